From an optimization exercise on the open Yosys and OpenROAD flow, aimed at small area and a short achievable clock period; shortcuts taken in it are not production practice. RTL that was checked went through simulation tests only; none was proved equivalent to the original. Order is by start time. A run may have started before the one above it ended, and the first run may already hold edits. Some runs may be left out. An edit can pass the tests and still lose a function that they never use. Function not checked in runs 3 to 8, 10, 11 and 13: the RTL went through the layout flow alone.

$ cat run.sh
#!/bin/bash
# synth_recipe.tcl (not shown) runs the flow's synth.tcl, then flattens the netlist and writes it again
# the make line also repeats each setting of config.mk as NAME=value (left out here)
make -C /OpenROAD-flow-scripts/flow DESIGN_CONFIG=/design/flow/config.mk WORK_HOME=/design/flow/orfs CLKGATE_MAP_FILE= SYNTH_SCRIPT=/design/flow/synth_recipe.tcl finish
$ cat config.mk
export PLATFORM = sky130hd
export DESIGN_NAME = queue
export DESIGN_NICKNAME = queue
export VERILOG_FILES = /design/flow/design.v
export SDC_FILE = /design/flow/constraint.sdc
export NUM_CORES = 4
export LEC_CHECK = 0
export CAP_MARGIN = 20
export CORE_MARGIN = 2
export CORE_UTILIZATION = 40
export SLEW_MARGIN = 20
$ cat constraint.sdc
create_clock -name core_clock -period 6.0 [get_ports {clk}]
set_input_delay 1.2000 -clock core_clock [delete_from_list [all_inputs] [get_ports {clk}]]
set_output_delay 1.2000 -clock core_clock [all_outputs]
set_load 0.01 [all_outputs]
$ cat design.v
module queue(clk,rst,datain,rw,dataout,full,empty);
  input clk,rst,rw;
  input [7:0] datain;
  reg [8:0] readptr;
  reg [8:0] writeptr;
  output full,empty;
  output reg [7:0] dataout;
  reg [7:0] mem[255:0];
  assign empty = (writeptr == readptr);
  assign full = (writeptr[7:0] == readptr[7:0]) && (writeptr[8] != readptr[8]);
  always @(posedge clk)
  begin
    if (rst == 1)
      begin
        dataout <= 0;
        readptr <= 0;
        writeptr <= 0;
      end
    else if (rw == 1 && !full)
      begin
        mem[writeptr[7:0]] <= datain;
        writeptr <= writeptr + 1;
      end
    else if (rw == 0 && !empty)
      begin
        dataout <= mem[readptr[7:0]];
        readptr <= readptr + 1;
      end
  end
endmodule
==> run notes, run 1 <==
Status: complete, no violations
DIE HEIGHT: 454 um
Req. time, crit path: 4800 ps
Post-route cell area: 91100 um2
Final HPWL DP: 134000 um
Setup ws final: 1100 ps
Most frequent cells in the layout: edfxtp_1, mux4_2, nor2_1, clkbuf_16, mux2i_1
Max frequency: 204 MHz
Vias in the first global route: 39.7k
Final Wtd Congestion: 0.882
Die footprint: 206000 um2
CP Launch Type: register
Dpl cells: 6419
Die W: 454 um
CTS Root Buffer Type: clkbuf_16
Max-Cap Viols: 0
Syn avg cell area: 21.0 um2
Final setup vio count: 0
CTS tree: yes
Antenna Nets Post-Route: 0
DR WL/cell: 32.3 um
Initial DRC Count: 5490
Non-filler cells in the finished layout: 6802
Port Buffers: 20
Cts repair resizes: 0
Final Hold Viols: 0
Layout cell share with drive strength beyond 1: 0.226
Flops & latches, synth: 2074
HP Start: readptr[8]$_SDFFE_PP0P_
Crit Path Class: register to primary output
R2R Path Start: readptr[0]$_SDFFE_PP0P_
CORE AREA: 202000 um2
Largest net degree at the start of global routing: 156
Post-cts hold buffer count: 0
Placed inst area: 84200 um2
Top FF cell, synth: edfxtp_1
Row count: 165
Initial antenna violation count: 8
Worst skew pair latency: 830 ps
Skew final: 35.9 ps
Fin crit share: 0.816
Nets@finish: 3971
I/O pins: 21
CTS Buffer Depth: 3
Starting Density: 0.402
HP Class: register to register
CP arrival: 3700 ps
Commonest non-fill, non-tap cell in the layout: edfxtp_1
Yosys warning count: 1
Synth cell types: 78
Sink Count: 2074
Place WS: 890 ps
Setup TNS: 0 ps
Fin. max-slew vios: 0
TritonCTS buffer count: 205
Number of synthesized flops with an enable pin: 2048
Tmin final: 4900 ps
Worst slew pin tran: 1190 ps
Relative slew slack: 0.207
Total length of routed wires: 220000 um
Async set or reset register ratio after synthesis: 0
GR Util All Layers: 0.212
CTS H-Tree Depth: 4
DR pass1 iterations: 8
Mapped cell area: 81100 um2
Clk pin slew, worst setup/hold paths: 60 ps
Post-synth net total: 3875
Global-route wire length before repair: 309000 um
Vias per inst: 5.92
Grt ovf: 0
Critical Path Fanout Max: 42
RSZ-0062 raised after global routing: false
Mapped Cells: 3859
Sequential area share after synthesis: 0.765
Layout overhead on the synthesized area: 12.4%
Vias: 40.2k
Worst Setup End Kind: primary output
Post-CTS Setup Inserts: 0
DRC viols: 0
Crit path from: readptr[0]$_SDFFE_PP0P_
[metal layers]
| layer | track usage | vias to the layer above | part of all wire |
|---|---|---|---|
| met1 | 0.304 | 21402 | 0.41 |
| li1 | - | 16289 | - |
| met4 | 0.0626 | 6 | 0.029 |
| met5 | 0 | - | 0.00019 |
| met2 | 0.319 | 2236 | 0.46 |
| met3 | 0.0538 | 309 | 0.10 |
[cell usage after synthesis, types with 12 or more instances]
master / n / area share
edfxtp_1: 2048 / 0.76
mux4_2: 454 / 0.13
nor2_1: 313 / 0.014
mux2i_1: 154 / 0.019
nand2_1: 88 / 0.0041
buf_2: 80 / 0.0049
clkbuf_1: 54 / 0.0025
a22oi_1: 42 / 0.0039
a21oi_1: 39 / 0.0024
buf_4: 38 / 0.0035
o21ai_0: 33 / 0.0020
o22ai_1: 33 / 0.0025
buf_6: 32 / 0.0044
nand3_1: 30 / 0.0019
a221oi_1: 27 / 0.0029
dfxtp_1: 26 / 0.0064
a211oi_1: 24 / 0.0022
o221ai_1: 24 / 0.0026
nor2b_1: 22 / 0.0017
a22o_1: 19 / 0.0021
mux2_2: 19 / 0.0026
mux4_1: 19 / 0.0062
nor3_1: 16 / 0.00099
xor2_1: 15 / 0.0016
buf_8: 13 / 0.0024
a31oi_1: 12 / 0.00093
[per-stage QoR]
stage          hold slack, ps   util
2_1_floorplan             495      -
3_3_place_gp              513  0.417
3_5_place_dp              544  0.417
4_1_cts                   552  0.451
5_1_grt                   585  0.451
6_report                  564  0.451
[worst paths after layout]
check	to	slack [ps]	cells after the start
setup reg to reg	mem[60][0]$_DFFE_PP_	1480	7
hold / removal	readptr[8]$_SDFFE_PP0P_	560	2
hold reg to reg	readptr[8]$_SDFFE_PP0P_	560	2
setup / recovery	full	1100	5
[sequential cells by signal (all words and copies together) (netlist names)]
register  cells
mem        2048
readptr       9
writeptr      9
dataout       8
[logic make-up after synthesis]
| family | after synthesis | share of synthesized area |
|---|---|---|
| flops | 2074 | 0.765 |
| mux | 646 | 0.154 |
| simple gates | 533 | 0.0285 |
| fa+ha+maj | 5 | 0.000771 |
| buf+inv | 241 | 0.0192 |
| compound gates | 335 | 0.0303 |
| xor+xnor | 25 | 0.00270 |
[critical path: stages (launching register included)]
cell and delay (ps):
dfxtp_4 990, xor2_1 130, nor4_1 670, nand2_1 150
nor2_1 330, clkdlybuf4s50_1 610
[area by class of cell]
| type | instances | area [um2] |
|---|---|---|
| repair buffers | 121 | 1230 |
| inverters | 9 | 38.8 |
| well taps | 2672 | 3340 |
| diodes | 2 | 5.00 |
| multi-input cells | 1544 | 17600 |
| clock buffers | 245 | 5370 |
| flip-flops and latches | 2074 | 62000 |
| clock inverters | 135 | 1510 |
| fillers | 16774 | 111000 |
Power of run 1 is not shown: the default activity estimate is doubtful for this run.
==> run 2: changes to the inputs <==
==> design.v (replaced) <==
module queue(clk,rst,datain,rw,dataout,full,empty);
  input clk,rst,rw;
  input [7:0] datain;
  output reg full, empty;
  output reg [7:0] dataout;
  reg [7:0] wp;
  reg [15:0] rcol, rrow;
  reg [7:0] rp;
  wire push = rw & ~full;
  wire pop  = ~rw & ~empty;
  wire [7:0] wp_n = wp + 8'd1;
  wire [7:0] rp_n = rp + 8'd1;
  reg [7:0] mem [0:255];
  wire [15:0] wcol = 16'd1 << wp[3:0];
  wire [15:0] wrow = 16'd1 << wp[7:4];
  genvar i, r;
  generate
    for (i = 0; i < 256; i = i + 1) begin : g_mem
      always @(posedge clk)
        if (~full & wcol[i%16] & wrow[i/16])
          mem[i] <= datain;
    end
  endgenerate
  wire [7:0] rowdata [0:15];
  generate
    for (r = 0; r < 16; r = r + 1) begin : g_row
      integer c;
      reg [7:0] acc;
      always @* begin
        acc = 8'd0;
        for (c = 0; c < 16; c = c + 1)
          acc = acc | (mem[r*16+c] & {8{rcol[c]}});
      end
      assign rowdata[r] = acc;
    end
  endgenerate
  reg [7:0] rdata;
  integer k;
  always @* begin
    rdata = 8'd0;
    for (k = 0; k < 16; k = k + 1)
      rdata = rdata | (rowdata[k] & {8{rrow[k]}});
  end
  always @(posedge clk) begin
    if (rst) begin
      wp <= 8'd0;
      rp <= 8'd0;
      rcol <= 16'd1;
      rrow <= 16'd1;
      full <= 1'b0;
      empty <= 1'b1;
      dataout <= 8'd0;
    end else begin
      if (push) begin
        wp <= wp_n;
        empty <= 1'b0;
        full <= (wp_n == rp);
      end
      if (pop) begin
        rp <= rp_n;
        rcol <= {rcol[14:0], rcol[15]};
        if (rcol[15])
          rrow <= {rrow[14:0], rrow[15]};
        full <= 1'b0;
        empty <= (rp_n == wp);
        dataout <= rdata;
      end
    end
  end
endmodule
==> run 2 against run 1 <==
Net effect:
- still clean
- via count is 5.2% higher
- non-clock buffer count fell by 50
- die area decreased by 5.1%
- critical path depth is 2 higher
- worst setup slack gained 1500 ps
- clock skew down 11 ps
- wire length shrank 4.1%
- maximum frequency rose by 42%
==> run notes, run 2 <==
Mux cell area share after synthesis: 0.000390
Crit Path Class: register to register
Register area: 62700 um2
Flops & latches, synth: 2106
Worst skew pair latency: 850 ps
Top cells by count, synth: edfxtp_1, a22o_1, a221oi_1, nor2_1, nand4_1
Number of diodes: 0
Mapped cell area: 76900 um2
Syn avg cell area: 18.5 um2
Req. time, crit path: 6670 ps
Final HPWL DP: 119000 um
Starting Density: 0.404
Critical Path Fanout Max: 73
Total length of routed wires: 211000 um
Slowest stage cell on the critical path: dfxtp_4
Worst path bufs/invs: 1
Post-Synth Adder-Cell Area: 0.00114
CTS tree: yes
Met2 Use GR: 0.332
Top FF cell, synth: edfxtp_1
Mapped Cells: 4163
DIE HEIGHT: 443 um
RSZ-0062 raised after global routing: false
DRC viols: 0
Most frequent cells in the layout: edfxtp_1, a22o_1, a221oi_1, nor2_1, clkbuf_16
Compound-gate portion of the synthesized area: 0.128
Max reg flops: 2048
GR Util met3: 0.0358
Hold path depth: 2
Port Buffers: 20
TritonCTS buffer count: 207
Tmin final: 3440 ps
Worst Setup End Kind: register
CTS Root Buffer Type: clkbuf_16
Reg2reg end: dataout[2]$_SDFFE_PP0P_
Synth area leaders: edfxtp_1, a22o_1, a221oi_1
Fin crit share: 0.573
Crit path from: rcol[0]$_SDFFE_PP1P_
Die W: 443 um
CTS Buffer Depth: 3
Async set or reset register ratio after synthesis: 0
Simple-gate share of the synthesized area: 0.0344
CTS H-Tree Depth: 4
Post-synth top area cell: edfxtp_1
Initial antenna violation count: 4
Max-Cap Viols: 0
DR WL/cell: 30.9 um
Post-cts hold buffer count: 0
Fill cells: 16.2k
Vias per inst: 6.20
Vias in the first global route: 40.7k
Post-CTS Setup Inserts: 0
HP Start: rp[1]$_SDFFE_PP0P_
Max frequency: 291 MHz
Largest net degree at the start of global routing: 160
Vias: 42.3k
Setup TNS: 0 ps
Row count: 160
Antenna Nets Post-Route: 0
Multi-input gate area: 12800 um2
Sequential area share after synthesis: 0.815
GR Util All Layers: 0.210
Final setup vio count: 0
CP arrival: 4110 ps
Skew final: 25.4 ps
Most Crowded Layer GR: met2
Critical path's largest stage delay: 590 ps
Global-route wire length before repair: 301000 um
R2R Path Start: rcol[0]$_SDFFE_PP1P_
Layout overhead on the synthesized area: 11.8%
Largest family of logic cells by synthesized area: compound AO/OA/AOI/OAI gates
Crit-path leading delay family: compound AO/OA/AOI/OAI gates
Number of synthesized flops with an enable pin: 2048
I/O pins: 21
Synth cell types: 39
Final Wtd Congestion: 0.849
CORE AREA: 191000 um2
Layout cell share with drive strength beyond 1: 0.0892
Met1 usage: 0.300
Cells along the critical path: buf_12 > a22o_1 > a221oi_1 > nand4_1 > a22oi_1 > and4_1 > a311oi_1
DR pass1 iterations: 8
Xor and xnor area share after synthesis: 0.00228
Relative slew slack: 0.208
Most frequent cell after synthesis: edfxtp_1
Clk pin slew, worst setup/hold paths: 60 ps
Cts repair resizes: 0
Commonest non-fill, non-tap cell in the layout: edfxtp_1
Worst Hold Path EP: rp[1]$_SDFFE_PP0P_
Worst slew pin tran: 1180 ps
Yosys warning count: 2
Worst R2R Path Depth: 7
HP Class: register to register
Nets@finish: 4163
Grt ovf: 0
Final Hold Viols: 0
Post-synth net total: 4181
Status: complete, no violations
Fin. max-slew vios: 0
R2R Setup Slk: 2560 ps
Initial DRC Count: 5855
Synth top area share: 0.800
CP Launch Type: register
Die footprint: 196000 um2
Sink Count: 2106
run 2: cells by family after synthesis:
kind of cell / count (synthesis)
xor+xnor: 20
buf+inv: 301
mux: 3
fa+ha+maj: 7
flops: 2106
compound gates: 1151
simple gates: 575
run 2: layout make-up:
cell class              instances  share of cell area
flip-flops and latches       2106               0.729
clock inverters               122              0.0111
inverters                       3            0.000131
clock buffers                 256              0.0637
multi-input cells            1756               0.149
repair buffers                 71             0.00998
well taps                    2511              0.0365
run 2: routing by layer:
layer / wire [um] / vias to the layer above
met5: 20 / -
met4: 5330 / 4
met3: 18800 / 299
met2: 99600 / 2214
met1: 86800 / 22176
li1: - / 17648
run 2: tightest hold or removal path: stages (launching register included):
cell	delay (ps)
dfxtp_1	340
nand2_1	70
a21oi_1	50
run 2: stage by stage:
step                       util  instances  hold WS (ps)  instance area [um2]  worst slack, ps
final                     0.451       6825           508                86000             2560
after detailed placement  0.417       6447           497                79600             2640
after global placement    0.417       6447           494                79600             2720
after floorplan               -       4163           472                76900             3700
after global routing      0.451       6825           553                86000             2540
after CTS                 0.451       6825           505                86000             2640
run 2: how the worst max path moves through the flow:
stage	end	slack, ps	depth (start not counted)
after global routing	dataout[3]$_SDFFE_PP0P_	2540	7
final	dataout[2]$_SDFFE_PP0P_	2560	7
after CTS	mem[182][3]$_DFFE_PP_	2640	3
after detailed placement	dataout[4]$_SDFFE_PP0P_	2640	5
after floorplan	dataout[5]$_SDFFE_PP0P_	3700	5
after global placement	mem[185][3]$_DFFE_PP_	2720	3
Power of run 2 is not shown: the default activity estimate is doubtful for this run.
==> run 3: changes to the inputs <==
--- a/design.v
+++ b/design.v
@@ -5,5 +5,4 @@
   output reg [7:0] dataout;
-  reg [7:0] wp;
-  reg [15:0] rcol, rrow;
-  reg [7:0] rp;
+  reg [7:0] wp;              
+  reg [15:0] rcol, rrow;     
   wire push = rw & ~full;
@@ -11,6 +10,11 @@
   wire [7:0] wp_n = wp + 8'd1;
-  wire [7:0] rp_n = rp + 8'd1;
-  reg [7:0] mem [0:255];
   wire [15:0] wcol = 16'd1 << wp[3:0];
   wire [15:0] wrow = 16'd1 << wp[7:4];
+  wire [15:0] wcol_n = 16'd1 << wp_n[3:0];
+  wire [15:0] wrow_n = 16'd1 << wp_n[7:4];
+  wire [15:0] rcol_n = {rcol[14:0], rcol[15]};
+  wire [15:0] rrow_n = rcol[15] ? {rrow[14:0], rrow[15]} : rrow;
+  wire last_out = (|(rcol_n & wcol)) & (|(rrow_n & wrow));
+  wire last_in  = (|(wcol_n & rcol)) & (|(wrow_n & rrow));
+  reg [7:0] mem [0:255];
   genvar i, r;
@@ -46,3 +50,2 @@
       wp <= 8'd0;
-      rp <= 8'd0;
       rcol <= 16'd1;
@@ -56,11 +59,9 @@
         empty <= 1'b0;
-        full <= (wp_n == rp);
+        full <= last_in;
       end
       if (pop) begin
-        rp <= rp_n;
-        rcol <= {rcol[14:0], rcol[15]};
-        if (rcol[15])
-          rrow <= {rrow[14:0], rrow[15]};
+        rcol <= rcol_n;
+        rrow <= rrow_n;
         full <= 1'b0;
-        empty <= (rp_n == wp);
+        empty <= last_out;
         dataout <= rdata;
--- a/config.mk
+++ b/config.mk
@@ -10,2 +10,5 @@
 export CORE_UTILIZATION = 40
+export CTS_CLUSTER_DIAMETER = 100
+export CTS_CLUSTER_SIZE = 24
+export SETUP_SLACK_MARGIN = 3.0
 export SLEW_MARGIN = 20
==> run 3 against run 2 <==
Net effect:
- sequential cell count fell by 8
- worst hold slack improved by 53 ps
- critical endpoint is now dataout[1]$_SDFFE_PP0P_
- via count rose by 3.9%
- clock skew rose by 31 ps
- sequential share of layout area rose by 1.5 points
- highest routed layer is now met4
- global-route usage rose by 2.0 points
- synthesized cell count rose by 2.3%
- core utilization fell by 1.4 points
- critical path depth did not move
- final cell count fell by 1.6%
- wire length rose by 13%
- register-to-register slack improved by 340 ps
==> run notes, run 3 <==
Final setup vio count: 0
Status: complete, no violations
DIE HEIGHT: 444 um
Top FF cell, synth: edfxtp_1
Port Buffers: 20
Worst slew pin tran: 1190 ps
CP Launch Type: register
Cells along the critical path: buf_12 > a22o_1 > a221oi_1 > nand4_1 > a22oi_2 > and4_2 > a311oi_1
Die W: 444 um
Slowest stage cell on the critical path: dfxtp_4
Max-Cap Viols: 0
DR WL/cell: 35.4 um
TritonCTS buffer count: 99
Min Hold Slack: 561 ps
Critical path's largest stage delay: 510 ps
Vias per inst: 6.55
Top cells by count, synth: edfxtp_1, a22o_1, a221oi_1, nor2_1, buf_2
R2R Path Start: rcol[12]$_SDFFE_PP0P_
HP Class: register to register
Largest net degree at the start of global routing: 151
Antenna Nets Post-Route: 0
Commonest non-fill, non-tap cell in the layout: edfxtp_1
R2R Setup Slk: 2900 ps
CTS tree: yes
Worst R2R Path Depth: 7
Req. time, crit path: 6620 ps
CORE AREA: 193000 um2
Setup TNS: 0 ps
Placed inst area: 80200 um2
HP Start: dataout[1]$_SDFFE_PP0P_
Final Wtd Congestion: 0.899
Flops & latches, synth: 2098
I/O pins: 21
Grt ovf: 0
Synth cell types: 61
Crit Path Class: register to register
Synth area leaders: edfxtp_1, a22o_1, a221oi_1
Dpl cells: 6552
Post-cts hold buffer count: 0
Global-route wire length before repair: 326000 um
Tmin final: 3100 ps
Vias: 44.0k
Fill cells: 16.6k
Reg2reg end: dataout[1]$_SDFFE_PP0P_
Most frequent cells in the layout: edfxtp_1, a22o_1, a221oi_1, nor2_2, nand4_1
Sink Count: 2098
Initial DRC Count: 7135
Post-synth top area cell: edfxtp_1
Async set or reset register ratio after synthesis: 0
Nets@finish: 4156
Layout cell share with drive strength beyond 1: 0.123
Row count: 161
Vias in the first global route: 41.3k
Yosys warning count: 2
Max reg flops: 2048
Max frequency: 323 MHz
DRC viols: 0
CTS H-Tree Depth: 3
Synth top area share: 0.792
Mapped Cells: 4259
Total length of routed wires: 238000 um
Final Hold Viols: 0
Starting Density: 0.403
Clk pin slew, worst setup/hold paths: 110 ps
Post-route cell area: 84100 um2
Number of synthesized flops with an enable pin: 2048
Initial antenna violation count: 4
Mapped cell area: 77600 um2
Die footprint: 198000 um2
Syn avg cell area: 18.2 um2
Most frequent cell after synthesis: edfxtp_1
CP arrival: 3720 ps
Worst skew pair latency: 790 ps
Layout overhead on the synthesized area: 8.39%
CTS Buffer Depth: 3
Worst Hold Path EP: dataout[1]$_SDFFE_PP0P_
Hold path depth: 2
DR pass1 iterations: 6
Worst Setup End Kind: register
Fin crit share: 0.516
Critical Path Fanout Max: 74
Fin. max-slew vios: 0
CTS Root Buffer Type: clkbuf_16
Final HPWL DP: 134000 um
GR Util All Layers: 0.230
RSZ-0062 raised after global routing: true
Sequential area share after synthesis: 0.805
Relative slew slack: 0.206
Post-synth net total: 4277
Non-filler cells in the finished layout: 6718
Skew final: 56.4 ps
## run 3: worst max path at each step
stage / depth (start not counted) / slack [ps] / end / startpoint
after global placement: 2 / 2650 / mem[106][7]$_DFFE_PP_ / wp[6]$_SDFFE_PP0P_
final: 7 / 2900 / dataout[1]$_SDFFE_PP0P_ / rcol[12]$_SDFFE_PP0P_
after global routing: 5 / 2850 / mem[9][2]$_DFFE_PP_ / wp[3]$_SDFFE_PP0P_
after detailed placement: 3 / 2530 / mem[47][3]$_DFFE_PP_ / wp[3]$_SDFFE_PP0P_
after CTS: 3 / 2720 / mem[26][6]$_DFFE_PP_ / wp[4]$_SDFFE_PP0P_
after floorplan: 6 / 3610 / rcol[8]$_SDFFE_PP0P_ / rw
## run 3: worst max-delay path, delay by kind of cell, from the launching register on
family | cells | cell delay [ps]
buffers and inverters | 1 | 250
AO/OA/AOI/OAI | 4 | 1330
AND/OR/NAND/NOR | 2 | 670
flip-flops | 1 | 510
## run 3: layout make-up
cell class                      count  area, um2  share of cell area
Multi-Input combinational cell   1817      14100               0.168
Antenna cell                        1       2.50           0.0000297
Clock buffer                      146       2680              0.0318
Tap cell                         2526       3160              0.0376
Sequential cell                  2098      62600               0.744
Inverter                           15       56.3            0.000669
Timing Repair Buffer              107       1360              0.0161
Clock inverter                      8        130             0.00155
## run 3: kinds of logic (layout without fill, tap and decap cells)
kind of cell,Yosys count,in the layout,share of synthesized area
AND/OR/NAND/NOR,586,586,0.0358
flip-flops,2098,2098,0.805
other,0,1,0
adder cells (fa/ha/maj),7,7,0.00113
XOR/XNOR,7,7,0.000790
multiplexers,8,8,0.00105
buffers and inverters,344,276,0.0243
AO/OA/AOI/OAI,1209,1209,0.132
## run 3: metal layers
metal | track usage | wire [um] | vias to the layer above
met5 | 0 | 0 | -
met4 | 0.0702 | 8640 | 0
met3 | 0.0406 | 24700 | 404
met2 | 0.359 | 111000 | 2829
met1 | 0.329 | 93900 | 23085
li1 | - | - | 17689
## run 3: timing repair
item	CTS	global route
pin swaps	7	13
endpoints found under the setup margin	1698	1480
cloned	0	1
gates resized for setup	198	108
setup buffers	1	9
## run 3: stage by stage
step	setup WS [ps]	utilization
CTS	2720	0.434
finish	2900	0.437
global placement	2650	0.416
detailed placement	2530	0.416
global route	2850	0.437
floorplan	3610	-
Power of run 3 is not shown: the default activity estimate is doubtful for this run.
==> run 4: changes to the inputs <==
--- a/config.mk
+++ b/config.mk
@@ -12,3 +12,3 @@
 export CTS_CLUSTER_SIZE = 24
-export SETUP_SLACK_MARGIN = 3.0
+export SETUP_SLACK_MARGIN = 3.6
 export SLEW_MARGIN = 20
==> run 4 against run 3 <==
Net effect:
- maximum frequency increased by 13%
- worst setup slack improved by 350 ps
- first-iteration DRC count increased by 16%
==> run notes, run 4 <==
Synth cell types: 61
Port Buffers: 20
Initial antenna violation count: 7
HP Class: register to register
I/O pins: 21
Global-route wire length before repair: 358000 um
Mapped Cells: 4259
Most frequent cell after synthesis: edfxtp_1
Syn avg cell area: 18.2 um2
Worst skew pair latency: 790 ps
Max-Cap Viols: 0
Hold path depth: 2
Die footprint: 198000 um2
Post-synth top area cell: edfxtp_1
Setup TNS: 0 ps
DIE HEIGHT: 444 um
Nets@finish: 4348
Synth area leaders: edfxtp_1, a22o_1, a221oi_1
Layout cell share with drive strength beyond 1: 0.211
Critical Path Fanout Max: 8
CTS Root Buffer Type: clkbuf_16
Worst R2R Path Depth: 6
GR Util All Layers: 0.258
CORE AREA: 193000 um2
Largest net degree at the start of global routing: 151
Crit Path Class: register to register
Fin crit share: 0.458
TritonCTS buffer count: 99
Vias in the first global route: 43.2k
Worst Hold Path EP: dataout[1]$_SDFFE_PP0P_
Total length of routed wires: 270000 um
Sink Count: 2098
Vias per inst: 6.79
CP Launch Type: register
Relative slew slack: 0.191
Final HPWL DP: 134000 um
Fin. max-slew vios: 0
Grt ovf: 0
Clk pin slew, worst setup/hold paths: 110 ps
Dpl cells: 6552
Final Hold Viols: 0
Commonest non-fill, non-tap cell in the layout: edfxtp_1
Post-synth net total: 4277
Number of synthesized flops with an enable pin: 2048
Mapped cell area: 77600 um2
Vias: 47.0k
Worst slew pin tran: 1210 ps
Row count: 161
DR WL/cell: 39.1 um
Antenna Nets Post-Route: 0
Top cells by count, synth: edfxtp_1, a22o_1, a221oi_1, nor2_1, buf_2
Req. time, crit path: 6630 ps
Final Wtd Congestion: 0.899
R2R Path Start: rcol[1]$_SDFFE_PP0P_
Async set or reset register ratio after synthesis: 0
Sequential area share after synthesis: 0.805
HP Start: dataout[1]$_SDFFE_PP0P_
CTS tree: yes
Yosys warning count: 2
Tmin final: 2750 ps
CP arrival: 3380 ps
Non-filler cells in the finished layout: 6914
Max reg flops: 2048
DRC viols: 0
Most frequent cells in the layout: edfxtp_1, a22o_1, a221oi_1, nor2_4, a221oi_2
Skew final: 62.3 ps
CTS H-Tree Depth: 3
Initial DRC Count: 8278
Starting Density: 0.403
Die W: 444 um
Flops & latches, synth: 2098
Worst Setup End Kind: register
Reg2reg end: dataout[5]$_SDFFE_PP0P_
CTS Buffer Depth: 3
Top FF cell, synth: edfxtp_1
Status: complete, no violations
DR pass1 iterations: 7
R2R Setup Slk: 3250 ps
Layout overhead on the synthesized area: 16.0%
Max frequency: 364 MHz
Synth top area share: 0.792
RSZ-0062 raised after global routing: true
Final setup vio count: 0
[run 4: what timing repair did]
action | 4_1_cts | 5_1_grt
pin swaps | 94 | 105
hold buffers | 0 | 0
endpoints found under the setup margin | 2070 | 1188
buffers inserted | 108 | 57
gates resized for setup | 803 | 125
gates cloned | 24 | 14
[run 4: worst max path at each step]
stage / start / end / slack (ps) / cells after the start
3_5_place_dp: wp[3]$_SDFFE_PP0P_ / mem[47][3]$_DFFE_PP_ / 2530 / 3
3_3_place_gp: wp[6]$_SDFFE_PP0P_ / mem[106][7]$_DFFE_PP_ / 2650 / 2
5_1_grt: rcol[11]$_SDFFE_PP0P_ / dataout[0]$_SDFFE_PP0P_ / 3350 / 7
6_report: rcol[1]$_SDFFE_PP0P_ / dataout[5]$_SDFFE_PP0P_ / 3250 / 6
4_1_cts: rcol[11]$_SDFFE_PP0P_ / dataout[5]$_SDFFE_PP0P_ / 3400 / 6
2_1_floorplan: rw / rcol[8]$_SDFFE_PP0P_ / 3610 / 6
[run 4: critical path, stage by stage, from the launching register on]
cell	delay, ps
dfxtp_4	430
buf_6	160
a22o_1	220
a221oi_2	270
nand4_1	250
a222oi_1	1050
a311oi_1	190
[run 4: kinds of logic after synthesis]
kind of cell / count (synthesis) / synth area share
simple gates: 586 / 0.0358
compound gates: 1209 / 0.132
xor+xnor: 7 / 0.000790
buf+inv: 344 / 0.0243
flops: 2098 / 0.805
mux: 8 / 0.00105
fa+ha+maj: 7 / 0.00113
[run 4: area by class of cell]
class | count | area (um2)
sequential | 2098 | 62600
multi-input combinational | 1817 | 16600
timing repair buffer | 299 | 4770
clock inverter | 8 | 130
fill | 15886 | 103000
clock buffer | 146 | 2680
inverter | 15 | 56.3
tap | 2526 | 3160
antenna | 5 | 12.5
[run 4: stage by stage]
step	setup slack, ps	utilization	cell area (um2)	hold slack (ps)
floorplan	3610	-	77600	518
global placement	2650	0.416	80200	583
detailed placement	2530	0.416	80200	579
CTS	3400	0.459	88400	575
global route	3350	0.468	90100	585
finish	3250	0.468	90100	574
[run 4: routing by layer]
metal | vias up | part of all wire | GRT usage
li1 | 18142 | - | -
met1 | 24498 | 0.37 | 0.353
met2 | 3662 | 0.45 | 0.393
met3 | 644 | 0.13 | 0.0635
met4 | 8 | 0.054 | 0.109
met5 | - | 0.00043 | 0
Power of run 4 is not shown: the default activity estimate is doubtful for this run.
==> run 5: changes to the inputs <==
--- a/design.v
+++ b/design.v
@@ -5,11 +5,9 @@
   output reg [7:0] dataout;
-  reg [7:0] wp;              
+  reg [15:0] wcol, wrow;     
   reg [15:0] rcol, rrow;     
-  wire push = rw & ~full;
-  wire pop  = ~rw & ~empty;
-  wire [7:0] wp_n = wp + 8'd1;
-  wire [15:0] wcol = 16'd1 << wp[3:0];
-  wire [15:0] wrow = 16'd1 << wp[7:4];
-  wire [15:0] wcol_n = 16'd1 << wp_n[3:0];
-  wire [15:0] wrow_n = 16'd1 << wp_n[7:4];
+  reg nfull, nempty;         
+  wire push = rw & nfull;
+  wire pop  = ~rw & nempty;
+  wire [15:0] wcol_n = {wcol[14:0], wcol[15]};
+  wire [15:0] wrow_n = wcol[15] ? {wrow[14:0], wrow[15]} : wrow;
   wire [15:0] rcol_n = {rcol[14:0], rcol[15]};
@@ -18,2 +16,3 @@
   wire last_in  = (|(wcol_n & rcol)) & (|(wrow_n & rrow));
+  wire [15:0] wcol_en = wcol & {16{nfull}};
   reg [7:0] mem [0:255];
@@ -23,3 +22,3 @@
       always @(posedge clk)
-        if (~full & wcol[i%16] & wrow[i/16])
+        if (wrow[i/16] & wcol_en[i%16])
           mem[i] <= datain;
@@ -49,3 +48,4 @@
     if (rst) begin
-      wp <= 8'd0;
+      wcol <= 16'd1;
+      wrow <= 16'd1;
       rcol <= 16'd1;
@@ -54,2 +54,4 @@
       empty <= 1'b1;
+      nfull <= 1'b1;
+      nempty <= 1'b0;
       dataout <= 8'd0;
@@ -57,5 +59,8 @@
       if (push) begin
-        wp <= wp_n;
+        wcol <= wcol_n;
+        wrow <= wrow_n;
         empty <= 1'b0;
         full <= last_in;
+        nempty <= 1'b1;
+        nfull <= ~last_in;
       end
@@ -66,2 +71,4 @@
         empty <= last_out;
+        nfull <= 1'b1;
+        nempty <= ~last_out;
         dataout <= rdata;
--- a/config.mk
+++ b/config.mk
@@ -9,6 +9,6 @@
 export CORE_MARGIN = 2
-export CORE_UTILIZATION = 40
+export CORE_UTILIZATION = 55
 export CTS_CLUSTER_DIAMETER = 100
 export CTS_CLUSTER_SIZE = 24
-export SETUP_SLACK_MARGIN = 3.6
+export SETUP_SLACK_MARGIN = 3.5
 export SLEW_MARGIN = 20
==> run 5 against run 4 <==
Net effect:
- global-route usage up 4.6 points
- maximum frequency fell by 7.8%
- worst hold slack worse by 46 ps
- sequential cell count grew 26
- non-clock buffer count fell by 138
- critical endpoint is now dataout[6]$_SDFFE_PP0P_
==> run notes, run 5 <==
Status: complete, no violations
Final Hold Viols: 0
DIE HEIGHT: 382 um
Most used cell, CP: nand4_1
Most frequent cells in the layout: edfxtp_1, a22oi_1, nand2_1, and3_1, nand4_1
Skew final: 33.9 ps
Global-route wire length before repair: 316000 um
Starting Density: 0.555
CTS Root Buffer Type: clkbuf_16
Final setup vio count: 0
CTS tree: yes
Most frequent cell after synthesis: edfxtp_1
Setup TNS: 0 ps
Layout overhead on the synthesized area: 8.71%
GR Util All Layers: 0.304
Synth cell types: 39
Register area: 63100 um2
CTS Buffer Depth: 3
Worst skew pair latency: 750 ps
Sequential area share after synthesis: 0.802
CTS H-Tree Depth: 3
DR WL/cell: 35.1 um
Syn avg cell area: 17.4 um2
Vias per inst: 6.92
Initial DRC Count: 6190
Crit-path leading delay family: simple AND/OR/NAND/NOR gates
Critical path's largest stage delay: 490 ps
Max frequency: 336 MHz
Commonest non-fill, non-tap cell in the layout: edfxtp_1
CP arrival: 3600 ps
Fin. max-slew vios: 0
Sink Count: 2124
Clk pin slew, worst setup/hold paths: 100 ps
Async set or reset register ratio after synthesis: 0
Number of synthesized flops with an enable pin: 2048
Vias: 44.3k
Cells along the critical path: buf_6 > a22oi_1 > nand4_1 > o31ai_4 > nand4_1 > nor4_2 > a211oi_1
Worst slew pin tran: 1230 ps
Fill cells: 10.3k
Max reg flops: 2048
Post-synth top area cell: edfxtp_1
Initial antenna violation count: 18
Final Wtd Congestion: 0.841
Crit Path Class: register to register
DR pass1 iterations: 8
Worst path bufs/invs: 1
Antenna Nets Post-Route: 0
DRC viols: 0
Row count: 138
CORE AREA: 142000 um2
Nets@finish: 4422
Req. time, crit path: 6620 ps
Grt ovf: 0
Final HPWL DP: 123000 um
Die footprint: 146000 um2
Min Hold Slack: 528 ps
Worst Setup End Kind: register
Top FF cell, synth: edfxtp_1
Relative slew slack: 0.177
Mapped Cells: 4523
Slowest stage cell on the critical path: nand4_1
Tmin final: 2980 ps
Yosys warning count: 2
Fin crit share: 0.497
Die W: 382 um
RSZ-0062 raised after global routing: true
Synth area leaders: edfxtp_1, a22oi_1, and3_1
Multi-input gate area: 14700 um2
Flops & latches, synth: 2124
Max-Cap Viols: 0
Post-synth net total: 4534
Layout cell share with drive strength beyond 1: 0.104
TritonCTS buffer count: 98
Vias in the first global route: 41.7k
Synth top area share: 0.782
Total length of routed wires: 224000 um
Largest net degree at the start of global routing: 157
Top cells by count, synth: edfxtp_1, a22oi_1, nand2_1, and3_1, clkbuf_1
Port Buffers: 20
CP Launch Type: register
Critical Path Fanout Max: 56
HP Class: register to register
Mapped cell area: 78600 um2
I/O pins: 21
==> run 5: cell types whose count changed after synthesis, moves of 234 or more <==
| cell | change |
|---|---|
| nor2_1 | -268 |
| a22oi_1 | +689 |
| and3_1 | +247 |
| nand2_1 | +234 |
| a221oi_1 | -357 |
| a22o_1 | -363 |
==> run 5: path summary, 6_finish.rpt <==
path | startpoint | to | slack (ps) | cells past startpoint
setup / recovery | rcol[13]$_SDFFE_PP0P_ | dataout[6]$_SDFFE_PP0P_ | 3020 | 7
hold reg to reg | dataout[7]$_SDFFE_PP0P_ | dataout[7]$_SDFFE_PP0P_ | 530 | 2
hold / removal | dataout[7]$_SDFFE_PP0P_ | dataout[7]$_SDFFE_PP0P_ | 530 | 2
setup reg to reg | rcol[13]$_SDFFE_PP0P_ | dataout[6]$_SDFFE_PP0P_ | 3020 | 7
==> run 5: cell type report <==
class                      instances  share of cell area
antenna                           24            0.000703
multi-input combinational       2026               0.172
clock buffer                     165              0.0326
timing repair buffer             161              0.0275
clock inverter                     2            0.000381
tap                             1890              0.0277
sequential                      2124               0.739
==> run 5: metrics by stage <==
step	area (um2)	utilization	worst slack, ps	std cells
after floorplan	78600	-	3680	4523
after global placement	80100	0.565	2020	6134
after detailed placement	80100	0.565	2160	6135
after CTS	84800	0.598	3090	6356
after global routing	85400	0.603	3070	6369
final	85500	0.603	3020	6392
==> run 5: timing repair <==
item | in CTS | in global routing
gates resized for setup | 250 | 89
hold buffers | 0 | 0
pin swaps | 53 | 64
setup buffers | 49 | 9
endpoints found under the setup margin | 677 | 449
cloned | 5 | 3
==> run 5: kinds of logic (layout without fill, tap and decap cells) <==
family / after synthesis / after routing / share of synthesized area
compound gates: 1251 / 1251 / 0.123
other cells: 0 / 24 / 0
buf+inv: 373 / 328 / 0.0242
simple gates: 765 / 765 / 0.0503
flops: 2124 / 2124 / 0.802
mux: 10 / 10 / 0.00145
==> run 5: tightest hold or removal path, stage by stage, from the launching register on <==
cell,delay [ps]
dfxtp_2,350
nor2_1,100
a211oi_1,50
==> run 5: layer usage <==
layer | track usage | up-vias | wire (um)
li1 | - | 18433 | -
met1 | 0.443 | 23124 | 90300
met2 | 0.479 | 2362 | 107000
met3 | 0.0466 | 329 | 20600
met4 | 0.0902 | 2 | 6950
met5 | 0 | - | 13
Power of run 5 is not shown: the default activity estimate is doubtful for this run.
==> run 6: changes to the inputs <==
--- a/design.v
+++ b/design.v
@@ -5,4 +5,5 @@
   output reg [7:0] dataout;
-  reg [15:0] wcol, wrow;     
+  reg [15:0] nwcol, nwrow;   
   reg [15:0] rcol, rrow;     
+  reg [15:0] nrcol;          
   reg nfull, nempty;         
@@ -10,10 +11,10 @@
   wire pop  = ~rw & nempty;
-  wire [15:0] wcol_n = {wcol[14:0], wcol[15]};
-  wire [15:0] wrow_n = wcol[15] ? {wrow[14:0], wrow[15]} : wrow;
+  wire [15:0] nwcol_n = {nwcol[14:0], nwcol[15]};
+  wire [15:0] nwrow_n = nwcol[15] ? nwrow : {nwrow[14:0], nwrow[15]};
   wire [15:0] rcol_n = {rcol[14:0], rcol[15]};
   wire [15:0] rrow_n = rcol[15] ? {rrow[14:0], rrow[15]} : rrow;
-  wire last_out = (|(rcol_n & wcol)) & (|(rrow_n & wrow));
-  wire last_in  = (|(wcol_n & rcol)) & (|(wrow_n & rrow));
-  wire [15:0] wcol_en = wcol & {16{nfull}};
-  reg [7:0] mem [0:255];
+  wire last_out = (|(rcol_n & ~nwcol)) & (|(rrow_n & ~nwrow));
+  wire last_in  = (|(~nwcol_n & rcol)) & (|(~nwrow_n & rrow));
+  wire [15:0] nwcol_en = nwcol | {16{~nfull}};
+  reg [7:0] nmem [0:255];
   genvar i, r;
@@ -22,4 +23,4 @@
       always @(posedge clk)
-        if (wrow[i/16] & wcol_en[i%16])
-          mem[i] <= datain;
+        if (~(nwrow[i/16] | nwcol_en[i%16]))
+          nmem[i] <= ~datain;
     end
@@ -34,3 +35,3 @@
         for (c = 0; c < 16; c = c + 1)
-          acc = acc | (mem[r*16+c] & {8{rcol[c]}});
+          acc = acc | (~nmem[r*16+c] & {{4{~nrcol[c]}}, {4{rcol[c]}}});
       end
@@ -48,5 +49,6 @@
     if (rst) begin
-      wcol <= 16'd1;
-      wrow <= 16'd1;
+      nwcol <= ~16'd1;
+      nwrow <= ~16'd1;
       rcol <= 16'd1;
+      nrcol <= ~16'd1;
       rrow <= 16'd1;
@@ -59,4 +61,4 @@
       if (push) begin
-        wcol <= wcol_n;
-        wrow <= wrow_n;
+        nwcol <= nwcol_n;
+        nwrow <= nwrow_n;
         empty <= 1'b0;
@@ -68,2 +70,3 @@
         rcol <= rcol_n;
+        nrcol <= {nrcol[14:0], nrcol[15]};
         rrow <= rrow_n;
==> run 6 against run 5 <==
Net effect:
- critical path depth rose by 2
- global-route usage is 5.4 points higher
- clock-buffer cell count shrank 22
- non-clock buffer count grew 161
- core utilization rose by 2.1 points
- wire length is 15% higher
- worst hold slack lost 53 ps
- synthesized cell count decreased by 0.35%
- clock skew is 2.9 ps higher
- final cell count rose by 2.4%
- via count is 5.5% higher
- sequential share of layout area is 0.96 points lower
- largest cell class unchanged
- highest routed layer unchanged
==> run notes, run 6 <==
Fin. max-slew vios: 0
Most Crowded Layer GR: met2
Commonest non-fill, non-tap cell in the layout: edfxtp_1
Relative slew slack: 0.142
Syn avg cell area: 17.1 um2
CTS Buffer Depth: 3
Largest net degree at the start of global routing: 204
Number of synthesized flops with an enable pin: 2048
Async set or reset register ratio after synthesis: 0
Vias: 46.7k
Global-route wire length before repair: 351000 um
R2R Setup Slk: 2710 ps
Placed inst area: 79600 um2
Flops & latches, synth: 2140
Sink Count: 2140
Fill cells: 9982
Port Buffers: 20
Clk pin slew, worst setup/hold paths: 110 ps
Final setup vio count: 0
Setup crit end: dataout[7]$_SDFFE_PP0P_
R2R Path Start: nrcol[11]$_SDFFE_PP1P_
Grt ovf: 0
Tmin final: 3290 ps
Min Hold Slack: 475 ps
Multi-input gate area: 13800 um2
Max frequency: 304 MHz
Die W: 379 um
Max-Cap Viols: 0
DR pass1 iterations: 7
Status: complete, no violations
Most frequent cell after synthesis: edfxtp_1
Worst Setup End Kind: register
Max reg flops: 2048
DR WL/cell: 39.3 um
CTS Root Buffer Type: clkbuf_16
Vias in the first global route: 43.4k
Layout cell share with drive strength beyond 1: 0.168
Row count: 137
HP Class: register to register
Fin crit share: 0.549
Antenna Nets Post-Route: 0
CTS tree: yes
Register area: 63500 um2
Initial DRC Count: 7632
Final Hold Viols: 0
Crit path from: nrcol[11]$_SDFFE_PP1P_
CP Launch Type: register
Die footprint: 143000 um2
Critical Path Fanout Max: 4
Final HPWL DP: 141000 um
Mapped cell area: 77200 um2
Synth area leaders: edfxtp_1, o22ai_1, dfxtp_1
Req. time, crit path: 6620 ps
Starting Density: 0.554
DIE HEIGHT: 379 um
Top FF cell, synth: edfxtp_1
Reg2reg end: dataout[7]$_SDFFE_PP0P_
CORE AREA: 140000 um2
TritonCTS buffer count: 99
CP arrival: 3910 ps
Met1 usage: 0.498
Met2 Use GR: 0.525
Initial antenna violation count: 10
Worst R2R Path Depth: 9
Worst slew pin tran: 1290 ps
Mapped Cells: 4507
Most frequent cells in the layout: edfxtp_1, o22ai_1, nor2_1, buf_4, nor2_2
Nets@finish: 4625
Yosys warning count: 2
RSZ-0062 raised after global routing: true
I/O pins: 21
Skew final: 36.8 ps
GR Util met3: 0.0966
Setup TNS: 0 ps
GR Util All Layers: 0.358
Sequential area share after synthesis: 0.820
Post-route cell area: 87100 um2
CTS H-Tree Depth: 3
Post-synth top area cell: edfxtp_1
Crit Path Class: register to register
DRC viols: 0
Top cells by count, synth: edfxtp_1, o22ai_1, nor2_1, clkbuf_1, nand2_1
Total length of routed wires: 257000 um
Synth cell types: 44
Worst skew pair latency: 770 ps
Post-synth net total: 4518
Layout overhead on the synthesized area: 12.7%
Vias per inst: 7.13
Final Wtd Congestion: 0.927
Synth top area share: 0.796
run 6: cell count changes after synthesis, moves of 47 or more:
| cell | previous run | this run |
|---|---|---|
| a22o_1 | 134 | 5 |
| o41ai_1 | 0 | 80 |
| o22ai_1 | 1 | 869 |
| nor2_1 | 8 | 358 |
| nand2_1 | 324 | 115 |
| o22a_1 | 0 | 84 |
| nand4_1 | 156 | 22 |
| a22oi_1 | 780 | 9 |
| a221oi_1 | 135 | 5 |
| o31ai_1 | 96 | 0 |
| or4_1 | 0 | 84 |
| o221ai_1 | 0 | 84 |
| and3_1 | 257 | 13 |
| clkbuf_1 | 230 | 183 |
run 6: what timing repair did:
| item | 4_1_cts | 5_1_grt |
|---|---|---|
| hold buffers | 0 | 0 |
| gates cloned | 29 | 1 |
| endpoints found under the setup margin | 1525 | 755 |
| pin swaps | 41 | 31 |
| buffers inserted | 152 | 23 |
| resized for setup | 413 | 116 |
run 6: worst min-delay path by stage:
stage,start,to,cells past startpoint,slack (ps)
CTS,nwcol[8]$_SDFFE_PP1P_,nwcol[8]$_SDFFE_PP1P_,1,470
global route,nwcol[8]$_SDFFE_PP1P_,nwcol[8]$_SDFFE_PP1P_,1,500
finish,nwcol[8]$_SDFFE_PP1P_,nwcol[8]$_SDFFE_PP1P_,1,470
global placement,nwcol[8]$_SDFFE_PP1P_,nwcol[8]$_SDFFE_PP1P_,1,440
detailed placement,nwcol[8]$_SDFFE_PP1P_,nwcol[8]$_SDFFE_PP1P_,1,450
floorplan,nwcol[8]$_SDFFE_PP1P_,nwcol[8]$_SDFFE_PP1P_,1,440
run 6: stage by stage:
stage / cells / utilization / setup slack (ps)
finish: 6543 / 0.624 / 2710
detailed placement: 6182 / 0.570 / 1340
global route: 6538 / 0.624 / 2730
global placement: 6179 / 0.570 / 98.5
floorplan: 4507 / - / 2400
CTS: 6512 / 0.619 / 2830
run 6: metal layers:
metal  part of all wire  routed length (um)
met1               0.37               94900
met2               0.44              113000
met3               0.13               33500
met4              0.061               15700
met5            0.00022                  57
run 6: cell families after synthesis:
kind of cell / after synthesis / synth area share
mux: 23 / 0.00298
compound gates: 1245 / 0.111
simple gates: 726 / 0.0453
flops: 2140 / 0.820
buf+inv: 373 / 0.0205
run 6: final cells by class:
| type | count | area share |
|---|---|---|
| repair buffers | 322 | 0.0475 |
| clock buffers | 143 | 0.0311 |
| well taps | 1876 | 0.0270 |
| diodes | 5 | 0.000144 |
| inverters | 42 | 0.00411 |
| clock inverters | 6 | 0.000920 |
| repair inverters | 14 | 0.00129 |
| flip-flops and latches | 2140 | 0.729 |
| multi-input cells | 1995 | 0.159 |
run 6: worst max-delay path: stages (launching register included):
cell and delay [ps]:
dfxtp_4 400, buf_6 140, o22ai_1 70, or4_4 560
o41ai_4 500, nand4_1 590, a2111oi_4 450, buf_6 220
and3_1 170, nor3_1 50
Power of run 6 is not shown: the default activity estimate is doubtful for this run.
==> run 7: changes to the inputs <==
==> design.v (replaced) <==
module queue(clk,rst,datain,rw,dataout,full,empty);
  input clk,rst,rw;
  input [7:0] datain;
  output reg full, empty;
  output reg [7:0] dataout;
  reg wb;                    
  reg [15:0] nwcol;          
  reg [7:0] nwrow;           
  reg rb;
  reg [15:0] rcol;           
  reg [7:0] rrow;            
  reg nfull, nempty;         
  wire push = rw & nfull;
  wire pop  = ~rw & nempty;
  wire [15:0] wcol = ~nwcol;
  wire [7:0] wrow = ~nwrow;
  wire [15:0] wcol_n = {wcol[14:0], wcol[15]};
  wire [7:0] wrow_n = wcol[15] ? {wrow[6:0], wrow[7]} : wrow;
  wire [15:0] rcol_n = {rcol[14:0], rcol[15]};
  wire [7:0] rrow_n = rcol[15] ? {rrow[6:0], rrow[7]} : rrow;
  wire same_cr    = (|(rcol & wcol)) & (|(rrow & wrow));
  wire r_next_cr  = (|(rcol_n & wcol)) & (|(rrow_n & wrow));   
  wire w_next_cr  = (|(wcol_n & rcol)) & (|(wrow_n & rrow));   
  wire last_out = rb ? (~wb & r_next_cr) : (wb & same_cr);
  wire last_in  = wb ? (~rb & w_next_cr) : (rb & same_cr);
  wire [15:0] nwcol_e = nwcol | {16{wb | ~nfull}};
  wire [15:0] nwcol_o = nwcol | {16{~wb | ~nfull}};
  reg [7:0] nmem_e [0:127];
  reg [7:0] nmem_o [0:127];
  genvar i, r;
  generate
    for (i = 0; i < 128; i = i + 1) begin : g_mem
      always @(posedge clk) begin
        if (~(nwrow[i/16] | nwcol_e[i%16]))
          nmem_e[i] <= ~datain;
        if (~(nwrow[i/16] | nwcol_o[i%16]))
          nmem_o[i] <= ~datain;
      end
    end
  endgenerate
  wire [15:0] ecol = rb ? rcol_n : rcol;
  wire [7:0] erow = rb ? rrow_n : rrow;
  wire [7:0] rowdata_e [0:7];
  wire [7:0] rowdata_o [0:7];
  generate
    for (r = 0; r < 8; r = r + 1) begin : g_row
      integer c;
      reg [7:0] acc_e, acc_o;
      always @* begin
        acc_e = 8'd0;
        acc_o = 8'd0;
        for (c = 0; c < 16; c = c + 1) begin
          acc_e = acc_e | (~nmem_e[r*16+c] & {8{ecol[c]}});
          acc_o = acc_o | (~nmem_o[r*16+c] & {8{rcol[c]}});
        end
      end
      assign rowdata_e[r] = acc_e;
      assign rowdata_o[r] = acc_o;
    end
  endgenerate
  reg [7:0] rdata_e, rdata_o;
  integer k;
  always @* begin
    rdata_e = 8'd0;
    rdata_o = 8'd0;
    for (k = 0; k < 8; k = k + 1) begin
      rdata_e = rdata_e | (rowdata_e[k] & {8{erow[k]}});
      rdata_o = rdata_o | (rowdata_o[k] & {8{rrow[k]}});
    end
  end
  reg [7:0] head_e, head_o;   
  reg [7:0] last_in_byte;     
  reg bypass;                 
  always @(posedge clk) begin
    head_e <= rdata_e;
    head_o <= rdata_o;
    last_in_byte <= datain;
  end
  always @(posedge clk) begin
    if (rst) begin
      wb <= 1'b0;
      nwcol <= ~16'd1;
      nwrow <= ~8'd1;
      rb <= 1'b0;
      rcol <= 16'd1;
      rrow <= 8'd1;
      full <= 1'b0;
      empty <= 1'b1;
      nfull <= 1'b1;
      nempty <= 1'b0;
      bypass <= 1'b0;
      dataout <= 8'd0;
    end else begin
      bypass <= push & ~nempty;
      if (push) begin
        wb <= ~wb;
        if (wb) begin
          nwcol <= ~wcol_n;
          nwrow <= ~wrow_n;
        end
        empty <= 1'b0;
        full <= last_in;
        nempty <= 1'b1;
        nfull <= ~last_in;
      end
      if (pop) begin
        rb <= ~rb;
        if (rb) begin
          rcol <= rcol_n;
          rrow <= rrow_n;
        end
        full <= 1'b0;
        empty <= last_out;
        nfull <= 1'b1;
        nempty <= ~last_out;
        dataout <= bypass ? last_in_byte : (rb ? head_o : head_e);
      end
    end
  end
endmodule
==> run 7 against run 6 <==
Net effect:
- worst setup slack better by 680 ps
- wire length shrank 3.6%
- design area grew 0.36%
- sequential share of layout area decreased by 0.47 points
- via count is 1.4% higher
- sequential cell count is 5 lower
- register-to-register slack better by 680 ps
==> run notes, run 7 <==
Fin. max-slew vios: 0
CTS H-Tree Depth: 3
Port Buffers: 20
Top FF cell, synth: edfxtp_1
Min Hold Slack: 463 ps
Status: complete, no violations
Relative slew slack: 0.246
Global-route wire length before repair: 337000 um
Number of synthesized flops with an enable pin: 2048
Vias in the first global route: 43.3k
Synth area leaders: edfxtp_1, o22ai_1, nor2_1
Sequential area share after synthesis: 0.819
Tmin final: 2620 ps
DR WL/cell: 36.5 um
Largest net degree at the start of global routing: 221
Worst Setup End Kind: register
Layout cell share with drive strength beyond 1: 0.164
GR Util All Layers: 0.337
Mapped cell area: 77200 um2
Yosys warning count: 3
TritonCTS buffer count: 99
Crit-path leading delay family: compound AO/OA/AOI/OAI gates
Mapped Cells: 4758
Top cells by count, synth: edfxtp_1, o22ai_1, nor2_1, clkbuf_1, nand4_1
Fin crit share: 0.436
CP arrival: 3200 ps
Setup TNS: 0 ps
Non-filler cells in the finished layout: 6799
Die W: 379 um
Max-Cap Viols: 0
Skew final: 35.5 ps
Post-synth top area cell: edfxtp_1
CTS Root Buffer Type: clkbuf_16
Async set or reset register ratio after synthesis: 0
Layout overhead on the synthesized area: 13.2%
Synth top area share: 0.797
Slowest stage cell on the critical path: dfxtp_1
Row count: 137
Final setup vio count: 0
Vias per inst: 6.96
Vias: 47.3k
I/O pins: 21
Setup ws final: 3380 ps
Worst skew pair latency: 780 ps
Crit Path Class: register to register
Most frequent cell after synthesis: edfxtp_1
Antenna Nets Post-Route: 0
Post-synth net total: 4769
Sink Count: 2135
Place WS: 1710 ps
Initial antenna violation count: 9
CTS Buffer Depth: 3
Worst path bufs/invs: 2
DIE HEIGHT: 379 um
Critical Path Fanout Max: 33
Cells along the critical path: inv_4 > buf_8 > o22ai_1 > nor4_1 > a31oi_2 > a21oi_1 > nand4_1
CP Launch Type: register
Max frequency: 382 MHz
Flops & latches, synth: 2135
Syn avg cell area: 16.2 um2
Final Wtd Congestion: 0.906
RSZ-0062 raised after global routing: true
DR pass1 iterations: 7
CORE AREA: 139000 um2
Req. time, crit path: 6580 ps
Commonest non-fill, non-tap cell in the layout: edfxtp_1
CTS tree: yes
Dpl cells: 6471
Total length of routed wires: 248000 um
Final HPWL DP: 138000 um
Die footprint: 143000 um2
Most frequent cells in the layout: edfxtp_1, o22ai_1, nor2_1, buf_4, nor2_2
Grt ovf: 0
Clk pin slew, worst setup/hold paths: 110 ps
HP Class: register to register
Final Hold Viols: 0
DRC viols: 0
Synth cell types: 43
Worst slew pin tran: 1130 ps
Nets@finish: 4870
Starting Density: 0.554
Critical path's largest stage delay: 420 ps
Initial DRC Count: 7921
[run 7: worst min-delay path: cells and delay by family (launching register included)]
kind / cells / cell delay (ps)
and+or+nand+nor: 1 / 50
AOI/OAI and AO/OA: 1 / 50
DFF: 1 / 330
[run 7: layout make-up]
class | count | area (um2)
Timing Repair Buffer | 302 | 4020
Fill cell | 9984 | 52000
Antenna cell | 5 | 12.5
Tap cell | 1876 | 2350
Clock inverter | 8 | 88.8
Sequential cell | 2135 | 63300
Inverter | 39 | 464
Clock buffer | 152 | 2720
Multi-Input combinational cell | 2275 | 14400
Timing Repair inverter | 7 | 52.6
[run 7: stage by stage]
stage,utilization,instance area [um2]
6_report,0.627,87400
5_1_grt,0.627,87400
4_1_cts,0.618,86100
3_5_place_dp,0.573,79900
3_3_place_gp,0.573,79800
2_1_floorplan,-,77200
[run 7: what timing repair did]
action	4_1_cts	5_1_grt
resized for setup	562	129
hold buffers	0	0
setup buffers	84	40
cloned	28	11
endpoints found under the setup margin	2428	951
pin swaps	42	53
[run 7: cell families after synthesis]
group,after synthesis,share of synthesized area
AO/OA/AOI/OAI,1225,0.0999
XOR/XNOR,2,0.000227
buffers and inverters,351,0.0188
flip-flops,2135,0.819
multiplexers,33,0.00470
AND/OR/NAND/NOR,1012,0.0570
[run 7: path summary, 6_finish.rpt]
path,startpoint,to,slack [ps],cells past startpoint
worst min register to register,dataout[1]$_SDFFE_PP0P_,dataout[1]$_SDFFE_PP0P_,460,2
worst min-delay path,dataout[1]$_SDFFE_PP0P_,dataout[1]$_SDFFE_PP0P_,460,2
worst max-delay path,rcol[13]$_SDFFE_PP0P_,head_o[6]$_DFF_P_,3380,7
worst max register to register,rcol[13]$_SDFFE_PP0P_,head_o[6]$_DFF_P_,3380,7
[run 7: metal layers]
metal	GRT usage	up-vias	share of wire
li1	-	19243	-
met1	0.496	24209	0.38
met2	0.502	3398	0.45
met3	0.0744	446	0.13
met4	0.116	6	0.037
met5	0	-	0.00042
Power of run 7 is not shown: the default activity estimate is doubtful for this run.
==> run 8: changes to the inputs <==
--- a/config.mk
+++ b/config.mk
@@ -12,3 +12,3 @@
 export CTS_CLUSTER_SIZE = 24
-export SETUP_SLACK_MARGIN = 3.5
+export SETUP_SLACK_MARGIN = 3.7
 export SLEW_MARGIN = 20
==> run 8 against run 7 <==
Net effect:
- final cell count is 1.1% higher
- via count grew 1.9%
- first-iteration DRC count rose by 5.7%
- critical endpoint is now head_e[3]$_DFF_P_
- maximum frequency increased by 0.46%
- register-to-register slack about the same
==> run notes, run 8 <==
Critical path's largest stage delay: 430 ps
Port Buffers: 20
Layout overhead on the synthesized area: 15.6%
Number of synthesized flops with an enable pin: 2048
Commonest non-fill, non-tap cell in the layout: edfxtp_1
DIE HEIGHT: 379 um
Skew final: 35.3 ps
Setup ws final: 3390 ps
Final Hold Viols: 0
Synth cell types: 43
Top cells by count, synth: edfxtp_1, o22ai_1, nor2_1, clkbuf_1, nand4_1
CTS tree: yes
Post-cts hold buffer count: 0
Crit-path leading delay family: buffers and inverters
Antenna Nets Post-Route: 0
CP arrival: 3240 ps
Final setup vio count: 0
Fill cells: 9710
Starting Density: 0.554
Most frequent cell after synthesis: edfxtp_1
Die W: 379 um
Worst Setup End Kind: register
DRC viols: 0
Tmin final: 2610 ps
Relative slew slack: 0.295
CORE AREA: 139000 um2
Nets@finish: 4943
DR pass1 iterations: 6
Grt ovf: 0
Die footprint: 143000 um2
Final Wtd Congestion: 0.906
Async set or reset register ratio after synthesis: 0
I/O pins: 21
Setup TNS: 0 ps
Flops & latches, synth: 2135
Largest net degree at the start of global routing: 209
Worst path bufs/invs: 5
RSZ-0062 raised after global routing: true
Final HPWL DP: 138000 um
Initial DRC Count: 8376
Layout cell share with drive strength beyond 1: 0.189
GR Util All Layers: 0.351
Clk pin slew, worst setup/hold paths: 100 ps
Max frequency: 384 MHz
CTS Root Buffer Type: clkbuf_16
TritonCTS buffer count: 99
Place WS: 1710 ps
Top FF cell, synth: edfxtp_1
Vias in the first global route: 44.2k
Critical Path Fanout Max: 8
Final Util: 0.640
Status: complete, no violations
Crit Path Class: register to register
Mapped Cells: 4758
Syn avg cell area: 16.2 um2
Vias per inst: 7.01
Synth area leaders: edfxtp_1, o22ai_1, nor2_1
Global-route wire length before repair: 348000 um
Max-Cap Viols: 0
Most frequent cells in the layout: edfxtp_1, o22ai_1, nor2_1, buf_4, nor2_4
Vias: 48.2k
Sink Count: 2135
Mapped cell area: 77200 um2
Initial antenna violation count: 12
CTS Buffer Depth: 3
Post-synth net total: 4769
Fin crit share: 0.434
Yosys warning count: 3
Cells along the critical path: buf_12 > buf_16 > mux2i_4 > buf_6 > buf_12 > buf_4 > o22ai_2 > nor2_1 > nand4_1 > a22oi_2 > nand4_1
CTS H-Tree Depth: 3
Slowest stage cell on the critical path: dfxtp_4
CP Launch Type: register
Worst slew pin tran: 1050 ps
Fin. max-slew vios: 0
Req. time, crit path: 6640 ps
DR WL/cell: 37.4 um
Synth top area share: 0.797
Worst skew pair latency: 780 ps
Post-synth top area cell: edfxtp_1
Total length of routed wires: 257000 um
Row count: 137
Sequential area share after synthesis: 0.819
HP Class: register to register
-- run 8: metal layers --
| metal | vias to the layer above | track usage | part of all wire |
|---|---|---|---|
| li1 | 19426 | - | - |
| met4 | 12 | 0.131 | 0.041 |
| met3 | 497 | 0.0774 | 0.14 |
| met2 | 3638 | 0.523 | 0.45 |
| met1 | 24613 | 0.513 | 0.37 |
| met5 | - | 0 | 0.00038 |
-- run 8: cells by family (layout without fill, tap and decap cells) --
group | count (synthesis) | in the layout | share of synthesized area
compound gates | 1225 | 1225 | 0.0999
simple gates | 1012 | 1013 | 0.0570
flops | 2135 | 2135 | 0.819
buf+inv | 351 | 581 | 0.0188
other cells | 0 | 4 | 0
mux | 33 | 35 | 0.00470
xor+xnor | 2 | 2 | 0.000227
-- run 8: repair_timing --
action	4_1_cts	5_1_grt
pin swaps	106	48
cloned	46	8
gates resized for setup	787	132
endpoints found under the setup margin	2607	1307
endpoints found under the hold margin	0	0
setup buffers	145	37
-- run 8: area by class of cell --
class                   count  area, um2  share of cell area
clock buffers             152       2720              0.0305
well taps                1876       2350              0.0263
multi-input cells        2275      14900               0.167
inverters                  39        392             0.00439
repair inverters           12       92.6             0.00104
flip-flops and latches   2135      63400               0.710
repair buffers            370       5330              0.0597
clock inverters             8       88.8            0.000995
diodes                      4       10.0            0.000112
-- run 8: worst min-delay path, delay by kind of cell, from the launching register on --
family	cells	cell delay, ps
DFF	1	340
AOI/OAI and AO/OA	1	50
and+or+nand+nor	1	50
-- run 8: metrics by stage --
stage / instances / hold slack, ps / area [um2]
after floorplan: 4758 / 442 / 77200
after global placement: 6468 / 450 / 79800
after detailed placement: 6471 / 453 / 79900
after CTS: 6822 / 473 / 88200
after global routing: 6867 / 500 / 89200
final: 6871 / 477 / 89300
-- run 8: worst paths after layout --
| check | start | to | slack [ps] | depth (start not counted) |
|---|---|---|---|---|
| max reg2reg | rb$_SDFFE_PP0P_ | head_e[3]$_DFF_P_ | 3390 | 11 |
| min | dataout[3]$_SDFFE_PP0P_ | dataout[3]$_SDFFE_PP0P_ | 480 | 2 |
| min reg2reg | dataout[3]$_SDFFE_PP0P_ | dataout[3]$_SDFFE_PP0P_ | 480 | 2 |
| max | rb$_SDFFE_PP0P_ | head_e[3]$_DFF_P_ | 3390 | 11 |
Power of run 8 is not shown: the default activity estimate is doubtful for this run.
==> run 9: changes to the inputs <==
==> design.v (replaced) <==
module queue(clk,rst,datain,rw,dataout,full,empty);
  input clk,rst,rw;
  input [7:0] datain;
  output reg full, empty;
  output reg [7:0] dataout;
  reg [15:0] wcol, wrow;     
  reg [15:0] rcol, rrow;     
  wire push = rw & ~full;
  wire pop  = ~rw & ~empty;
  wire [15:0] wcol_n = {wcol[14:0], wcol[15]};
  wire [15:0] wrow_n = wcol[15] ? {wrow[14:0], wrow[15]} : wrow;
  wire [15:0] rcol_n = {rcol[14:0], rcol[15]};
  wire [15:0] rrow_n = rcol[15] ? {rrow[14:0], rrow[15]} : rrow;
  wire last_out = (|(rcol_n & wcol)) & (|(rrow_n & wrow));
  wire last_in  = (|(wcol_n & rcol)) & (|(wrow_n & rrow));
  wire [15:0] wcol_en = wcol & {16{~full}};
  reg [7:0] mem [0:255];
  genvar i, r;
  generate
    for (i = 0; i < 256; i = i + 1) begin : g_mem
      always @(posedge clk)
        if (wrow[i/16] & wcol_en[i%16])
          mem[i] <= datain;
    end
  endgenerate
  wire [7:0] rowdata [0:15];
  generate
    for (r = 0; r < 16; r = r + 1) begin : g_row
      integer c;
      reg [7:0] acc;
      always @* begin
        acc = 8'd0;
        for (c = 0; c < 16; c = c + 1)
          acc = acc | (mem[r*16+c] & {8{rcol[c]}});
      end
      assign rowdata[r] = acc;
    end
  endgenerate
  reg [7:0] rdata;
  integer k;
  always @* begin
    rdata = 8'd0;
    for (k = 0; k < 16; k = k + 1)
      rdata = rdata | (rowdata[k] & {8{rrow[k]}});
  end
  always @(posedge clk) begin
    if (rst) begin
      wcol <= 16'd1;
      wrow <= 16'd1;
      rcol <= 16'd1;
      rrow <= 16'd1;
      full <= 1'b0;
      empty <= 1'b1;
      dataout <= 8'd0;
    end else begin
      if (push) begin
        wcol <= wcol_n;
        wrow <= wrow_n;
        empty <= 1'b0;
        full <= last_in;
      end
      if (pop) begin
        rcol <= rcol_n;
        rrow <= rrow_n;
        full <= 1'b0;
        empty <= last_out;
        dataout <= rdata;
      end
    end
  end
endmodule
--- a/config.mk
+++ b/config.mk
@@ -12,3 +12,3 @@
 export CTS_CLUSTER_SIZE = 24
-export SETUP_SLACK_MARGIN = 3.7
+export SETUP_SLACK_MARGIN = 3.5
 export SLEW_MARGIN = 20
==> run 9 against run 8 <==
Net effect:
- still clean
- sequential share of layout area rose by 2.3 points
- clock skew up 10 ps
- wire length fell by 13%
- clock-buffer cell count fell by 20
- final cell count fell by 11%
==> run notes, run 9 <==
Status: complete, no violations
Row count: 138
Simple-gate share of the synthesized area: 0.0416
Flops & latches, synth: 2122
Worst Setup End Kind: register
Global-route wire length before repair: 313000 um
Largest net degree at the start of global routing: 149
Worst Hold Path EP: wcol[1]$_SDFFE_PP0P_
Fill cells: 10.2k
Req. time, crit path: 6590 ps
Synth area leaders: edfxtp_1, a221oi_1, a22o_1
Mapped Cells: 4240
Mux cell area share after synthesis: 0.00144
Port Buffers: 20
Most frequent cells in the layout: edfxtp_1, a22o_1, a221oi_1, and2_1, a221oi_2
Top cells by count, synth: edfxtp_1, a221oi_1, a22o_1, and2_1, clkbuf_1
Async set or reset register ratio after synthesis: 0
Post-synth top area cell: edfxtp_1
Top FF cell, synth: edfxtp_1
Total length of routed wires: 223000 um
R2R Path Start: rcol[12]$_SDFFE_PP0P_
Initial antenna violation count: 18
Starting Density: 0.553
Xor and xnor area share after synthesis: 0
CTS Buffer Depth: 3
Synth top area share: 0.787
Layout cell share with drive strength beyond 1: 0.135
Final HPWL DP: 120000 um
CP Launch Type: register
HP Start: wcol[1]$_SDFFE_PP0P_
Tmin final: 2630 ps
Worst slew pin tran: 1150 ps
DIE HEIGHT: 381 um
Relative slew slack: 0.234
Die footprint: 145000 um2
Nets@finish: 4204
Antenna Nets Post-Route: 0
Post-synth net total: 4251
CP arrival: 3220 ps
Vias per inst: 7.01
DR pass1 iterations: 6
Vias in the first global route: 40.5k
Number of synthesized flops with an enable pin: 2048
Worst R2R Path Depth: 6
TritonCTS buffer count: 98
Hold path depth: 2
Reg2reg end: dataout[0]$_SDFFE_PP0P_
Crit Path Class: register to register
Critical Path Fanout Max: 48
HP Class: register to register
DR WL/cell: 36.4 um
Setup TNS: 0 ps
Clk pin slew, worst setup/hold paths: 100 ps
Max frequency: 381 MHz
Skew final: 45.3 ps
Sequential area share after synthesis: 0.806
Post-Synth Adder-Cell Area: 0
Final setup vio count: 0
Final Wtd Congestion: 0.862
Synth cell types: 32
Max reg flops: 2048
Compound-gate portion of the synthesized area: 0.131
CTS tree: yes
DRC viols: 0
Vias: 42.9k
Largest family of logic cells by synthesized area: compound AO/OA/AOI/OAI gates
Grt ovf: 0
Final Hold Viols: 0
Sink Count: 2122
Commonest non-fill, non-tap cell in the layout: edfxtp_1
Mapped cell area: 78100 um2
Layout overhead on the synthesized area: 10.2%
CORE AREA: 141000 um2
Worst skew pair latency: 760 ps
Fin. max-slew vios: 0
CTS Root Buffer Type: clkbuf_16
Max-Cap Viols: 0
Most frequent cell after synthesis: edfxtp_1
Fin crit share: 0.438
Syn avg cell area: 18.4 um2
CTS H-Tree Depth: 3
GR Util All Layers: 0.303
I/O pins: 21
Yosys warning count: 2
Initial DRC Count: 6012
Die W: 381 um
RSZ-0062 raised after global routing: true
R2R Setup Slk: 3370 ps
## run 9: worst max path at each step
stage / slack, ps / depth (start not counted) / startpoint / end
finish: 3370 / 6 / rcol[12]$_SDFFE_PP0P_ / dataout[0]$_SDFFE_PP0P_
global placement: 2310 / 5 / rw / wrow[6]$_SDFFE_PP0P_
CTS: 3370 / 1 / full$_SDFFE_PP0P_ / full
global route: 3360 / 8 / rcol[6]$_SDFFE_PP0P_ / dataout[0]$_SDFFE_PP0P_
detailed placement: 2250 / 5 / rw / wrow[9]$_SDFFE_PP0P_
floorplan: 3600 / 7 / rw / wrow[9]$_SDFFE_PP0P_
## run 9: critical path, stage by stage (launching register included)
cell,delay [ps]
dfxtp_4,520
buf_12,290
a221oi_1,550
nand4_1,340
a22oi_1,290
and4_4,330
a311oi_1,110
## run 9: cell families (layout without fill, tap and decap cells)
group | count (synthesis) | in the layout
flops | 2122 | 2122
compound gates | 1204 | 1204
simple gates | 573 | 573
buf+inv | 331 | 319
mux | 10 | 10
other cells | 0 | 5
## run 9: repair_timing
item,in CTS,in global routing
hold buffers,0,0
gates cloned,11,3
setup endpoints to repair,559,144
pin swaps,65,44
endpoints found under the hold margin,0,0
gates resized for setup,308,89
setup buffers,76,8
## run 9: area by class of cell
cell class              count  area, um2  area share
clock inverters             3       33.8    0.000392
well taps                1890       2360      0.0275
diodes                      5       12.5    0.000145
multi-input cells        1787      15100       0.175
repair buffers            184       2870      0.0334
flip-flops and latches   2122      63100       0.733
clock buffers             132       2640      0.0307
## run 9: per-layer routing
layer,track usage,vias up,routed length [um]
met4,0.0981,10,7590
met1,0.448,22670,91300
met3,0.0489,340,19800
li1,-,17736,-
met5,0,-,59
met2,0.465,2172,104000
## run 9: stage by stage
step                hold slack (ps)  std cells  area (um2)  utilization  setup WS [ps]
floorplan                       465       4240       78100            -           3600
global placement                497       5884       79900        0.566           2310
detailed placement              503       5885       80000        0.566           2250
CTS                             516       6107       85400        0.605           3370
global route                    543       6120       86100        0.609           3360
finish                          522       6123       86100        0.609           3370
Power of run 9 is not shown: the default activity estimate is doubtful for this run.
==> run 10: changes to the inputs <==
==> design.v (replaced) <==
module queue(clk,rst,datain,rw,dataout,full,empty);
  input clk,rst,rw;
  input [7:0] datain;
  output reg full, empty;
  output reg [7:0] dataout;
  reg wb;                    
  reg [15:0] nwcol;          
  reg [7:0] nwrow;           
  reg rb;
  reg [15:0] rcol;           
  reg [7:0] rrow;            
  reg [15:0] ecol;           
  reg [7:0] erow;            
  reg nfull, nempty;         
  wire push = rw & nfull;
  wire pop  = ~rw & nempty;
  wire [15:0] wcol = ~nwcol;
  wire [7:0] wrow = ~nwrow;
  wire [15:0] wcol_n = {wcol[14:0], wcol[15]};
  wire [7:0] wrow_n = wcol[15] ? {wrow[6:0], wrow[7]} : wrow;
  wire [15:0] rcol_n = {rcol[14:0], rcol[15]};
  wire [7:0] rrow_n = rcol[15] ? {rrow[6:0], rrow[7]} : rrow;
  wire same_cr    = (|(rcol & wcol)) & (|(rrow & wrow));
  wire r_next_cr  = (|(rcol_n & wcol)) & (|(rrow_n & wrow));   
  wire w_next_cr  = (|(wcol_n & rcol)) & (|(wrow_n & rrow));   
  wire last_out = rb ? (~wb & r_next_cr) : (wb & same_cr);
  wire last_in  = wb ? (~rb & w_next_cr) : (rb & same_cr);
  wire [15:0] nwcol_e = nwcol | {16{wb | ~nfull}};
  wire [15:0] nwcol_o = nwcol | {16{~wb | ~nfull}};
  reg [7:0] mem_e [0:127];
  reg [7:0] mem_o [0:127];
  genvar i, r;
  generate
    for (i = 0; i < 128; i = i + 1) begin : g_mem
      always @(posedge clk) begin
        if (~(nwrow[i/16] | nwcol_e[i%16]))
          mem_e[i] <= datain;
        if (~(nwrow[i/16] | nwcol_o[i%16]))
          mem_o[i] <= datain;
      end
    end
  endgenerate
  wire [15:0] ecol_n = {ecol[14:0], ecol[15]};
  wire [7:0] erow_n = ecol[15] ? {erow[6:0], erow[7]} : erow;
  wire [7:0] rowdata_e [0:7];
  wire [7:0] rowdata_o [0:7];
  generate
    for (r = 0; r < 8; r = r + 1) begin : g_row
      integer c;
      reg [7:0] acc_e, acc_o;
      always @* begin
        acc_e = 8'd0;
        acc_o = 8'd0;
        for (c = 0; c < 16; c = c + 1) begin
          acc_e = acc_e | (mem_e[r*16+c] & {8{ecol[c]}});
          acc_o = acc_o | (mem_o[r*16+c] & {8{rcol[c]}});
        end
      end
      assign rowdata_e[r] = acc_e;
      assign rowdata_o[r] = acc_o;
    end
  endgenerate
  reg [7:0] rdata_e, rdata_o;
  integer k;
  always @* begin
    rdata_e = 8'd0;
    rdata_o = 8'd0;
    for (k = 0; k < 8; k = k + 1) begin
      rdata_e = rdata_e | (rowdata_e[k] & {8{erow[k]}});
      rdata_o = rdata_o | (rowdata_o[k] & {8{rrow[k]}});
    end
  end
  reg [7:0] head_e, head_o;   
  reg [7:0] last_in_byte;     
  reg bypass;                 
  always @(posedge clk) begin
    head_e <= rdata_e;
    head_o <= rdata_o;
    last_in_byte <= datain;
  end
  always @(posedge clk) begin
    if (rst) begin
      wb <= 1'b0;
      nwcol <= ~16'd1;
      nwrow <= ~8'd1;
      rb <= 1'b0;
      rcol <= 16'd1;
      rrow <= 8'd1;
      ecol <= 16'd1;
      erow <= 8'd1;
      full <= 1'b0;
      empty <= 1'b1;
      nfull <= 1'b1;
      nempty <= 1'b0;
      bypass <= 1'b0;
      dataout <= 8'd0;
    end else begin
      bypass <= push & ~nempty;
      if (push) begin
        wb <= ~wb;
        if (wb) begin
          nwcol <= ~wcol_n;
          nwrow <= ~wrow_n;
        end
        empty <= 1'b0;
        full <= last_in;
        nempty <= 1'b1;
        nfull <= ~last_in;
      end
      if (pop) begin
        rb <= ~rb;
        if (rb) begin
          rcol <= rcol_n;
          rrow <= rrow_n;
        end else begin
          ecol <= ecol_n;
          erow <= erow_n;
        end
        full <= 1'b0;
        empty <= last_out;
        nfull <= 1'b1;
        nempty <= ~last_out;
        dataout <= bypass ? last_in_byte : (rb ? head_o : head_e);
      end
    end
  end
endmodule
==> run 10 against run 9 <==
Net effect:
- synthesized cell count up 3.9%
- synthesized area rose by 0.73%
- wire length increased by 4.4%
- largest cell class unchanged
- highest routed layer unchanged
- final cell count grew 1.5%
==> run notes, run 10 <==
Skew final: 32.2 ps
Reg2reg end: mem_e[106][0]$_DFFE_PN_
Final Wtd Congestion: 0.871
Total length of routed wires: 233000 um
Async set or reset register ratio after synthesis: 0
R2R Path Start: nfull$_SDFFE_PP1P_
Setup TNS: 0 ps
DR pass1 iterations: 7
Synth area leaders: edfxtp_1, a221oi_1, a22o_1
Worst slew pin tran: 1440 ps
Cells along the critical path: inv_2 > or3_1 > nor2_2
Mapped Cells: 4404
CTS tree: yes
Number of synthesized flops with an enable pin: 2048
GR Util All Layers: 0.312
Clk pin slew, worst setup/hold paths: 110 ps
Crit-path leading delay family: simple AND/OR/NAND/NOR gates
Final Util: 0.607
Syn avg cell area: 17.9 um2
Worst skew pair latency: 770 ps
TritonCTS buffer count: 100
Setup ws final: 3320 ps
Die W: 382 um
Max frequency: 373 MHz
Top FF cell, synth: edfxtp_1
Post-cts hold buffer count: 0
Sequential area share after synthesis: 0.810
Layout cell share with drive strength beyond 1: 0.142
Vias in the first global route: 41.6k
I/O pins: 21
Initial antenna violation count: 3
Largest net degree at the start of global routing: 149
Vias: 44.6k
DIE HEIGHT: 382 um
Critical Path Fanout Max: 18
Grt ovf: 0
Worst path bufs/invs: 1
Port Buffers: 20
CTS Buffer Depth: 3
Place WS: 2280 ps
DR WL/cell: 37.5 um
Fin. max-slew vios: 0
Final Hold Viols: 0
Yosys warning count: 3
Die footprint: 146000 um2
Layout overhead on the synthesized area: 9.34%
Post-synth net total: 4415
Starting Density: 0.555
Worst Hold Path EP: nwrow[0]$_SDFFE_PP0P_
Most frequent cell after synthesis: edfxtp_1
Post-synth top area cell: edfxtp_1
Commonest non-fill, non-tap cell in the layout: edfxtp_1
Antenna Nets Post-Route: 0
Relative slew slack: 0.0399
CTS H-Tree Depth: 3
Final setup vio count: 0
HP Class: register to register
Crit Path Class: register to register
DRC viols: 0
Max-Cap Viols: 0
CORE AREA: 142000 um2
HP Start: nwrow[7]$_SDFFE_PP1P_
CP Launch Type: register
Mapped cell area: 78700 um2
Synth cell types: 46
Worst R2R Path Depth: 3
Sink Count: 2159
Req. time, crit path: 6390 ps
Global-route wire length before repair: 324000 um
Hold path depth: 2
Slowest stage cell on the critical path: or3_1
Tmin final: 2680 ps
Row count: 138
Initial DRC Count: 6947
CTS Root Buffer Type: clkbuf_16
Vias per inst: 7.18
CP arrival: 3070 ps
Fin crit share: 0.447
Worst Setup End Kind: register
Synth top area share: 0.782
Critical path's largest stage delay: 870 ps
Top cells by count, synth: edfxtp_1, a221oi_1, a22o_1, nor2_1, clkbuf_1
Flops & latches, synth: 2159
Crit path from: nfull$_SDFFE_PP1P_
Most frequent cells in the layout: edfxtp_1, a22o_1, a221oi_1, nor2_4, nand2_1
Final HPWL DP: 129000 um
R2R Setup Slk: 3320 ps
Status: complete, no violations
Nets@finish: 4285
RSZ-0062 raised after global routing: true
## run 10: how the worst max path moves through the flow
| stage | endpoint | depth (start not counted) | slack, ps |
|---|---|---|---|
| floorplan | nwrow[6]$_SDFFE_PP1P_ | 5 | 3750 |
| global placement | erow[7]$_SDFFE_PP0P_ | 6 | 2400 |
| CTS | mem_e[21][3]$_DFFE_PN_ | 3 | 3190 |
| global route | mem_e[10][7]$_DFFE_PN_ | 3 | 3290 |
| finish | mem_e[106][0]$_DFFE_PN_ | 3 | 3320 |
| detailed placement | erow[3]$_SDFFE_PP0P_ | 6 | 2280 |
## run 10: through the flow
step | hold WS [ps] | area, um2 | std cells
after floorplan | 437 | 78700 | 4404
after global placement | 449 | 80700 | 6039
after detailed placement | 462 | 80700 | 6039
after CTS | 477 | 84800 | 6197
after global routing | 522 | 86000 | 6209
final | 483 | 86000 | 6212
## run 10: repair_timing
action / in CTS / in global routing
pin swaps: 20 / 21
hold endpoints to repair: 0 / 0
setup buffers: 11 / 12
gates resized for setup: 396 / 227
endpoints found under the setup margin: 1984 / 1611
## run 10: cells by family (layout without fill, tap and decap cells)
| kind of cell | Yosys count | in the layout | synth area share |
|---|---|---|---|
| compound gates | 1194 | 1194 | 0.129 |
| xor+xnor | 1 | 1 | 0.000111 |
| buf+inv | 352 | 267 | 0.0176 |
| flops | 2159 | 2159 | 0.810 |
| mux | 17 | 17 | 0.00216 |
| other cells | 0 | 3 | 0 |
| simple gates | 681 | 681 | 0.0412 |
## run 10: routing by layer
metal | GRT usage | routed length, um | share of wire
met5 | 0 | 14 | 0.000060
met4 | 0.0725 | 5610 | 0.024
met3 | 0.0573 | 24700 | 0.11
met2 | 0.465 | 106000 | 0.46
met1 | 0.482 | 96500 | 0.41
## run 10: worst register-to-register path: stages, from the launching register on
cell and delay (ps):
dfxtp_1 460, inv_2 170, or3_1 870, nor2_2 790
## run 10: final cells by class
type,instances,area [um2]
Fill cell,10249,55700
Antenna cell,3,7.51
Tap cell,1890,2360
Timing Repair Buffer,103,1440
Inverter,17,63.8
Multi-Input combinational cell,1893,15500
Clock buffer,144,2730
Sequential cell,2159,63900
Clock inverter,3,37.5
Power of run 10 is not shown: the default activity estimate is doubtful for this run.
==> run 11: changes to the inputs <==
--- a/design.v
+++ b/design.v
@@ -14,2 +14,3 @@
   reg nfull, nempty;         
+  reg [7:0] ndout;           
   wire push = rw & nfull;
@@ -95,2 +96,3 @@
       bypass <= 1'b0;
+      ndout <= 8'hff;
       dataout <= 8'd0;
@@ -98,2 +100,5 @@
       bypass <= push & ~nempty;
+      full <= ~nfull;
+      empty <= ~nempty;
+      dataout <= ~ndout;
       if (push) begin
@@ -122,2 +127,3 @@
         nempty <= ~last_out;
+        ndout <= ~(bypass ? last_in_byte : (rb ? head_o : head_e));
         dataout <= bypass ? last_in_byte : (rb ? head_o : head_e);
--- a/config.mk
+++ b/config.mk
@@ -14 +14,2 @@
 export SLEW_MARGIN = 20
+export TNS_END_PERCENT = 5
==> run 11 against run 10 <==
Net effect:
- die area about the same
- synthesized area about the same
- final cell count about the same
- global-route usage decreased by 0.71 points
- design area decreased by 2.2%
- register-to-register slack got worse by 180 ps
- critical path type unchanged
- highest routed layer unchanged
==> run notes, run 11 <==
DIE HEIGHT: 382 um
Reg2reg end: head_e[0]$_DFF_P_
CTS H-Tree Depth: 3
Final Wtd Congestion: 0.863
Grt ovf: 0
Synth top area share: 0.781
Starting Density: 0.555
Most frequent cell after synthesis: edfxtp_1
Compound-gate portion of the synthesized area: 0.130
CP Launch Type: register
Synth cell types: 43
GR Util All Layers: 0.305
Tmin final: 2860 ps
Register area: 64000 um2
Total length of routed wires: 225000 um
DR pass1 iterations: 5
Port Buffers: 20
Initial DRC Count: 6591
Top cells by count, synth: edfxtp_1, a22o_1, a221oi_1, clkbuf_1, nor2_1
Post-Synth Adder-Cell Area: 0
Post-synth net total: 4423
Async set or reset register ratio after synthesis: 0
Antenna Nets Post-Route: 0
Multi-input gate area: 14000 um2
Die W: 382 um
Row count: 138
Final HPWL DP: 130000 um
Synth area leaders: edfxtp_1, a22o_1, a221oi_1
Largest family of logic cells by synthesized area: compound AO/OA/AOI/OAI gates
Final Util: 0.594
Largest net degree at the start of global routing: 141
Final setup vio count: 0
Layout cell share with drive strength beyond 1: 0.0890
Most frequent cells in the layout: edfxtp_1, a22o_1, a221oi_1, nor2_1, nand4_1
Setup TNS: 0 ps
Post-synth top area cell: edfxtp_1
Status: complete, no violations
CTS Root Buffer Type: clkbuf_16
CTS tree: yes
Fin crit share: 0.477
Number of synthesized flops with an enable pin: 2048
CORE AREA: 142000 um2
Critical Path Fanout Max: 47
Simple-gate share of the synthesized area: 0.0389
Mapped Cells: 4412
HP Start: nwcol[0]$_SDFFE_PP0P_
Worst R2R Path Depth: 6
TritonCTS buffer count: 100
Worst skew pair latency: 750 ps
CTS Buffer Depth: 3
DR WL/cell: 36.3 um
HP Class: register to register
Max frequency: 350 MHz
I/O pins: 21
Worst slew pin tran: 1350 ps
Commonest non-fill, non-tap cell in the layout: edfxtp_1
Sequential area share after synthesis: 0.811
Crit Path Class: register to register
Vias per inst: 7.10
Sink Count: 2167
Initial antenna violation count: 7
Relative slew slack: 0.100
Fin. max-slew vios: 0
Worst Setup End Kind: register
Vias in the first global route: 41.4k
DRC viols: 0
Yosys warning count: 3
Clk pin slew, worst setup/hold paths: 100 ps
Top FF cell, synth: edfxtp_1
Mapped cell area: 78700 um2
Max-Cap Viols: 0
CP arrival: 3420 ps
Die footprint: 146000 um2
Nets@finish: 4280
Fill cells: 10.3k
Layout overhead on the synthesized area: 6.90%
Worst Hold Path EP: nwcol[0]$_SDFFE_PP0P_
Req. time, crit path: 6560 ps
Final Hold Viols: 0
Skew final: 37.1 ps
Hold path depth: 2
Syn avg cell area: 17.8 um2
R2R Setup Slk: 3140 ps
RSZ-0062 raised after global routing: true
Flops & latches, synth: 2167
Vias: 44.0k
R2R Path Start: ecol[10]$_SDFFE_PP0P_
Mux cell area share after synthesis: 0.00216
Global-route wire length before repair: 318000 um
Xor and xnor area share after synthesis: 0.000111
==> run 11: cell types whose count changed after synthesis, sizes merged, moves of 8 or more <==
cell	delta
nand2	-21
dfxtp	+8
nor2b	+12
buf	-47
a211oi	+8
a211o	-8
clkbuf	+51
nand3	+19
or3	-15
nand2b	-8
nand3b	-17
==> run 11: worst max path at each step <==
stage	start	end	slack [ps]	cells past startpoint
global placement	rw	erow[0]$_SDFFE_PP1P_	2130	6
CTS	nwcol[15]$_SDFFE_PP1P_	mem_o[31][3]$_DFFE_PN_	3050	3
global route	rw	nwrow[0]$_SDFFE_PP0P_	3110	5
detailed placement	rw	erow[1]$_SDFFE_PP0P_	2130	6
finish	ecol[10]$_SDFFE_PP0P_	head_e[0]$_DFF_P_	3140	6
floorplan	rw	rcol[0]$_SDFFE_PP1P_	3630	6
==> run 11: logic make-up (layout without fill, tap and decap cells) <==
group / count (synthesis) / count (layout)
DFF: 2167 / 2167
AOI/OAI and AO/OA: 1205 / 1205
and+or+nand+nor: 658 / 658
buffers and inverters: 364 / 266
muxes: 17 / 17
xor gates and xnor gates: 1 / 1
other: 0 / 2
==> run 11: layout make-up <==
| cell class | instances | area share |
|---|---|---|
| Clock buffer | 146 | 0.0331 |
| Inverter | 25 | 0.00116 |
| Clock inverter | 1 | 0.000238 |
| Sequential cell | 2167 | 0.761 |
| Antenna cell | 2 | 0.0000595 |
| Tap cell | 1890 | 0.0281 |
| Timing Repair Buffer | 94 | 0.0106 |
| Multi-Input combinational cell | 1881 | 0.166 |
==> run 11: worst max-delay path, cell delays in order (launching register included) <==
cell,delay (ps)
dfxtp_4,460
buf_4,380
a22o_1,320
a221oi_1,450
nand4_1,310
a22oi_1,450
nand4_1,230
==> run 11: routing by layer <==
layer  track usage  vias to the layer above  part of all wire
li1              -                    18027                 -
met1         0.471                    23178              0.42
met2         0.452                     2535              0.45
met3        0.0603                      289              0.11
met4        0.0705                        4             0.021
met5             0                        -          0.000067
==> run 11: repair_timing <==
action	CTS	global route
setup endpoints to repair	1635	1865
setup buffers	1	0
hold endpoints to repair	0	0
pin swaps	3	1
hold buffers	0	0
gates resized for setup	107	120
gates cloned	0	0
==> run 11: per-stage QoR <==
| stage | hold slack [ps] | instances | cell area, um2 | setup slack [ps] |
|---|---|---|---|---|
| CTS | 480 | 6203 | 83700 | 3050 |
| floorplan | 439 | 4412 | 78700 | 3630 |
| global route | 513 | 6204 | 84200 | 3110 |
| detailed placement | 466 | 6055 | 80800 | 2130 |
| finish | 482 | 6206 | 84200 | 3140 |
| global placement | 459 | 6055 | 80800 | 2130 |
Power of run 11 is not shown: the default activity estimate is doubtful for this run.
==> run 12: changes to the inputs <==
==> design.v (replaced) <==
module queue(clk,rst,datain,rw,dataout,full,empty);
  input clk,rst,rw;
  input [7:0] datain;
  output reg full, empty;
  output reg [7:0] dataout;
  reg [15:0] wcol, wrow;     
  reg [15:0] rcol, rrow;     
  wire push = rw & ~full;
  wire pop  = ~rw & ~empty;
  wire [15:0] wcol_n = {wcol[14:0], wcol[15]};
  wire [15:0] wrow_n = wcol[15] ? {wrow[14:0], wrow[15]} : wrow;
  wire [15:0] rcol_n = {rcol[14:0], rcol[15]};
  wire [15:0] rrow_n = rcol[15] ? {rrow[14:0], rrow[15]} : rrow;
  wire last_out = (|(rcol_n & wcol)) & (|(rrow_n & wrow));
  wire last_in  = (|(wcol_n & rcol)) & (|(wrow_n & rrow));
  wire [15:0] wcol_en = wcol & {16{~full}};
  reg [7:0] mem [0:255];
  genvar i, r;
  generate
    for (i = 0; i < 256; i = i + 1) begin : g_mem
      always @(posedge clk)
        if (wrow[i/16] & wcol_en[i%16])
          mem[i] <= datain;
    end
  endgenerate
  wire [7:0] rowdata [0:15];
  generate
    for (r = 0; r < 16; r = r + 1) begin : g_row
      integer c;
      reg [7:0] acc;
      always @* begin
        acc = 8'd0;
        for (c = 0; c < 16; c = c + 1)
          acc = acc | (mem[r*16+c] & {8{rcol[c]}});
      end
      assign rowdata[r] = acc;
    end
  endgenerate
  reg [7:0] rdata;
  integer k;
  always @* begin
    rdata = 8'd0;
    for (k = 0; k < 16; k = k + 1)
      rdata = rdata | (rowdata[k] & {8{rrow[k]}});
  end
  always @(posedge clk) begin
    if (rst) begin
      wcol <= 16'd1;
      wrow <= 16'd1;
      rcol <= 16'd1;
      rrow <= 16'd1;
      full <= 1'b0;
      empty <= 1'b1;
      dataout <= 8'd0;
    end else begin
      if (push) begin
        wcol <= wcol_n;
        wrow <= wrow_n;
        empty <= 1'b0;
        full <= last_in;
      end
      if (pop) begin
        rcol <= rcol_n;
        rrow <= rrow_n;
        full <= 1'b0;
        empty <= last_out;
        dataout <= rdata;
      end
    end
  end
endmodule
--- a/config.mk
+++ b/config.mk
@@ -12,3 +12,3 @@
 export CTS_CLUSTER_SIZE = 24
-export SETUP_SLACK_MARGIN = 3.5
+export SETUP_SLACK_MARGIN = 3.6
 export SLEW_MARGIN = 20
==> run 12 against run 11 <==
Net effect:
- clock skew is 13 ps higher
- global-route usage is 0.65 points higher
- wire length is 1.3% higher
- critical path depth is 2 lower
- non-clock buffer count is 100 higher
- sequential share of layout area is 3.3 points lower
- sequential cell count is 45 lower
- clock-buffer cell count is 14 lower
- final cell count is 1.0% lower
- critical path type unchanged
- largest cell class unchanged
==> run notes, run 12 <==
Final Wtd Congestion: 0.862
Post-cts hold buffer count: 0
Crit Path Class: register to register
Most frequent cell after synthesis: edfxtp_1
I/O pins: 21
Reg2reg end: mem[218][2]$_DFFE_PP_
Largest net degree at the start of global routing: 149
Max frequency: 380 MHz
RSZ-0062 raised after global routing: true
CP Launch Type: register
CP arrival: 3030 ps
Grt ovf: 0
Max-Cap Viols: 0
Worst Hold Path EP: wcol[1]$_SDFFE_PP0P_
Yosys warning count: 2
R2R Path Start: full$_SDFFE_PP0P_
Syn avg cell area: 18.4 um2
Die W: 381 um
Most frequent cells in the layout: edfxtp_1, a22o_1, a221oi_1, and2_1, a221oi_2
Vias: 43.5k
Worst R2R Path Depth: 4
Worst slew pin tran: 1210 ps
Tmin final: 2630 ps
DIE HEIGHT: 381 um
Total length of routed wires: 228000 um
Synth cell types: 32
CTS Root Buffer Type: clkbuf_16
Hold path depth: 2
Sink Count: 2122
DR WL/cell: 37.2 um
Layout overhead on the synthesized area: 10.9%
Vias per inst: 7.08
Relative slew slack: 0.189
Mapped cell area: 78100 um2
Fill cells: 10.1k
Async set or reset register ratio after synthesis: 0
Nets@finish: 4214
Initial DRC Count: 5871
Global-route wire length before repair: 320000 um
DRC viols: 0
Status: complete, no violations
Row count: 138
CORE AREA: 141000 um2
CTS H-Tree Depth: 3
HP Start: wcol[1]$_SDFFE_PP0P_
DR pass1 iterations: 8
Commonest non-fill, non-tap cell in the layout: edfxtp_1
Top FF cell, synth: edfxtp_1
Vias in the first global route: 41.0k
Die footprint: 145000 um2
Starting Density: 0.553
R2R Setup Slk: 3370 ps
Synth top area share: 0.787
Layout cell share with drive strength beyond 1: 0.139
Critical Path Fanout Max: 16
Number of synthesized flops with an enable pin: 2048
CTS Buffer Depth: 3
Post-synth net total: 4251
Final HPWL DP: 120000 um
HP Class: register to register
Worst Setup End Kind: register
CTS tree: yes
Synth area leaders: edfxtp_1, a221oi_1, a22o_1
Port Buffers: 20
TritonCTS buffer count: 98
Mapped Cells: 4240
Max reg flops: 2048
Sequential area share after synthesis: 0.806
Top cells by count, synth: edfxtp_1, a221oi_1, a22o_1, and2_1, clkbuf_1
GR Util All Layers: 0.311
Worst skew pair latency: 770 ps
Antenna Nets Post-Route: 0
Final Hold Viols: 0
Initial antenna violation count: 19
Req. time, crit path: 6400 ps
Fin crit share: 0.438
Fin. max-slew vios: 0
Post-synth top area cell: edfxtp_1
Setup TNS: 0 ps
Flops & latches, synth: 2122
Final setup vio count: 0
Skew final: 50.4 ps
Clk pin slew, worst setup/hold paths: 110 ps
## run 12: worst max-delay path: stages, from the launching register on
cell and delay, ps:
dfxtp_4 370, buf_4 240, buf_16 210, nor2b_4 880
and2_1 550
## run 12: area by class of cell
cell class	instances	area, um2	share of cell area
multi-input combinational	1787	15300	0.176
antenna	16	40.0	0.000462
sequential	2122	63100	0.728
clock buffer	132	2640	0.0305
clock inverter	3	33.8	0.000390
tap	1890	2360	0.0273
timing repair buffer	194	3210	0.0371
## run 12: worst max path at each step
stage | startpoint | to | slack, ps | cells after the start
after floorplan | rw | wrow[9]$_SDFFE_PP0P_ | 3600 | 7
after global placement | rw | wrow[6]$_SDFFE_PP0P_ | 2310 | 5
after detailed placement | rw | wrow[9]$_SDFFE_PP0P_ | 2250 | 5
after CTS | full$_SDFFE_PP0P_ | full | 3370 | 1
after global routing | rcol[11]$_SDFFE_PP0P_ | dataout[7]$_SDFFE_PP0P_ | 3380 | 8
final | full$_SDFFE_PP0P_ | mem[218][2]$_DFFE_PP_ | 3370 | 4
## run 12: repair_timing
item / 4_1_cts / 5_1_grt
gates resized for setup: 409 / 26
gates cloned: 22 / 2
setup endpoints to repair: 1038 / 695
setup buffers: 80 / 4
pin swaps: 104 / 26
## run 12: kinds of logic after synthesis
kind of cell           count (synthesis)  share of synthesized area
AO/OA/AOI/OAI                       1204                      0.131
multiplexers                          10                    0.00144
buffers and inverters                331                     0.0202
AND/OR/NAND/NOR                      573                     0.0416
flip-flops                          2122                      0.806
## run 12: per-layer routing
layer / vias to the layer above / routed length, um / global-route usage / part of all wire
met2: 2297 / 106000 / 0.477 / 0.46
met4: 8 / 9010 / 0.108 / 0.039
met1: 23005 / 93100 / 0.455 / 0.41
li1: 17794 / - / - / -
met3: 401 / 20300 / 0.0554 / 0.089
met5: - / 48 / 0 / 0.00021
## run 12: per-stage QoR
step	setup WS, ps	instances	cell area, um2	util	hold WS [ps]
floorplan	3600	4240	78100	-	465
global placement	2310	5884	79900	0.566	497
detailed placement	2250	5885	80000	0.566	503
CTS	3370	6122	86400	0.611	516
global route	3380	6132	86600	0.613	544
finish	3370	6144	86600	0.613	524
Power of run 12 is not shown: the default activity estimate is doubtful for this run.
==> run 13: changes to the inputs <==
==> design.v (replaced) <==
module queue(clk,rst,datain,rw,dataout,full,empty);
  input clk,rst,rw;
  input [7:0] datain;
  output reg full, empty;
  output reg [7:0] dataout;
  reg wb;                    
  reg [15:0] nwcol;          
  reg [7:0] nwrow;           
  reg [15:0] nwce, nwco;     
  reg rb;
  reg [15:0] rcol;           
  reg [7:0] rrow;            
  reg [15:0] ecol;           
  reg [7:0] erow;            
  reg nfull, nempty;         
  reg [7:0] ndout;           
  wire push = rw & nfull;
  wire pop  = ~rw & nempty;
  wire [15:0] wcol = ~nwcol;
  wire [7:0] wrow = ~nwrow;
  wire [15:0] wcol_n = {wcol[14:0], wcol[15]};
  wire [7:0] wrow_n = wcol[15] ? {wrow[6:0], wrow[7]} : wrow;
  wire [15:0] rcol_n = {rcol[14:0], rcol[15]};
  wire [7:0] rrow_n = rcol[15] ? {rrow[6:0], rrow[7]} : rrow;
  wire same_cr    = (|(rcol & wcol)) & (|(rrow & wrow));
  wire r_next_cr  = (|(rcol_n & wcol)) & (|(rrow_n & wrow));   
  wire w_next_cr  = (|(wcol_n & rcol)) & (|(wrow_n & rrow));   
  wire last_out = rb ? (~wb & r_next_cr) : (wb & same_cr);
  wire last_in  = wb ? (~rb & w_next_cr) : (rb & same_cr);
  wire wb_nx = push ? ~wb : wb;
  wire [15:0] wcol_nx = (push & wb) ? wcol_n : wcol;
  wire full_nx = push ? last_in : (pop ? 1'b0 : ~nfull);
  wire [15:0] nwcol_e = nwce;
  wire [15:0] nwcol_o = nwco;
  reg [7:0] nmem_e [0:127];
  reg [7:0] nmem_o [0:127];
  genvar i, r;
  generate
    for (i = 0; i < 128; i = i + 1) begin : g_mem
      always @(posedge clk) begin
        if (~(nwrow[i/16] | nwcol_e[i%16]))
          nmem_e[i] <= ~datain;
        if (~(nwrow[i/16] | nwcol_o[i%16]))
          nmem_o[i] <= ~datain;
      end
    end
  endgenerate
  wire [15:0] ecol_n = {ecol[14:0], ecol[15]};
  wire [7:0] erow_n = ecol[15] ? {erow[6:0], erow[7]} : erow;
  wire [7:0] rowdata_e [0:7];
  wire [7:0] rowdata_o [0:7];
  generate
    for (r = 0; r < 8; r = r + 1) begin : g_row
      integer c;
      reg [7:0] acc_e, acc_o;
      always @* begin
        acc_e = 8'd0;
        acc_o = 8'd0;
        for (c = 0; c < 16; c = c + 1) begin
          acc_e = acc_e | (~nmem_e[r*16+c] & {8{ecol[c]}});
          acc_o = acc_o | (~nmem_o[r*16+c] & {8{rcol[c]}});
        end
      end
      assign rowdata_e[r] = acc_e;
      assign rowdata_o[r] = acc_o;
    end
  endgenerate
  reg [7:0] rdata_e, rdata_o;
  integer k;
  always @* begin
    rdata_e = 8'd0;
    rdata_o = 8'd0;
    for (k = 0; k < 8; k = k + 1) begin
      rdata_e = rdata_e | (rowdata_e[k] & {8{erow[k]}});
      rdata_o = rdata_o | (rowdata_o[k] & {8{rrow[k]}});
    end
  end
  reg [7:0] head_e, head_o;   
  reg [7:0] last_in_byte;     
  reg bypass;                 
  always @(posedge clk) begin
    head_e <= rdata_e;
    head_o <= rdata_o;
    last_in_byte <= datain;
  end
  always @(posedge clk) begin
    if (rst) begin
      wb <= 1'b0;
      nwcol <= ~16'd1;
      nwrow <= ~8'd1;
      nwce <= ~16'd1;
      nwco <= ~16'd0;
      rb <= 1'b0;
      rcol <= 16'd1;
      rrow <= 8'd1;
      ecol <= 16'd1;
      erow <= 8'd1;
      full <= 1'b0;
      empty <= 1'b1;
      nfull <= 1'b1;
      nempty <= 1'b0;
      bypass <= 1'b0;
      ndout <= 8'hff;
      dataout <= 8'd0;
    end else begin
      bypass <= push & ~nempty;
      nwce <= ~(wcol_nx & {16{~wb_nx & ~full_nx}});
      nwco <= ~(wcol_nx & {16{wb_nx & ~full_nx}});
      full <= ~nfull;
      empty <= ~nempty;
      dataout <= ~ndout;
      if (push) begin
        wb <= ~wb;
        if (wb) begin
          nwcol <= ~wcol_n;
          nwrow <= ~wrow_n;
        end
        empty <= 1'b0;
        full <= last_in;
        nempty <= 1'b1;
        nfull <= ~last_in;
      end
      if (pop) begin
        rb <= ~rb;
        if (rb) begin
          rcol <= rcol_n;
          rrow <= rrow_n;
        end else begin
          ecol <= ecol_n;
          erow <= erow_n;
        end
        full <= 1'b0;
        empty <= last_out;
        nfull <= 1'b1;
        nempty <= ~last_out;
        ndout <= ~(bypass ? last_in_byte : (rb ? head_o : head_e));
        dataout <= bypass ? last_in_byte : (rb ? head_o : head_e);
      end
    end
  end
endmodule
--- a/config.mk
+++ b/config.mk
@@ -14,2 +14 @@
 export SLEW_MARGIN = 20
-export TNS_END_PERCENT = 5
==> run 13 against run 12 <==
Net effect:
- via count up 6.3%
- critical endpoint is now nmem_o[27][3]$_DFFE_PN_
- synthesized area up 0.95%
- clock-buffer cell count unchanged
- register-to-register slack better by 100 ps
- synthesized cell count up 17%
- first-iteration DRC count up 21%
- largest cell class unchanged
- maximum frequency up 0.96%
- design area down 1.1%
- die area up 0.94%
- global-route usage up 0.77 points
- highest routed layer is now met4
- final cell count up 11%
==> run notes, run 13 <==
CORE AREA: 142000 um2
Post-cts hold buffer count: 0
Most frequent cell after synthesis: edfxtp_1
GR Util All Layers: 0.319
Largest net degree at the start of global routing: 195
Synth top area share: 0.780
Tmin final: 2600 ps
Post-route cell area: 85700 um2
Vias in the first global route: 43.5k
Layout cell share with drive strength beyond 1: 0.0800
Setup TNS: 0 ps
CTS Root Buffer Type: clkbuf_16
Async set or reset register ratio after synthesis: 0
Sequential area share after synthesis: 0.818
Port Buffers: 20
Hold path depth: 2
Global-route wire length before repair: 331000 um
Status: complete, no violations
Sink Count: 2199
Nets@finish: 4912
CP Launch Type: primary input
R2R Path Start: ecol[0]$_SDFFE_PP1P_
CTS Buffer Depth: 3
Final setup vio count: 0
Final HPWL DP: 130000 um
Die W: 383 um
CTS H-Tree Depth: 3
Mapped cell area: 78900 um2
Initial antenna violation count: 1
Skew final: 28.8 ps
DR pass1 iterations: 5
Crit Path Class: primary input to register
Initial DRC Count: 7126
TritonCTS buffer count: 101
Final Hold Viols: 0
Worst slew pin tran: 1230 ps
Relative slew slack: 0.183
Worst Hold Path EP: ecol[10]$_SDFFE_PP0P_
Antenna Nets Post-Route: 0
Synth area leaders: edfxtp_1, o22ai_1, dfxtp_1
Placed inst area: 81300 um2
Commonest non-fill, non-tap cell in the layout: edfxtp_1
Most frequent cells in the layout: edfxtp_1, o22ai_1, nor2_1, nand4_1, dfxtp_1
Top FF cell, synth: edfxtp_1
Met1 usage: 0.446
Number of synthesized flops with an enable pin: 2048
Flops & latches, synth: 2199
Reg2reg end: head_e[5]$_DFF_P_
Starting Density: 0.556
DR WL/cell: 35.1 um
Fin. max-slew vios: 0
Total length of routed wires: 240000 um
Syn avg cell area: 15.9 um2
DRC viols: 0
Met2 Use GR: 0.506
Yosys warning count: 3
Fin crit share: 0.434
HP Start: ecol[9]$_SDFFE_PP0P_
Max-Cap Viols: 0
R2R Setup Slk: 3470 ps
Worst Setup End Kind: register
Critical Path Fanout Max: 168
Mapped Cells: 4960
DIE HEIGHT: 383 um
Row count: 138
Req. time, crit path: 6190 ps
Vias per inst: 6.78
Synth cell types: 40
Worst R2R Path Depth: 7
HP Class: register to register
GR Util met3: 0.0425
Top cells by count, synth: edfxtp_1, o22ai_1, nor2_1, clkbuf_1, dfxtp_1
Post-synth net total: 4972
Worst skew pair latency: 770 ps
Post-synth top area cell: edfxtp_1
CP arrival: 2800 ps
Vias: 46.3k
Final Wtd Congestion: 0.875
Layout overhead on the synthesized area: 8.61%
Grt ovf: 0
Final Util: 0.604
Clk pin slew, worst setup/hold paths: 100 ps
Most Crowded Layer GR: met2
RSZ-0062 raised after global routing: true
Die footprint: 146000 um2
Max frequency: 384 MHz
CTS tree: yes
I/O pins: 21
## run 13: cell families (layout without fill, tap and decap cells)
| logic type | after synthesis | after routing | synth area share |
|---|---|---|---|
| flip-flops | 2199 | 2199 | 0.818 |
| AO/OA/AOI/OAI | 1201 | 1202 | 0.0971 |
| AND/OR/NAND/NOR | 1141 | 1142 | 0.0621 |
| buffers and inverters | 393 | 366 | 0.0194 |
| multiplexers | 25 | 25 | 0.00317 |
| adder cells (fa/ha/maj) | 1 | 1 | 0.000159 |
| other | 0 | 1 | 0 |
## run 13: worst max-delay path by stage
stage | startpoint | end | slack [ps] | cells past startpoint
global placement | rw | erow[4]$_SDFFE_PP0P_ | 2050 | 6
finish | datain[3] | nmem_o[27][3]$_DFFE_PN_ | 3400 | 3
CTS | datain[0] | nmem_e[56][0]$_DFFE_PN_ | 3510 | 2
global route | ecol[0]$_SDFFE_PP1P_ | head_e[5]$_DFF_P_ | 3440 | 7
detailed placement | rw | erow[6]$_SDFFE_PP0P_ | 1960 | 6
floorplan | datain[0] | nmem_e[0][0]$_DFFE_PN_ | 2400 | 1
## run 13: repair_timing
action / CTS / global route
resized for setup: 224 / 54
buffers inserted: 8 / 8
cloned: 20 / 6
pin swaps: 10 / 14
setup endpoints to repair: 747 / 441
## run 13: through the flow
stage | hold slack (ps) | std cells | setup WS (ps)
6_report | 483 | 6826 | 3400
5_1_grt | 510 | 6825 | 3440
4_1_cts | 466 | 6807 | 3510
3_5_place_dp | 440 | 6641 | 1960
3_3_place_gp | 445 | 6637 | 2050
2_1_floorplan | 414 | 4960 | 2400
## run 13: worst max-delay path, cell delays in order
cell             delay, ps
clkdlybuf4s50_1        690
clkinvlp_4             240
buf_12                 220
## run 13: area by class of cell
type | count | area, um2
flip-flops and latches | 2199 | 64600
fillers | 10597 | 56300
multi-input cells | 2370 | 13100
clock buffers | 132 | 2670
well taps | 1890 | 2360
repair buffers | 150 | 2310
inverters | 72 | 536
clock inverters | 6 | 62.6
repair inverters | 6 | 43.8
diodes | 1 | 2.50
## run 13: layer usage
layer  vias up  part of all wire  wire [um]
li1      19358                 -          -
met1     23780              0.39      92700
met2      2601              0.47     113000
met3       515             0.088      21000
met4         0             0.054      12900
met5         -                 0          0
Power of run 13 is not shown: the default activity estimate is doubtful for this run.
==> run 14: changes to the inputs <==
--- a/design.v
+++ b/design.v
@@ -34,4 +34,4 @@
   wire [15:0] nwcol_o = nwco;
-  reg [7:0] nmem_e [0:127];
-  reg [7:0] nmem_o [0:127];
+  reg [7:0] mem_e [0:127];
+  reg [7:0] mem_o [0:127];
   genvar i, r;
@@ -41,5 +41,5 @@
         if (~(nwrow[i/16] | nwcol_e[i%16]))
-          nmem_e[i] <= ~datain;
+          mem_e[i] <= datain;
         if (~(nwrow[i/16] | nwcol_o[i%16]))
-          nmem_o[i] <= ~datain;
+          mem_o[i] <= datain;
       end
@@ -59,4 +59,4 @@
         for (c = 0; c < 16; c = c + 1) begin
-          acc_e = acc_e | (~nmem_e[r*16+c] & {8{ecol[c]}});
-          acc_o = acc_o | (~nmem_o[r*16+c] & {8{rcol[c]}});
+          acc_e = acc_e | (mem_e[r*16+c] & {8{ecol[c]}});
+          acc_o = acc_o | (mem_o[r*16+c] & {8{rcol[c]}});
         end
--- a/config.mk
+++ b/config.mk
@@ -9,3 +9,3 @@
 export CORE_MARGIN = 2
-export CORE_UTILIZATION = 55
+export CORE_UTILIZATION = 60
 export CTS_CLUSTER_DIAMETER = 100
==> run 14 against run 13 <==
Net effect:
- still clean
- worst setup slack better by 120 ps
- worst hold slack better by 57 ps
- non-clock buffer count decreased by 9
- design area hardly changed
- die area down 7.5%
==> run notes, run 14 <==
Clk pin slew, worst setup/hold paths: 110 ps
HP Start: nempty$_SDFFE_PP0P_
Vias: 45.0k
Synth top area share: 0.773
Post-synth top area cell: edfxtp_1
Grt ovf: 0
Worst Setup End Kind: primary output
Most frequent cells in the layout: edfxtp_1, a22o_1, a221oi_1, nor2_1, nand4_1
I/O pins: 21
Layout cell share with drive strength beyond 1: 0.0891
Status: complete, no violations
Register area: 64700 um2
RSZ-0062 raised after global routing: true
CTS Buffer Depth: 3
Sink Count: 2199
Max frequency: 402 MHz
Nets@finish: 4364
Critical path's largest stage delay: 410 ps
Req. time, crit path: 4800 ps
Total length of routed wires: 233000 um
Most frequent cell after synthesis: edfxtp_1
Top FF cell, synth: edfxtp_1
Cells along the critical path: buf_6
Synth area leaders: edfxtp_1, a221oi_1, a22o_1
Layout overhead on the synthesized area: 7.68%
Fin crit share: 0.415
CTS H-Tree Depth: 3
Crit path from: empty$_SDFF_PP1_
Initial DRC Count: 6757
CTS tree: yes
Async set or reset register ratio after synthesis: 0
Initial antenna violation count: 6
Top cells by count, synth: edfxtp_1, a221oi_1, a22o_1, nor2_1, clkbuf_1
CP arrival: 1290 ps
Tmin final: 2490 ps
Critical Path Fanout Max: 1
Slowest stage cell on the critical path: dfxtp_4
Relative slew slack: 0.146
Global-route wire length before repair: 322000 um
Antenna Nets Post-Route: 0
Final Wtd Congestion: 0.869
Worst slew pin tran: 1280 ps
Die footprint: 136000 um2
Row count: 133
Vias per inst: 7.30
Commonest non-fill, non-tap cell in the layout: edfxtp_1
Crit-path leading delay family: flip-flops
Multi-input gate area: 14000 um2
DR pass1 iterations: 5
DR WL/cell: 37.8 um
Flops & latches, synth: 2199
Max-Cap Viols: 0
R2R Path Start: rcol[3]$_SDFFE_PP0P_
DIE HEIGHT: 368 um
Mapped cell area: 79500 um2
Starting Density: 0.605
Yosys warning count: 3
Setup TNS: 0 ps
Synth cell types: 41
Die W: 368 um
Largest net degree at the start of global routing: 159
Final Hold Viols: 0
Post-synth net total: 4465
CTS Root Buffer Type: clkbuf_16
DRC viols: 0
Final HPWL DP: 127000 um
Mapped Cells: 4453
CP Launch Type: register
HP Class: register to register
Fill cells: 9038
TritonCTS buffer count: 101
Port Buffers: 20
Skew final: 28.9 ps
Sequential area share after synthesis: 0.811
Vias in the first global route: 41.6k
GR Util All Layers: 0.337
CORE AREA: 131000 um2
Final setup vio count: 0
Syn avg cell area: 17.9 um2
Post-cts hold buffer count: 0
Worst path bufs/invs: 1
Fin. max-slew vios: 0
Crit Path Class: register to primary output
Number of synthesized flops with an enable pin: 2048
Worst skew pair latency: 760 ps
## run 14: cell types whose count changed in the layout (fill, tap and decap cells not counted), moves of 31 or more
cell and delta:
a221oi_1 +485, a22o_1 +512, dfxtp_4 +31, nand3_1 -32, nor2_1 -499, o22ai_1 -1031
## run 14: routing by layer
metal,routed length [um],GRT usage,share of wire
met1,96500,0.524,0.41
met4,6700,0.0894,0.029
met5,31,0,0.00013
met2,104000,0.493,0.45
met3,25500,0.0669,0.11
## run 14: stage by stage
| stage | area (um2) | worst slack [ps] | instances | hold slack [ps] | util |
|---|---|---|---|---|---|
| after floorplan | 79600 | 3610 | 4453 | 414 | - |
| after global placement | 81400 | 2260 | 5946 | 488 | 0.619 |
| after detailed placement | 81400 | 2210 | 5946 | 483 | 0.619 |
| after CTS | 85100 | 3490 | 6122 | 525 | 0.647 |
| after global routing | 85600 | 3480 | 6153 | 551 | 0.651 |
| final | 85700 | 3510 | 6159 | 540 | 0.652 |
## run 14: path summary, 6_finish.rpt
path                             to  slack [ps]  depth (start not counted)
setup / recovery              empty        3510                          1
hold / removal    bypass$_SDFF_PP0_         540                          1
setup reg to reg  head_o[4]$_DFF_P_        3560                          6
hold reg to reg   bypass$_SDFF_PP0_         540                          1
## run 14: cell families (layout without fill, tap and decap cells)
group	count (synthesis)	in the layout	synth area share
AO/OA/AOI/OAI	1205	1205	0.128
buffers and inverters	383	327	0.0186
AND/OR/NAND/NOR	644	645	0.0392
flip-flops	2199	2199	0.811
adder cells (fa/ha/maj)	1	1	0.000157
multiplexers	21	21	0.00266
other	0	6	0
## run 14: area by class of cell
class,count,area share
sequential,2199,0.755
multi-input combinational,1872,0.164
clock buffer,143,0.0318
tap,1755,0.0256
timing repair buffer,141,0.0212
inverter,37,0.00162
clock inverter,6,0.000643
antenna,6,0.000175
## run 14: repair_timing
action,4_1_cts,5_1_grt
setup buffers,27,29
pin swaps,21,22
cloned,0,1
setup endpoints to repair,101,71
resized for setup,173,45
Power of run 14 is not shown: the default activity estimate is doubtful for this run.
==> run 15: changes to the inputs <==
--- a/config.mk
+++ b/config.mk
@@ -9,6 +9,6 @@
 export CORE_MARGIN = 2
-export CORE_UTILIZATION = 60
+export CORE_UTILIZATION = 55
 export CTS_CLUSTER_DIAMETER = 100
 export CTS_CLUSTER_SIZE = 24
-export SETUP_SLACK_MARGIN = 3.6
+export SETUP_SLACK_MARGIN = 3.7
 export SLEW_MARGIN = 20
==> run 15 against run 14 <==
Net effect:
- still clean
- maximum frequency is 1.5% lower
- worst hold slack worse by 16 ps
- die area is 9.0% higher
- sequential share of layout area is 1.1 points lower
- clock-buffer cell count is 23 higher
- final cell count is 3.5% higher
- critical path depth stayed put
- global-route usage is 1.6 points lower
==> run notes, run 15 <==
CORE AREA: 144000 um2
Largest net degree at the start of global routing: 163
Async set or reset register ratio after synthesis: 0
RSZ-0062 raised after global routing: true
Dpl cells: 6099
WL met2: 108000 um
Mapped Cells: 4453
CTS H-Tree Depth: 3
Yosys warning count: 3
Die W: 384 um
Crit-path leading delay family: flip-flops
Non-filler cells in the finished layout: 6374
Sink Count: 2199
Most frequent cell after synthesis: edfxtp_1
Flops & latches, synth: 2199
Die footprint: 148000 um2
DRC viols: 0
Clk pin slew, worst setup/hold paths: 100 ps
Antenna Nets Post-Route: 0
Critical path's largest stage delay: 430 ps
Initial antenna violation count: 7
Layout overhead on the synthesized area: 9.25%
CP Launch Type: register
Final HPWL DP: 130000 um
CTS Root Buffer Type: clkbuf_16
Worst R2R Path Depth: 6
Setup TNS: 0 ps
Cells along the critical path: buf_6
Initial DRC Count: 6875
Final Hold Viols: 0
Syn avg cell area: 17.9 um2
Number of synthesized flops with an enable pin: 2048
DIE HEIGHT: 384 um
Critical Path Fanout Max: 1
CP arrival: 1330 ps
Final setup vio count: 0
Total length of routed wires: 242000 um
Top FF cell, synth: edfxtp_1
DR WL met3: 29300 um
HP Class: register to register
Starting Density: 0.554
Worst Setup End Kind: primary output
Top routing layer in use: met5
Synth cell types: 41
CTS Buffer Depth: 3
Crit Path Class: register to primary output
Fin crit share: 0.421
Synth top area share: 0.773
Grt ovf: 0
GR Util All Layers: 0.322
Global-route wire length before repair: 333000 um
TritonCTS buffer count: 101
Post-synth net total: 4465
Worst skew pair latency: 760 ps
Req. time, crit path: 4800 ps
Post-synth top area cell: edfxtp_1
Max-Cap Viols: 0
Post-cts hold buffer count: 0
Vias: 45.5k
Port Buffers: 20
DR pass1 iterations: 17
Layout cell share with drive strength beyond 1: 0.106
CTS tree: yes
Nets@finish: 4413
Sequential area share after synthesis: 0.811
Vias in the first global route: 42.1k
Top cells by count, synth: edfxtp_1, a221oi_1, a22o_1, nor2_1, clkbuf_1
Fin. max-slew vios: 0
Hold path depth: 1
I/O pins: 21
Commonest non-fill, non-tap cell in the layout: edfxtp_1
Met1 Wirelength: 99200 um
Vias per inst: 7.14
Slowest stage cell on the critical path: dfxtp_4
Status: complete, no violations
Tmin final: 2530 ps
Relative slew slack: 0.130
Row count: 139
Worst slew pin tran: 1300 ps
Most frequent cells in the layout: edfxtp_1, a22o_1, a221oi_1, nor2_1, nand4_1
DR WL/cell: 38.0 um
Max frequency: 396 MHz
WP depth: 1
Mapped cell area: 79500 um2
Synth area leaders: edfxtp_1, a221oi_1, a22o_1
Worst path bufs/invs: 1
Final Wtd Congestion: 0.882
Skew final: 26.2 ps
[run 15: changes by cell type in the layout (fill, tap and decap cells not counted), sizes merged]
| cell | change |
|---|---|
| dlymetal6s2s | -1 |
| inv | -3 |
| clkbuf | +24 |
| clkinv | +2 |
| dlygate4sd2 | +1 |
| diode | -4 |
| bufbuf | +1 |
| buf | +47 |
[run 15: cells by family after synthesis]
family / share of synthesized area
multiplexers: 0.00266
adder cells (fa/ha/maj): 0.000157
flip-flops: 0.811
AO/OA/AOI/OAI: 0.128
buffers and inverters: 0.0186
AND/OR/NAND/NOR: 0.0392
[run 15: stage by stage]
stage | area, um2 | utilization | setup WS (ps) | hold WS, ps
after floorplan | 79700 | - | 3690 | 414
after CTS | 86200 | 0.600 | 3450 | 506
final | 86900 | 0.605 | 3470 | 523
after global routing | 86900 | 0.605 | 3440 | 531
after detailed placement | 81700 | 0.569 | 2570 | 469
after global placement | 81700 | 0.568 | 2670 | 481
[run 15: worst reg2reg max path, cell delays in order (launching register included)]
cell and delay (ps):
dfxtp_4 470, buf_6 260, a22o_1 280, a221oi_1 280
nand4_1 260, a22oi_2 480, nand4_1 210
[run 15: cell type report]
cell class,count,area (um2)
inverter,37,139
fill,10484,56700
timing repair buffer,190,2500
sequential,2199,64700
antenna,2,5.00
clock inverter,5,58.8
tap,1903,2380
clock buffer,166,2820
multi-input combinational,1872,14300
[run 15: what timing repair did]
| item | CTS | global route |
|---|---|---|
| pin swaps | 38 | 38 |
| gates resized for setup | 210 | 43 |
| gates cloned | 1 | 1 |
| buffers inserted | 64 | 34 |
| setup endpoints to repair | 101 | 54 |
[run 15: worst paths after layout]
check / startpoint / to / slack (ps)
worst max register to register: rcol[14]$_SDFFE_PP0P_ / head_o[1]$_DFF_P_ / 3620
worst min register to register: nempty$_SDFFE_PP0P_ / bypass$_SDFF_PP0_ / 520
worst min-delay path: nempty$_SDFFE_PP0P_ / bypass$_SDFF_PP0_ / 520
worst max-delay path: dataout[4]$_SDFF_PP0_ / dataout[4] / 3470
[run 15: metal layers]
metal,up-vias,track usage
li1,18403,-
met1,24059,0.490
met2,2712,0.474
met3,336,0.0705
met4,6,0.0828
met5,-,0
Power of run 15 is not shown: the default activity estimate is doubtful for this run.
==> run 16: changes to the inputs <==
--- a/config.mk
+++ b/config.mk
@@ -9,6 +9,6 @@
 export CORE_MARGIN = 2
-export CORE_UTILIZATION = 55
+export CORE_UTILIZATION = 60
 export CTS_CLUSTER_DIAMETER = 100
 export CTS_CLUSTER_SIZE = 24
-export SETUP_SLACK_MARGIN = 3.7
+export SETUP_SLACK_MARGIN = 3.75
 export SLEW_MARGIN = 20
==> run 16 against run 15 <==
Net effect:
- still clean on timing, DRC and antenna
- wire length fell by 2.2%
- synthesized area is the same
- register-to-register slack better by 70 ps
- critical path depth unchanged
- global-route usage rose by 2.4 points
- design area shrank 0.22%
- sequential cell count unchanged
- highest routed layer unchanged
==> run notes, run 16 <==
Post-route cell area: 86700 um2
Dpl cells: 5947
TritonCTS buffer count: 101
DR pass1 iterations: 6
Final Wtd Congestion: 0.889
Status: complete, no violations
Critical Path Fanout Max: 1
Max-Cap Viols: 0
Antenna Nets Post-Route: 0
Synth area leaders: edfxtp_1, a221oi_1, a22o_1
Crit Path Class: register to primary output
CTS H-Tree Depth: 3
Fill cells: 8853
Fin. max-slew vios: 0
Syn avg cell area: 17.9 um2
Async set or reset register ratio after synthesis: 0
R2R Path Start: ecol[15]$_SDFFE_PP0P_
Setup TNS: 0 ps
Mapped Cells: 4453
Most frequent cell after synthesis: edfxtp_1
Multi-input gate area: 14400 um2
Vias: 45.2k
HP Start: nempty$_SDFFE_PP0P_
Yosys warning count: 3
Top cells by count, synth: edfxtp_1, a221oi_1, a22o_1, nor2_1, clkbuf_1
Post-synth net total: 4465
Slowest stage cell on the critical path: dfxtp_4
Register area: 64700 um2
Top FF cell, synth: edfxtp_1
Fin crit share: 0.410
Mapped cell area: 79500 um2
Worst Setup End Kind: primary output
Global-route wire length before repair: 328000 um
Worst R2R Path Depth: 6
Largest net degree at the start of global routing: 145
Cells along the critical path: buf_6
Critical path's largest stage delay: 400 ps
Post-cts hold buffer count: 0
Final Hold Viols: 0
CTS Buffer Depth: 3
Worst slew pin tran: 1280 ps
Flops & latches, synth: 2199
Initial DRC Count: 6576
DR WL/cell: 38.2 um
Vias in the first global route: 42.2k
RSZ-0062 raised after global routing: true
Layout overhead on the synthesized area: 9.01%
CTS Root Buffer Type: clkbuf_16
Port Buffers: 20
Worst skew pair latency: 750 ps
CP Launch Type: register
Final HPWL DP: 128000 um
Grt ovf: 0
Synth cell types: 41
Post-synth top area cell: edfxtp_1
Non-filler cells in the finished layout: 6206
Starting Density: 0.605
Commonest non-fill, non-tap cell in the layout: edfxtp_1
CTS tree: yes
I/O pins: 21
CP arrival: 1260 ps
Worst Hold Path EP: bypass$_SDFF_PP0_
Initial antenna violation count: 5
Clk pin slew, worst setup/hold paths: 100 ps
Worst path bufs/invs: 1
GR Util All Layers: 0.346
R2R Setup Slk: 3690 ps
Number of synthesized flops with an enable pin: 2048
Row count: 133
Die footprint: 136000 um2
Sequential area share after synthesis: 0.811
CORE AREA: 131000 um2
Layout cell share with drive strength beyond 1: 0.106
DIE HEIGHT: 368 um
Skew final: 36.4 ps
Hold path depth: 1
Sink Count: 2199
Most frequent cells in the layout: edfxtp_1, a22o_1, a221oi_1, nor2_1, nand4_1
Tmin final: 2460 ps
Die W: 368 um
HP Class: register to register
Crit-path leading delay family: flip-flops
Reg2reg end: head_e[4]$_DFF_P_
Vias per inst: 7.28
Max frequency: 407 MHz
Final setup vio count: 0
Total length of routed wires: 237000 um
Req. time, crit path: 4800 ps
Placed inst area: 81400 um2
DRC viols: 0
Relative slew slack: 0.146
Nets@finish: 4395
Synth top area share: 0.773
==> run 16: changes by cell type in the layout (fill, tap and decap cells not counted), moves of 7 or more <==
cell | before | now
a221oi_1 | 452 | 442
a221oi_2 | 57 | 69
buf_12 | 48 | 40
buf_16 | 6 | 13
buf_4 | 76 | 54
dfxtp_2 | 7 | 19
dfxtp_4 | 43 | 36
==> run 16: through the flow <==
stage	utilization	hold slack [ps]	setup WS [ps]
4_1_cts	0.654	503	3510
3_3_place_gp	0.619	476	2140
3_5_place_dp	0.619	475	2170
2_1_floorplan	-	414	3680
6_report	0.660	509	3540
5_1_grt	0.660	538	3520
==> run 16: worst reg2reg max path, cell delays in order (launching register included) <==
cell and delay (ps):
dfxtp_4 400, buf_8 220, a22o_1 240, a221oi_1 640
nand4_1 170, a22oi_1 350, nand4_1 140
==> run 16: repair_timing <==
| item | in CTS | in global routing |
|---|---|---|
| endpoints found under the hold margin | 0 | 0 |
| resized for setup | 235 | 67 |
| gates cloned | 2 | 2 |
| pin swaps | 42 | 41 |
| setup buffers | 59 | 24 |
| endpoints found under the setup margin | 121 | 259 |
==> run 16: layer usage <==
| metal | GRT usage | routed length (um) | up-vias |
|---|---|---|---|
| li1 | - | - | 18356 |
| met3 | 0.0735 | 27900 | 364 |
| met1 | 0.529 | 95600 | 23736 |
| met4 | 0.102 | 7000 | 4 |
| met2 | 0.507 | 106000 | 2724 |
| met5 | 0 | 151 | - |
==> run 16: worst max path at each step <==
stage | to | from | depth (start not counted)
finish | empty | empty$_SDFF_PP1_ | 1
global route | empty | empty$_SDFF_PP1_ | 1
CTS | dataout[1] | dataout[1]$_SDFF_PP0_ | 1
detailed placement | erow[1]$_SDFFE_PP0P_ | rw | 7
global placement | erow[5]$_SDFFE_PP0P_ | rw | 7
floorplan | nwco[10]$_SDFF_PP1_ | rw | 6
==> run 16: cell families after synthesis <==
group,Yosys count,share of synthesized area
buffers and inverters,383,0.0186
adders and majority gates,1,0.000157
muxes,21,0.00266
AOI/OAI and AO/OA,1205,0.128
DFF,2199,0.811
and+or+nand+nor,644,0.0392
==> run 16: area by class of cell <==
type	count	share of cell area
Timing Repair Buffer	172	0.0283
Clock buffer	166	0.0329
Inverter	37	0.00160
Multi-Input combinational cell	1872	0.166
Clock inverter	1	0.000130
Sequential cell	2199	0.746
Tap cell	1755	0.0253
Antenna cell	4	0.000115
Power of run 16 is not shown: the default activity estimate is doubtful for this run.
==> run 17: changes to the inputs <==
--- a/config.mk
+++ b/config.mk
@@ -9,6 +9,6 @@
 export CORE_MARGIN = 2
-export CORE_UTILIZATION = 60
+export CORE_UTILIZATION = 66
 export CTS_CLUSTER_DIAMETER = 100
 export CTS_CLUSTER_SIZE = 24
-export SETUP_SLACK_MARGIN = 3.75
+export SETUP_SLACK_MARGIN = 3.7
 export SLEW_MARGIN = 20
==> run 17 against run 16 <==
Net effect:
- clock skew is 7.8 ps lower
- maximum frequency fell by 1.6%
- sequential cell count is the same
- worst setup slack got worse by 41 ps
- critical path depth unchanged
- global-route usage is 3.4 points higher
- first-iteration DRC count rose by 21%
- final cell count fell by 1.9%
- die area shrank 9.0%
- non-clock buffer count up 3
- critical endpoint unchanged
- largest cell class unchanged
==> run notes, run 17 <==
Status: complete, no violations
Critical Path Fanout Max: 1
Place WS: 2450 ps
Mapped cell area: 79500 um2
DRC viols: 0
Top cells by count, synth: edfxtp_1, a221oi_1, a22o_1, nor2_1, clkbuf_1
Final Hold Viols: 0
CP arrival: 1300 ps
Final Util: 0.724
Layout cell share with drive strength beyond 1: 0.107
Worst R2R Path Depth: 6
Die W: 351 um
Final setup vio count: 0
HP Class: register to register
Flops & latches, synth: 2199
Vias per inst: 7.56
DIE HEIGHT: 351 um
Synth cell types: 41
Synth top area share: 0.773
Mapped Cells: 4453
Non-filler cells in the finished layout: 6085
Critical path's largest stage delay: 430 ps
Fin. max-slew vios: 0
Worst path bufs/invs: 1
Req. time, crit path: 4800 ps
Yosys warning count: 3
CP Launch Type: register
Tmin final: 2500 ps
Vias: 46.0k
Synth area leaders: edfxtp_1, a221oi_1, a22o_1
Crit-path leading delay family: flip-flops
Syn avg cell area: 17.9 um2
Number of synthesized flops with an enable pin: 2048
Worst skew pair latency: 740 ps
Worst slew pin tran: 1260 ps
Vias in the first global route: 42.3k
Row count: 127
Post-synth top area cell: edfxtp_1
CTS H-Tree Depth: 3
Initial antenna violation count: 9
Post-cts hold buffer count: 0
Max-Cap Viols: 0
Post-synth net total: 4465
Antenna Nets Post-Route: 0
DR WL/cell: 38.8 um
CORE AREA: 120000 um2
Most frequent cell after synthesis: edfxtp_1
Setup ws final: 3500 ps
Crit Path Class: register to primary output
Largest net degree at the start of global routing: 155
I/O pins: 21
Fin crit share: 0.417
CTS tree: yes
CTS Buffer Depth: 3
Top FF cell, synth: edfxtp_1
TritonCTS buffer count: 101
CTS Root Buffer Type: clkbuf_16
Port Buffers: 20
Final HPWL DP: 123000 um
Sequential area share after synthesis: 0.811
Global-route wire length before repair: 325000 um
Fill cells: 7377
Final Wtd Congestion: 0.892
Initial DRC Count: 7979
GR Util All Layers: 0.380
Most frequent cells in the layout: edfxtp_1, a22o_1, a221oi_1, nor2_1, nand4_1
Slowest stage cell on the critical path: dfxtp_4
Multi-input gate area: 14400 um2
Worst Setup End Kind: primary output
Hold path depth: 1
Commonest non-fill, non-tap cell in the layout: edfxtp_1
Nets@finish: 4399
Register area: 64700 um2
Clk pin slew, worst setup/hold paths: 100 ps
Die footprint: 123000 um2
Setup TNS: 0 ps
Async set or reset register ratio after synthesis: 0
DR pass1 iterations: 8
Starting Density: 0.664
Layout overhead on the synthesized area: 9.00%
Skew final: 28.6 ps
RSZ-0062 raised after global routing: true
Max frequency: 400 MHz
Dpl cells: 5804
Cells along the critical path: buf_6
WP depth: 1
Sink Count: 2199
Relative slew slack: 0.157
Total length of routed wires: 236000 um
Grt ovf: 0
[run 17: cell types whose count changed in the layout (fill, tap and decap cells not counted), sizes merged]
cell / change
clkbuf: +16
nor2b: +1
buf: -1
diode: +6
[run 17: cell families (layout without fill, tap and decap cells)]
logic type | after synthesis | after routing | share of synthesized area
mux | 21 | 21 | 0.00266
other cells | 0 | 10 | 0
fa+ha+maj | 1 | 1 | 0.000157
flops | 2199 | 2199 | 0.811
simple gates | 644 | 646 | 0.0392
compound gates | 1205 | 1205 | 0.128
buf+inv | 383 | 391 | 0.0186
[run 17: area by class of cell]
type                       count  share of cell area
sequential                  2199               0.746
multi-input combinational   1873               0.166
clock buffer                 178              0.0335
timing repair buffer         175              0.0289
tap                         1612              0.0233
inverter                      37             0.00160
antenna                       10            0.000289
clock inverter                 1            0.000130
[run 17: path summary, 6_finish.rpt]
kind | start | end | slack, ps
worst max-delay path | empty$_SDFF_PP1_ | empty | 3500
worst min-delay path | nempty$_SDFFE_PP0P_ | bypass$_SDFF_PP0_ | 490
worst max register to register | rcol[10]$_SDFFE_PP0P_ | head_o[3]$_DFF_P_ | 3610
worst min register to register | nempty$_SDFFE_PP0P_ | bypass$_SDFF_PP0_ | 490
[run 17: metrics by stage]
step	area (um2)	hold slack, ps
after detailed placement	81200	453
after global routing	86700	535
after floorplan	79700	414
after CTS	85900	485
final	86700	494
after global placement	81200	468
[run 17: worst register-to-register path, stage by stage, from the launching register on]
cell and delay, ps:
dfxtp_4 430, buf_12 180, buf_12 190, a221oi_1 440
nand4_1 460, a22oi_1 330, nand4_1 190
[run 17: per-layer routing]
layer  vias to the layer above  wire [um]  GRT usage
met1                     23725      88800      0.576
met4                         8       7690      0.112
met5                         -        102          0
met2                      3444     106000      0.554
met3                       462      33700     0.0962
li1                      18391          -          -
[run 17: what timing repair did]
| item | 4_1_cts | 5_1_grt |
|---|---|---|
| gates resized for setup | 217 | 77 |
| gates cloned | 2 | 4 |
| setup endpoints to repair | 153 | 100 |
| pin swaps | 34 | 47 |
| setup buffers | 60 | 25 |
Power of run 17 is not shown: the default activity estimate is doubtful for this run.
==> run 18: changes to the inputs <==
--- a/config.mk
+++ b/config.mk
@@ -9,6 +9,6 @@
 export CORE_MARGIN = 2
-export CORE_UTILIZATION = 66
+export CORE_UTILIZATION = 57
 export CTS_CLUSTER_DIAMETER = 100
 export CTS_CLUSTER_SIZE = 24
-export SETUP_SLACK_MARGIN = 3.7
+export SETUP_SLACK_MARGIN = 3.75
 export SLEW_MARGIN = 20
==> run 18 against run 17 <==
Net effect:
- worst setup slack better by 7.2 ps
- global-route usage fell by 4.1 points
- final cell count rose by 4.3%
- wire length grew 2.7%
- core utilization decreased by 9.7 points
- synthesized cell count stayed put
- first-iteration DRC count decreased by 13%
- critical path depth did not move
- design area grew 0.44%
- clock skew is 4.3 ps lower
- sequential cell count unchanged
- still clean on timing, DRC and antenna
- highest routed layer unchanged
- die area is 16% higher
==> run notes, run 18 <==
CTS tree: yes
Worst skew pair latency: 750 ps
TritonCTS buffer count: 101
Post-synth top area cell: edfxtp_1
Grt ovf: 0
Critical path's largest stage delay: 420 ps
Final Hold Viols: 0
Status: complete, no violations
Skew final: 24.4 ps
Fin crit share: 0.415
Worst Setup End Kind: primary output
CP arrival: 1290 ps
Relative slew slack: 0.142
Worst R2R Path Depth: 6
CTS Root Buffer Type: clkbuf_16
DIE HEIGHT: 378 um
Slowest stage cell on the critical path: dfxtp_4
Vias per inst: 7.21
GR Util All Layers: 0.339
Crit Path Class: register to primary output
WP depth: 1
CTS Buffer Depth: 3
Total length of routed wires: 243000 um
RSZ-0062 raised after global routing: true
Simple-gate share of the synthesized area: 0.0392
Mux cell area share after synthesis: 0.00266
I/O pins: 21
CTS H-Tree Depth: 3
Syn avg cell area: 17.9 um2
Largest net degree at the start of global routing: 162
Flops & latches, synth: 2199
Sequential area share after synthesis: 0.811
Final Util: 0.626
Vias: 45.8k
Cells along the critical path: buf_6
Number of synthesized flops with an enable pin: 2048
Final HPWL DP: 128000 um
Synth cell types: 41
Req. time, crit path: 4800 ps
Compound-gate portion of the synthesized area: 0.128
HP Class: register to register
Max frequency: 401 MHz
Commonest non-fill, non-tap cell in the layout: edfxtp_1
Async set or reset register ratio after synthesis: 0
Yosys warning count: 3
Mapped cell area: 79500 um2
Most frequent cells in the layout: edfxtp_1, a22o_1, a221oi_1, nor2_1, nand4_1
Layout overhead on the synthesized area: 9.48%
Initial antenna violation count: 9
CP Launch Type: register
Final Wtd Congestion: 0.884
Setup TNS: 0 ps
Xor and xnor area share after synthesis: 0
Critical Path Fanout Max: 1
DRC viols: 0
Most frequent cell after synthesis: edfxtp_1
Initial DRC Count: 6974
Antenna Nets Post-Route: 0
Post-Synth Adder-Cell Area: 0.000157
Worst slew pin tran: 1290 ps
Row count: 137
Non-filler cells in the finished layout: 6345
Synth top area share: 0.773
Port Buffers: 20
Top FF cell, synth: edfxtp_1
Top cells by count, synth: edfxtp_1, a221oi_1, a22o_1, nor2_1, clkbuf_1
Global-route wire length before repair: 336000 um
Die W: 378 um
Max-Cap Viols: 0
Hold path depth: 2
Worst path bufs/invs: 1
Die footprint: 143000 um2
Fill cells: 9833
Vias in the first global route: 42.3k
CORE AREA: 139000 um2
DR WL/cell: 38.3 um
Clk pin slew, worst setup/hold paths: 100 ps
Layout cell share with drive strength beyond 1: 0.111
Starting Density: 0.572
Nets@finish: 4408
Dpl cells: 6066
Synth area leaders: edfxtp_1, a221oi_1, a22o_1
DR pass1 iterations: 6
Post-synth net total: 4465
Final setup vio count: 0
Largest family of logic cells by synthesized area: compound AO/OA/AOI/OAI gates
Fin. max-slew vios: 0
Tmin final: 2490 ps
Mapped Cells: 4453
Crit-path leading delay family: flip-flops
Sink Count: 2199
run 18: cell counts after synthesis:
Identical to the previous run, type by type.
run 18: timing repair:
action                     4_1_cts  5_1_grt
pin swaps                       35       36
resized for setup              212       78
buffers inserted                80       18
setup endpoints to repair       90      139
gates cloned                     2        2
hold buffers                     0        0
run 18: cell type report:
cell class,count,area (um2),area share
inverters,37,139,0.00159
diodes,3,7.51,0.0000862
multi-input cells,1873,14400,0.166
clock inverters,7,104,0.00119
flip-flops and latches,2199,64700,0.743
clock buffers,166,2810,0.0323
well taps,1876,2350,0.0270
repair buffers,184,2560,0.0294
run 18: final timing paths:
check / from / endpoint / slack [ps]
max: dataout[0]$_SDFF_PP0_ / dataout[0] / 3510
min: ecol[4]$_SDFFE_PP0P_ / ecol[4]$_SDFFE_PP0P_ / 480
max reg2reg: rcol[11]$_SDFFE_PP0P_ / head_o[1]$_DFF_P_ / 3710
min reg2reg: ecol[4]$_SDFFE_PP0P_ / ecol[4]$_SDFFE_PP0P_ / 480
run 18: logic make-up (layout without fill, tap and decap cells):
| group | Yosys count | count (layout) |
|---|---|---|
| simple gates | 644 | 645 |
| mux | 21 | 21 |
| compound gates | 1205 | 1206 |
| buf+inv | 383 | 394 |
| fa+ha+maj | 1 | 1 |
| other cells | 0 | 3 |
| flops | 2199 | 2199 |
run 18: metal layers:
layer | track usage | up-vias | share of wire
met5 | 0 | - | 0.00032
met4 | 0.0998 | 10 | 0.033
met3 | 0.0589 | 408 | 0.11
met2 | 0.497 | 2870 | 0.44
met1 | 0.524 | 24047 | 0.41
li1 | - | 18421 | -
run 18: per-stage QoR:
step                cell area [um2]  hold slack (ps)  worst slack [ps]
floorplan                     79700              414              3680
global placement              81600              449              2630
detailed placement            81600              451              2630
CTS                           86400              474              3480
global route                  87100              522              3500
finish                        87100              481              3510
Power of run 18 is not shown: the default activity estimate is doubtful for this run.
==> run 19: changes to the inputs <==
--- a/config.mk
+++ b/config.mk
@@ -9,6 +9,6 @@
 export CORE_MARGIN = 2
-export CORE_UTILIZATION = 57
+export CORE_UTILIZATION = 60
 export CTS_CLUSTER_DIAMETER = 100
 export CTS_CLUSTER_SIZE = 24
-export SETUP_SLACK_MARGIN = 3.75
+export SETUP_SLACK_MARGIN = 3.85
 export SLEW_MARGIN = 20
==> run 19 against run 18 <==
Net effect:
- worst setup slack lost 33 ps
- via count grew 3.2%
- final cell count grew 0.17%
- synthesized area is the same
- sequential share of layout area shrank 2.3 points
==> run notes, run 19 <==
Met1 usage: 0.552
DR pass1 iterations: 8
Port Buffers: 20
CTS H-Tree Depth: 3
Min Hold Slack: 466 ps
Total length of routed wires: 257000 um
Number of synthesized flops with an enable pin: 2048
Layout cell share with drive strength beyond 1: 0.164
Final setup vio count: 0
Commonest non-fill, non-tap cell in the layout: edfxtp_1
CP Launch Type: register
Most frequent cells in the layout: edfxtp_1, a22o_1, a221oi_1, nor2_1, a221oi_2
Initial DRC Count: 7861
Starting Density: 0.605
Synth area leaders: edfxtp_1, a221oi_1, a22o_1
Max frequency: 396 MHz
CTS Root Buffer Type: clkbuf_16
Max-Cap Viols: 0
Crit Path Class: register to primary output
GR Util met3: 0.101
Largest net degree at the start of global routing: 148
Tmin final: 2530 ps
Vias in the first global route: 43.5k
Post-cts hold buffer count: 0
HP Start: nempty$_SDFFE_PP0P_
Worst path bufs/invs: 1
Yosys warning count: 3
Critical path's largest stage delay: 440 ps
DIE HEIGHT: 368 um
Flops & latches, synth: 2199
Initial antenna violation count: 8
RSZ-0062 raised after global routing: true
Clk pin slew, worst setup/hold paths: 100 ps
Sequential area share after synthesis: 0.811
Worst skew pair latency: 760 ps
Final Wtd Congestion: 0.890
Vias per inst: 7.43
Global-route wire length before repair: 347000 um
Vias: 47.2k
Status: complete, no violations
Most Crowded Layer GR: met1
Worst Setup End Kind: primary output
CP arrival: 1330 ps
Setup ws final: 3470 ps
Die W: 368 um
Row count: 133
Final Hold Viols: 0
Reg2reg end: head_o[1]$_DFF_P_
Req. time, crit path: 4800 ps
Post-synth top area cell: edfxtp_1
CORE AREA: 131000 um2
Slowest stage cell on the critical path: dfxtp_4
CTS Buffer Depth: 3
I/O pins: 21
GR Util All Layers: 0.368
HP Class: register to register
Worst slew pin tran: 1280 ps
Skew final: 21.6 ps
DR WL/cell: 40.4 um
Cells along the critical path: buf_6
Sink Count: 2199
Relative slew slack: 0.148
Setup TNS: 0 ps
CTS tree: yes
Synth cell types: 41
Post-synth net total: 4465
Syn avg cell area: 17.9 um2
DRC viols: 0
R2R Setup Slk: 3680 ps
WP depth: 1
Critical Path Fanout Max: 1
Nets@finish: 4519
Fin. max-slew vios: 0
Met2 Use GR: 0.533
Worst Hold Path EP: bypass$_SDFF_PP0_
Top cells by count, synth: edfxtp_1, a221oi_1, a22o_1, nor2_1, clkbuf_1
R2R Path Start: rcol[1]$_SDFFE_PP0P_
Most frequent cell after synthesis: edfxtp_1
Worst R2R Path Depth: 7
TritonCTS buffer count: 101
Die footprint: 136000 um2
Mapped Cells: 4453
Crit-path leading delay family: flip-flops
Place WS: 2590 ps
Layout overhead on the synthesized area: 13.0%
Final HPWL DP: 128000 um
Async set or reset register ratio after synthesis: 0
Fin crit share: 0.421
Hold path depth: 1
Top FF cell, synth: edfxtp_1
Synth top area share: 0.773
Mapped cell area: 79500 um2
Antenna Nets Post-Route: 0
Grt ovf: 0
==> run 19: cell counts after synthesis <==
Identical to the previous run, type by type.
==> run 19: final cells by class <==
type | count | area (um2)
flip-flops and latches | 2199 | 64700
fillers | 8625 | 41600
multi-input cells | 1874 | 15500
repair buffers | 294 | 4360
clock buffers | 187 | 2920
well taps | 1755 | 2200
inverters | 37 | 139
clock inverters | 5 | 51.3
diodes | 5 | 12.5
==> run 19: per-stage QoR <==
stage	instance area, um2	utilization	cells
finish	89900	0.683	6356
global route	89800	0.683	6352
CTS	88000	0.669	6276
detailed placement	81500	0.620	5948
global placement	81500	0.620	5948
floorplan	79800	-	4453
==> run 19: per-layer routing <==
metal	routed length, um	part of all wire
met4	8570	0.033
met3	34800	0.14
met1	100000	0.39
met5	73	0.00028
met2	113000	0.44
==> run 19: how the worst max path moves through the flow <==
stage,end,slack [ps],startpoint
floorplan,nwco[10]$_SDFF_PP1_,3710,rw
global placement,nwrow[4]$_SDFFE_PP1P_,2620,rw
detailed placement,nwrow[5]$_SDFFE_PP1P_,2590,rw
CTS,dataout[5],3470,dataout[5]$_SDFF_PP0_
global route,dataout[0],3480,dataout[0]$_SDFF_PP0_
finish,dataout[5],3470,dataout[5]$_SDFF_PP0_
==> run 19: cells by family after synthesis <==
family / count (synthesis) / share of synthesized area
adders and majority gates: 1 / 0.000157
DFF: 2199 / 0.811
muxes: 21 / 0.00266
buffers and inverters: 383 / 0.0186
and+or+nand+nor: 644 / 0.0392
AOI/OAI and AO/OA: 1205 / 0.128
==> run 19: what timing repair did <==
item                                    4_1_cts  5_1_grt
pin swaps                                    80      108
setup buffers                               124       60
endpoints found under the setup margin      162      474
resized for setup                           342      176
gates cloned                                 12       13
Power of run 19 is not shown: the default activity estimate is doubtful for this run.

==> re-timing with driven ports <==
No port has a modelled driver above. Below, the same layouts with a new extraction and two added sets of constraints.
Step 1 assumes that a clkbuf_16 drives the clock port and a buf_2 every other input.
Step 2, shift: input delay + t, output delay - t, t = (earliest + latest rising clock arrival at the registers) / 2. This alone moves slack from input paths to output paths.
Slacks: ideal / step 1 / step 2; pairs: ideal / step 1.
run | t (ns) | setup WS [ns] | hold WS [ns] | worst register clock-pin slew, ns | worst slew at a driven data input, ns
run 1 | 0.899 | 1.102 / 1.019 / 0.854 | 0.564 / 0.564 / 0.564 | 0.07 / 0.07 | 0.11
run 2 | 0.913 | 2.560 / 2.560 / 2.560 | 0.508 / 0.508 / 0.508 | 0.07 / 0.07 | 0.10
run 3 | 0.847 | 2.901 / 2.901 / 2.761 | 0.561 / 0.561 / 0.561 | 0.11 / 0.11 | 0.09
run 4 | 0.852 | 3.251 / 3.251 / 2.831 | 0.574 / 0.574 / 0.574 | 0.11 / 0.11 | 0.09
run 5 | 0.817 | 3.020 / 3.020 / 2.628 | 0.528 / 0.528 / 0.528 | 0.10 / 0.10 | 0.13
run 6 | 0.835 | 2.707 / 2.707 / 2.707 | 0.475 / 0.475 / 0.475 | 0.11 / 0.11 | 0.10
run 7 | 0.850 | 3.383 / 3.374 / 2.622 | 0.463 / 0.463 / 0.463 | 0.11 / 0.11 | 0.15
run 8 | 0.855 | 3.395 / 3.365 / 2.782 | 0.477 / 0.477 / 0.477 | 0.11 / 0.11 | 0.17
run 9 | 0.824 | 3.372 / 3.372 / 2.728 | 0.522 / 0.522 / 0.522 | 0.10 / 0.10 | 0.09
run 10 | 0.833 | 3.320 / 3.320 / 2.704 | 0.483 / 0.483 / 0.483 | 0.11 / 0.11 | 0.19
run 11 | 0.821 | 3.139 / 3.107 / 2.303 | 0.482 / 0.482 / 0.482 | 0.11 / 0.11 | 0.18
run 12 | 0.832 | 3.370 / 3.370 / 2.797 | 0.524 / 0.524 / 0.524 | 0.11 / 0.11 | 0.09
run 13 | 0.827 | 3.395 / 3.449 / 2.622 | 0.483 / 0.483 / 0.483 | 0.10 / 0.10 | 0.04
run 14 | 0.831 | 3.511 / 3.427 / 3.013 | 0.540 / 0.540 / 0.540 | 0.11 / 0.11 | 0.15
run 15 | 0.835 | 3.472 / 3.387 / 2.938 | 0.523 / 0.523 / 0.523 | 0.10 / 0.10 | 0.13
run 16 | 0.818 | 3.541 / 3.460 / 2.999 | 0.509 / 0.509 / 0.509 | 0.11 / 0.11 | 0.16
run 17 | 0.804 | 3.500 / 3.426 / 2.890 | 0.494 / 0.494 / 0.494 | 0.10 / 0.10 | 0.13
run 18 | 0.833 | 3.508 / 3.418 / 2.975 | 0.481 / 0.481 / 0.481 | 0.10 / 0.10 | 0.17
run 19 | 0.832 | 3.474 / 3.391 / 3.089 | 0.466 / 0.466 / 0.466 | 0.11 / 0.11 | 0.19
After both steps setup and hold are still met in every run listed. For run 11, which loses most, drivers alone change the setup slack by -0.032 ns; drivers and shift together by -0.836 ns.
